Source: an optimization exercise on an open RTL-to-GDS flow (aim: small area and a short achievable clock period). Production flows keep margins and buffers that such runs may drop. At most, simulation tests tie the RTL to the original design; equivalence was not proved. Runs are listed by start time; runs that overlapped did not see each other's results, and the first one shown may already differ from the original design. Some runs may be left out. An edit can pass the tests and still lose a function that they never use. No functional check of the RTL was part of runs 11, 14, 16 and 19. Power is estimated from default activity; no workload was simulated.

===== design/flow/run.sh =====
#!/bin/bash
# synth_recipe.tcl (not shown) runs the flow's synth.tcl, then flattens the netlist and writes it again
# the make line also repeats each setting of config.mk as NAME=value (left out here)
make -C /OpenROAD-flow-scripts/flow DESIGN_CONFIG=/design/flow/config.mk WORK_HOME=/design/flow/orfs CLKGATE_MAP_FILE= SYNTH_SCRIPT=/design/flow/synth_recipe.tcl finish

===== design/flow/config.mk =====
export PLATFORM = sky130hd
export DESIGN_NAME = JTAG_Interface
export DESIGN_NICKNAME = JTAG_Interface
export VERILOG_FILES = /design/flow/design.v
export SDC_FILE = /design/flow/constraint.sdc
export NUM_CORES = 4
export LEC_CHECK = 0
export CAP_MARGIN = 20
export CORE_AREA = 10 10 350 350
export DIE_AREA = 0 0 360 360
export SLEW_MARGIN = 20

===== design/flow/constraint.sdc =====
create_clock -name core_clock -period 5.0 [get_ports {iCLK}]
set_input_delay 1.0000 -clock core_clock [delete_from_list [all_inputs] [get_ports {iCLK}]]
set_output_delay 1.0000 -clock core_clock [all_outputs]
set_load 0.01 [all_outputs]

===== design/flow/design.v =====
module Synchronizer(iCLK, iRST, iSIGNAL, oSYNCHRONIZED);
	input  iCLK, iRST, iSIGNAL;
	output oSYNCHRONIZED;
	reg sync1;
	reg sync2;
	assign oSYNCHRONIZED = sync2;
	always @(posedge iCLK) begin
		if(iRST) begin
			sync1 <= 1'b0;
			sync2 <= 1'b0;
		end else begin
			sync1 <= iSIGNAL;
			sync2 <= sync1;
		end
	end
endmodule
module JTAG_Synchronizer(
	iMAIN_CLK,
	iRST,
	iTCK,
	iTDI,
	iSTATE_SDR,
	iTDO,
	iSTATE_CDR,
	iSTATE_UDR,
	oTDO,
	oTCK_RISE,
	oTDI,
	oSTATE_SDR,
	oSTATE_CDR,
	oSTATE_UDR
);
input wire	iMAIN_CLK;
input wire	iRST;
input wire	iTCK;
input wire	iTDI;
input wire	iSTATE_SDR;
input wire	iTDO;
input wire	iSTATE_CDR;
input wire	iSTATE_UDR;
output reg	oTDO;
output wire	oTCK_RISE;
output wire	oTDI;
output wire	oSTATE_SDR;
output wire	oSTATE_CDR;
output wire	oSTATE_UDR;
wire	SYNTHESIZED_WIRE_0;
wire	oTCK;
reg	tck_prev;
Synchronizer	b2v_inst(
	.iCLK(iMAIN_CLK),
	.iRST(iRST),
	.iSIGNAL(iTCK),
	.oSYNCHRONIZED(SYNTHESIZED_WIRE_0));
Synchronizer	b2v_inst2(
	.iCLK(iMAIN_CLK),
	.iRST(iRST),
	.iSIGNAL(iTDI),
	.oSYNCHRONIZED(oTDI));
Synchronizer	b2v_inst3(
	.iCLK(iMAIN_CLK),
	.iRST(iRST),
	.iSIGNAL(iSTATE_SDR),
	.oSYNCHRONIZED(oSTATE_SDR));
always@(posedge iMAIN_CLK)
begin
	if(iRST)
		tck_prev <= 1'b0;
	else
		tck_prev <= oTCK;
end
assign	oTCK_RISE = oTCK & ~tck_prev;
always@(posedge iMAIN_CLK)
begin
	if(iRST)
		oTDO <= 1'b0;
	else if(oTCK_RISE)
		oTDO <= iTDO;
end
Synchronizer	b2v_inst5(
	.iCLK(iMAIN_CLK),
	.iRST(iRST),
	.iSIGNAL(SYNTHESIZED_WIRE_0),
	.oSYNCHRONIZED(oTCK));
Synchronizer	b2v_inst6(
	.iCLK(iMAIN_CLK),
	.iRST(iRST),
	.iSIGNAL(iSTATE_CDR),
	.oSYNCHRONIZED(oSTATE_CDR));
Synchronizer	b2v_inst7(
	.iCLK(iMAIN_CLK),
	.iRST(iRST),
	.iSIGNAL(iSTATE_UDR),
	.oSYNCHRONIZED(oSTATE_UDR));
endmodule
module JTAG_Memory(iCLK, iRST, iTCK_RISE, iADDRESS, iTDI, iSTATE_SDR, iSTATE_CDR, iSTATE_UDR,
					    iREAD_0, iREAD_1, iREAD_2, iREAD_3, iREAD_4, iREAD_5, iREAD_6, iREAD_7, iREAD_8, iREAD_9, iREAD_A, iREAD_B, iREAD_C, iREAD_D, iREAD_E,
					    oWRITE_0, oWRITE_1, oWRITE_2, oWRITE_3, oWRITE_4, oWRITE_5, oWRITE_6, oWRITE_7, oWRITE_8, oWRITE_9, oWRITE_A, oWRITE_B, oWRITE_C, oWRITE_D, oWRITE_E,
						 oTDO);
	input  [8:0] iADDRESS;
	input  iCLK, iRST, iTCK_RISE, iTDI;
	input  iSTATE_SDR, iSTATE_CDR, iSTATE_UDR;
	input [31:0] iREAD_0;
	input [31:0] iREAD_1;
	input [31:0] iREAD_2;
	input [31:0] iREAD_3;
	input [31:0] iREAD_4;
	input [31:0] iREAD_5;
	input [31:0] iREAD_6;
	input [31:0] iREAD_7;
	input [31:0] iREAD_8;
	input [31:0] iREAD_9;
	input [31:0] iREAD_A;
	input [31:0] iREAD_B;
	input [31:0] iREAD_C;
	input [31:0] iREAD_D;
	input [31:0] iREAD_E;
	output [31:0] oWRITE_0;
	output [31:0] oWRITE_1;
	output [31:0] oWRITE_2;
	output [31:0] oWRITE_3;
	output [31:0] oWRITE_4;
	output [31:0] oWRITE_5;
	output [31:0] oWRITE_6;
	output [31:0] oWRITE_7;
	output [31:0] oWRITE_8;
	output [31:0] oWRITE_9;
	output [31:0] oWRITE_A;
	output [31:0] oWRITE_B;
	output [31:0] oWRITE_C;
	output [31:0] oWRITE_D;
	output [31:0] oWRITE_E;
	output oTDO;
	reg [31:0] workReg;
	reg [31:0] oWRITE_0;
	reg [31:0] oWRITE_1;
	reg [31:0] oWRITE_2;
	reg [31:0] oWRITE_3;
	reg [31:0] oWRITE_4;
	reg [31:0] oWRITE_5;
	reg [31:0] oWRITE_6;
	reg [31:0] oWRITE_7;
	reg [31:0] oWRITE_8;
	reg [31:0] oWRITE_9;
	reg [31:0] oWRITE_A;
	reg [31:0] oWRITE_B;
	reg [31:0] oWRITE_C;
	reg [31:0] oWRITE_D;
	reg [31:0] oWRITE_E;
	assign oTDO = workReg[0];
	always @(posedge iCLK) begin
		if(iRST) begin
			workReg <= 32'b0;
			oWRITE_0 <= 32'b0;
			oWRITE_1 <= 32'b0;
			oWRITE_2 <= 32'b0;
			oWRITE_3 <= 32'b0;
			oWRITE_4 <= 32'b0;
			oWRITE_5 <= 32'b0;
			oWRITE_6 <= 32'b0;
			oWRITE_7 <= 32'b0;
			oWRITE_8 <= 32'b0;
			oWRITE_9 <= 32'b0;
			oWRITE_A <= 32'b0;
			oWRITE_B <= 32'b0;
			oWRITE_C <= 32'b0;
			oWRITE_D <= 32'b0;
			oWRITE_E <= 32'b0;
		end else if(!iTCK_RISE) begin
		end else if(iSTATE_CDR) begin
			case(iADDRESS[3:0])		 
				4'b0000:	workReg <= iREAD_0;
				4'b0001:	workReg <= iREAD_1;
				4'b0010:	workReg <= iREAD_2;
				4'b0011:	workReg <= iREAD_3;
				4'b0100:	workReg <= iREAD_4;
				4'b0101:	workReg <= iREAD_5;
				4'b0110:	workReg <= iREAD_6;
				4'b0111:	workReg <= iREAD_7;
				4'b1000:	workReg <= iREAD_8;
				4'b1001:	workReg <= iREAD_9;
				4'b1010:	workReg <= iREAD_A;
				4'b1011:	workReg <= iREAD_B;
				4'b1100:	workReg <= iREAD_C;
				4'b1101:	workReg <= iREAD_D;
				4'b1110:	workReg <= iREAD_E;
				default:	workReg <= 32'b0;
			endcase
		end else if(iSTATE_SDR) begin
			workReg <= {iTDI, workReg[31:1]};
		end else if(iSTATE_UDR) begin
			case(iADDRESS[7:4])		 
				4'b0000:	oWRITE_0 <= workReg;
				4'b0001:	oWRITE_1 <= workReg;
				4'b0010:	oWRITE_2 <= workReg;
				4'b0011:	oWRITE_3 <= workReg;
				4'b0100:	oWRITE_4 <= workReg;
				4'b0101:	oWRITE_5 <= workReg;
				4'b0110:	oWRITE_6 <= workReg;
				4'b0111:	oWRITE_7 <= workReg;
				4'b1000:	oWRITE_8 <= workReg;
				4'b1001:	oWRITE_9 <= workReg;
				4'b1010:	oWRITE_A <= workReg;
				4'b1011:	oWRITE_B <= workReg;
				4'b1100:	oWRITE_C <= workReg;
				4'b1101:	oWRITE_D <= workReg;
				4'b1110:	oWRITE_E <= workReg;
				default:	;	 
			endcase
		end
	end
endmodule
module JTAG_Interface(
	iCLK,
	iRST,
	iTCK,
	iTDI,
	iIR_IN,
	iSTATE_CDR,
	iSTATE_SDR,
	iSTATE_UDR,
	iREAD_0,
	iREAD_1,
	iREAD_2,
	iREAD_3,
	iREAD_4,
	iREAD_5,
	iREAD_6,
	iREAD_7,
	iREAD_8,
	iREAD_9,
	iREAD_A,
	iREAD_B,
	iREAD_C,
	iREAD_D,
	iREAD_E,
	oTDO,
	oWRITE_0,
	oWRITE_1,
	oWRITE_2,
	oWRITE_3,
	oWRITE_4,
	oWRITE_5,
	oWRITE_6,
	oWRITE_7,
	oWRITE_8,
	oWRITE_9,
	oWRITE_A,
	oWRITE_B,
	oWRITE_C,
	oWRITE_D,
	oWRITE_E
);
input wire	iCLK;
input wire	iRST;
input wire	iTCK;
input wire	iTDI;
input wire	[8:0] iIR_IN;
input wire	iSTATE_CDR;
input wire	iSTATE_SDR;
input wire	iSTATE_UDR;
input wire	[31:0] iREAD_0;
input wire	[31:0] iREAD_1;
input wire	[31:0] iREAD_2;
input wire	[31:0] iREAD_3;
input wire	[31:0] iREAD_4;
input wire	[31:0] iREAD_5;
input wire	[31:0] iREAD_6;
input wire	[31:0] iREAD_7;
input wire	[31:0] iREAD_8;
input wire	[31:0] iREAD_9;
input wire	[31:0] iREAD_A;
input wire	[31:0] iREAD_B;
input wire	[31:0] iREAD_C;
input wire	[31:0] iREAD_D;
input wire	[31:0] iREAD_E;
output wire	oTDO;
output wire	[31:0] oWRITE_0;
output wire	[31:0] oWRITE_1;
output wire	[31:0] oWRITE_2;
output wire	[31:0] oWRITE_3;
output wire	[31:0] oWRITE_4;
output wire	[31:0] oWRITE_5;
output wire	[31:0] oWRITE_6;
output wire	[31:0] oWRITE_7;
output wire	[31:0] oWRITE_8;
output wire	[31:0] oWRITE_9;
output wire	[31:0] oWRITE_A;
output wire	[31:0] oWRITE_B;
output wire	[31:0] oWRITE_C;
output wire	[31:0] oWRITE_D;
output wire	[31:0] oWRITE_E;
wire	SYNTHESIZED_WIRE_6;
wire	SYNTHESIZED_WIRE_7;
wire	SYNTHESIZED_WIRE_8;
wire	SYNTHESIZED_WIRE_9;
wire	SYNTHESIZED_WIRE_10;
wire	SYNTHESIZED_WIRE_11;
JTAG_Synchronizer	b2v_inst24(
	.iMAIN_CLK(iCLK),
	.iRST(iRST),
	.iTCK(iTCK),
	.iTDI(iTDI),
	.iSTATE_SDR(iSTATE_SDR),
	.iSTATE_CDR(iSTATE_CDR),
	.iSTATE_UDR(iSTATE_UDR),
	.iTDO(SYNTHESIZED_WIRE_6),
	.oTCK_RISE(SYNTHESIZED_WIRE_7),
	.oTDI(SYNTHESIZED_WIRE_8),
	.oSTATE_SDR(SYNTHESIZED_WIRE_9),
	.oSTATE_CDR(SYNTHESIZED_WIRE_10),
	.oSTATE_UDR(SYNTHESIZED_WIRE_11),
	.oTDO(oTDO));
JTAG_Memory	b2v_inst26(
	.iCLK(iCLK),
	.iRST(iRST),
	.iTCK_RISE(SYNTHESIZED_WIRE_7),
	.iTDI(SYNTHESIZED_WIRE_8),
	.iSTATE_SDR(SYNTHESIZED_WIRE_9),
	.iSTATE_CDR(SYNTHESIZED_WIRE_10),
	.iSTATE_UDR(SYNTHESIZED_WIRE_11),
	.iADDRESS(iIR_IN),
	.iREAD_0(iREAD_0),
	.iREAD_1(iREAD_1),
	.iREAD_2(iREAD_2),
	.iREAD_3(iREAD_3),
	.iREAD_4(iREAD_4),
	.iREAD_5(iREAD_5),
	.iREAD_6(iREAD_6),
	.iREAD_7(iREAD_7),
	.iREAD_8(iREAD_8),
	.iREAD_9(iREAD_9),
	.iREAD_A(iREAD_A),
	.iREAD_B(iREAD_B),
	.iREAD_C(iREAD_C),
	.iREAD_D(iREAD_D),
	.iREAD_E(iREAD_E),
	.oTDO(SYNTHESIZED_WIRE_6),
	.oWRITE_0(oWRITE_0),
	.oWRITE_1(oWRITE_1),
	.oWRITE_2(oWRITE_2),
	.oWRITE_3(oWRITE_3),
	.oWRITE_4(oWRITE_4),
	.oWRITE_5(oWRITE_5),
	.oWRITE_6(oWRITE_6),
	.oWRITE_7(oWRITE_7),
	.oWRITE_8(oWRITE_8),
	.oWRITE_9(oWRITE_9),
	.oWRITE_A(oWRITE_A),
	.oWRITE_B(oWRITE_B),
	.oWRITE_C(oWRITE_C),
	.oWRITE_D(oWRITE_D),
	.oWRITE_E(oWRITE_E));
endmodule

==> results_tabular.tex, run 1 <==
\begin{tabular}{lr}
\hline
Metric & Value \\
\hline
\multicolumn{2}{l}{\textbf{Status}} \\
Run status & complete, no violations \\
\multicolumn{2}{l}{\textbf{CTS}} \\
TritonCTS buffer count & 59 \\
TritonCTS clock tree & yes \\
Buffer levels on the longest clock path & 3 \\
Post-cts gate resize count & 0 \\
Reg clk slew, reported paths & 0.07 ns \\
Clock net sink count & 526 \\
H-tree levels & 2 \\
Clk\_lat worst skew & 0.65 ns \\
Buffer cell driving the clock tree root & clkbuf\_16 \\
Hold-fix buffers at CTS & 0 \\
Number of buffers inserted by post-CTS setup repair & 0 \\
\multicolumn{2}{l}{\textbf{STA}} \\
Final-report setup violation count & 0 \\
Fin Setup TNS & 0 ns \\
Minimum period implied by the final worst setup slack & 3.55 ns \\
Fin crit share & 71.0\% \\
Peak Freq & 0.282 GHz \\
Worst Tran Pin Value & 1.14 ns \\
Slew margin rel. & 21.9\% \\
Slew Limit Fails & 0 \\
Layout Skew & 0.0470 ns \\
Setup repair after global routing missed its margin & no \\
Count of endpoints failing hold in the final timing report & 0 \\
\multicolumn{2}{l}{\textbf{Logic synthesis}} \\
Library cells used by synthesis & 45 \\
Syn Area/Cell & 7.58 um2 \\
Most common cell in the synthesized netlist & nand2\_1 \\
Biggest area contributors in the synthesized netlist & dfxtp\_1 47\%, nand2\_1 16\%, a21oi\_1 12\% \\
Top cell types by occurrence after synthesis & 975 x nand2\_1, 526 x dfxtp\_1, 514 x a21oi\_1 \\
Sequential share of the synthesized area & 47.4\% \\
Total number of yosys warnings & 3 \\
Predominant post-synthesis flop cell & dfxtp\_1 \\
Post-synth top area cell & dfxtp\_1 \\
Syn Inst Count & 2932 \\
FF+latch count, synth & 526 \\
Number of flops mapped to enable cells by yosys & 0 \\
Synth top area share & 47.4\% \\
Share of synthesized flip-flops with an asynchronous set or reset & 0\% \\
Synthesized area & 0.0222 mm2 \\
\multicolumn{2}{l}{\textbf{Detailed routing}} \\
Number of nets still failing antenna checks after routing & 0 \\
Average wire per cell in the routed design & 27.2 um \\
Average via count per standard cell & 4.67 \\
Residual DRC count & 0 \\
Router iterations before antenna repair & 6 \\
Total wirelength of the detailed-routed design & 144000 um \\
Via count of the routed design & 24798 \\
Drt initial violations & 2233 \\
\multicolumn{2}{l}{\textbf{Critical path}} \\
Crit start category & primary input \\
Required time at the endpoint of the critical path & 5.52 ns \\
Worst Setup End Kind & register \\
Crit path DAT & 4.07 ns \\
First element of the critical path & iIR\_IN[3] \\
Reg2Reg Launch Point & b2v\_inst24.b2v\_inst6.sync2\$\_SDFF\_PP0\_ \\
Reg-to-reg critical path endpoint & b2v\_inst26.oWRITE\_9[6]\$\_SDFFE\_PP0P\_ \\
R2r worst-path depth & 6 \\
Maximum fanout along the worst path & 29 \\
Flop-to-flop setup slack & 2.14 ns \\
Kind of critical path & in2reg \\
\multicolumn{2}{l}{\textbf{GRT}} \\
Overall fraction of global-route tracks in use & 20.9\% \\
Total congestion overflow after global routing & 0 \\
Global-route wire length before repair & 195000 um \\
Pin count of the biggest net entering global routing & 206 \\
Antenna violations before repair & 40 \\
Via count of the first global-routing pass & 23577 \\
\multicolumn{2}{l}{\textbf{Power}} \\
Post-layout total power & 9.84 mW \\
Peak ir drop on the vdd network & 0.300 mV \\
Pwr dens & 278 mW/mm2 \\
Leakage power figure & 11.7 nW \\
\multicolumn{2}{l}{\textbf{Floorplan}} \\
I/O pin count & 977 \\
Area of the core & 0.115 mm2 \\
Starting density of the core & 19.4\% \\
Width of the die & 360 um \\
Vertical die dimension & 360 um \\
Overall die area & 0.130 mm2 \\
Number of standard-cell rows in the floorplan & 124 \\
\multicolumn{2}{l}{\textbf{Place}} \\
Quantity of I/O buffers inserted on ports & 975 \\
DPL Wire Length & 108000 um \\
Final RePlAce weighted congestion & 0.980 \\
\multicolumn{2}{l}{\textbf{Min path}} \\
Hold path cells & 1 \\
Worst hold path type & reg2reg \\
Worst hold path endpoint & b2v\_inst24.b2v\_inst5.sync2\$\_SDFF\_PP0\_ \\
Hold Startpoint & b2v\_inst24.b2v\_inst5.sync1\$\_SDFF\_PP0\_ \\
\multicolumn{2}{l}{\textbf{Finish}} \\
Share of cells above drive strength 1 & 5.93\% \\
Growth of design area from synthesis to finish & 59.6\% \\
Net total in the final layout & 4225 \\
Multi-input combinational cell area & 0.0106 mm2 \\
FF/Latch Area & 0.0105 mm2 \\
Fillcell total & 12137 \\
\multicolumn{2}{l}{\textbf{Flow run}} \\
Number of max-cap violations & 0 \\
\hline
\end{tabular}
[where the power goes]
part	internal (mW)	total (mW)	switching (mW)
combinational	0.475	0.921	0.445
sequential	4.20	4.21	0.0152
clock	2.80	4.71	1.91
[sequential cells by signal (all words and copies together), names as in the netlist, 32 cells and up]
name                 flops
b2v_inst26.oWRITE_8     32
b2v_inst26.oWRITE_2     32
b2v_inst26.oWRITE_E     32
b2v_inst26.oWRITE_0     32
b2v_inst26.workReg      32
b2v_inst26.oWRITE_4     32
b2v_inst26.oWRITE_7     32
b2v_inst26.oWRITE_B     32
b2v_inst26.oWRITE_1     32
b2v_inst26.oWRITE_D     32
b2v_inst26.oWRITE_3     32
b2v_inst26.oWRITE_9     32
b2v_inst26.oWRITE_6     32
b2v_inst26.oWRITE_C     32
b2v_inst26.oWRITE_A     32
b2v_inst26.oWRITE_5     32
[per-stage QoR]
| step | cells | hold slack, ns | worst slack, ns | cell area, um2 | util (%) |
|---|---|---|---|---|---|
| floorplan | 2932 | 0.414 | 2.44 | 22200 | - |
| global placement | 5178 | 0.422 | 0.885 | 33300 | 29.1 |
| detailed placement | 5178 | 0.421 | 0.944 | 33300 | 29.1 |
| CTS | 5289 | 0.436 | 1.63 | 35400 | 30.9 |
| global route | 5300 | 0.455 | 1.44 | 35400 | 30.9 |
| finish | 5309 | 0.433 | 1.45 | 35500 | 31.0 |
[critical path: stages]
cell and delay [ns]:
buf_2 0.60, inv_1 0.19, nand2_1 0.70, buf_4 0.25, nor2_1 0.04, a2111oi_0 0.95, buf_4 0.25, a21oi_1 0.06
[layout make-up]
class,count,area share (%)
sequential,526,29.7
multi-input combinational,2094,29.8
clock inverter,27,1.08
clock buffer,84,4.83
tap,1512,5.34
timing repair buffer,1042,29.0
antenna,18,0.127
inverter,6,0.0635
[worst max-delay path by stage]
stage,endpoint,slack (ns)
2_1_floorplan,b2v_inst26.workReg[18]$_SDFFE_PP0P_,2.44
3_3_place_gp,b2v_inst26.workReg[2]$_SDFFE_PP0P_,0.88
3_5_place_dp,b2v_inst26.workReg[2]$_SDFFE_PP0P_,0.94
4_1_cts,b2v_inst26.workReg[2]$_SDFFE_PP0P_,1.63
5_1_grt,b2v_inst26.workReg[2]$_SDFFE_PP0P_,1.44
6_report,b2v_inst26.workReg[2]$_SDFFE_PP0P_,1.45
[metal layers]
layer	up-vias	routed length (um)	global-route usage, %
li1	11483	-	-
met1	11945	60600	26.8
met2	1157	62700	31.6
met3	197	16700	8.40
met4	16	4090	6.48
met5	-	106	0
[cell usage in the layout (no fill, tap or decap), drive strengths merged, types with 11 or more instances in the layout]
cell / instances
diode: 18
clkbuf: 84
mux2i: 120
o221ai: 31
inv: 11
o22ai: 58
nor2: 118
nor4: 14
nand2: 975
a2111oi: 15
a22oi: 85
o21ai: 39
clkinv: 11
dfxtp: 526
clkdlybuf4s50: 970
buf: 72
a21oi: 514
nor2b: 22
nor3: 24
[cell families (layout without fill, tap and decap cells)]
family                 Yosys count  in the layout  share of synthesized area (%)
buffers and inverters          312           1159                           5.61
DFF                            526            526                           47.4
muxes                          120            120                           5.41
AOI/OAI and AO/OA              782            782                           20.3
other                            0             18                              0
and+or+nand+nor               1192           1192                           21.3
==> run 2, diff against run 1 <==
==> design/flow/design.v (replaced) <==
module JTAG_Interface(
	iCLK,
	iRST,
	iTCK,
	iTDI,
	iIR_IN,
	iSTATE_CDR,
	iSTATE_SDR,
	iSTATE_UDR,
	iREAD_0,
	iREAD_1,
	iREAD_2,
	iREAD_3,
	iREAD_4,
	iREAD_5,
	iREAD_6,
	iREAD_7,
	iREAD_8,
	iREAD_9,
	iREAD_A,
	iREAD_B,
	iREAD_C,
	iREAD_D,
	iREAD_E,
	oTDO,
	oWRITE_0,
	oWRITE_1,
	oWRITE_2,
	oWRITE_3,
	oWRITE_4,
	oWRITE_5,
	oWRITE_6,
	oWRITE_7,
	oWRITE_8,
	oWRITE_9,
	oWRITE_A,
	oWRITE_B,
	oWRITE_C,
	oWRITE_D,
	oWRITE_E
);
input wire	iCLK;
input wire	iRST;
input wire	iTCK;
input wire	iTDI;
input wire	[8:0] iIR_IN;
input wire	iSTATE_CDR;
input wire	iSTATE_SDR;
input wire	iSTATE_UDR;
input wire	[31:0] iREAD_0;
input wire	[31:0] iREAD_1;
input wire	[31:0] iREAD_2;
input wire	[31:0] iREAD_3;
input wire	[31:0] iREAD_4;
input wire	[31:0] iREAD_5;
input wire	[31:0] iREAD_6;
input wire	[31:0] iREAD_7;
input wire	[31:0] iREAD_8;
input wire	[31:0] iREAD_9;
input wire	[31:0] iREAD_A;
input wire	[31:0] iREAD_B;
input wire	[31:0] iREAD_C;
input wire	[31:0] iREAD_D;
input wire	[31:0] iREAD_E;
output wire	oTDO;
output wire	[31:0] oWRITE_0;
output wire	[31:0] oWRITE_1;
output wire	[31:0] oWRITE_2;
output wire	[31:0] oWRITE_3;
output wire	[31:0] oWRITE_4;
output wire	[31:0] oWRITE_5;
output wire	[31:0] oWRITE_6;
output wire	[31:0] oWRITE_7;
output wire	[31:0] oWRITE_8;
output wire	[31:0] oWRITE_9;
output wire	[31:0] oWRITE_A;
output wire	[31:0] oWRITE_B;
output wire	[31:0] oWRITE_C;
output wire	[31:0] oWRITE_D;
output wire	[31:0] oWRITE_E;
reg t1, t2, t3, t4;
reg c1, s1, u1;
reg d1, d2;
reg ev, cap, shf, upd;
reg tdo;
reg [31:0] W;
reg [479:0] wr;
wire rise = t3 & ~t4;
always @(posedge iCLK) begin
	if (iRST) begin
		t1 <= 1'b0; t2 <= 1'b0; t3 <= 1'b0; t4 <= 1'b0;
		c1 <= 1'b0; s1 <= 1'b0; u1 <= 1'b0;
		d1 <= 1'b0; d2 <= 1'b0;
		ev <= 1'b0; cap <= 1'b0; shf <= 1'b0; upd <= 1'b0;
		tdo <= 1'b0;
	end else begin
		t1 <= iTCK; t2 <= t1; t3 <= t2; t4 <= t3;
		c1 <= iSTATE_CDR; s1 <= iSTATE_SDR; u1 <= iSTATE_UDR;
		d1 <= iTDI; d2 <= d1;
		ev  <= rise;
		cap <= rise & c1;
		shf <= rise & ~c1 & s1;
		upd <= rise & ~c1 & ~s1 & u1;
		if (ev) tdo <= W[0];
	end
end
assign oTDO = tdo;
wire [479:0] rd = {iREAD_E, iREAD_D, iREAD_C, iREAD_B, iREAD_A, iREAD_9, iREAD_8, iREAD_7, iREAD_6, iREAD_5, iREAD_4, iREAD_3, iREAD_2, iREAD_1, iREAD_0};
wire nrst = ~iRST;
wire hold = nrst & ~cap & ~shf;
wire shift = nrst & shf;
wire [31:0] Wsh = {d2, W[31:1]};
reg  [31:0] Wd;
integer n;
always @(*) begin
	Wd = ({32{hold}} & W) | ({32{shift}} & Wsh);
	for (n = 0; n < 15; n = n + 1)
		Wd = Wd | ({32{nrst & cap & (iIR_IN[3:0] == n)}} & rd[32*n +: 32]);
end
always @(posedge iCLK) W <= Wd;
genvar m;
generate for (m = 0; m < 15; m = m + 1) begin : g_wr
	wire sel = upd & (iIR_IN[7:4] == m);
	wire we = nrst & sel;
	wire keep = nrst & ~sel;
	always @(posedge iCLK) wr[32*m +: 32] <= ({32{we}} & W) | ({32{keep}} & wr[32*m +: 32]);
end endgenerate
assign oWRITE_0 = wr[31:0];
assign oWRITE_1 = wr[63:32];
assign oWRITE_2 = wr[95:64];
assign oWRITE_3 = wr[127:96];
assign oWRITE_4 = wr[159:128];
assign oWRITE_5 = wr[191:160];
assign oWRITE_6 = wr[223:192];
assign oWRITE_7 = wr[255:224];
assign oWRITE_8 = wr[287:256];
assign oWRITE_9 = wr[319:288];
assign oWRITE_A = wr[351:320];
assign oWRITE_B = wr[383:352];
assign oWRITE_C = wr[415:384];
assign oWRITE_D = wr[447:416];
assign oWRITE_E = wr[479:448];
endmodule
==> run 2 against run 1 <==
Compared with the run above:
- synthesized area down 9.0%
- non-clock buffer count rose by 54
- flip-flop and latch count unchanged
- register-to-register slack worse by 0.07 ns
- global-route usage increased by 0.53 points
- die area did not move
- critical path depth is the same
- still clean
- sequential power about the same
- highest routed layer unchanged
- clock power rose by 5.3%
- fmax increased by 0.76%
==> results_tabular.tex, run 2 <==
\begin{tabular}{lr}
\hline
Metric & Value \\
\hline
\multicolumn{2}{l}{\textbf{Detailed routing}} \\
Total wirelength of the detailed-routed design & 149000 um \\
Router iterations before antenna repair & 5 \\
Drt initial violations & 2226 \\
Via count of the routed design & 21906 \\
Average wire per cell in the routed design & 33.8 um \\
Residual DRC count & 0 \\
Average via count per standard cell & 4.99 \\
Number of nets still failing antenna checks after routing & 0 \\
\multicolumn{2}{l}{\textbf{Min path}} \\
Hold Startpoint & d1\$\_SDFF\_PP0\_ \\
Worst hold path type & reg2reg \\
\multicolumn{2}{l}{\textbf{CTS}} \\
Reg clk slew, reported paths & 0.06 ns \\
TritonCTS clock tree & yes \\
Clock net sink count & 526 \\
Number of buffers inserted by post-CTS setup repair & 0 \\
Clk\_lat worst skew & 0.66 ns \\
Hold-fix buffers at CTS & 0 \\
Post-cts gate resize count & 0 \\
H-tree levels & 2 \\
Buffer cell driving the clock tree root & clkbuf\_16 \\
TritonCTS buffer count & 57 \\
Buffer levels on the longest clock path & 3 \\
\multicolumn{2}{l}{\textbf{Power}} \\
Pwr dens & 286 mW/mm2 \\
Internal Dissipation & 7.58 mW \\
Share of total power in combinational logic & 7.0\% \\
Peak ir drop on the vdd network & 0.274 mV \\
Net switching share of the total power & 23.1\% \\
Leakage power figure & 13.4 nW \\
NetSw & 2.27 mW \\
Clock power frac & 50.4\% \\
Sequential power share & 42.6\% \\
\multicolumn{2}{l}{\textbf{Critical path}} \\
First element of the critical path & iIR\_IN[1] \\
Required time at the endpoint of the critical path & 5.49 ns \\
Crit path DAT & 4.01 ns \\
Crit start category & primary input \\
Maximum fanout along the worst path & 42 \\
Reg2Reg Launch Point & cap\$\_SDFF\_PP0\_ \\
Kind of critical path & in2reg \\
Worst Setup End Kind & register \\
\multicolumn{2}{l}{\textbf{Logic synthesis}} \\
Syn Area/Cell & 10.6 um2 \\
Number of flops mapped to enable cells by yosys & 0 \\
Library cells used by synthesis & 48 \\
Biggest area contributors in the synthesized netlist & dfxtp\_1 52\%, a22o\_1 22\%, and3\_1 8.3\% \\
FF+latch count, synth & 526 \\
Top cell types by occurrence after synthesis & 526 x dfxtp\_1, 509 x a22o\_1, 267 x and3\_1 \\
Total number of yosys warnings & 1 \\
Sequential share of the synthesized area & 52.1\% \\
Post-synth top area cell & dfxtp\_1 \\
Synth top area share & 52.1\% \\
Most common cell in the synthesized netlist & dfxtp\_1 \\
Synthesized area & 0.0202 mm2 \\
Share of synthesized flip-flops with an asynchronous set or reset & 0\% \\
Syn Inst Count & 1905 \\
Predominant post-synthesis flop cell & dfxtp\_1 \\
\multicolumn{2}{l}{\textbf{STA}} \\
Slew Limit Fails & 0 \\
Final hold slack & 0.439 ns \\
Final-report setup violation count & 0 \\
Fin Setup TNS & 0 ns \\
Minimum period implied by the final worst setup slack & 3.52 ns \\
Worst Tran Pin Value & 1.14 ns \\
Layout Skew & 0.0220 ns \\
Setup repair after global routing missed its margin & no \\
Count of endpoints failing hold in the final timing report & 0 \\
Fin crit share & 70.4\% \\
Peak Freq & 0.284 GHz \\
Slew margin rel. & 24.2\% \\
\multicolumn{2}{l}{\textbf{GRT}} \\
Via count of the first global-routing pass & 21655 \\
Antenna violations before repair & 64 \\
Total congestion overflow after global routing & 0 \\
Overall fraction of global-route tracks in use & 21.4\% \\
Pin count of the biggest net entering global routing & 83 \\
Global-route wire length before repair & 195000 um \\
\multicolumn{2}{l}{\textbf{Finish}} \\
Growth of design area from synthesis to finish & 70.4\% \\
Net total in the final layout & 3298 \\
Max reg flops & 480 \\
Final cell count without fillers & 4393 \\
Share of cells above drive strength 1 & 10.3\% \\
Fillcell total & 11877 \\
Final non-filler cell area & 0.0345 mm2 \\
Largest registers & wr x480, W x32 \\
Leading cell type in the layout, fill and taps excluded & clkdlybuf4s50\_1 \\
Util after Layout & 30.1\% \\
Most flop-heavy register & wr \\
Most used cells in the layout excluding fill and tap cells & 972 x clkdlybuf4s50\_1, 519 x dfxtp\_1, 509 x a22o\_1, 267 x and3\_1, 118 x buf\_4 \\
\multicolumn{2}{l}{\textbf{Place}} \\
Number of cells after detailed placement & 4255 \\
Cell area after placement & 0.0322 mm2 \\
DPL Wire Length & 115000 um \\
Quantity of I/O buffers inserted on ports & 975 \\
Final RePlAce weighted congestion & 0.918 \\
\multicolumn{2}{l}{\textbf{Floorplan}} \\
Vertical die dimension & 360 um \\
Starting density of the core & 17.7\% \\
I/O pin count & 977 \\
Area of the core & 0.115 mm2 \\
Number of standard-cell rows in the floorplan & 124 \\
Overall die area & 0.130 mm2 \\
Width of the die & 360 um \\
\multicolumn{2}{l}{\textbf{Flow run}} \\
Number of max-cap violations & 0 \\
\multicolumn{2}{l}{\textbf{Status}} \\
Run status & complete, no violations \\
\hline
\end{tabular}
## run 2: changes by cell type after synthesis, sizes merged, moves of 26 or more
cell	delta
nor2	-96
and3	+263
a21oi	-498
nand2	-972
o21ai	-39
nand3	+26
o221ai	-31
clkbuf	-66
nand4	+31
mux2i	-119
o22ai	-41
a2111oi	+77
a22o	+500
a22oi	-79
## run 2: path summary, 6_finish.rpt
path / to / slack, ns / cells past startpoint
hold / removal: d2$_SDFF_PP0_ / 0.44 / 1
setup reg to reg: W[24]$_DFF_P_ / 2.07 / 7
setup / recovery: W[24]$_DFF_P_ / 1.48 / 8
hold reg to reg: d2$_SDFF_PP0_ / 0.44 / 1
## run 2: layer usage
| layer | GRT usage [%] | vias up | routed length (um) |
|---|---|---|---|
| met3 | 8.23 | 327 | 16100 |
| met5 | 0 | - | 243 |
| li1 | - | 9310 | - |
| met2 | 35.5 | 1424 | 69400 |
| met4 | 10.8 | 38 | 7970 |
| met1 | 23.8 | 10807 | 54900 |
## run 2: power groups by stage
| stage | Combinational [mW] | Clock, mW | Sequential, mW |
|---|---|---|---|
| 3_5_place_dp | 0.677 | 0 | 4.29 |
| 4_1_cts | 0.680 | 5.04 | 4.20 |
| 2_1_floorplan | 0.133 | 0 | 4.29 |
| 6_report | 0.689 | 4.96 | 4.20 |
| 3_3_place_gp | 0.676 | 0 | 4.29 |
| 5_1_grt | 0.708 | 5.20 | 4.20 |
## run 2: cell type report
cell class	count	area, um2	share of cell area [%]
inverters	1	3.75	0.0109
diodes	30	75.1	0.218
clock buffers	69	1540	4.47
repair buffers	1096	10700	31.1
clock inverters	39	681	1.98
flip-flops and latches	526	10500	30.6
well taps	1512	1890	5.49
multi-input cells	1120	9020	26.2
## run 2: per-stage QoR
step           total power, mW  setup slack (ns)
6_report                  9.85              1.48
5_1_grt                   10.1              1.36
4_1_cts                   9.92              1.41
3_5_place_dp              4.97             0.684
3_3_place_gp              4.97             0.723
2_1_floorplan             4.42              2.58
## run 2: cell families (layout without fill, tap and decap cells)
| group | Yosys count | count (layout) | share of synthesized area (%) |
|---|---|---|---|
| simple gates | 443 | 443 | 13.8 |
| buf+inv | 259 | 1205 | 5.23 |
| mux | 2 | 2 | 0.161 |
| other cells | 0 | 30 | 0 |
| compound gates | 675 | 675 | 28.7 |
| flops | 526 | 526 | 52.1 |
## run 2: worst max-delay path, cell delays in order
cell,delay [ns]
clkdlybuf4s50_1,0.78
nor4b_4,0.09
buf_4,0.31
buf_4,0.36
and3_1,0.23
a2111oi_1,0.85
buf_4,0.25
nand4_1,0.09
==> run 3, diff against run 2 <==
--- a/design/flow/design.v
+++ b/design/flow/design.v
@@ -1,2 +1,27 @@
+module JTAG_AOI222(a0, b0, a1, b1, a2, b2, y);
+	input  a0, b0, a1, b1, a2, b2;
+	output y;
+	assign y = ~((a0 & b0) | (a1 & b1) | (a2 & b2));
+endmodule
+module JTAG_WriteMux(we, keep, w, q, d);
+	input  we, keep;
+	input  [31:0] w, q;
+	output [31:0] d;
+	assign d = ({32{we}} & w) | ({32{keep}} & q);
+endmodule
+module JTAG_ReadBit(sel, r, sh, wsh, hold, w, d);
+	input  [14:0] sel;
+	input  [14:0] r;
+	input  sh, wsh, hold, w;
+	output d;
+	wire [5:0] y;
+	JTAG_AOI222 u0(.a0(sel[0]),  .b0(r[0]),  .a1(sel[1]),  .b1(r[1]),  .a2(sel[2]),  .b2(r[2]),  .y(y[0]));
+	JTAG_AOI222 u1(.a0(sel[3]),  .b0(r[3]),  .a1(sel[4]),  .b1(r[4]),  .a2(sel[5]),  .b2(r[5]),  .y(y[1]));
+	JTAG_AOI222 u2(.a0(sel[6]),  .b0(r[6]),  .a1(sel[7]),  .b1(r[7]),  .a2(sel[8]),  .b2(r[8]),  .y(y[2]));
+	JTAG_AOI222 u3(.a0(sel[9]),  .b0(r[9]),  .a1(sel[10]), .b1(r[10]), .a2(sel[11]), .b2(r[11]), .y(y[3]));
+	JTAG_AOI222 u4(.a0(sel[12]), .b0(r[12]), .a1(sel[13]), .b1(r[13]), .a2(sel[14]), .b2(r[14]), .y(y[4]));
+	assign y[5] = ~((sh & wsh) | (hold & w));
+	assign d = ~(&y);
+endmodule
 module JTAG_Interface(
 	iCLK,
@@ -111,11 +136,17 @@
 wire shift = nrst & shf;
 wire [31:0] Wsh = {d2, W[31:1]};
-reg  [31:0] Wd;
-integer n;
-always @(*) begin
-	Wd = ({32{hold}} & W) | ({32{shift}} & Wsh);
-	for (n = 0; n < 15; n = n + 1)
-		Wd = Wd | ({32{nrst & cap & (iIR_IN[3:0] == n)}} & rd[32*n +: 32]);
-end
+wire [14:0] rsel;
+genvar n, b;
+generate for (n = 0; n < 15; n = n + 1) begin : g_rsel
+	assign rsel[n] = nrst & cap & (iIR_IN[3:0] == n);
+end endgenerate
+wire [31:0] Wd;
+generate for (b = 0; b < 32; b = b + 1) begin : g_wd
+	wire [14:0] rb;
+	for (n = 0; n < 15; n = n + 1) begin : g_rb
+		assign rb[n] = rd[32*n + b];
+	end
+	JTAG_ReadBit u_bit(.sel(rsel), .r(rb), .sh(shift), .wsh(Wsh[b]), .hold(hold), .w(W[b]), .d(Wd[b]));
+end endgenerate
 always @(posedge iCLK) W <= Wd;
 genvar m;
@@ -124,5 +155,7 @@
 	wire we = nrst & sel;
 	wire keep = nrst & ~sel;
-	always @(posedge iCLK) wr[32*m +: 32] <= ({32{we}} & W) | ({32{keep}} & wr[32*m +: 32]);
+	wire [31:0] nxt;
+	JTAG_WriteMux u_mux(.we(we), .keep(keep), .w(W), .q(wr[32*m +: 32]), .d(nxt));
+	always @(posedge iCLK) wr[32*m +: 32] <= nxt;
 end endgenerate
 assign oWRITE_0 = wr[31:0];
==> design/flow/flow/run.sh (new file) <==
#!/bin/bash
# The standard ORFS layout, with the port buffers made of the smallest
# buffer (sky130_fd_sc_hd__buf_1); repair_design resizes them where needed.
set -euo pipefail
bash standard.sh "BUFFER_PORTS_ARGS=-buffer_cell sky130_fd_sc_hd__buf_1" finish > standard_make.log 2>&1
==> design/flow/standard.sh (new file) <==
#!/bin/bash
# synth_recipe.tcl (not shown) runs the flow's synth.tcl, then flattens the netlist and writes it again
# the make line also repeats each setting of config.mk as NAME=value (left out here)
make -C /OpenROAD-flow-scripts/flow DESIGN_CONFIG=/design/flow/config.mk WORK_HOME=/design/flow/orfs CLKGATE_MAP_FILE= SYNTH_SCRIPT=/design/flow/synth_recipe.tcl "${@:-finish}"
--- a/design/flow/config.mk
+++ b/design/flow/config.mk
@@ -10,2 +10,4 @@
 export DIE_AREA = 0 0 360 360
 export SLEW_MARGIN = 20
+export SYNTH_HIERARCHICAL = 1
+export SYNTH_MINIMUM_KEEP_SIZE = 0
removed: design/flow/run.sh
==> run 3 against run 2 <==
Compared with the run above:
- via count decreased by 11%
- largest cell class is now sequential cells
- flip-flop and latch count unchanged
- count of clock-buffer cells in the layout increased by 8
- synthesized cell count decreased by 23%
- global-route usage decreased by 3.7 points
- setup slack improved by 0.44 ns
- first-iteration DRC count increased by 13%
- still clean
- cell area decreased by 24%
- critical path depth decreased by 1
- combinational power decreased by 51%
- worst hold slack got worse by 0.0031 ns
==> results_tabular.tex, run 3 <==
\begin{tabular}{lr}
\hline
Metric & Value \\
\hline
\multicolumn{2}{l}{\textbf{Status}} \\
Run status & complete, no violations \\
\multicolumn{2}{l}{\textbf{Detailed routing}} \\
Average via count per standard cell & 4.83 \\
Drt initial violations & 2511 \\
Average wire per cell in the routed design & 30.4 um \\
Residual DRC count & 0 \\
Total wirelength of the detailed-routed design & 123000 um \\
Via count of the routed design & 19470 \\
Number of nets still failing antenna checks after routing & 0 \\
Router iterations before antenna repair & 10 \\
\multicolumn{2}{l}{\textbf{Logic synthesis}} \\
Predominant post-synthesis flop cell & dfxtp\_1 \\
Share of synthesized flip-flops with an asynchronous set or reset & 0\% \\
FF+latch count, synth & 526 \\
Syn Inst Count & 1473 \\
Post-synth top area cell & dfxtp\_1 \\
Total number of yosys warnings & 7 \\
Sequential share of the synthesized area & 56.5\% \\
Biggest area contributors in the synthesized netlist & dfxtp\_1 56\%, a22o\_1 23\%, a222oi\_1 8.6\% \\
Syn Area/Cell & 12.7 um2 \\
Top cell types by occurrence after synthesis & 526 x dfxtp\_1, 482 x a22o\_1, 160 x a222oi\_1 \\
Library cells used by synthesis & 28 \\
Synth top area share & 56.5\% \\
Synthesized area & 0.0186 mm2 \\
Most common cell in the synthesized netlist & dfxtp\_1 \\
Number of flops mapped to enable cells by yosys & 0 \\
\multicolumn{2}{l}{\textbf{CTS}} \\
Clk\_lat worst skew & 0.65 ns \\
Clock net sink count & 526 \\
Reg clk slew, reported paths & 0.06 ns \\
H-tree levels & 2 \\
Hold-fix buffers at CTS & 0 \\
TritonCTS clock tree & yes \\
Number of buffers inserted by post-CTS setup repair & 0 \\
TritonCTS buffer count & 56 \\
Buffer cell driving the clock tree root & clkbuf\_16 \\
Buffer levels on the longest clock path & 3 \\
Post-cts gate resize count & 0 \\
\multicolumn{2}{l}{\textbf{Critical path}} \\
Worst setup endpoint & W[20]\$\_DFF\_P\_ \\
Worst Setup End Kind & register \\
First element of the critical path & iRST \\
Cell depth of the worst setup path & 7 \\
Required time at the endpoint of the critical path & 5.49 ns \\
Reg-to-reg critical path endpoint & W[15]\$\_DFF\_P\_ \\
Kind of critical path & in2reg \\
Flop-to-flop setup slack & 2.26 ns \\
Crit path DAT & 3.57 ns \\
Critical-path cell list & clkbuf\_2 > nand4bb\_1 > nor2\_4 > buf\_4 > a222oi\_1 > nand3\_1 > or3\_1 \\
Reg2Reg Launch Point & cap\$\_SDFF\_PP0\_ \\
Maximum fanout along the worst path & 18 \\
Bufs and invs on worst path & 2 \\
Top delay family on crit path & simple AND/OR/NAND/NOR gates \\
Crit start category & primary input \\
R2r worst-path depth & 6 \\
Slowest cell delay on critical path & 0.79 ns \\
Slowest stage cell, crit path & a222oi\_1 \\
\multicolumn{2}{l}{\textbf{STA}} \\
Fin Setup TNS & 0 ns \\
Count of endpoints failing hold in the final timing report & 0 \\
Worst Tran Pin Value & 1.18 ns \\
Slew margin rel. & 21.4\% \\
Layout Skew & 0.0415 ns \\
Peak Freq & 0.325 GHz \\
Setup repair after global routing missed its margin & no \\
Fin crit share & 61.6\% \\
Slew Limit Fails & 0 \\
Final worst setup slack & 1.92 ns \\
Final-report setup violation count & 0 \\
Minimum period implied by the final worst setup slack & 3.08 ns \\
\multicolumn{2}{l}{\textbf{GRT}} \\
Via count of the first global-routing pass & 19400 \\
Antenna violations before repair & 30 \\
Total congestion overflow after global routing & 0 \\
Overall fraction of global-route tracks in use & 17.7\% \\
Pin count of the biggest net entering global routing & 33 \\
Global-route wire length before repair & 164000 um \\
\multicolumn{2}{l}{\textbf{Place}} \\
Quantity of I/O buffers inserted on ports & 975 \\
Place WS & 1.33 ns \\
Final RePlAce weighted congestion & 0.874 \\
DPL Wire Length & 94800 um \\
\multicolumn{2}{l}{\textbf{Min path}} \\
Worst hold path type & reg2reg \\
\multicolumn{2}{l}{\textbf{Power}} \\
Net switching share of the total power & 23.2\% \\
NetSw & 2.07 mW \\
Leakage power figure & 9.30 nW \\
Sequential power share & 47.2\% \\
Peak ir drop on the vdd network & 0.228 mV \\
Pwr dens & 342 mW/mm2 \\
Internal Dissipation & 6.84 mW \\
Clock power frac & 49.0\% \\
Share of total power in combinational logic & 3.8\% \\
\multicolumn{2}{l}{\textbf{Floorplan}} \\
Area of the core & 0.115 mm2 \\
Starting density of the core & 16.3\% \\
Vertical die dimension & 360 um \\
Width of the die & 360 um \\
I/O pin count & 977 \\
Number of standard-cell rows in the floorplan & 124 \\
Overall die area & 0.130 mm2 \\
\multicolumn{2}{l}{\textbf{Flow run}} \\
Number of max-cap violations & 0 \\
\multicolumn{2}{l}{\textbf{Finish}} \\
Share of cells above drive strength 1 & 9.71\% \\
Util after Layout & 22.7\% \\
Net total in the final layout & 2963 \\
Leading cell type in the layout, fill and taps excluded & buf\_1 \\
Largest registers & wr x480, W x32 \\
Growth of design area from synthesis to finish & 39.6\% \\
Max reg flops & 480 \\
Most used cells in the layout excluding fill and tap cells & 974 x buf\_1, 512 x dfxtp\_1, 482 x a22o\_1, 160 x a222oi\_1, 57 x clkbuf\_16 \\
Most flop-heavy register & wr \\
Fillcell total & 12605 \\
\hline
\end{tabular}
-- run 3: cell types whose count changed after synthesis, sizes merged, moves of 10 or more --
| cell | previous run | this run |
|---|---|---|
| a2111oi | 92 | 0 |
| a221oi | 18 | 0 |
| a222oi | 1 | 160 |
| a32o | 10 | 0 |
| and3 | 267 | 1 |
| clkbuf | 174 | 3 |
| nand2 | 3 | 34 |
| nand3b | 20 | 0 |
| nand4 | 32 | 0 |
| o22ai | 17 | 0 |
| or3 | 0 | 32 |
-- run 3: per-module statistics from Yosys, one instance, submodules excluded --
module / cells inside / area [um2]
JTAG_Interface: 615 / 11000
JTAG_AOI222: 1 / 10.0
JTAG_WriteMux: 38 / 350
JTAG_ReadBit: 4 / 23.8
-- run 3: kinds of logic (layout without fill, tap and decap cells) --
logic type,after synthesis,count (layout),synth area share [%]
AO/OA/AOI/OAI,687,687,33.3
buffers and inverters,96,1137,5.56
flip-flops,526,526,56.5
multiplexers,1,1,0.0537
other,0,8,0
AND/OR/NAND/NOR,163,163,4.66
-- run 3: per-layer routing --
| metal | share of wire, % | wire length [um] | vias to the layer above | track usage (%) |
|---|---|---|---|---|
| met2 | 50 | 61100 | 1327 | 31.5 |
| li1 | - | - | 8221 | - |
| met4 | 3.7 | 4500 | 4 | 6.30 |
| met5 | 0.028 | 35 | - | 0 |
| met3 | 8.7 | 10600 | 232 | 3.98 |
| met1 | 38 | 46500 | 9686 | 20.8 |
-- run 3: final cells by class --
cell class                 instances  area (um2)  area share (%)
antenna                            8        20.0          0.0769
clock buffer                      77        1610            6.19
clock inverter                    28         327            1.25
inverter                           1        3.75          0.0144
multi-input combinational        851        7480            28.7
sequential                       526       10500            40.5
tap                             1512        1890            7.27
timing repair buffer            1031        4150            16.0
-- run 3: how the worst min path moves through the flow --
stage	startpoint	depth (start not counted)	end	slack [ns]
4_1_cts	t1$_SDFF_PP0_	1	t2$_SDFF_PP0_	0.44
3_3_place_gp	t1$_SDFF_PP0_	1	t2$_SDFF_PP0_	0.42
5_1_grt	t1$_SDFF_PP0_	1	t2$_SDFF_PP0_	0.46
3_5_place_dp	t1$_SDFF_PP0_	1	t2$_SDFF_PP0_	0.43
2_1_floorplan	s1$_SDFF_PP0_	1	upd$_SDFF_PP0_	0.39
6_report	t1$_SDFF_PP0_	1	t2$_SDFF_PP0_	0.44
-- run 3: stage by stage --
step	total power [mW]	area (um2)	cells	hold slack, ns
2_1_floorplan	4.40	18600	1473	0.390
3_3_place_gp	4.63	24000	3918	0.422
3_5_place_dp	4.63	24000	3918	0.428
4_1_cts	8.98	25900	4023	0.443
5_1_grt	9.17	26000	4028	0.455
6_report	8.90	26000	4034	0.436
-- run 3: power by group through the flow --
stage | registers (mW) | clock network, mW | logic [mW]
6_report | 4.21 | 4.36 | 0.337
5_1_grt | 4.20 | 4.61 | 0.359
4_1_cts | 4.21 | 4.44 | 0.334
3_5_place_dp | 4.30 | 0 | 0.333
3_3_place_gp | 4.30 | 0 | 0.329
2_1_floorplan | 4.29 | 0 | 0.105
==> run 4, diff against run 3 <==
--- a/design/flow/config.mk
+++ b/design/flow/config.mk
@@ -7,6 +7,7 @@
 export LEC_CHECK = 0
 export CAP_MARGIN = 20
-export CORE_AREA = 10 10 350 350
-export DIE_AREA = 0 0 360 360
+export CORE_AREA = 5 5 245 245
+export DIE_AREA = 0 0 250 250
+export SETUP_SLACK_MARGIN = 2.6
 export SLEW_MARGIN = 20
 export SYNTH_HIERARCHICAL = 1
==> run 4 against run 3 <==
Compared with the run above:
- the run now fails in I/O pin placement
- synthesized area unchanged
- synthesized cell count unchanged
==> results_tabular.tex, run 4 <==
\begin{tabular}{lr}
\hline
Metric & Value \\
\hline
\multicolumn{2}{l}{\textbf{Status}} \\
Run status & did not finish \\
Stage where the run ended & I/O pin placement \\
Error & [ERROR PPL-0024] Number of IO pins (977) exceeds maximum number of available positions (900). Increase the die perimeter from 1000.00um to 1328.72um. \\
\multicolumn{2}{l}{\textbf{Logic synthesis}} \\
Most common cell in the synthesized netlist & dfxtp\_1 \\
Syn Inst Count & 1473 \\
Top cell types by occurrence after synthesis & 526 x dfxtp\_1, 482 x a22o\_1, 160 x a222oi\_1 \\
Total number of yosys warnings & 7 \\
Syn Area/Cell & 12.7 um2 \\
Synth top area share & 56.5\% \\
Biggest area contributors in the synthesized netlist & dfxtp\_1 56\%, a22o\_1 23\%, a222oi\_1 8.6\% \\
Predominant post-synthesis flop cell & dfxtp\_1 \\
Post-synth top area cell & dfxtp\_1 \\
Library cells used by synthesis & 28 \\
FF+latch count, synth & 526 \\
Share of synthesized flip-flops with an asynchronous set or reset & 0\% \\
Number of flops mapped to enable cells by yosys & 0 \\
Sequential share of the synthesized area & 56.5\% \\
Synthesized area & 0.0186 mm2 \\
\multicolumn{2}{l}{\textbf{Floorplan}} \\
Number of standard-cell rows in the floorplan & 88 \\
Vertical die dimension & 250 um \\
Starting density of the core & 32.5\% \\
Width of the die & 250 um \\
\hline
\end{tabular}
[run 4: cells by family after synthesis]
logic type,share of synthesized area (%)
DFF,56.5
buffers and inverters,5.56
and+or+nand+nor,4.66
AOI/OAI and AO/OA,33.3
muxes,0.0537
[run 4: per-module statistics from Yosys (local to each module, per instance)]
module,cell area [um2],flops+latches
JTAG_Interface,11000,526
JTAG_AOI222,10.0,0
JTAG_ReadBit,23.8,0
JTAG_WriteMux,350,0
==> run 5, diff against run 4 <==
--- a/design/flow/config.mk
+++ b/design/flow/config.mk
@@ -7,6 +7,6 @@
 export LEC_CHECK = 0
 export CAP_MARGIN = 20
-export CORE_AREA = 5 5 245 245
-export DIE_AREA = 0 0 250 250
+export CORE_AREA = 10 10 350 350
+export DIE_AREA = 0 0 360 360
 export SETUP_SLACK_MARGIN = 2.6
 export SLEW_MARGIN = 20
==> run 5 against run 4 <==
Compared with the run above:
- now clean on timing, DRC and antenna
- synthesized cell count unchanged
- synthesized area unchanged
==> results_tabular.tex, run 5 <==
\begin{tabular}{lr}
\hline
Metric & Value \\
\hline
\multicolumn{2}{l}{\textbf{Floorplan}} \\
Vertical die dimension & 360 um \\
Area of the core & 0.115 mm2 \\
Width of the die & 360 um \\
Overall die area & 0.130 mm2 \\
Starting density of the core & 16.3\% \\
I/O pin count & 977 \\
Number of standard-cell rows in the floorplan & 124 \\
\multicolumn{2}{l}{\textbf{CTS}} \\
Clock net sink count & 526 \\
Clk\_lat worst skew & 0.66 ns \\
TritonCTS clock tree & yes \\
Reg clk slew, reported paths & 0.06 ns \\
Hold-fix buffers at CTS & 0 \\
H-tree levels & 2 \\
TritonCTS buffer count & 57 \\
Buffer cell driving the clock tree root & clkbuf\_16 \\
Buffer levels on the longest clock path & 3 \\
\multicolumn{2}{l}{\textbf{Critical path}} \\
Flop-to-flop setup slack & 2.48 ns \\
Kind of critical path & in2reg \\
Crit start category & primary input \\
Worst setup endpoint & W[30]\$\_DFF\_P\_ \\
Required time at the endpoint of the critical path & 5.54 ns \\
Worst Setup End Kind & register \\
R2r worst-path depth & 9 \\
Maximum fanout along the worst path & 6 \\
Crit path DAT & 3.10 ns \\
First element of the critical path & iIR\_IN[0] \\
Reg2Reg Launch Point & cap\$\_SDFF\_PP0\_ \\
Reg-to-reg critical path endpoint & W[30]\$\_DFF\_P\_ \\
\multicolumn{2}{l}{\textbf{Power}} \\
Post-layout total power & 9.07 mW \\
Leakage power figure & 10.0 nW \\
Peak ir drop on the vdd network & 0.241 mV \\
Pwr dens & 331 mW/mm2 \\
\multicolumn{2}{l}{\textbf{Finish}} \\
Net total in the final layout & 3066 \\
Most flop-heavy register & wr \\
Largest registers & wr x480, W x32 \\
Leading cell type in the layout, fill and taps excluded & buf\_1 \\
Most used cells in the layout excluding fill and tap cells & 967 x buf\_1, 509 x dfxtp\_1, 482 x a22o\_1, 160 x a222oi\_1, 118 x buf\_4 \\
Growth of design area from synthesis to finish & 46.9\% \\
Share of cells above drive strength 1 & 14.1\% \\
Max reg flops & 480 \\
\multicolumn{2}{l}{\textbf{STA}} \\
Layout Skew & 0.0240 ns \\
Fin crit share & 51.0\% \\
Fin Setup TNS & 0 ns \\
Count of endpoints failing hold in the final timing report & 0 \\
Final-report setup violation count & 0 \\
Minimum period implied by the final worst setup slack & 2.55 ns \\
Slew Limit Fails & 0 \\
Setup repair after global routing missed its margin & yes \\
Worst Tran Pin Value & 1.16 ns \\
Slew margin rel. & 22.4\% \\
Final worst setup slack & 2.45 ns \\
Peak Freq & 0.392 GHz \\
\multicolumn{2}{l}{\textbf{Detailed routing}} \\
Residual DRC count & 0 \\
Drt initial violations & 3175 \\
Router iterations before antenna repair & 9 \\
Average via count per standard cell & 4.87 \\
Via count of the routed design & 20174 \\
Average wire per cell in the routed design & 33.9 um \\
Total wirelength of the detailed-routed design & 140000 um \\
Number of nets still failing antenna checks after routing & 0 \\
\multicolumn{2}{l}{\textbf{Place}} \\
Place WS & 1.06 ns \\
Quantity of I/O buffers inserted on ports & 975 \\
DPL Wire Length & 99800 um \\
Final RePlAce weighted congestion & 0.946 \\
\multicolumn{2}{l}{\textbf{Logic synthesis}} \\
Predominant post-synthesis flop cell & dfxtp\_1 \\
Synth top area share & 56.5\% \\
Library cells used by synthesis & 28 \\
Biggest area contributors in the synthesized netlist & dfxtp\_1 56\%, a22o\_1 23\%, a222oi\_1 8.6\% \\
Synthesized area & 0.0186 mm2 \\
Sequential share of the synthesized area & 56.5\% \\
Top cell types by occurrence after synthesis & 526 x dfxtp\_1, 482 x a22o\_1, 160 x a222oi\_1 \\
Syn Area/Cell & 12.7 um2 \\
Total number of yosys warnings & 7 \\
Syn Inst Count & 1473 \\
Post-synth top area cell & dfxtp\_1 \\
FF+latch count, synth & 526 \\
Number of flops mapped to enable cells by yosys & 0 \\
Share of synthesized flip-flops with an asynchronous set or reset & 0\% \\
Most common cell in the synthesized netlist & dfxtp\_1 \\
\multicolumn{2}{l}{\textbf{Flow run}} \\
Number of max-cap violations & 0 \\
\multicolumn{2}{l}{\textbf{Status}} \\
Run status & complete, no violations \\
\multicolumn{2}{l}{\textbf{GRT}} \\
Overall fraction of global-route tracks in use & 19.9\% \\
Total congestion overflow after global routing & 0 \\
Global-route wire length before repair & 180000 um \\
Via count of the first global-routing pass & 19626 \\
Antenna violations before repair & 17 \\
Pin count of the biggest net entering global routing & 33 \\
\multicolumn{2}{l}{\textbf{Min path}} \\
Worst hold path type & reg2reg \\
\hline
\end{tabular}
==> run 5: cell counts after synthesis <==
Identical to the previous run, type by type.
==> run 5: how the worst min path moves through the flow <==
| stage | slack [ns] | to | from | cells past startpoint |
|---|---|---|---|---|
| 6_report | 0.43 | t3$_SDFF_PP0_ | t2$_SDFF_PP0_ | 1 |
| 3_5_place_dp | 0.42 | t3$_SDFF_PP0_ | t2$_SDFF_PP0_ | 1 |
| 4_1_cts | 0.43 | t3$_SDFF_PP0_ | t2$_SDFF_PP0_ | 1 |
| 3_3_place_gp | 0.42 | t2$_SDFF_PP0_ | t1$_SDFF_PP0_ | 1 |
| 5_1_grt | 0.45 | t3$_SDFF_PP0_ | t2$_SDFF_PP0_ | 1 |
| 2_1_floorplan | 0.39 | upd$_SDFF_PP0_ | s1$_SDFF_PP0_ | 1 |
==> run 5: stage by stage <==
stage	instance area [um2]	utilization, %	cells	hold WS (ns)
after floorplan	18700	-	1473	0.390
after global placement	24100	21.0	3926	0.417
after detailed placement	24100	21.0	3926	0.424
after CTS	26800	23.4	4082	0.429
after global routing	27400	23.9	4133	0.446
final	27400	23.9	4140	0.429
==> run 5: modules after synthesis (local to each module, per instance) <==
module / times used / area [um2] / cells
JTAG_ReadBit: 32 / 23.8 / 4
JTAG_Interface: 1 / 11000 / 615
JTAG_AOI222: 160 / 10.0 / 1
JTAG_WriteMux: 15 / 350 / 38
==> run 5: cell type report <==
cell class	count	area (um2)
multi-input combinational	859	7690
sequential	526	10600
antenna	16	40.0
timing repair buffer	1125	5270
tap	1512	1890
clock buffer	79	1660
inverter	1	3.75
clock inverter	22	294
fill	12481	87100
==> run 5: what timing repair did <==
action	CTS	global route
gates cloned	9	7
endpoints found under the hold margin	0	0
pin swaps	38	26
endpoints found under the setup margin	411	45
resized for setup	51	23
buffers inserted	46	32
==> run 5: report_power, final <==
part / switching, mW / leakage (nW) / internal, mW
sequential: 0.0126 / 4.25 / 4.19
combinational: 0.262 / 4.80 / 0.127
clock: 1.94 / 0.949 / 2.54
total: 2.21 / 10.0 / 6.86
==> run 5: layer usage <==
metal / up-vias / global-route usage [%] / wire length [um]
met3: 207 / 4.51 / 11800
met5: - / 0 / 45
li1: 8444 / - / -
met1: 10222 / 24.4 / 56800
met4: 6 / 6.53 / 4360
met2: 1295 / 34.0 / 67300
==> run 5: critical path, stage by stage <==
cell and delay, ns:
buf_8 0.11, nand4bb_4 0.18, buf_4 0.12, buf_4 0.13, nor3_4 0.06, buf_4 0.19, a222oi_1 0.73, nand2_1 0.21
or3_1 0.36
==> run 5: kinds of logic after synthesis <==
family,share of synthesized area [%]
compound gates,33.3
buf+inv,5.56
mux,0.0537
simple gates,4.66
flops,56.5
==> run 6, diff against run 5 <==
--- a/design/flow/config.mk
+++ b/design/flow/config.mk
@@ -8,4 +8,5 @@
 export CAP_MARGIN = 20
 export CORE_AREA = 10 10 350 350
+export CTS_BUF_LIST = sky130_fd_sc_hd__clkbuf_4 sky130_fd_sc_hd__clkbuf_8
 export DIE_AREA = 0 0 360 360
 export SETUP_SLACK_MARGIN = 2.6
==> run 6 against run 5 <==
Compared with the run above:
- highest routed layer is now met4
- sequential power barely moved
- synthesized area did not move
- largest cell class unchanged
- flip-flop and latch count did not move
- register-to-register slack improved by 0.06 ns
- clock power rose by 6.7%
- critical path depth did not move
- via count fell by 0.22%
- routed wire length fell by 1.3%
- total power rose by 3.2%
==> results_tabular.tex, run 6 <==
\begin{tabular}{lr}
\hline
Metric & Value \\
\hline
\multicolumn{2}{l}{\textbf{Critical path}} \\
Kind of critical path & in2reg \\
Crit path DAT & 3.17 ns \\
Top delay family on crit path & simple AND/OR/NAND/NOR gates \\
Flop-to-flop setup slack & 2.54 ns \\
Cell depth of the worst setup path & 9 \\
Crit start category & primary input \\
Reg2Reg Launch Point & cap\$\_SDFF\_PP0\_ \\
Critical-path cell list & buf\_4 > nand4bb\_4 > buf\_4 > buf\_4 > nor2\_4 > buf\_12 > a222oi\_1 > nand3\_1 > or3\_1 \\
R2r worst-path depth & 6 \\
Most common cell on crit path & buf\_4 \\
Worst Setup End Kind & register \\
Bufs and invs on worst path & 4 \\
Maximum fanout along the worst path & 11 \\
First element of the critical path & iIR\_IN[0] \\
Required time at the endpoint of the critical path & 5.63 ns \\
Slowest stage cell, crit path & a222oi\_1 \\
Slowest cell delay on critical path & 0.75 ns \\
Worst setup endpoint & W[23]\$\_DFF\_P\_ \\
Reg-to-reg critical path endpoint & W[30]\$\_DFF\_P\_ \\
\multicolumn{2}{l}{\textbf{CTS}} \\
Buffer cell driving the clock tree root & clkbuf\_8 \\
TritonCTS clock tree & yes \\
Reg clk slew, reported paths & 0.06 ns \\
Buffer levels on the longest clock path & 3 \\
H-tree levels & 3 \\
Hold-fix buffers at CTS & 0 \\
Clock net sink count & 526 \\
TritonCTS buffer count & 94 \\
Clk\_lat worst skew & 0.75 ns \\
\multicolumn{2}{l}{\textbf{Floorplan}} \\
Number of standard-cell rows in the floorplan & 124 \\
Starting density of the core & 16.3\% \\
Area of the core & 0.115 mm2 \\
Overall die area & 0.130 mm2 \\
I/O pin count & 977 \\
Width of the die & 360 um \\
Vertical die dimension & 360 um \\
\multicolumn{2}{l}{\textbf{STA}} \\
Layout Skew & 0.0657 ns \\
Minimum period implied by the final worst setup slack & 2.54 ns \\
Fin Setup TNS & 0 ns \\
Final hold slack & 0.439 ns \\
Worst Tran Pin Value & 1.16 ns \\
Slew margin rel. & 22.9\% \\
Setup repair after global routing missed its margin & yes \\
Slew Limit Fails & 0 \\
Peak Freq & 0.393 GHz \\
Count of endpoints failing hold in the final timing report & 0 \\
Final-report setup violation count & 0 \\
Fin crit share & 50.9\% \\
\multicolumn{2}{l}{\textbf{Logic synthesis}} \\
Number of flops mapped to enable cells by yosys & 0 \\
Predominant post-synthesis flop cell & dfxtp\_1 \\
Library cells used by synthesis & 28 \\
Post-synth top area cell & dfxtp\_1 \\
FF+latch count, synth & 526 \\
Synthesized area & 0.0186 mm2 \\
Syn Area/Cell & 12.7 um2 \\
Syn Inst Count & 1473 \\
Most common cell in the synthesized netlist & dfxtp\_1 \\
Biggest area contributors in the synthesized netlist & dfxtp\_1 56\%, a22o\_1 23\%, a222oi\_1 8.6\% \\
Sequential share of the synthesized area & 56.5\% \\
Synth top area share & 56.5\% \\
Total number of yosys warnings & 7 \\
Top cell types by occurrence after synthesis & 526 x dfxtp\_1, 482 x a22o\_1, 160 x a222oi\_1 \\
Share of synthesized flip-flops with an asynchronous set or reset & 0\% \\
\multicolumn{2}{l}{\textbf{Finish}} \\
Most used cells in the layout excluding fill and tap cells & 925 x buf\_1, 507 x dfxtp\_1, 482 x a22o\_1, 160 x a222oi\_1, 122 x clkbuf\_8 \\
Util after Layout & 24.0\% \\
Max reg flops & 480 \\
Net total in the final layout & 3077 \\
Largest registers & wr x480, W x32 \\
Most flop-heavy register & wr \\
Final cell count without fillers & 4180 \\
Leading cell type in the layout, fill and taps excluded & buf\_1 \\
Share of cells above drive strength 1 & 17.3\% \\
Final non-filler cell area & 0.0274 mm2 \\
Growth of design area from synthesis to finish & 47.1\% \\
\multicolumn{2}{l}{\textbf{GRT}} \\
Antenna violations before repair & 10 \\
Pin count of the biggest net entering global routing & 33 \\
Via count of the first global-routing pass & 19931 \\
Overall fraction of global-route tracks in use & 19.7\% \\
Total congestion overflow after global routing & 0 \\
Global-route wire length before repair & 179000 um \\
\multicolumn{2}{l}{\textbf{Power}} \\
Pwr dens & 341 mW/mm2 \\
NetSw & 2.33 mW \\
Net switching share of the total power & 24.9\% \\
Sequential power share & 45.0\% \\
Share of total power in combinational logic & 4.1\% \\
Leakage power figure & 10.2 nW \\
Internal Dissipation & 7.03 mW \\
Peak ir drop on the vdd network & 0.253 mV \\
Clock power frac & 51.0\% \\
\multicolumn{2}{l}{\textbf{Min path}} \\
Worst hold path type & reg2reg \\
\multicolumn{2}{l}{\textbf{Detailed routing}} \\
Total wirelength of the detailed-routed design & 138000 um \\
Average wire per cell in the routed design & 33.1 um \\
Via count of the routed design & 20129 \\
Drt initial violations & 2945 \\
Router iterations before antenna repair & 9 \\
Residual DRC count & 0 \\
Average via count per standard cell & 4.82 \\
Number of nets still failing antenna checks after routing & 0 \\
\multicolumn{2}{l}{\textbf{Place}} \\
Cell area after placement & 0.0241 mm2 \\
Final RePlAce weighted congestion & 0.946 \\
Number of cells after detailed placement & 3926 \\
Quantity of I/O buffers inserted on ports & 975 \\
DPL Wire Length & 99800 um \\
\multicolumn{2}{l}{\textbf{Status}} \\
Run status & complete, no violations \\
\multicolumn{2}{l}{\textbf{Flow run}} \\
Number of max-cap violations & 0 \\
\hline
\end{tabular}
-- run 6: changes by cell type in the layout (fill, tap and decap cells not counted), moves of 5 or more --
cell,before,now
clkbuf_8,15,122
clkinv_2,5,10
buf_6,9,4
buf_4,118,103
diode_2,16,11
buf_1,967,925
clkinvlp_4,4,9
buf_2,1,32
clkbuf_2,0,9
nor2_4,27,21
clkbuf_4,0,17
clkbuf_1,7,0
clkbuf_16,65,4
-- run 6: cells by family after synthesis --
group                  share of synthesized area, %
AO/OA/AOI/OAI                                  33.3
multiplexers                                 0.0537
buffers and inverters                          5.56
AND/OR/NAND/NOR                                4.66
flip-flops                                     56.5
-- run 6: per-stage QoR --
stage	power [mW]	setup WS, ns
after floorplan	4.40	2.31
after global placement	4.65	1.07
after detailed placement	4.65	1.06
after CTS	9.43	2.31
after global routing	9.64	2.33
final	9.36	2.46
-- run 6: worst min path at each step --
stage             startpoint  slack [ns]        endpoint  cells past startpoint
2_1_floorplan  s1$_SDFF_PP0_        0.39  upd$_SDFF_PP0_                      1
3_3_place_gp   t1$_SDFF_PP0_        0.42   t2$_SDFF_PP0_                      1
3_5_place_dp   t2$_SDFF_PP0_        0.42   t3$_SDFF_PP0_                      1
4_1_cts           iSTATE_UDR        0.39   u1$_SDFF_PP0_                      2
5_1_grt           iSTATE_UDR        0.42   u1$_SDFF_PP0_                      2
6_report       t2$_SDFF_PP0_        0.44   t3$_SDFF_PP0_                      1
-- run 6: worst register-to-register path, delay by kind of cell (launching register included) --
kind | cells | cell delay (ns)
simple gates | 4 | 1.10
compound gates | 1 | 0.73
flops | 1 | 0.37
buf+inv | 1 | 0.15
-- run 6: cell type report --
| class | count | area [um2] |
|---|---|---|
| clock buffer | 139 | 1810 |
| fill | 12515 | 87100 |
| antenna | 11 | 27.5 |
| tap | 1512 | 1890 |
| clock inverter | 33 | 409 |
| multi-input combinational | 856 | 7620 |
| sequential | 526 | 10600 |
| inverter | 1 | 3.75 |
| timing repair buffer | 1102 | 5110 |
-- run 6: metal layers --
layer  global-route usage, %  vias up  wire (um)
li1                        -     8464          -
met1                    24.0    10154      56000
met2                    33.3     1287      66100
met3                    4.99      224      11500
met4                    7.21        0       4760
met5                       0        -          0
-- run 6: per-module statistics from Yosys (local to each module, per instance) --
module	area (um2)	flops+latches	times used
JTAG_AOI222	10.0	0	160
JTAG_Interface	11000	526	1
JTAG_ReadBit	23.8	0	32
JTAG_WriteMux	350	0	15
-- run 6: what timing repair did --
item	in CTS	in global routing
gates resized for setup	69	32
buffers inserted	27	27
cloned	6	5
pin swaps	21	22
endpoints found under the hold margin	0	0
endpoints found under the setup margin	429	138
-- run 6: power groups by stage --
stage / combinational (mW) / sequential, mW / clock, mW
2_1_floorplan: 0.106 / 4.29 / 0
3_5_place_dp: 0.352 / 4.30 / 0
4_1_cts: 0.362 / 4.21 / 4.86
5_1_grt: 0.402 / 4.21 / 5.03
3_3_place_gp: 0.353 / 4.30 / 0
6_report: 0.381 / 4.21 / 4.77
==> run 7, diff against run 6 <==
--- a/design/flow/config.mk
+++ b/design/flow/config.mk
@@ -8,7 +8,6 @@
 export CAP_MARGIN = 20
 export CORE_AREA = 10 10 350 350
-export CTS_BUF_LIST = sky130_fd_sc_hd__clkbuf_4 sky130_fd_sc_hd__clkbuf_8
 export DIE_AREA = 0 0 360 360
-export SETUP_SLACK_MARGIN = 2.6
+export SETUP_SLACK_MARGIN = 2.9
 export SLEW_MARGIN = 20
 export SYNTH_HIERARCHICAL = 1
==> run 7 against run 6 <==
Compared with the run above:
- still clean on timing, DRC and antenna
- fmax rose by 5.1%
- routed wire length is 9.8% higher
- final cell count up 2.9%
- non-clock buffer count increased by 178
- utilization up 5.2 points
==> results_tabular.tex, run 7 <==
\begin{tabular}{lr}
\hline
Metric & Value \\
\hline
\multicolumn{2}{l}{\textbf{STA}} \\
Minimum period implied by the final worst setup slack & 2.42 ns \\
Fin crit share & 48.4\% \\
Fin Setup TNS & 0 ns \\
Peak Freq & 0.413 GHz \\
Slew Limit Fails & 0 \\
Count of endpoints failing hold in the final timing report & 0 \\
Worst Tran Pin Value & 1.20 ns \\
Slew margin rel. & 20.2\% \\
Layout Skew & 0.0338 ns \\
Final-report setup violation count & 0 \\
Setup repair after global routing missed its margin & yes \\
\multicolumn{2}{l}{\textbf{Critical path}} \\
Bufs and invs on worst path & 3 \\
Top delay family on crit path & compound AO/OA/AOI/OAI gates \\
Slowest stage cell, crit path & a222oi\_1 \\
Maximum fanout along the worst path & 6 \\
Crit path DAT & 2.94 ns \\
Required time at the endpoint of the critical path & 5.52 ns \\
Reg-to-reg critical path endpoint & W[24]\$\_DFF\_P\_ \\
Critical-path cell list & clkbuf\_16 > nand4bb\_4 > buf\_4 > nor3\_4 > buf\_8 > a222oi\_1 > nand2\_1 > or3\_1 \\
First element of the critical path & iRST \\
R2r worst-path depth & 8 \\
Flop-to-flop setup slack & 2.62 ns \\
Crit start category & primary input \\
Reg2Reg Launch Point & cap\$\_SDFF\_PP0\_ \\
Slowest cell delay on critical path & 0.91 ns \\
Worst Setup End Kind & register \\
Kind of critical path & in2reg \\
\multicolumn{2}{l}{\textbf{Floorplan}} \\
Width of the die & 360 um \\
Starting density of the core & 16.3\% \\
Overall die area & 0.130 mm2 \\
I/O pin count & 977 \\
Area of the core & 0.115 mm2 \\
Vertical die dimension & 360 um \\
Number of standard-cell rows in the floorplan & 124 \\
\multicolumn{2}{l}{\textbf{Finish}} \\
Net total in the final layout & 3225 \\
Share of cells above drive strength 1 & 53.9\% \\
Max reg flops & 480 \\
Most flop-heavy register & wr \\
Growth of design area from synthesis to finish & 78.9\% \\
Leading cell type in the layout, fill and taps excluded & buf\_6 \\
Most used cells in the layout excluding fill and tap cells & 521 x buf\_6, 494 x dfxtp\_2, 486 x buf\_1, 482 x a22o\_1, 213 x buf\_4 \\
Final non-filler cell area & 0.0334 mm2 \\
Largest registers & wr x480, W x32 \\
\multicolumn{2}{l}{\textbf{Place}} \\
Cell area after placement & 0.0241 mm2 \\
Quantity of I/O buffers inserted on ports & 975 \\
DPL Wire Length & 105000 um \\
Final RePlAce weighted congestion & 0.968 \\
\multicolumn{2}{l}{\textbf{CTS}} \\
Buffer levels on the longest clock path & 3 \\
TritonCTS buffer count & 58 \\
H-tree levels & 2 \\
Clock net sink count & 526 \\
Buffer cell driving the clock tree root & clkbuf\_16 \\
Reg clk slew, reported paths & 0.06 ns \\
Clk\_lat worst skew & 0.66 ns \\
TritonCTS clock tree & yes \\
Hold-fix buffers at CTS & 0 \\
\multicolumn{2}{l}{\textbf{Detailed routing}} \\
Average via count per standard cell & 4.99 \\
Average wire per cell in the routed design & 35.3 um \\
Number of nets still failing antenna checks after routing & 0 \\
Via count of the routed design & 21474 \\
Drt initial violations & 2981 \\
Residual DRC count & 0 \\
Router iterations before antenna repair & 7 \\
Total wirelength of the detailed-routed design & 152000 um \\
\multicolumn{2}{l}{\textbf{Logic synthesis}} \\
Biggest area contributors in the synthesized netlist & dfxtp\_1 56\%, a22o\_1 23\%, a222oi\_1 8.6\% \\
Predominant post-synthesis flop cell & dfxtp\_1 \\
Share of synthesized flip-flops with an asynchronous set or reset & 0\% \\
Library cells used by synthesis & 28 \\
Syn Inst Count & 1473 \\
Sequential share of the synthesized area & 56.5\% \\
Most common cell in the synthesized netlist & dfxtp\_1 \\
Syn Area/Cell & 12.7 um2 \\
Post-synth top area cell & dfxtp\_1 \\
FF+latch count, synth & 526 \\
Number of flops mapped to enable cells by yosys & 0 \\
Synth top area share & 56.5\% \\
Synthesized area & 0.0186 mm2 \\
Top cell types by occurrence after synthesis & 526 x dfxtp\_1, 482 x a22o\_1, 160 x a222oi\_1 \\
Total number of yosys warnings & 7 \\
\multicolumn{2}{l}{\textbf{GRT}} \\
Pin count of the biggest net entering global routing & 33 \\
Global-route wire length before repair & 196000 um \\
Via count of the first global-routing pass & 21160 \\
Total congestion overflow after global routing & 0 \\
Overall fraction of global-route tracks in use & 21.6\% \\
Antenna violations before repair & 21 \\
\multicolumn{2}{l}{\textbf{Power}} \\
Peak ir drop on the vdd network & 0.284 mV \\
Post-layout total power & 9.11 mW \\
Leakage power figure & 13.7 nW \\
Pwr dens & 273 mW/mm2 \\
\multicolumn{2}{l}{\textbf{Flow run}} \\
Number of max-cap violations & 0 \\
\multicolumn{2}{l}{\textbf{Min path}} \\
Worst hold path endpoint & t2\$\_SDFF\_PP0\_ \\
Hold path cells & 1 \\
Hold Startpoint & t1\$\_SDFF\_PP0\_ \\
Worst hold path type & reg2reg \\
\multicolumn{2}{l}{\textbf{Status}} \\
Run status & complete, no violations \\
\hline
\end{tabular}
[run 7: cell counts after synthesis]
No cell type changed its count.
[run 7: area by class of cell]
class,count,area [um2]
flip-flops and latches,526,11200
diodes,11,27.5
fillers,11687,81100
multi-input cells,862,7810
repair buffers,1280,10500
clock inverters,28,322
inverters,1,3.75
clock buffers,81,1640
well taps,1512,1890
[run 7: layer usage]
layer | track usage [%] | wire length [um] | part of all wire [%] | up-vias
met1 | 26.2 | 60100 | 40 | 10950
met2 | 36.0 | 72100 | 47 | 1450
met5 | 0 | 11 | 0.0072 | -
met4 | 9.44 | 6730 | 4.4 | 2
li1 | - | - | - | 8761
met3 | 5.32 | 13000 | 8.5 | 311
[run 7: kinds of logic after synthesis]
kind of cell | share of synthesized area (%)
DFF | 56.5
buffers and inverters | 5.56
muxes | 0.0537
and+or+nand+nor | 4.66
AOI/OAI and AO/OA | 33.3
[run 7: repair_timing]
item                                   in CTS  in global routing
resized for setup                        1728                 32
setup buffers                             175                 56
endpoints found under the hold margin       0                  0
gates cloned                               18                  5
setup endpoints to repair                 994                818
pin swaps                                 128                 65
[run 7: modules after synthesis, one instance, submodules excluded]
module,flip-flops and latches,copies in the design,area [um2]
JTAG_ReadBit,0,32,23.8
JTAG_WriteMux,0,15,350
JTAG_Interface,526,1,11000
JTAG_AOI222,0,160,10.0
[run 7: metrics by stage]
step                cells  util (%)  hold slack [ns]  setup slack [ns]
finish               4301      29.1            0.438              2.58
global route         4296      29.1            0.461              2.63
detailed placement   3927      21.1            0.426              1.17
CTS                  4229      28.5            0.440              2.72
global placement     3927      21.1            0.416              1.20
floorplan            1473         -            0.390              2.31
[run 7: how the worst max path moves through the flow]
| stage | endpoint | slack, ns | cells after the start |
|---|---|---|---|
| finish | W[24]$_DFF_P_ | 2.58 | 8 |
| global route | W[24]$_DFF_P_ | 2.63 | 8 |
| CTS | W[31]$_DFF_P_ | 2.72 | 9 |
| detailed placement | W[31]$_DFF_P_ | 1.17 | 7 |
| global placement | W[31]$_DFF_P_ | 1.20 | 7 |
| floorplan | W[0]$_DFF_P_ | 2.31 | 5 |
[run 7: where the power goes]
part / switching [mW] / internal [mW] / total [mW]
clock network: 1.93 / 2.56 / 4.49
registers: 0.0132 / 4.19 / 4.20
logic: 0.278 / 0.141 / 0.419
[run 7: worst register-to-register path, cell delays in order, from the launching register on]
cell       delay, ns
dfxtp_4         0.37
buf_12          0.14
nand4bb_4       0.10
buf_4           0.13
nor3_4          0.07
buf_8           0.13
a222oi_1        0.91
nand2_1         0.08
or3_1           0.34
==> run 8, diff against run 7 <==
==> design/flow/flow/run.sh (replaced) <==
#!/bin/bash
# The standard ORFS layout, with the port buffers made of the smallest
# buffer (sky130_fd_sc_hd__buf_1; repair_design resizes them where needed)
# and the pins placed by flow/pins.tcl (each bit slice's pins together).
set -euo pipefail
here=$(cd "$(dirname "$0")" && pwd)
bash standard.sh "BUFFER_PORTS_ARGS=-buffer_cell sky130_fd_sc_hd__buf_1" \
  "PRE_IO_PLACEMENT_TCL=$here/pins.tcl" finish > standard_make.log 2>&1
==> design/flow/flow/pins.tcl (new file) <==
# Pin placement: each bit slice's fifteen write outputs and fifteen read
# inputs sit together on the die edge, slices in bit order around the die
# (bottom, right, top, left), control pins in the middle of the left edge.
# Die 360 x 360 um. Pins are two routing tracks apart.
set die 360.0
set hex {0 1 2 3 4 5 6 7 8 9 A B C D E}
proc put {name edge t} {
  global die
  if {$edge eq "bottom" || $edge eq "top"} {
    set x [expr {0.23 + 0.46 * $t}]
    set y [expr {$edge eq "bottom" ? 0.24 : $die - 0.24}]
    place_pin -pin_name $name -layer met2 -location [list $x $y] -pin_size {0.14 0.48}
  } else {
    set y [expr {0.34 + 0.68 * $t}]
    set x [expr {$edge eq "left" ? 0.4 : $die - 0.4}]
    place_pin -pin_name $name -layer met3 -location [list $x $y] -pin_size {0.8 0.3}
  }
}
proc slice_pins {b} {
  global hex
  set l {}
  foreach h $hex { lappend l "oWRITE_${h}\[$b\]" }
  foreach h $hex { lappend l "iREAD_${h}\[$b\]" }
  return $l
}
proc put_slice {b edge t0 dir} {
  set j 0
  foreach n [slice_pins $b] {
    put $n $edge [expr {$t0 + $dir * 2 * $j}]
    incr j
  }
}
set b 0
# bottom: 10 slices, left to right, 32 um apart
for {set k 0} {$k < 10} {incr k} {
  put_slice $b bottom [expr {int((20 + 32 * $k) / 0.46)}] 1; incr b
}
# right: 6 slices, bottom to top, 52 um apart
for {set k 0} {$k < 6} {incr k} {
  put_slice $b right [expr {int((25 + 52 * $k) / 0.68)}] 1; incr b
}
# top: 10 slices, right to left
for {set k 0} {$k < 10} {incr k} {
  put_slice $b top [expr {int((340 - 32 * $k) / 0.46)}] -1; incr b
}
# left: 6 slices, top to bottom, around the control pins
foreach y1 {335 288 241 147 100 53} {
  put_slice $b left [expr {int($y1 / 0.68)}] -1; incr b
}
set ctrl {iTDI oTDO iTCK iSTATE_CDR iSTATE_SDR iSTATE_UDR iRST iCLK}
for {set i 0} {$i < 9} {incr i} { lappend ctrl "iIR_IN\[$i\]" }
set j 0
foreach n $ctrl {
  put $n left [expr {int(160 / 0.68) + 2 * $j}]
  incr j
}
--- a/design/flow/config.mk
+++ b/design/flow/config.mk
@@ -9,5 +9,5 @@
 export CORE_AREA = 10 10 350 350
 export DIE_AREA = 0 0 360 360
-export SETUP_SLACK_MARGIN = 2.9
+export SETUP_SLACK_MARGIN = 2.6
 export SLEW_MARGIN = 20
 export SYNTH_HIERARCHICAL = 1
==> run 8 against run 7 <==
Compared with the run above:
- the flow now stops in I/O pin placement
- synthesized cell count unchanged
- synthesized area unchanged
==> results_tabular.tex, run 8 <==
\begin{tabular}{lr}
\hline
Metric & Value \\
\hline
\multicolumn{2}{l}{\textbf{Status}} \\
Run status & did not finish \\
Stage where the run ended & I/O pin placement \\
Error & Error: io\_placement.tcl, 21 can't read "hex": no such variable \\
\multicolumn{2}{l}{\textbf{Logic synthesis}} \\
Post-synth top area cell & dfxtp\_1 \\
Top cell types by occurrence after synthesis & 526 x dfxtp\_1, 482 x a22o\_1, 160 x a222oi\_1 \\
Synthesized area & 0.0186 mm2 \\
Library cells used by synthesis & 28 \\
Predominant post-synthesis flop cell & dfxtp\_1 \\
Share of synthesized flip-flops with an asynchronous set or reset & 0\% \\
Syn Inst Count & 1473 \\
Most common cell in the synthesized netlist & dfxtp\_1 \\
Number of flops mapped to enable cells by yosys & 0 \\
Syn Area/Cell & 12.7 um2 \\
Total number of yosys warnings & 7 \\
Biggest area contributors in the synthesized netlist & dfxtp\_1 56\%, a22o\_1 23\%, a222oi\_1 8.6\% \\
FF+latch count, synth & 526 \\
Synth top area share & 56.5\% \\
Sequential share of the synthesized area & 56.5\% \\
\multicolumn{2}{l}{\textbf{Floorplan}} \\
Starting density of the core & 16.3\% \\
Vertical die dimension & 360 um \\
Number of standard-cell rows in the floorplan & 124 \\
Width of the die & 360 um \\
\hline
\end{tabular}
run 8: cell families after synthesis:
| family | Yosys count | share of synthesized area (%) |
|---|---|---|
| compound gates | 687 | 33.3 |
| flops | 526 | 56.5 |
| simple gates | 163 | 4.66 |
| buf+inv | 96 | 5.56 |
| mux | 1 | 0.0537 |
run 8: Yosys stat by module (local to each module, per instance):
module	flops+latches	area (um2)
JTAG_Interface	526	11000
JTAG_ReadBit	0	23.8
JTAG_AOI222	0	10.0
JTAG_WriteMux	0	350
==> run 9, diff against run 8 <==
--- a/design/flow/flow/pins.tcl
+++ b/design/flow/flow/pins.tcl
@@ -3,8 +3,8 @@
 # (bottom, right, top, left), control pins in the middle of the left edge.
 # Die 360 x 360 um. Pins are two routing tracks apart.
-set die 360.0
-set hex {0 1 2 3 4 5 6 7 8 9 A B C D E}
+set ::die 360.0
+set ::hex {0 1 2 3 4 5 6 7 8 9 A B C D E}
 proc put {name edge t} {
-  global die
+  set die $::die
   if {$edge eq "bottom" || $edge eq "top"} {
     set x [expr {0.23 + 0.46 * $t}]
@@ -18,5 +18,5 @@
 }
 proc slice_pins {b} {
-  global hex
+  set hex $::hex
   set l {}
   foreach h $hex { lappend l "oWRITE_${h}\[$b\]" }
==> run 9 against run 8 <==
Compared with the run above:
- the run now finishes clean
- synthesized cell count is the same
- synthesized area stayed put
==> results_tabular.tex, run 9 <==
\begin{tabular}{lr}
\hline
Metric & Value \\
\hline
\multicolumn{2}{l}{\textbf{Status}} \\
Run status & complete, no violations \\
\multicolumn{2}{l}{\textbf{Critical path}} \\
Bufs and invs on worst path & 2 \\
Slowest stage cell, crit path & or4b\_4 \\
Critical-path cell list & clkbuf\_4 > or4b\_4 > nor3\_4 > buf\_8 > a222oi\_1 > nand2\_1 > or3\_1 \\
Maximum fanout along the worst path & 32 \\
Top delay family on crit path & simple AND/OR/NAND/NOR gates \\
Required time at the endpoint of the critical path & 5.55 ns \\
Slowest cell delay on critical path & 0.59 ns \\
Crit path DAT & 2.96 ns \\
Crit start category & primary input \\
Kind of critical path & in2reg \\
Worst Setup End Kind & register \\
\multicolumn{2}{l}{\textbf{Power}} \\
Internal Dissipation & 6.68 mW \\
Leakage power figure & 9.50 nW \\
NetSw & 2.06 mW \\
Share of total power in combinational logic & 4.4\% \\
Sequential power share & 48.1\% \\
Post-layout total power & 8.74 mW \\
Net switching share of the total power & 23.6\% \\
Pwr dens & 330 mW/mm2 \\
Clock power frac & 47.5\% \\
Peak ir drop on the vdd network & 0.235 mV \\
\multicolumn{2}{l}{\textbf{GRT}} \\
Pin count of the biggest net entering global routing & 33 \\
Overall fraction of global-route tracks in use & 16.0\% \\
Total congestion overflow after global routing & 0 \\
Global-route wire length before repair & 149000 um \\
Via count of the first global-routing pass & 19432 \\
Antenna violations before repair & 2 \\
\multicolumn{2}{l}{\textbf{Detailed routing}} \\
Total wirelength of the detailed-routed design & 114000 um \\
Drt initial violations & 3647 \\
Router iterations before antenna repair & 7 \\
Residual DRC count & 0 \\
Average via count per standard cell & 5.00 \\
Average wire per cell in the routed design & 28.2 um \\
Number of nets still failing antenna checks after routing & 0 \\
Via count of the routed design & 20215 \\
\multicolumn{2}{l}{\textbf{Finish}} \\
Max reg flops & 480 \\
Final non-filler cell area & 0.0265 mm2 \\
Share of cells above drive strength 1 & 10.2\% \\
Most used cells in the layout excluding fill and tap cells & 970 x buf\_1, 526 x dfxtp\_1, 482 x a22o\_1, 160 x a222oi\_1, 58 x clkbuf\_16 \\
Antenna fix cells & 0 \\
Most flop-heavy register & wr \\
Final cell count without fillers & 4046 \\
Leading cell type in the layout, fill and taps excluded & buf\_1 \\
Growth of design area from synthesis to finish & 42.0\% \\
Net total in the final layout & 2987 \\
Largest registers & wr x480, W x32 \\
\multicolumn{2}{l}{\textbf{Floorplan}} \\
Area of the core & 0.115 mm2 \\
Vertical die dimension & 360 um \\
Width of the die & 360 um \\
I/O pin count & 0 \\
Number of standard-cell rows in the floorplan & 124 \\
Overall die area & 0.130 mm2 \\
Starting density of the core & 16.3\% \\
\multicolumn{2}{l}{\textbf{STA}} \\
Slew Limit Fails & 0 \\
Peak Freq & 0.415 GHz \\
Final-report setup violation count & 0 \\
Fin Setup TNS & 0 ns \\
Fin crit share & 48.2\% \\
Minimum period implied by the final worst setup slack & 2.41 ns \\
Count of endpoints failing hold in the final timing report & 0 \\
Layout Skew & 0.0256 ns \\
Slew margin rel. & 34.3\% \\
Worst Tran Pin Value & 0.985 ns \\
Setup repair after global routing missed its margin & no \\
\multicolumn{2}{l}{\textbf{CTS}} \\
Clk\_lat worst skew & 0.63 ns \\
Reg clk slew, reported paths & 0.06 ns \\
Clock net sink count & 526 \\
TritonCTS clock tree & yes \\
TritonCTS buffer count & 56 \\
Hold-fix buffers at CTS & 0 \\
Buffer levels on the longest clock path & 3 \\
Buffer cell driving the clock tree root & clkbuf\_16 \\
H-tree levels & 2 \\
\multicolumn{2}{l}{\textbf{Logic synthesis}} \\
Synth top area share & 56.5\% \\
Syn Inst Count & 1473 \\
Synthesized area & 0.0186 mm2 \\
Number of flops mapped to enable cells by yosys & 0 \\
FF+latch count, synth & 526 \\
Syn Area/Cell & 12.7 um2 \\
Total number of yosys warnings & 7 \\
Most common cell in the synthesized netlist & dfxtp\_1 \\
Library cells used by synthesis & 28 \\
Share of synthesized flip-flops with an asynchronous set or reset & 0\% \\
Sequential share of the synthesized area & 56.5\% \\
Post-synth top area cell & dfxtp\_1 \\
Biggest area contributors in the synthesized netlist & dfxtp\_1 56\%, a22o\_1 23\%, a222oi\_1 8.6\% \\
Predominant post-synthesis flop cell & dfxtp\_1 \\
Top cell types by occurrence after synthesis & 526 x dfxtp\_1, 482 x a22o\_1, 160 x a222oi\_1 \\
\multicolumn{2}{l}{\textbf{Place}} \\
Quantity of I/O buffers inserted on ports & 975 \\
Final RePlAce weighted congestion & 0.728 \\
Cell area after placement & 0.0241 mm2 \\
DPL Wire Length & 71700 um \\
Number of cells after detailed placement & 3920 \\
\multicolumn{2}{l}{\textbf{Min path}} \\
Worst hold path type & reg2reg \\
\multicolumn{2}{l}{\textbf{Flow run}} \\
Number of max-cap violations & 0 \\
\hline
\end{tabular}
-- run 9: metrics by stage --
step / hold WS, ns / util, % / setup WS [ns]
final: 0.429 / 23.1 / 2.59
after global routing: 0.426 / 23.1 / 2.60
after CTS: 0.420 / 23.0 / 2.52
after detailed placement: 0.411 / 21.1 / 1.29
after global placement: 0.404 / 21.0 / 1.34
after floorplan: 0.390 / - / 2.31
-- run 9: final cells by class --
type,count,area (um2)
fillers,12423,88000
flip-flops and latches,526,10500
multi-input cells,851,7590
repair buffers,1055,4670
well taps,1512,1890
clock buffers,84,1640
clock inverters,17,156
inverters,1,3.75
-- run 9: routing by layer --
metal,vias to the layer above,global-route usage (%),part of all wire [%]
met1,9889,18.9,36
met5,-,0,0
met3,336,6.66,14
li1,8226,-,-
met4,0,8.92,6.0
met2,1764,24.3,44
-- run 9: kinds of logic after synthesis --
| kind of cell | count (synthesis) | synth area share (%) |
|---|---|---|
| AOI/OAI and AO/OA | 687 | 33.3 |
| buffers and inverters | 96 | 5.56 |
| DFF | 526 | 56.5 |
| muxes | 1 | 0.0537 |
| and+or+nand+nor | 163 | 4.66 |
-- run 9: timing repair --
action	CTS	global route
hold endpoints to repair	0	0
pin swaps	14	5
gates resized for setup	36	26
setup buffers	20	4
gates cloned	0	1
endpoints found under the setup margin	512	317
-- run 9: path summary, 6_finish.rpt --
kind                                startpoint             end  slack (ns)  cells after the start
worst max-delay path                      iRST   W[11]$_DFF_P_        2.59                      7
worst min-delay path             s1$_SDFF_PP0_  upd$_SDFF_PP0_        0.43                      1
worst max register to register  cap$_SDFF_PP0_   W[11]$_DFF_P_        2.62                      6
worst min register to register   s1$_SDFF_PP0_  upd$_SDFF_PP0_        0.43                      1
-- run 9: Yosys stat by module, one instance, submodules excluded --
module / area, um2 / times used / cells inside / flops+latches
JTAG_AOI222: 10.0 / 160 / 1 / 0
JTAG_Interface: 11000 / 1 / 615 / 526
JTAG_ReadBit: 23.8 / 32 / 4 / 0
JTAG_WriteMux: 350 / 15 / 38 / 0
-- run 9: power by group through the flow --
stage / Clock (mW) / Sequential, mW / Combinational (mW)
after floorplan: 0 / 4.29 / 0.106
after global placement: 0 / 4.30 / 0.341
after detailed placement: 0 / 4.30 / 0.355
after CTS: 4.20 / 4.20 / 0.362
after global routing: 4.36 / 4.20 / 0.397
final: 4.15 / 4.20 / 0.387
==> run 10, diff against run 9 <==
--- a/design/flow/config.mk
+++ b/design/flow/config.mk
@@ -9,5 +9,5 @@
 export CORE_AREA = 10 10 350 350
 export DIE_AREA = 0 0 360 360
-export SETUP_SLACK_MARGIN = 2.6
+export SETUP_SLACK_MARGIN = 2.8
 export SLEW_MARGIN = 20
 export SYNTH_HIERARCHICAL = 1
==> run 10 against run 9 <==
Compared with the run above:
- final cell count about the same
- global-route usage increased by 0.33 points
- first-iteration DRC count increased by 0.52%
==> results_tabular.tex, run 10 <==
\begin{tabular}{lr}
\hline
Metric & Value \\
\hline
\multicolumn{2}{l}{\textbf{Status}} \\
Run status & complete, no violations \\
\multicolumn{2}{l}{\textbf{Logic synthesis}} \\
Synthesized area & 0.0186 mm2 \\
Synth top area share & 56.5\% \\
Top cell types by occurrence after synthesis & 526 x dfxtp\_1, 482 x a22o\_1, 160 x a222oi\_1 \\
Biggest area contributors in the synthesized netlist & dfxtp\_1 56\%, a22o\_1 23\%, a222oi\_1 8.6\% \\
Most common cell in the synthesized netlist & dfxtp\_1 \\
Number of flops mapped to enable cells by yosys & 0 \\
Post-synth top area cell & dfxtp\_1 \\
FF+latch count, synth & 526 \\
Share of synthesized flip-flops with an asynchronous set or reset & 0\% \\
Library cells used by synthesis & 28 \\
Total number of yosys warnings & 7 \\
Predominant post-synthesis flop cell & dfxtp\_1 \\
Sequential share of the synthesized area & 56.5\% \\
Syn Area/Cell & 12.7 um2 \\
Syn Inst Count & 1473 \\
\multicolumn{2}{l}{\textbf{Place}} \\
Cell area after placement & 0.0241 mm2 \\
Final RePlAce weighted congestion & 0.737 \\
DPL Wire Length & 70800 um \\
Quantity of I/O buffers inserted on ports & 975 \\
\multicolumn{2}{l}{\textbf{Finish}} \\
Largest registers & wr x480, W x32 \\
Share of cells above drive strength 1 & 27.3\% \\
Most flop-heavy register & wr \\
Most used cells in the layout excluding fill and tap cells & 556 x buf\_1, 511 x dfxtp\_1, 482 x a22o\_1, 331 x buf\_2, 160 x a222oi\_1 \\
Antenna fix cells & 0 \\
Final non-filler cell area & 0.0273 mm2 \\
Max reg flops & 480 \\
Growth of design area from synthesis to finish & 46.4\% \\
Net total in the final layout & 2985 \\
Leading cell type in the layout, fill and taps excluded & buf\_1 \\
\multicolumn{2}{l}{\textbf{Critical path}} \\
Kind of critical path & in2reg \\
Maximum fanout along the worst path & 32 \\
Worst Setup End Kind & register \\
Crit path DAT & 2.86 ns \\
Required time at the endpoint of the critical path & 5.58 ns \\
Crit start category & primary input \\
\multicolumn{2}{l}{\textbf{STA}} \\
Final-report setup violation count & 0 \\
Count of endpoints failing hold in the final timing report & 0 \\
Slew Limit Fails & 0 \\
Final hold slack & 0.428 ns \\
Fin crit share & 45.7\% \\
Slew margin rel. & 39.8\% \\
Worst Tran Pin Value & 0.903 ns \\
Minimum period implied by the final worst setup slack & 2.28 ns \\
Fin Setup TNS & 0 ns \\
Peak Freq & 0.438 GHz \\
Layout Skew & 0.0189 ns \\
Setup repair after global routing missed its margin & yes \\
\multicolumn{2}{l}{\textbf{Detailed routing}} \\
Router iterations before antenna repair & 9 \\
Average wire per cell in the routed design & 28.4 um \\
Total wirelength of the detailed-routed design & 115000 um \\
Number of nets still failing antenna checks after routing & 0 \\
Average via count per standard cell & 4.98 \\
Via count of the routed design & 20149 \\
Drt initial violations & 3666 \\
Residual DRC count & 0 \\
\multicolumn{2}{l}{\textbf{GRT}} \\
Antenna violations before repair & 0 \\
Via count of the first global-routing pass & 19508 \\
Total congestion overflow after global routing & 0 \\
Pin count of the biggest net entering global routing & 33 \\
Global-route wire length before repair & 152000 um \\
Overall fraction of global-route tracks in use & 16.3\% \\
\multicolumn{2}{l}{\textbf{Power}} \\
Peak ir drop on the vdd network & 0.205 mV \\
Leakage power figure & 11.3 nW \\
Pwr dens & 325 mW/mm2 \\
\multicolumn{2}{l}{\textbf{CTS}} \\
TritonCTS buffer count & 56 \\
Clk\_lat worst skew & 0.64 ns \\
Buffer cell driving the clock tree root & clkbuf\_16 \\
H-tree levels & 2 \\
TritonCTS clock tree & yes \\
Clock net sink count & 526 \\
Reg clk slew, reported paths & 0.06 ns \\
Buffer levels on the longest clock path & 3 \\
Hold-fix buffers at CTS & 0 \\
\multicolumn{2}{l}{\textbf{Floorplan}} \\
Number of standard-cell rows in the floorplan & 124 \\
Overall die area & 0.130 mm2 \\
I/O pin count & 0 \\
Vertical die dimension & 360 um \\
Width of the die & 360 um \\
Starting density of the core & 16.3\% \\
Area of the core & 0.115 mm2 \\
\multicolumn{2}{l}{\textbf{Flow run}} \\
Number of max-cap violations & 0 \\
\multicolumn{2}{l}{\textbf{Min path}} \\
Worst hold path type & reg2reg \\
\hline
\end{tabular}
run 10: cell count changes in the layout (fill, tap and decap cells not counted), sizes merged, moves of 2 or more:
cell	delta
buf	-74
clkbuf	+70
clkdlybuf4s15	-2
inv	-2
clkinvlp	+3
run 10: critical path: stages:
cell and delay, ns:
clkbuf_2 0.13, or4b_4 0.63, nor3_4 0.24, buf_12 0.34
a222oi_1 0.20, nand2_1 0.11, or3_1 0.11
run 10: cells by family after synthesis:
logic type | Yosys count | synth area share, %
flip-flops | 526 | 56.5
AO/OA/AOI/OAI | 687 | 33.3
AND/OR/NAND/NOR | 163 | 4.66
buffers and inverters | 96 | 5.56
multiplexers | 1 | 0.0537
run 10: per-module statistics from Yosys (local to each module, per instance):
module	flip-flops and latches	copies in the design	area, um2	cells inside
JTAG_Interface	526	1	11000	615
JTAG_WriteMux	0	15	350	38
JTAG_ReadBit	0	32	23.8	4
JTAG_AOI222	0	160	10.0	1
run 10: metal layers:
layer  up-vias  track usage (%)  routed length, um  share of wire [%]
met5         -                0                 51              0.044
met4         2             8.39               6940                6.0
met3       342             7.17              16400                 14
met2      1764             25.2              50700                 44
met1      9807             19.0              40900                 36
li1       8234                -                  -                  -
run 10: final timing paths:
kind	cells after the start	startpoint	to	slack, ns
worst max-delay path	7	iIR_IN[0]	W[10]$_DFF_P_	2.72
worst min-delay path	1	s1$_SDFF_PP0_	upd$_SDFF_PP0_	0.43
worst max register to register	6	cap$_SDFF_PP0_	W[10]$_DFF_P_	2.84
worst min register to register	1	s1$_SDFF_PP0_	upd$_SDFF_PP0_	0.43
run 10: power breakdown:
group          leakage (nW)  internal (mW)  total, mW  switching [mW]
sequential             4.24           4.19       4.20         0.00857
clock                 0.915           2.44       4.28            1.83
combinational          6.18          0.126      0.383           0.257
run 10: layout make-up:
type	count	area [um2]
clock buffers	82	1650
clock inverters	20	223
fillers	12269	87200
inverters	1	3.75
multi-input cells	851	7600
flip-flops and latches	526	10500
well taps	1512	1890
repair buffers	1053	5390
run 10: timing repair:
| item | CTS | global route |
|---|---|---|
| pin swaps | 17 | 11 |
| gates cloned | 5 | 0 |
| resized for setup | 406 | 127 |
| endpoints found under the setup margin | 855 | 411 |
| setup buffers | 21 | 1 |
run 10: metrics by stage:
stage,utilization (%),power (mW),setup slack [ns],cells
floorplan,-,4.40,2.31,1473
global placement,21.0,4.64,1.32,3916
detailed placement,21.0,4.64,1.27,3916
CTS,23.6,8.89,2.78,4044
global route,23.9,9.10,2.79,4045
finish,23.9,8.86,2.72,4045
==> run 11, diff against run 10 <==
--- a/design/flow/design.v
+++ b/design/flow/design.v
@@ -9,4 +9,25 @@
 	output [31:0] d;
 	assign d = ({32{we}} & w) | ({32{keep}} & q);
+endmodule
+module JTAG_Decode(a, en, y);
+	input  [3:0] a;
+	input  en;
+	output [14:0] y;
+	wire [3:0] lo, hi;
+	JTAG_Pre2 u_lo(.a(a[1:0]), .en(1'b1), .y(lo));
+	JTAG_Pre2 u_hi(.a(a[3:2]), .en(en), .y(hi));
+	genvar n;
+	generate for (n = 0; n < 15; n = n + 1) begin : g_y
+		assign y[n] = lo[n % 4] & hi[n / 4];
+	end endgenerate
+endmodule
+module JTAG_Pre2(a, en, y);
+	input  [1:0] a;
+	input  en;
+	output [3:0] y;
+	assign y[0] = en & ~a[1] & ~a[0];
+	assign y[1] = en & ~a[1] &  a[0];
+	assign y[2] = en &  a[1] & ~a[0];
+	assign y[3] = en &  a[1] &  a[0];
 endmodule
 module JTAG_ReadBit(sel, r, sh, wsh, hold, w, d);
@@ -138,7 +159,5 @@
 wire [14:0] rsel;
 genvar n, b;
-generate for (n = 0; n < 15; n = n + 1) begin : g_rsel
-	assign rsel[n] = nrst & cap & (iIR_IN[3:0] == n);
-end endgenerate
+JTAG_Decode u_rdec(.a(iIR_IN[3:0]), .en(nrst & cap), .y(rsel));
 wire [31:0] Wd;
 generate for (b = 0; b < 32; b = b + 1) begin : g_wd
@@ -150,9 +169,10 @@
 end endgenerate
 always @(posedge iCLK) W <= Wd;
+wire [14:0] wsel;
+JTAG_Decode u_wdec(.a(iIR_IN[7:4]), .en(nrst & upd), .y(wsel));
 genvar m;
 generate for (m = 0; m < 15; m = m + 1) begin : g_wr
-	wire sel = upd & (iIR_IN[7:4] == m);
-	wire we = nrst & sel;
-	wire keep = nrst & ~sel;
+	wire we = wsel[m];
+	wire keep = ~(iRST | we);
 	wire [31:0] nxt;
 	JTAG_WriteMux u_mux(.we(we), .keep(keep), .w(W), .q(wr[32*m +: 32]), .d(nxt));
==> run 11 against run 10 <==
Compared with the run above:
- still clean on timing, DRC and antenna
- flip-flop and latch count is the same
- global-route usage is 3.7 points higher
- fmax shrank 5.1%
- critical path depth grew 4
- critical endpoint is now W[11]$_DFF_P_
- largest cell class unchanged
- highest routed layer unchanged
==> results_tabular.tex, run 11 <==
\begin{tabular}{lr}
\hline
Metric & Value \\
\hline
\multicolumn{2}{l}{\textbf{Place}} \\
Number of cells after detailed placement & 3897 \\
Final RePlAce weighted congestion & 0.724 \\
DPL Wire Length & 68500 um \\
Quantity of I/O buffers inserted on ports & 975 \\
Cell area after placement & 0.0237 mm2 \\
Place WS & 1.14 ns \\
\multicolumn{2}{l}{\textbf{Power}} \\
Net switching share of the total power & 23.7\% \\
NetSw & 2.15 mW \\
Sequential power share & 46.4\% \\
Peak ir drop on the vdd network & 0.271 mV \\
Post-layout total power & 9.05 mW \\
Share of total power in combinational logic & 4.4\% \\
Pwr dens & 322 mW/mm2 \\
Clock power frac & 49.2\% \\
Leakage power figure & 12.0 nW \\
Internal Dissipation & 6.90 mW \\
\multicolumn{2}{l}{\textbf{GRT}} \\
Pin count of the biggest net entering global routing & 33 \\
Via count of the first global-routing pass & 19906 \\
Total congestion overflow after global routing & 0 \\
Overall fraction of global-route tracks in use & 20.0\% \\
Antenna violations before repair & 13 \\
Global-route wire length before repair & 178000 um \\
\multicolumn{2}{l}{\textbf{Logic synthesis}} \\
Area fraction in compound gates after synthesis & 32.7\% \\
Most common cell in the synthesized netlist & dfxtp\_1 \\
Library cells used by synthesis & 23 \\
Total number of yosys warnings & 7 \\
Predominant post-synthesis flop cell & dfxtp\_1 \\
FF+latch count, synth & 526 \\
Synth Area in XOR/XNOR & 0\% \\
Largest family of logic cells by synthesized area & compound AO/OA/AOI/OAI gates \\
Post-synthesis share of cell area spent on full adders, half adders and majority gates & 0\% \\
Share of synthesized flip-flops with an asynchronous set or reset & 0\% \\
Synth top area share & 56.3\% \\
Sequential share of the synthesized area & 56.3\% \\
Biggest area contributors in the synthesized netlist & dfxtp\_1 56\%, a22o\_1 23\%, a222oi\_1 8.6\% \\
Synthesized area & 0.0187 mm2 \\
Post-synth top area cell & dfxtp\_1 \\
Syn Inst Count & 1470 \\
Syn Area/Cell & 12.7 um2 \\
Top cell types by occurrence after synthesis & 526 x dfxtp\_1, 482 x a22o\_1, 160 x a222oi\_1 \\
Post-synthesis share of cell area spent on and, or, nand and nor gates & 5.34\% \\
Number of flops mapped to enable cells by yosys & 0 \\
Fraction of synthesized area in multiplexers & 0.0535\% \\
\multicolumn{2}{l}{\textbf{Critical path}} \\
Required time at the endpoint of the critical path & 5.52 ns \\
Crit path DAT & 2.92 ns \\
Slowest stage cell, crit path & or3\_1 \\
Slowest cell delay on critical path & 0.37 ns \\
Worst Setup End Kind & register \\
Kind of critical path & in2reg \\
Most common cell on crit path & buf\_6 \\
Maximum fanout along the worst path & 12 \\
Critical-path cell list & clkbuf\_16 > buf\_16 > nor2b\_4 > buf\_6 > buf\_6 > and3b\_4 > and2\_4 > buf\_12 > a222oi\_1 > nand2\_1 > or3\_1 \\
Crit start category & primary input \\
\multicolumn{2}{l}{\textbf{Floorplan}} \\
I/O pin count & 0 \\
Area of the core & 0.115 mm2 \\
Overall die area & 0.130 mm2 \\
Number of standard-cell rows in the floorplan & 124 \\
Width of the die & 360 um \\
Starting density of the core & 16.3\% \\
Vertical die dimension & 360 um \\
\multicolumn{2}{l}{\textbf{Flow run}} \\
Number of max-cap violations & 0 \\
\multicolumn{2}{l}{\textbf{STA}} \\
Worst Tran Pin Value & 0.929 ns \\
Setup repair after global routing missed its margin & yes \\
Layout Skew & 0.0168 ns \\
Slew margin rel. & 38.1\% \\
Final-report setup violation count & 0 \\
Count of endpoints failing hold in the final timing report & 0 \\
Final worst setup slack & 2.59 ns \\
Fin Setup TNS & 0 ns \\
Slew Limit Fails & 0 \\
Final hold slack & 0.437 ns \\
Fin crit share & 48.1\% \\
Minimum period implied by the final worst setup slack & 2.41 ns \\
Peak Freq & 0.415 GHz \\
\multicolumn{2}{l}{\textbf{CTS}} \\
Hold-fix buffers at CTS & 0 \\
Buffer levels on the longest clock path & 3 \\
TritonCTS buffer count & 55 \\
TritonCTS clock tree & yes \\
Reg clk slew, reported paths & 0.06 ns \\
H-tree levels & 2 \\
Clk\_lat worst skew & 0.66 ns \\
Clock net sink count & 526 \\
Buffer cell driving the clock tree root & clkbuf\_16 \\
\multicolumn{2}{l}{\textbf{Finish}} \\
Final cell count without fillers & 4134 \\
Most used cells in the layout excluding fill and tap cells & 536 x buf\_1, 503 x dfxtp\_1, 482 x a22o\_1, 339 x buf\_2, 160 x a222oi\_1 \\
Share of cells above drive strength 1 & 30.6\% \\
Final non-filler cell area & 0.0281 mm2 \\
Growth of design area from synthesis to finish & 50.3\% \\
Largest registers & wr x480, W x32 \\
Most flop-heavy register & wr \\
Fillcell total & 12187 \\
Net total in the final layout & 3065 \\
Leading cell type in the layout, fill and taps excluded & buf\_1 \\
Util after Layout & 24.5\% \\
Max reg flops & 480 \\
\multicolumn{2}{l}{\textbf{Detailed routing}} \\
Number of nets still failing antenna checks after routing & 0 \\
Total wirelength of the detailed-routed design & 142000 um \\
Average via count per standard cell & 5.13 \\
Router iterations before antenna repair & 10 \\
Drt initial violations & 4059 \\
Residual DRC count & 0 \\
Average wire per cell in the routed design & 34.4 um \\
Via count of the routed design & 21198 \\
\multicolumn{2}{l}{\textbf{Min path}} \\
Worst hold path type & reg2reg \\
\multicolumn{2}{l}{\textbf{Status}} \\
Run status & complete, no violations \\
\hline
\end{tabular}
## run 11: cell families (layout without fill, tap and decap cells)
| group | count (synthesis) | after routing |
|---|---|---|
| AO/OA/AOI/OAI | 672 | 672 |
| buffers and inverters | 94 | 1189 |
| flip-flops | 526 | 526 |
| multiplexers | 1 | 1 |
| other | 2 | 16 |
| AND/OR/NAND/NOR | 175 | 218 |
## run 11: layout make-up
class / instances / area, um2 / share of cell area [%]
Inverter: 1 / 3.75 / 0.0134
Multi-Input combinational cell: 899 / 7800 / 27.8
Antenna cell: 8 / 20.0 / 0.0713
Clock buffer: 70 / 1480 / 5.28
Sequential cell: 526 / 10600 / 37.6
Clock inverter: 32 / 444 / 1.58
Tap cell: 1512 / 1890 / 6.73
Timing Repair Buffer: 1086 / 5900 / 21.0
## run 11: metal layers
layer / part of all wire (%) / global-route usage, % / vias to the layer above
met2: 43 / 30.2 / 2018
met4: 6.1 / 10.8 / 2
met5: 0.090 / 0.185 / -
li1: - / - / 8412
met3: 13 / 7.72 / 395
met1: 38 / 24.3 / 10371
## run 11: worst max-delay path, delay by kind of cell
kind,cells,cell delay (ns)
AO/OA/AOI/OAI,1,0.28
buffers and inverters,5,0.61
AND/OR/NAND/NOR,5,0.95
## run 11: modules after synthesis, one instance, submodules excluded
| module | cell area (um2) | flip-flops and latches | cells inside | times used |
|---|---|---|---|---|
| JTAG_ReadBit | 23.8 | 0 | 4 | 32 |
| JTAG_Interface | 10700 | 526 | 564 | 1 |
| JTAG_Decode | 97.6 | 0 | 16 | 2 |
| JTAG_Pre2 | 37.5 | 0 | 4 | 4 |
| JTAG_AOI222 | 10.0 | 0 | 1 | 160 |
| JTAG_WriteMux | 350 | 0 | 38 | 15 |
## run 11: worst paths after layout
kind / start / to / slack [ns] / cells past startpoint
max: iRST / W[11]$_DFF_P_ / 2.59 / 11
min: s1$_SDFF_PP0_ / upd$_SDFF_PP0_ / 0.44 / 1
max reg2reg: cap$_SDFF_PP0_ / W[11]$_DFF_P_ / 2.74 / 9
min reg2reg: s1$_SDFF_PP0_ / upd$_SDFF_PP0_ / 0.44 / 1
## run 11: power groups by stage
stage | registers [mW] | logic (mW) | clock network, mW
final | 4.20 | 0.394 | 4.46
after global routing | 4.20 | 0.402 | 4.67
after CTS | 4.20 | 0.366 | 4.50
after detailed placement | 4.29 | 0.334 | 0
after global placement | 4.29 | 0.326 | 0
after floorplan | 4.29 | 0.103 | 0
## run 11: timing repair
item | in CTS | in global routing
resized for setup | 450 | 123
setup endpoints to repair | 878 | 372
setup buffers | 71 | 10
pin swaps | 111 | 57
gates cloned | 42 | 4
hold endpoints to repair | 0 | 0
==> run 12, diff against run 11 <==
--- a/design/flow/design.v
+++ b/design/flow/design.v
@@ -9,25 +9,4 @@
 	output [31:0] d;
 	assign d = ({32{we}} & w) | ({32{keep}} & q);
-endmodule
-module JTAG_Decode(a, en, y);
-	input  [3:0] a;
-	input  en;
-	output [14:0] y;
-	wire [3:0] lo, hi;
-	JTAG_Pre2 u_lo(.a(a[1:0]), .en(1'b1), .y(lo));
-	JTAG_Pre2 u_hi(.a(a[3:2]), .en(en), .y(hi));
-	genvar n;
-	generate for (n = 0; n < 15; n = n + 1) begin : g_y
-		assign y[n] = lo[n % 4] & hi[n / 4];
-	end endgenerate
-endmodule
-module JTAG_Pre2(a, en, y);
-	input  [1:0] a;
-	input  en;
-	output [3:0] y;
-	assign y[0] = en & ~a[1] & ~a[0];
-	assign y[1] = en & ~a[1] &  a[0];
-	assign y[2] = en &  a[1] & ~a[0];
-	assign y[3] = en &  a[1] &  a[0];
 endmodule
 module JTAG_ReadBit(sel, r, sh, wsh, hold, w, d);
@@ -159,5 +138,7 @@
 wire [14:0] rsel;
 genvar n, b;
-JTAG_Decode u_rdec(.a(iIR_IN[3:0]), .en(nrst & cap), .y(rsel));
+generate for (n = 0; n < 15; n = n + 1) begin : g_rsel
+	assign rsel[n] = nrst & cap & (iIR_IN[3:0] == n);
+end endgenerate
 wire [31:0] Wd;
 generate for (b = 0; b < 32; b = b + 1) begin : g_wd
@@ -169,10 +150,9 @@
 end endgenerate
 always @(posedge iCLK) W <= Wd;
-wire [14:0] wsel;
-JTAG_Decode u_wdec(.a(iIR_IN[7:4]), .en(nrst & upd), .y(wsel));
 genvar m;
 generate for (m = 0; m < 15; m = m + 1) begin : g_wr
-	wire we = wsel[m];
-	wire keep = ~(iRST | we);
+	wire sel = upd & (iIR_IN[7:4] == m);
+	wire we = nrst & sel;
+	wire keep = nrst & ~sel;
 	wire [31:0] nxt;
 	JTAG_WriteMux u_mux(.we(we), .keep(keep), .w(W), .q(wr[32*m +: 32]), .d(nxt));
--- a/design/flow/config.mk
+++ b/design/flow/config.mk
@@ -8,4 +8,6 @@
 export CAP_MARGIN = 20
 export CORE_AREA = 10 10 350 350
+export CTS_CLUSTER_DIAMETER = 80
+export CTS_CLUSTER_SIZE = 30
 export DIE_AREA = 0 0 360 360
 export SETUP_SLACK_MARGIN = 2.8
==> run 12 against run 11 <==
Compared with the run above:
- fmax is 7.1% higher
- first-iteration DRC count down 8.2%
- clock skew rose by 0.0081 ns
- final cell count decreased by 3.5%
- highest routed layer is now met4
==> results_tabular.tex, run 12 <==
\begin{tabular}{lr}
\hline
Metric & Value \\
\hline
\multicolumn{2}{l}{\textbf{Status}} \\
Run status & complete, no violations \\
\multicolumn{2}{l}{\textbf{Detailed routing}} \\
Average via count per standard cell & 5.04 \\
Drt initial violations & 3726 \\
Router iterations before antenna repair & 9 \\
Residual DRC count & 0 \\
Total wirelength of the detailed-routed design & 114000 um \\
Via count of the routed design & 20113 \\
Average wire per cell in the routed design & 28.6 um \\
Number of nets still failing antenna checks after routing & 0 \\
\multicolumn{2}{l}{\textbf{CTS}} \\
Clock net sink count & 526 \\
Hold-fix buffers at CTS & 0 \\
Buffer levels on the longest clock path & 3 \\
Buffer cell driving the clock tree root & clkbuf\_16 \\
TritonCTS buffer count & 26 \\
TritonCTS clock tree & yes \\
Clk\_lat worst skew & 0.65 ns \\
Reg clk slew, reported paths & 0.11 ns \\
H-tree levels & 1 \\
\multicolumn{2}{l}{\textbf{Critical path}} \\
Kind of critical path & in2reg \\
Slowest cell delay on critical path & 0.64 ns \\
Flop-to-flop setup slack & 2.83 ns \\
Required time at the endpoint of the critical path & 5.60 ns \\
Worst Setup End Kind & register \\
Maximum fanout along the worst path & 16 \\
Crit start category & primary input \\
Slowest stage cell, crit path & or4b\_4 \\
R2r worst-path depth & 7 \\
Critical-path cell list & clkbuf\_2 > or4b\_4 > nor3\_4 > buf\_12 > buf\_6 > a222oi\_1 > nand2\_1 > or3\_1 \\
Crit path DAT & 2.85 ns \\
\multicolumn{2}{l}{\textbf{STA}} \\
Slew Limit Fails & 0 \\
Layout Skew & 0.0249 ns \\
Peak Freq & 0.445 GHz \\
Fin crit share & 45.0\% \\
Fin Setup TNS & 0 ns \\
Setup repair after global routing missed its margin & no \\
Slew margin rel. & 40.0\% \\
Minimum period implied by the final worst setup slack & 2.25 ns \\
Count of endpoints failing hold in the final timing report & 0 \\
Worst Tran Pin Value & 0.900 ns \\
Final-report setup violation count & 0 \\
\multicolumn{2}{l}{\textbf{GRT}} \\
Global-route wire length before repair & 148000 um \\
Via count of the first global-routing pass & 18998 \\
Total congestion overflow after global routing & 0 \\
Antenna violations before repair & 0 \\
Global-route met3 utilization & 6.56\% \\
Overall fraction of global-route tracks in use & 15.8\% \\
Pin count of the biggest net entering global routing & 33 \\
Met2 track utilization from global routing & 24.7\% \\
Global route hottest layer & met2 \\
Met1 usage in global routing & 18.8\% \\
\multicolumn{2}{l}{\textbf{Logic synthesis}} \\
Synthesized area & 0.0186 mm2 \\
Biggest area contributors in the synthesized netlist & dfxtp\_1 56\%, a22o\_1 23\%, a222oi\_1 8.6\% \\
Post-synth top area cell & dfxtp\_1 \\
Top cell types by occurrence after synthesis & 526 x dfxtp\_1, 482 x a22o\_1, 160 x a222oi\_1 \\
Synth top area share & 56.5\% \\
Predominant post-synthesis flop cell & dfxtp\_1 \\
Sequential share of the synthesized area & 56.5\% \\
Library cells used by synthesis & 28 \\
FF+latch count, synth & 526 \\
Number of flops mapped to enable cells by yosys & 0 \\
Syn Inst Count & 1473 \\
Share of synthesized flip-flops with an asynchronous set or reset & 0\% \\
Total number of yosys warnings & 7 \\
Syn Area/Cell & 12.7 um2 \\
Most common cell in the synthesized netlist & dfxtp\_1 \\
\multicolumn{2}{l}{\textbf{Place}} \\
Cell area after placement & 0.0241 mm2 \\
DPL Wire Length & 70800 um \\
Quantity of I/O buffers inserted on ports & 975 \\
Final RePlAce weighted congestion & 0.737 \\
\multicolumn{2}{l}{\textbf{Finish}} \\
Largest registers & wr x480, W x32 \\
Max reg flops & 480 \\
Leading cell type in the layout, fill and taps excluded & buf\_1 \\
Util after Layout & 23.2\% \\
Fillcell total & 12340 \\
Growth of design area from synthesis to finish & 42.5\% \\
Most flop-heavy register & wr \\
Share of cells above drive strength 1 & 32.4\% \\
Most used cells in the layout excluding fill and tap cells & 505 x buf\_1, 482 x a22o\_1, 406 x dfxtp\_1, 396 x buf\_2, 160 x a222oi\_1 \\
Net total in the final layout & 2954 \\
Antenna fix cells & 0 \\
Final non-filler cell area & 0.0266 mm2 \\
\multicolumn{2}{l}{\textbf{Floorplan}} \\
I/O pin count & 0 \\
Width of the die & 360 um \\
Area of the core & 0.115 mm2 \\
Number of standard-cell rows in the floorplan & 124 \\
Overall die area & 0.130 mm2 \\
Starting density of the core & 16.3\% \\
Vertical die dimension & 360 um \\
\multicolumn{2}{l}{\textbf{Power}} \\
Net switching share of the total power & 25.2\% \\
Leakage power figure & 11.2 nW \\
NetSw & 1.86 mW \\
Peak ir drop on the vdd network & 0.264 mV \\
Internal Dissipation & 5.54 mW \\
Clock power frac & 38.1\% \\
Sequential power share & 56.7\% \\
Pwr dens & 279 mW/mm2 \\
Share of total power in combinational logic & 5.2\% \\
\multicolumn{2}{l}{\textbf{Min path}} \\
Hold path cells & 1 \\
Worst hold path type & reg2reg \\
\multicolumn{2}{l}{\textbf{Flow run}} \\
Number of max-cap violations & 0 \\
\hline
\end{tabular}
==> run 12: changes by cell type after synthesis, moves of 3 or more <==
cell	before	now
nor2_1	16	24
nand2b_1	0	4
nand4bb_1	0	4
and2_1	31	1
and3b_1	8	2
a31oi_1	0	3
nor3_1	1	9
and3_2	4	0
nor3b_2	4	0
a21oi_1	0	12
==> run 12: final cells by class <==
cell class | instances | area [um2] | area share, %
inverters | 1 | 3.75 | 0.0141
multi-input cells | 851 | 7610 | 28.6
clock inverters | 17 | 263 | 0.989
well taps | 1512 | 1890 | 7.12
flip-flops and latches | 526 | 10700 | 40.2
repair buffers | 1052 | 5430 | 20.4
clock buffers | 29 | 693 | 2.61
==> run 12: cells by family after synthesis <==
logic type	Yosys count	synth area share, %
compound gates	687	33.3
flops	526	56.5
simple gates	163	4.66
buf+inv	96	5.56
mux	1	0.0537
==> run 12: metrics by stage <==
stage               cells  hold slack (ns)  setup WS (ns)  power (mW)
floorplan            1473            0.390           2.31        4.40
global placement     3916            0.405           1.32        4.64
detailed placement   3916            0.409           1.27        4.64
CTS                  3982            0.428           2.73        7.40
global route         3988            0.447           2.79        7.59
finish               3988            0.430           2.75        7.40
==> run 12: power by group through the flow <==
stage | Sequential (mW) | Clock, mW | Combinational [mW]
after floorplan | 4.29 | 0 | 0.108
after global placement | 4.30 | 0 | 0.339
after detailed placement | 4.30 | 0 | 0.347
after CTS | 4.20 | 2.85 | 0.358
after global routing | 4.20 | 2.99 | 0.394
final | 4.20 | 2.82 | 0.385
==> run 12: final timing paths <==
kind,start,endpoint
worst max-delay path,iIR_IN[0],W[28]$_DFF_P_
worst min-delay path,s1$_SDFF_PP0_,upd$_SDFF_PP0_
worst max register to register,cap$_SDFF_PP0_,W[28]$_DFF_P_
worst min register to register,s1$_SDFF_PP0_,upd$_SDFF_PP0_
==> run 12: worst max-delay path, delay by kind of cell <==
kind | cells | cell delay [ns]
AO/OA/AOI/OAI | 1 | 0.18
buffers and inverters | 3 | 0.60
AND/OR/NAND/NOR | 4 | 1.02
==> run 12: Yosys stat by module, one instance, submodules excluded <==
module          copies in the design  flops+latches
JTAG_AOI222                      160              0
JTAG_Interface                     1            526
JTAG_ReadBit                      32              0
JTAG_WriteMux                     15              0
==> run 12: layer usage <==
metal  share of wire (%)  up-vias
met5                   0        -
met4                 5.8        0
met3                  14      328
met2                  44     1810
met1                  36     9829
li1                    -     8146
==> run 12: what timing repair did <==
item,CTS,global route
cloned,2,4
gates resized for setup,496,192
pin swaps,15,9
buffers inserted,18,2
endpoints found under the setup margin,920,463
==> run 13, diff against run 12 <==
--- a/design/flow/config.mk
+++ b/design/flow/config.mk
@@ -8,8 +8,6 @@
 export CAP_MARGIN = 20
 export CORE_AREA = 10 10 350 350
-export CTS_CLUSTER_DIAMETER = 80
-export CTS_CLUSTER_SIZE = 30
 export DIE_AREA = 0 0 360 360
-export SETUP_SLACK_MARGIN = 2.8
+export SETUP_SLACK_MARGIN = 3.0
 export SLEW_MARGIN = 20
 export SYNTH_HIERARCHICAL = 1
==> run 13 against run 12 <==
Compared with the run above:
- still clean on timing, DRC and antenna
- routed wire length rose by 16%
- cell area rose by 25%
- first-iteration DRC count rose by 13%
- non-clock buffer count rose by 196
- die area did not move
- critical path type unchanged
- largest power group is now clock
==> results_tabular.tex, run 13 <==
\begin{tabular}{lr}
\hline
Metric & Value \\
\hline
\multicolumn{2}{l}{\textbf{Place}} \\
Place WS & 1.27 ns \\
DPL Wire Length & 69500 um \\
Final RePlAce weighted congestion & 0.722 \\
Number of cells after detailed placement & 3915 \\
Quantity of I/O buffers inserted on ports & 975 \\
\multicolumn{2}{l}{\textbf{CTS}} \\
Buffer cell driving the clock tree root & clkbuf\_16 \\
Buffer levels on the longest clock path & 3 \\
Clk\_lat worst skew & 0.64 ns \\
TritonCTS clock tree & yes \\
TritonCTS buffer count & 55 \\
Hold-fix buffers at CTS & 0 \\
Reg clk slew, reported paths & 0.06 ns \\
H-tree levels & 2 \\
Clock net sink count & 526 \\
\multicolumn{2}{l}{\textbf{Logic synthesis}} \\
Post-synth top area cell & dfxtp\_1 \\
Synth top area share & 56.5\% \\
Total number of yosys warnings & 7 \\
Top cell types by occurrence after synthesis & 526 x dfxtp\_1, 482 x a22o\_1, 160 x a222oi\_1 \\
Library cells used by synthesis & 28 \\
FF+latch count, synth & 526 \\
Sequential share of the synthesized area & 56.5\% \\
Most common cell in the synthesized netlist & dfxtp\_1 \\
Number of flops mapped to enable cells by yosys & 0 \\
Synthesized area & 0.0186 mm2 \\
Syn Area/Cell & 12.7 um2 \\
Syn Inst Count & 1473 \\
Share of synthesized flip-flops with an asynchronous set or reset & 0\% \\
Predominant post-synthesis flop cell & dfxtp\_1 \\
Biggest area contributors in the synthesized netlist & dfxtp\_1 56\%, a22o\_1 23\%, a222oi\_1 8.6\% \\
\multicolumn{2}{l}{\textbf{Detailed routing}} \\
Residual DRC count & 0 \\
Router iterations before antenna repair & 8 \\
Total wirelength of the detailed-routed design & 133000 um \\
Drt initial violations & 4214 \\
Number of nets still failing antenna checks after routing & 0 \\
Average wire per cell in the routed design & 31.3 um \\
Average via count per standard cell & 5.11 \\
Via count of the routed design & 21674 \\
\multicolumn{2}{l}{\textbf{Status}} \\
Run status & complete, no violations \\
\multicolumn{2}{l}{\textbf{Critical path}} \\
Kind of critical path & in2reg \\
Crit path DAT & 2.80 ns \\
Flop-to-flop setup slack & 2.87 ns \\
Worst Setup End Kind & register \\
Required time at the endpoint of the critical path & 5.56 ns \\
Maximum fanout along the worst path & 8 \\
Crit start category & primary input \\
\multicolumn{2}{l}{\textbf{Power}} \\
Leakage power figure & 13.6 nW \\
Pwr dens & 273 mW/mm2 \\
Post-layout total power & 9.10 mW \\
Peak ir drop on the vdd network & 0.206 mV \\
\multicolumn{2}{l}{\textbf{Finish}} \\
Most flop-heavy register & wr \\
Growth of design area from synthesis to finish & 78.7\% \\
Net total in the final layout & 3179 \\
Share of cells above drive strength 1 & 52.5\% \\
Final cell count without fillers & 4242 \\
Max reg flops & 480 \\
Multi-input combinational cell area & 0.00772 mm2 \\
Most used cells in the layout excluding fill and tap cells & 502 x buf\_6, 486 x buf\_1, 482 x a22o\_1, 481 x dfxtp\_2, 175 x buf\_4 \\
FF/Latch Area & 0.0111 mm2 \\
Fillcell total & 11524 \\
Largest registers & wr x480, W x32 \\
Leading cell type in the layout, fill and taps excluded & buf\_6 \\
\multicolumn{2}{l}{\textbf{STA}} \\
Final worst setup slack & 2.75 ns \\
Layout Skew & 0.0189 ns \\
Slew margin rel. & 38.4\% \\
Final-report setup violation count & 0 \\
Count of endpoints failing hold in the final timing report & 0 \\
Setup repair after global routing missed its margin & yes \\
Fin crit share & 44.9\% \\
Peak Freq & 0.445 GHz \\
Worst Tran Pin Value & 0.924 ns \\
Minimum period implied by the final worst setup slack & 2.25 ns \\
Fin Setup TNS & 0 ns \\
Slew Limit Fails & 0 \\
\multicolumn{2}{l}{\textbf{Floorplan}} \\
Number of standard-cell rows in the floorplan & 124 \\
Area of the core & 0.115 mm2 \\
Starting density of the core & 16.3\% \\
Overall die area & 0.130 mm2 \\
Width of the die & 360 um \\
I/O pin count & 0 \\
Vertical die dimension & 360 um \\
\multicolumn{2}{l}{\textbf{GRT}} \\
Pin count of the biggest net entering global routing & 33 \\
Overall fraction of global-route tracks in use & 17.8\% \\
Total congestion overflow after global routing & 0 \\
Global-route wire length before repair & 166000 um \\
Antenna violations before repair & 9 \\
Via count of the first global-routing pass & 21542 \\
\multicolumn{2}{l}{\textbf{Min path}} \\
Worst hold path type & reg2reg \\
\multicolumn{2}{l}{\textbf{Flow run}} \\
Number of max-cap violations & 0 \\
\hline
\end{tabular}
run 13: modules after synthesis (local to each module, per instance):
module / cells inside / copies in the design / cell area, um2
JTAG_Interface: 615 / 1 / 11000
JTAG_ReadBit: 4 / 32 / 23.8
JTAG_AOI222: 1 / 160 / 10.0
JTAG_WriteMux: 38 / 15 / 350
run 13: timing repair:
action | in CTS | in global routing
pin swaps | 83 | 61
setup endpoints to repair | 993 | 913
gates cloned | 12 | 12
buffers inserted | 151 | 48
gates resized for setup | 1640 | 47
run 13: kinds of logic (layout without fill, tap and decap cells):
family | count (synthesis) | in the layout | share of synthesized area [%]
mux | 1 | 1 | 0.0537
flops | 526 | 526 | 56.5
buf+inv | 96 | 1352 | 5.56
simple gates | 163 | 163 | 4.66
compound gates | 687 | 687 | 33.3
other cells | 0 | 1 | 0
run 13: path summary, 6_finish.rpt:
kind	depth (start not counted)	startpoint	end
worst max-delay path	9	iRST	wr[277]$_DFF_P_
worst min-delay path	1	t2$_SDFF_PP0_	t3$_SDFF_PP0_
worst max register to register	8	cap$_SDFF_PP0_	W[28]$_DFF_P_
worst min register to register	1	t2$_SDFF_PP0_	t3$_SDFF_PP0_
run 13: per-stage QoR:
| step | utilization [%] | hold slack (ns) | area [um2] |
|---|---|---|---|
| 2_1_floorplan | - | 0.390 | 18900 |
| 3_3_place_gp | 21.1 | 0.408 | 24100 |
| 3_5_place_dp | 21.1 | 0.417 | 24100 |
| 4_1_cts | 28.4 | 0.427 | 32500 |
| 5_1_grt | 29.1 | 0.461 | 33300 |
| 6_report | 29.1 | 0.440 | 33300 |
run 13: routing by layer:
metal  vias up  track usage, %  wire length (um)
li1       8638               -                 -
met1     10576            20.3             46900
met2      2039            27.7             59000
met3       415            7.98             18500
met4         6            9.69              8090
met5         -               0               222
run 13: final cells by class:
cell class              instances  share of cell area (%)
repair buffers               1248                    31.8
flip-flops and latches        526                    33.4
multi-input cells             851                    23.2
well taps                    1512                    5.68
inverters                       1                  0.0113
clock inverters                24                   0.969
diodes                          1                 0.00751
clock buffers                  79                    4.94
run 13: where the power goes:
part | switching, mW | total (mW) | internal [mW]
combinational | 0.272 | 0.414 | 0.142
clock | 1.84 | 4.49 | 2.65
sequential | 0.00877 | 4.20 | 4.19
run 13: worst max-delay path, cell delays in order:
cell and delay [ns]:
clkbuf_16 0.13, buf_12 0.12, buf_16 0.12, or4b_4 0.55, buf_6 0.16, nor2_4 0.10, buf_12 0.18, clkbuf_16 0.23
a22o_1 0.16
==> run 14, diff against run 13 <==
--- a/design/flow/design.v
+++ b/design/flow/design.v
@@ -10,8 +10,8 @@
 	assign d = ({32{we}} & w) | ({32{keep}} & q);
 endmodule
-module JTAG_ReadBit(sel, r, sh, wsh, hold, w, d);
+module JTAG_ReadBit(sel, r, sh, wsh, hold, w, nrst, d);
 	input  [14:0] sel;
 	input  [14:0] r;
-	input  sh, wsh, hold, w;
+	input  sh, wsh, hold, w, nrst;
 	output d;
 	wire [5:0] y;
@@ -22,5 +22,5 @@
 	JTAG_AOI222 u4(.a0(sel[12]), .b0(r[12]), .a1(sel[13]), .b1(r[13]), .a2(sel[14]), .b2(r[14]), .y(y[4]));
 	assign y[5] = ~((sh & wsh) | (hold & w));
-	assign d = ~(&y);
+	assign d = nrst & ~(&y);
 endmodule
 module JTAG_Interface(
@@ -133,11 +133,11 @@
 wire [479:0] rd = {iREAD_E, iREAD_D, iREAD_C, iREAD_B, iREAD_A, iREAD_9, iREAD_8, iREAD_7, iREAD_6, iREAD_5, iREAD_4, iREAD_3, iREAD_2, iREAD_1, iREAD_0};
 wire nrst = ~iRST;
-wire hold = nrst & ~cap & ~shf;
-wire shift = nrst & shf;
+wire hold = ~cap & ~shf;
+wire shift = shf;
 wire [31:0] Wsh = {d2, W[31:1]};
 wire [14:0] rsel;
 genvar n, b;
 generate for (n = 0; n < 15; n = n + 1) begin : g_rsel
-	assign rsel[n] = nrst & cap & (iIR_IN[3:0] == n);
+	assign rsel[n] = cap & (iIR_IN[3:0] == n);
 end endgenerate
 wire [31:0] Wd;
@@ -147,5 +147,5 @@
 		assign rb[n] = rd[32*n + b];
 	end
-	JTAG_ReadBit u_bit(.sel(rsel), .r(rb), .sh(shift), .wsh(Wsh[b]), .hold(hold), .w(W[b]), .d(Wd[b]));
+	JTAG_ReadBit u_bit(.sel(rsel), .r(rb), .sh(shift), .wsh(Wsh[b]), .hold(hold), .w(W[b]), .nrst(nrst), .d(Wd[b]));
 end endgenerate
 always @(posedge iCLK) W <= Wd;
--- a/design/flow/config.mk
+++ b/design/flow/config.mk
@@ -8,6 +8,8 @@
 export CAP_MARGIN = 20
 export CORE_AREA = 10 10 350 350
+export CTS_CLUSTER_DIAMETER = 80
+export CTS_CLUSTER_SIZE = 30
 export DIE_AREA = 0 0 360 360
-export SETUP_SLACK_MARGIN = 3.0
+export SETUP_SLACK_MARGIN = 2.8
 export SLEW_MARGIN = 20
 export SYNTH_HIERARCHICAL = 1
==> run 14 against run 13 <==
Compared with the run above:
- still clean on timing, DRC and antenna
- total power decreased by 21%
- utilization decreased by 6.2 points
- cell area decreased by 21%
- routed wire length decreased by 15%
- clock skew increased by 0.0083 ns
- setup slack got worse by 0.035 ns
- flip-flop and latch count unchanged
- combinational power decreased by 6.5%
- critical path depth decreased by 4
- sequential share of layout area increased by 7.0 points
- first-iteration DRC count decreased by 7.4%
- largest cell class unchanged
- largest power group is now sequential cells
- highest routed layer unchanged
==> results_tabular.tex, run 14 <==
\begin{tabular}{lr}
\hline
Metric & Value \\
\hline
\multicolumn{2}{l}{\textbf{Finish}} \\
Leading cell type in the layout, fill and taps excluded & buf\_1 \\
Most used cells in the layout excluding fill and tap cells & 543 x buf\_1, 482 x dfxtp\_1, 482 x a22o\_1, 296 x buf\_2, 160 x a222oi\_1 \\
Final non-filler cell area & 0.0262 mm2 \\
Final cell count without fillers & 3979 \\
Max reg flops & 480 \\
Largest registers & wr x480, W x32 \\
Share of cells above drive strength 1 & 27.4\% \\
Most flop-heavy register & wr \\
Util after Layout & 22.9\% \\
Growth of design area from synthesis to finish & 39.8\% \\
Net total in the final layout & 2948 \\
Antenna fix cells & 0 \\
\multicolumn{2}{l}{\textbf{Place}} \\
Final RePlAce weighted congestion & 0.723 \\
Place WS & 1.19 ns \\
Number of cells after detailed placement & 3919 \\
DPL Wire Length & 70200 um \\
Quantity of I/O buffers inserted on ports & 975 \\
Cell area after placement & 0.0242 mm2 \\
\multicolumn{2}{l}{\textbf{Logic synthesis}} \\
Synth top area share & 56.2\% \\
Synth Area in XOR/XNOR & 0\% \\
Top cell types by occurrence after synthesis & 526 x dfxtp\_1, 482 x a22o\_1, 160 x a222oi\_1 \\
Library cells used by synthesis & 30 \\
Sequential share of the synthesized area & 56.2\% \\
Syn Area/Cell & 12.7 um2 \\
Post-synthesis share of cell area spent on and, or, nand and nor gates & 3.57\% \\
Fraction of synthesized area in multiplexers & 0.0534\% \\
Share of synthesized flip-flops with an asynchronous set or reset & 0\% \\
Most common cell in the synthesized netlist & dfxtp\_1 \\
Post-synth top area cell & dfxtp\_1 \\
Synthesized area & 0.0187 mm2 \\
Largest family of logic cells by synthesized area & compound AO/OA/AOI/OAI gates \\
FF+latch count, synth & 526 \\
Total number of yosys warnings & 7 \\
Area fraction in compound gates after synthesis & 34.6\% \\
Post-synthesis share of cell area spent on full adders, half adders and majority gates & 0\% \\
Number of flops mapped to enable cells by yosys & 0 \\
Predominant post-synthesis flop cell & dfxtp\_1 \\
Biggest area contributors in the synthesized netlist & dfxtp\_1 56\%, a22o\_1 23\%, a222oi\_1 8.5\% \\
Syn Inst Count & 1476 \\
\multicolumn{2}{l}{\textbf{Detailed routing}} \\
Wire length on met1 & 40500 um \\
Total wirelength of the detailed-routed design & 113000 um \\
Number of nets still failing antenna checks after routing & 0 \\
Via count of the routed design & 20119 \\
Average via count per standard cell & 5.06 \\
Router iterations before antenna repair & 8 \\
Residual DRC count & 0 \\
Drt initial violations & 3903 \\
Routed length on met2 & 48800 um \\
Average wire per cell in the routed design & 28.3 um \\
DR WL met3 & 15900 um \\
Highest routing layer actually used & met5 \\
\multicolumn{2}{l}{\textbf{STA}} \\
Slew margin rel. & 34.7\% \\
Worst Tran Pin Value & 0.979 ns \\
Count of endpoints failing hold in the final timing report & 0 \\
Minimum period implied by the final worst setup slack & 2.28 ns \\
Layout Skew & 0.0272 ns \\
Setup repair after global routing missed its margin & yes \\
Peak Freq & 0.438 GHz \\
Fin crit share & 45.6\% \\
Fin Setup TNS & 0 ns \\
Final hold slack & 0.439 ns \\
Final worst setup slack & 2.72 ns \\
Final-report setup violation count & 0 \\
Slew Limit Fails & 0 \\
\multicolumn{2}{l}{\textbf{GRT}} \\
Global-route wire length before repair & 147000 um \\
Total congestion overflow after global routing & 0 \\
Antenna violations before repair & 1 \\
Overall fraction of global-route tracks in use & 15.7\% \\
Pin count of the biggest net entering global routing & 34 \\
Via count of the first global-routing pass & 18935 \\
\multicolumn{2}{l}{\textbf{Critical path}} \\
Slowest stage cell, crit path & buf\_4 \\
Bufs and invs on worst path & 2 \\
First element of the critical path & iIR\_IN[5] \\
Worst setup endpoint & wr[429]\$\_DFF\_P\_ \\
Top delay family on crit path & buffers and inverters \\
Slowest cell delay on critical path & 0.65 ns \\
R2r worst-path depth & 6 \\
Worst Setup End Kind & register \\
Cell depth of the worst setup path & 5 \\
Maximum fanout along the worst path & 32 \\
Flop-to-flop setup slack & 2.77 ns \\
Crit path DAT & 2.84 ns \\
Crit start category & primary input \\
Critical-path cell list & buf\_1 > and3b\_1 > a31oi\_4 > buf\_4 > a22o\_1 \\
Reg2Reg Launch Point & cap\$\_SDFF\_PP0\_ \\
Required time at the endpoint of the critical path & 5.56 ns \\
Kind of critical path & in2reg \\
Reg-to-reg critical path endpoint & W[5]\$\_DFF\_P\_ \\
\multicolumn{2}{l}{\textbf{Power}} \\
Leakage power figure & 10.7 nW \\
Pwr dens & 274 mW/mm2 \\
Post-layout total power & 7.18 mW \\
Peak ir drop on the vdd network & 0.273 mV \\
\multicolumn{2}{l}{\textbf{Flow run}} \\
Number of max-cap violations & 0 \\
\multicolumn{2}{l}{\textbf{CTS}} \\
TritonCTS clock tree & yes \\
TritonCTS buffer count & 25 \\
Clock net sink count & 526 \\
Reg clk slew, reported paths & 0.11 ns \\
H-tree levels & 1 \\
Buffer cell driving the clock tree root & clkbuf\_16 \\
Clk\_lat worst skew & 0.64 ns \\
Buffer levels on the longest clock path & 3 \\
\multicolumn{2}{l}{\textbf{Min path}} \\
Hold Startpoint & c1\$\_SDFF\_PP0\_ \\
Worst hold path type & reg2reg \\
\multicolumn{2}{l}{\textbf{Status}} \\
Run status & complete, no violations \\
\multicolumn{2}{l}{\textbf{Floorplan}} \\
Starting density of the core & 16.4\% \\
Width of the die & 360 um \\
Overall die area & 0.130 mm2 \\
I/O pin count & 0 \\
Vertical die dimension & 360 um \\
Area of the core & 0.115 mm2 \\
Number of standard-cell rows in the floorplan & 124 \\
\hline
\end{tabular}
## run 14: final cells by class
class,count,area [um2]
clock inverter,14,181
fill,12393,88300
sequential,526,10600
clock buffer,28,657
timing repair buffer,1047,5150
tap,1512,1890
inverter,2,7.51
multi-input combinational,850,7730
## run 14: kinds of logic (layout without fill, tap and decap cells)
| group | after synthesis | count (layout) |
|---|---|---|
| AO/OA/AOI/OAI | 719 | 719 |
| multiplexers | 1 | 1 |
| buffers and inverters | 100 | 1091 |
| AND/OR/NAND/NOR | 130 | 130 |
| flip-flops | 526 | 526 |
## run 14: metal layers
layer  vias to the layer above  track usage, %
met5                         -           0.185
met2                      1857            24.1
met3                       346            6.05
met1                      9766            18.9
met4                         2            7.80
li1                       8148               -
## run 14: report_power, final
group	switching (mW)	internal, mW
clock	1.54	1.06
combinational	0.262	0.125
sequential	0.00851	4.19
total	1.81	5.37
## run 14: timing repair
item	CTS	global route
cloned	0	0
setup buffers	17	1
gates resized for setup	350	210
hold buffers	0	0
endpoints found under the setup margin	807	495
pin swaps	14	6
## run 14: worst min-delay path by stage
stage / end / slack (ns) / cells past startpoint
2_1_floorplan: upd$_SDFF_PP0_ / 0.39 / 1
3_3_place_gp: upd$_SDFF_PP0_ / 0.41 / 1
3_5_place_dp: upd$_SDFF_PP0_ / 0.41 / 1
4_1_cts: upd$_SDFF_PP0_ / 0.43 / 1
5_1_grt: upd$_SDFF_PP0_ / 0.45 / 1
6_report: shf$_SDFF_PP0_ / 0.44 / 1
## run 14: per-module statistics from Yosys (local to each module, per instance)
| module | cells | flops+latches |
|---|---|---|
| JTAG_ReadBit | 4 | 0 |
| JTAG_WriteMux | 38 | 0 |
| JTAG_AOI222 | 1 | 0 |
| JTAG_Interface | 618 | 526 |
==> run 15, diff against run 14 <==
--- a/design/flow/design.v
+++ b/design/flow/design.v
@@ -10,8 +10,8 @@
 	assign d = ({32{we}} & w) | ({32{keep}} & q);
 endmodule
-module JTAG_ReadBit(sel, r, sh, wsh, hold, w, nrst, d);
+module JTAG_ReadBit(sel, r, sh, wsh, hold, w, d);
 	input  [14:0] sel;
 	input  [14:0] r;
-	input  sh, wsh, hold, w, nrst;
+	input  sh, wsh, hold, w;
 	output d;
 	wire [5:0] y;
@@ -22,5 +22,5 @@
 	JTAG_AOI222 u4(.a0(sel[12]), .b0(r[12]), .a1(sel[13]), .b1(r[13]), .a2(sel[14]), .b2(r[14]), .y(y[4]));
 	assign y[5] = ~((sh & wsh) | (hold & w));
-	assign d = nrst & ~(&y);
+	assign d = ~(&y);
 endmodule
 module JTAG_Interface(
@@ -133,11 +133,11 @@
 wire [479:0] rd = {iREAD_E, iREAD_D, iREAD_C, iREAD_B, iREAD_A, iREAD_9, iREAD_8, iREAD_7, iREAD_6, iREAD_5, iREAD_4, iREAD_3, iREAD_2, iREAD_1, iREAD_0};
 wire nrst = ~iRST;
-wire hold = ~cap & ~shf;
-wire shift = shf;
+wire hold = nrst & ~cap & ~shf;
+wire shift = nrst & shf;
 wire [31:0] Wsh = {d2, W[31:1]};
 wire [14:0] rsel;
 genvar n, b;
 generate for (n = 0; n < 15; n = n + 1) begin : g_rsel
-	assign rsel[n] = cap & (iIR_IN[3:0] == n);
+	assign rsel[n] = nrst & cap & (iIR_IN[3:0] == n);
 end endgenerate
 wire [31:0] Wd;
@@ -147,5 +147,5 @@
 		assign rb[n] = rd[32*n + b];
 	end
-	JTAG_ReadBit u_bit(.sel(rsel), .r(rb), .sh(shift), .wsh(Wsh[b]), .hold(hold), .w(W[b]), .nrst(nrst), .d(Wd[b]));
+	JTAG_ReadBit u_bit(.sel(rsel), .r(rb), .sh(shift), .wsh(Wsh[b]), .hold(hold), .w(W[b]), .d(Wd[b]));
 end endgenerate
 always @(posedge iCLK) W <= Wd;
--- a/design/flow/config.mk
+++ b/design/flow/config.mk
@@ -8,6 +8,6 @@
 export CAP_MARGIN = 20
 export CORE_AREA = 10 10 350 350
-export CTS_CLUSTER_DIAMETER = 80
-export CTS_CLUSTER_SIZE = 30
+export CTS_CLUSTER_DIAMETER = 70
+export CTS_CLUSTER_SIZE = 22
 export DIE_AREA = 0 0 360 360
 export SETUP_SLACK_MARGIN = 2.8
==> run 15 against run 14 <==
Compared with the run above:
- clock power grew about 30%
- non-clock buffer count is 2 higher
- cell area decreased by 0.19%
- routed wire length is 0.48% higher
- flip-flop and latch count stayed put
- synthesized area decreased by 0.51%
- setup slack lost 0.024 ns
- combinational power hardly changed
- sequential share of layout area is 0.13 points lower
- count of clock-buffer cells in the layout rose by 11
==> results_tabular.tex, run 15 <==
\begin{tabular}{lr}
\hline
Metric & Value \\
\hline
\multicolumn{2}{l}{\textbf{Place}} \\
Final RePlAce weighted congestion & 0.737 \\
DPL Wire Length & 70800 um \\
Quantity of I/O buffers inserted on ports & 975 \\
\multicolumn{2}{l}{\textbf{Logic synthesis}} \\
Most common cell in the synthesized netlist & dfxtp\_1 \\
Synthesized area & 0.0186 mm2 \\
Number of flops mapped to enable cells by yosys & 0 \\
FF+latch count, synth & 526 \\
Predominant post-synthesis flop cell & dfxtp\_1 \\
Share of synthesized flip-flops with an asynchronous set or reset & 0\% \\
Top cell types by occurrence after synthesis & 526 x dfxtp\_1, 482 x a22o\_1, 160 x a222oi\_1 \\
Post-synth top area cell & dfxtp\_1 \\
Library cells used by synthesis & 28 \\
Syn Area/Cell & 12.7 um2 \\
Total number of yosys warnings & 7 \\
Sequential share of the synthesized area & 56.5\% \\
Biggest area contributors in the synthesized netlist & dfxtp\_1 56\%, a22o\_1 23\%, a222oi\_1 8.6\% \\
Syn Inst Count & 1473 \\
Synth top area share & 56.5\% \\
\multicolumn{2}{l}{\textbf{Finish}} \\
Share of cells above drive strength 1 & 12.0\% \\
Leading cell type in the layout, fill and taps excluded & buf\_1 \\
Util after Layout & 22.8\% \\
Largest registers & wr x480, W x32 \\
Most used cells in the layout excluding fill and tap cells & 897 x buf\_1, 525 x dfxtp\_1, 482 x a22o\_1, 160 x a222oi\_1, 44 x clkbuf\_2 \\
Max reg flops & 480 \\
Net total in the final layout & 2959 \\
Most flop-heavy register & wr \\
Antenna fix cells & 0 \\
Growth of design area from synthesis to finish & 40.2\% \\
\multicolumn{2}{l}{\textbf{CTS}} \\
Buffer cell driving the clock tree root & clkbuf\_16 \\
TritonCTS clock tree & yes \\
Clock net sink count & 526 \\
Hold-fix buffers at CTS & 0 \\
Buffer levels on the longest clock path & 3 \\
H-tree levels & 2 \\
TritonCTS buffer count & 34 \\
Reg clk slew, reported paths & 0.08 ns \\
Clk\_lat worst skew & 0.60 ns \\
\multicolumn{2}{l}{\textbf{Critical path}} \\
Maximum fanout along the worst path & 32 \\
Required time at the endpoint of the critical path & 5.54 ns \\
Critical-path cell list & clkbuf\_2 > or4b\_4 > nor3\_4 > clkbuf\_16 > a222oi\_1 > nand2\_1 > or3\_1 \\
Bufs and invs on worst path & 2 \\
Crit path DAT & 2.84 ns \\
Top delay family on crit path & simple AND/OR/NAND/NOR gates \\
Worst Setup End Kind & register \\
Kind of critical path & in2reg \\
Slowest cell delay on critical path & 0.64 ns \\
Slowest stage cell, crit path & or4b\_4 \\
Crit start category & primary input \\
\multicolumn{2}{l}{\textbf{Power}} \\
Net switching share of the total power & 23.6\% \\
Peak ir drop on the vdd network & 0.212 mV \\
Clock power frac & 42.4\% \\
NetSw & 1.88 mW \\
Leakage power figure & 9.52 nW \\
Internal Dissipation & 6.07 mW \\
Sequential power share & 52.8\% \\
Pwr dens & 304 mW/mm2 \\
Share of total power in combinational logic & 4.8\% \\
\multicolumn{2}{l}{\textbf{Status}} \\
Run status & complete, no violations \\
\multicolumn{2}{l}{\textbf{Detailed routing}} \\
Average wire per cell in the routed design & 28.3 um \\
Average via count per standard cell & 5.03 \\
Drt initial violations & 3677 \\
Via count of the routed design & 20101 \\
Router iterations before antenna repair & 7 \\
Number of nets still failing antenna checks after routing & 0 \\
Residual DRC count & 0 \\
Total wirelength of the detailed-routed design & 113000 um \\
\multicolumn{2}{l}{\textbf{STA}} \\
Setup repair after global routing missed its margin & yes \\
Slew Limit Fails & 0 \\
Count of endpoints failing hold in the final timing report & 0 \\
Worst Tran Pin Value & 0.916 ns \\
Final-report setup violation count & 0 \\
Peak Freq & 0.434 GHz \\
Layout Skew & 0.0203 ns \\
Fin crit share & 46.1\% \\
Minimum period implied by the final worst setup slack & 2.30 ns \\
Slew margin rel. & 38.9\% \\
Fin Setup TNS & 0 ns \\
\multicolumn{2}{l}{\textbf{GRT}} \\
Global-route wire length before repair & 149000 um \\
Pin count of the biggest net entering global routing & 33 \\
Via count of the first global-routing pass & 19123 \\
Overall fraction of global-route tracks in use & 16.0\% \\
Total congestion overflow after global routing & 0 \\
Antenna violations before repair & 0 \\
\multicolumn{2}{l}{\textbf{Floorplan}} \\
Starting density of the core & 16.3\% \\
Area of the core & 0.115 mm2 \\
Overall die area & 0.130 mm2 \\
Vertical die dimension & 360 um \\
Width of the die & 360 um \\
I/O pin count & 0 \\
Number of standard-cell rows in the floorplan & 124 \\
\multicolumn{2}{l}{\textbf{Flow run}} \\
Number of max-cap violations & 0 \\
\multicolumn{2}{l}{\textbf{Min path}} \\
Worst hold path type & reg2reg \\
\hline
\end{tabular}
run 15: cell type report:
class | instances | area, um2
sequential | 526 | 10500
timing repair buffer | 1049 | 4860
inverter | 1 | 3.75
multi-input combinational | 851 | 7610
clock buffer | 39 | 943
tap | 1512 | 1890
fill | 12364 | 88300
clock inverter | 18 | 315
run 15: cells by family (layout without fill, tap and decap cells):
kind of cell	Yosys count	count (layout)	share of synthesized area (%)
and+or+nand+nor	163	163	4.66
muxes	1	1	0.0537
AOI/OAI and AO/OA	687	687	33.3
buffers and inverters	96	1107	5.56
DFF	526	526	56.5
run 15: per-module statistics from Yosys, one instance, submodules excluded:
| module | cells inside | cell area (um2) | flip-flops and latches |
|---|---|---|---|
| JTAG_AOI222 | 1 | 10.0 | 0 |
| JTAG_ReadBit | 4 | 23.8 | 0 |
| JTAG_Interface | 615 | 11000 | 526 |
| JTAG_WriteMux | 38 | 350 | 0 |
run 15: what timing repair did:
| item | 4_1_cts | 5_1_grt |
|---|---|---|
| endpoints found under the setup margin | 541 | 394 |
| setup buffers | 19 | 0 |
| gates resized for setup | 95 | 75 |
| pin swaps | 17 | 8 |
| cloned | 4 | 0 |
| hold endpoints to repair | 0 | 0 |
run 15: final timing paths:
check,startpoint,cells past startpoint,to,slack [ns]
max,iIR_IN[0],7,W[10]$_DFF_P_,2.70
min,s1$_SDFF_PP0_,1,upd$_SDFF_PP0_,0.43
max reg2reg,cap$_SDFF_PP0_,6,W[10]$_DFF_P_,2.86
min reg2reg,s1$_SDFF_PP0_,1,upd$_SDFF_PP0_,0.43
run 15: power groups by stage:
stage / clock network (mW) / logic, mW / registers, mW
final: 3.37 / 0.384 / 4.20
after global routing: 3.56 / 0.395 / 4.20
after global placement: 0 / 0.339 / 4.30
after CTS: 3.43 / 0.362 / 4.20
after detailed placement: 0 / 0.347 / 4.30
after floorplan: 0 / 0.108 / 4.29
run 15: metal layers:
metal	global-route usage [%]	vias to the layer above	wire, um
met1	18.8	9816	40400
met4	7.98	2	6650
met2	24.7	1801	49700
li1	-	8156	-
met3	7.12	326	16300
met5	0	-	39
run 15: stage by stage:
stage	setup slack, ns	cells	hold WS [ns]	power [mW]	instance area, um2
6_report	2.70	3996	0.428	7.95	26200
5_1_grt	2.78	3996	0.442	8.16	26200
4_1_cts	2.74	3996	0.424	7.99	26000
3_5_place_dp	1.27	3916	0.409	4.64	24100
3_3_place_gp	1.32	3916	0.405	4.64	24100
2_1_floorplan	2.31	1473	0.390	4.40	18800
==> run 16, diff against run 15 <==
--- a/design/flow/design.v
+++ b/design/flow/design.v
@@ -10,8 +10,37 @@
 	assign d = ({32{we}} & w) | ({32{keep}} & q);
 endmodule
-module JTAG_ReadBit(sel, r, sh, wsh, hold, w, d);
+module JTAG_Decode(a, en, rst, y);
+	input  [3:0] a;
+	input  en, rst;
+	output [14:0] y;
+	wire [3:0] lo, hi;
+	JTAG_Pre2  u_lo(.a(a[1:0]), .y(lo));
+	JTAG_Pre2E u_hi(.a(a[3:2]), .en(en), .rst(rst), .y(hi));
+	genvar n;
+	generate for (n = 0; n < 15; n = n + 1) begin : g_y
+		assign y[n] = lo[n % 4] & hi[n / 4];
+	end endgenerate
+endmodule
+module JTAG_Pre2(a, y);
+	input  [1:0] a;
+	output [3:0] y;
+	assign y[0] = ~a[1] & ~a[0];
+	assign y[1] = ~a[1] &  a[0];
+	assign y[2] =  a[1] & ~a[0];
+	assign y[3] =  a[1] &  a[0];
+endmodule
+module JTAG_Pre2E(a, en, rst, y);
+	input  [1:0] a;
+	input  en, rst;
+	output [3:0] y;
+	assign y[0] = en & ~rst & ~a[1] & ~a[0];
+	assign y[1] = en & ~rst & ~a[1] &  a[0];
+	assign y[2] = en & ~rst &  a[1] & ~a[0];
+	assign y[3] = en & ~rst &  a[1] &  a[0];
+endmodule
+module JTAG_ReadBit(sel, r, sh, wsh, hold, w, nrst, d);
 	input  [14:0] sel;
 	input  [14:0] r;
-	input  sh, wsh, hold, w;
+	input  sh, wsh, hold, w, nrst;
 	output d;
 	wire [5:0] y;
@@ -22,5 +51,5 @@
 	JTAG_AOI222 u4(.a0(sel[12]), .b0(r[12]), .a1(sel[13]), .b1(r[13]), .a2(sel[14]), .b2(r[14]), .y(y[4]));
 	assign y[5] = ~((sh & wsh) | (hold & w));
-	assign d = ~(&y);
+	assign d = nrst & ~(&y);
 endmodule
 module JTAG_Interface(
@@ -133,12 +162,10 @@
 wire [479:0] rd = {iREAD_E, iREAD_D, iREAD_C, iREAD_B, iREAD_A, iREAD_9, iREAD_8, iREAD_7, iREAD_6, iREAD_5, iREAD_4, iREAD_3, iREAD_2, iREAD_1, iREAD_0};
 wire nrst = ~iRST;
-wire hold = nrst & ~cap & ~shf;
-wire shift = nrst & shf;
+wire hold = ~cap & ~shf;
+wire shift = shf;
 wire [31:0] Wsh = {d2, W[31:1]};
 wire [14:0] rsel;
 genvar n, b;
-generate for (n = 0; n < 15; n = n + 1) begin : g_rsel
-	assign rsel[n] = nrst & cap & (iIR_IN[3:0] == n);
-end endgenerate
+JTAG_Decode u_rdec(.a(iIR_IN[3:0]), .en(cap), .rst(1'b0), .y(rsel));
 wire [31:0] Wd;
 generate for (b = 0; b < 32; b = b + 1) begin : g_wd
@@ -147,12 +174,13 @@
 		assign rb[n] = rd[32*n + b];
 	end
-	JTAG_ReadBit u_bit(.sel(rsel), .r(rb), .sh(shift), .wsh(Wsh[b]), .hold(hold), .w(W[b]), .d(Wd[b]));
+	JTAG_ReadBit u_bit(.sel(rsel), .r(rb), .sh(shift), .wsh(Wsh[b]), .hold(hold), .w(W[b]), .nrst(nrst), .d(Wd[b]));
 end endgenerate
 always @(posedge iCLK) W <= Wd;
+wire [14:0] wsel;
+JTAG_Decode u_wdec(.a(iIR_IN[7:4]), .en(upd), .rst(iRST), .y(wsel));
 genvar m;
 generate for (m = 0; m < 15; m = m + 1) begin : g_wr
-	wire sel = upd & (iIR_IN[7:4] == m);
-	wire we = nrst & sel;
-	wire keep = nrst & ~sel;
+	wire we = wsel[m];
+	wire keep = ~(iRST | we);
 	wire [31:0] nxt;
 	JTAG_WriteMux u_mux(.we(we), .keep(keep), .w(W), .q(wr[32*m +: 32]), .d(nxt));
==> design/flow/flow/pins.tcl (replaced) <==
# Pin placement: each bit slice's fifteen write outputs and fifteen read
# inputs sit together on the die edge, slices in bit order around the die
# (10 on the bottom, 6 on the right, 10 on the top, 6 on the left), control
# pins in the middle of the left edge. Pins are two routing tracks apart.
set ::die 320.0
set ::hex {0 1 2 3 4 5 6 7 8 9 A B C D E}
proc put {name edge t} {
  set die $::die
  if {$edge eq "bottom" || $edge eq "top"} {
    set x [expr {0.23 + 0.46 * $t}]
    set y [expr {$edge eq "bottom" ? 0.24 : $die - 0.24}]
    place_pin -pin_name $name -layer met2 -location [list $x $y] -pin_size {0.14 0.48}
  } else {
    set y [expr {0.34 + 0.68 * $t}]
    set x [expr {$edge eq "left" ? 0.4 : $die - 0.4}]
    place_pin -pin_name $name -layer met3 -location [list $x $y] -pin_size {0.8 0.3}
  }
}
proc slice_pins {b} {
  set l {}
  foreach h $::hex { lappend l "oWRITE_${h}\[$b\]" }
  foreach h $::hex { lappend l "iREAD_${h}\[$b\]" }
  return $l
}
# a slice of 30 pins from track t0, 2 tracks apart, in direction dir
proc put_slice {b edge t0 dir} {
  set j 0
  foreach n [slice_pins $b] {
    put $n $edge [expr {$t0 + $dir * 2 * $j}]
    incr j
  }
}
set lo 12.0
set hi [expr {$::die - 12.0}]
# slice pitch along bottom/top (10 slices of 27.6 um) and left/right
set px [expr {($hi - $lo - 27.6) / 9.0}]
set b 0
for {set k 0} {$k < 10} {incr k} {
  put_slice $b bottom [expr {int(($lo + $px * $k) / 0.46)}] 1; incr b
}
# right: 6 slices of 40.8 um, bottom to top, evenly spread
set py [expr {($hi - $lo - 40.8) / 5.0}]
for {set k 0} {$k < 6} {incr k} {
  put_slice $b right [expr {int(($lo + $py * $k) / 0.68)}] 1; incr b
}
for {set k 0} {$k < 10} {incr k} {
  put_slice $b top [expr {int(($hi - $px * $k) / 0.46)}] -1; incr b
}
# left: 3 slices down from the top, 3 slices up from the bottom
set gap 2.0
for {set k 0} {$k < 3} {incr k} {
  put_slice $b left [expr {int(($hi - (40.8 + $gap) * $k) / 0.68)}] -1; incr b
}
for {set k 2} {$k >= 0} {incr k -1} {
  put_slice $b left [expr {int(($lo + 40.8 + (40.8 + $gap) * $k) / 0.68)}] -1; incr b
}
set ctrl {iTDI oTDO iTCK iSTATE_CDR iSTATE_SDR iSTATE_UDR iRST iCLK}
for {set i 0} {$i < 9} {incr i} { lappend ctrl "iIR_IN\[$i\]" }
set j 0
foreach n $ctrl {
  put $n left [expr {int(($::die / 2 - 11.0) / 0.68) + 2 * $j}]
  incr j
}
--- a/design/flow/config.mk
+++ b/design/flow/config.mk
@@ -7,8 +7,8 @@
 export LEC_CHECK = 0
 export CAP_MARGIN = 20
-export CORE_AREA = 10 10 350 350
+export CORE_AREA = 10 10 310 310
 export CTS_CLUSTER_DIAMETER = 70
 export CTS_CLUSTER_SIZE = 22
-export DIE_AREA = 0 0 360 360
+export DIE_AREA = 0 0 320 320
 export SETUP_SLACK_MARGIN = 2.8
 export SLEW_MARGIN = 20
==> run 16 against run 15 <==
Compared with the run above:
- register-to-register slack worse by 0.16 ns
- flip-flop and latch count did not move
- global-route usage up 3.1 points
- clock skew is essentially flat
- total power fell by 7.9%
- via count rose by 1.8%
- synthesized area grew 0.66%
- clock power decreased by 18%
- synthesized cell count down 0.41%
- critical path depth fell by 1
- largest power group unchanged
==> results_tabular.tex, run 16 <==
\begin{tabular}{lr}
\hline
Metric & Value \\
\hline
\multicolumn{2}{l}{\textbf{Floorplan}} \\
Area of the core & 0.0888 mm2 \\
Number of standard-cell rows in the floorplan & 109 \\
I/O pin count & 0 \\
Overall die area & 0.102 mm2 \\
Vertical die dimension & 320 um \\
Width of the die & 320 um \\
Starting density of the core & 21.1\% \\
\multicolumn{2}{l}{\textbf{GRT}} \\
Overall fraction of global-route tracks in use & 19.2\% \\
Total congestion overflow after global routing & 0 \\
Via count of the first global-routing pass & 18742 \\
Pin count of the biggest net entering global routing & 34 \\
Antenna violations before repair & 10 \\
Global-route wire length before repair & 143000 um \\
\multicolumn{2}{l}{\textbf{Flow run}} \\
Number of max-cap violations & 0 \\
\multicolumn{2}{l}{\textbf{Power}} \\
Peak ir drop on the vdd network & 0.270 mV \\
Post-layout total power & 7.32 mW \\
Leakage power figure & 10.8 nW \\
Pwr dens & 279 mW/mm2 \\
\multicolumn{2}{l}{\textbf{Logic synthesis}} \\
Top cell types by occurrence after synthesis & 526 x dfxtp\_1, 482 x a22o\_1, 160 x a222oi\_1 \\
Number of flops mapped to enable cells by yosys & 0 \\
FF+latch count, synth & 526 \\
Synthesized area & 0.0188 mm2 \\
Fraction of synthesized area in multiplexers & 0.0533\% \\
Most common cell in the synthesized netlist & dfxtp\_1 \\
Post-synth top area cell & dfxtp\_1 \\
Synth Area in XOR/XNOR & 0\% \\
Sequential share of the synthesized area & 56.1\% \\
Synth top area share & 56.1\% \\
Post-synthesis share of cell area spent on full adders, half adders and majority gates & 0\% \\
Share of synthesized flip-flops with an asynchronous set or reset & 0\% \\
Library cells used by synthesis & 25 \\
Largest family of logic cells by synthesized area & compound AO/OA/AOI/OAI gates \\
Syn Area/Cell & 12.8 um2 \\
Biggest area contributors in the synthesized netlist & dfxtp\_1 56\%, a22o\_1 22\%, a222oi\_1 8.5\% \\
Total number of yosys warnings & 7 \\
Post-synthesis share of cell area spent on and, or, nand and nor gates & 4.17\% \\
Syn Inst Count & 1467 \\
Predominant post-synthesis flop cell & dfxtp\_1 \\
Area fraction in compound gates after synthesis & 34.1\% \\
\multicolumn{2}{l}{\textbf{Place}} \\
DPL Wire Length & 68600 um \\
Quantity of I/O buffers inserted on ports & 975 \\
Number of cells after detailed placement & 3557 \\
Final RePlAce weighted congestion & 0.770 \\
\multicolumn{2}{l}{\textbf{CTS}} \\
H-tree levels & 1 \\
Buffer levels on the longest clock path & 3 \\
Reg clk slew, reported paths & 0.09 ns \\
Buffer cell driving the clock tree root & clkbuf\_16 \\
TritonCTS clock tree & yes \\
Clock net sink count & 526 \\
Clk\_lat worst skew & 0.63 ns \\
TritonCTS buffer count & 31 \\
\multicolumn{2}{l}{\textbf{Min path}} \\
Hold path cells & 1 \\
Worst hold path type & reg2reg \\
Worst hold path endpoint & upd\$\_SDFF\_PP0\_ \\
Hold Startpoint & s1\$\_SDFF\_PP0\_ \\
\multicolumn{2}{l}{\textbf{Detailed routing}} \\
Average via count per standard cell & 5.56 \\
Router iterations before antenna repair & 11 \\
Total wirelength of the detailed-routed design & 127000 um \\
Residual DRC count & 0 \\
Number of nets still failing antenna checks after routing & 0 \\
Average wire per cell in the routed design & 34.4 um \\
Drt initial violations & 3904 \\
Via count of the routed design & 20471 \\
\multicolumn{2}{l}{\textbf{Critical path}} \\
Reg-to-reg critical path endpoint & W[1]\$\_DFF\_P\_ \\
Maximum fanout along the worst path & 16 \\
Reg2Reg Launch Point & cap\$\_SDFF\_PP0\_ \\
Required time at the endpoint of the critical path & 5.58 ns \\
Kind of critical path & in2reg \\
R2r worst-path depth & 5 \\
Crit start category & primary input \\
Flop-to-flop setup slack & 2.70 ns \\
Crit path DAT & 2.98 ns \\
Worst Setup End Kind & register \\
\multicolumn{2}{l}{\textbf{STA}} \\
Worst Tran Pin Value & 1.26 ns \\
Minimum period implied by the final worst setup slack & 2.40 ns \\
Setup repair after global routing missed its margin & no \\
Layout Skew & 0.0204 ns \\
Slew margin rel. & 15.9\% \\
Final-report setup violation count & 0 \\
Count of endpoints failing hold in the final timing report & 0 \\
Fin Setup TNS & 0 ns \\
Peak Freq & 0.417 GHz \\
Slew Limit Fails & 0 \\
Fin crit share & 47.9\% \\
\multicolumn{2}{l}{\textbf{Finish}} \\
Final cell count without fillers & 3685 \\
Most flop-heavy register & wr \\
Max reg flops & 480 \\
Leading cell type in the layout, fill and taps excluded & buf\_1 \\
Most used cells in the layout excluding fill and tap cells & 602 x buf\_1, 482 x a22o\_1, 468 x dfxtp\_1, 284 x buf\_2, 160 x a222oi\_1 \\
Share of cells above drive strength 1 & 27.1\% \\
Growth of design area from synthesis to finish & 39.6\% \\
Net total in the final layout & 2995 \\
Largest registers & wr x480, W x32 \\
Fillcell total & 9275 \\
\multicolumn{2}{l}{\textbf{Status}} \\
Run status & complete, no violations \\
\hline
\end{tabular}
[run 16: per-module statistics from Yosys, one instance, submodules excluded, excerpt]
module / area (um2) / times used
JTAG_Pre2E: 50.0 / 2
JTAG_Decode: 93.8 / 2
JTAG_Interface: 10700 / 1
JTAG_WriteMux: 350 / 15
JTAG_Pre2: 26.3 / 2
JTAG_AOI222: 10.0 / 160
[run 16: layout make-up]
cell class / instances / area [um2] / area share [%]
diodes: 8 / 20.0 / 0.0764
clock buffers: 33 / 783 / 2.99
clock inverters: 13 / 148 / 0.563
inverters: 2 / 7.51 / 0.0286
multi-input cells: 869 / 7590 / 29.0
flip-flops and latches: 526 / 10600 / 40.5
well taps: 1165 / 1460 / 5.56
repair buffers: 1069 / 5600 / 21.4
[run 16: report_power, final]
part           internal, mW  switching (mW)  leakage [nW]  total [mW]
clock network          1.21            1.54         0.452        2.75
logic                 0.133           0.241          6.13       0.375
registers              4.19         0.00552          4.27        4.19
[run 16: worst max path at each step]
stage / end / slack, ns / start / cells past startpoint
3_5_place_dp: wr[414]$_DFF_P_ / 1.43 / iRST / 8
5_1_grt: W[31]$_DFF_P_ / 2.70 / iIR_IN[3] / 6
2_1_floorplan: W[0]$_DFF_P_ / 2.78 / iIR_IN[2] / 5
3_3_place_gp: wr[414]$_DFF_P_ / 1.45 / iRST / 8
6_report: W[1]$_DFF_P_ / 2.60 / iIR_IN[2] / 6
4_1_cts: W[10]$_DFF_P_ / 2.77 / iIR_IN[2] / 6
[run 16: cell families (layout without fill, tap and decap cells)]
group | Yosys count | in the layout
AOI/OAI and AO/OA | 704 | 704
buffers and inverters | 95 | 1117
DFF | 526 | 526
muxes | 1 | 1
other | 1 | 12
and+or+nand+nor | 140 | 160
[run 16: layer usage]
| layer | wire (um) | track usage [%] | vias to the layer above |
|---|---|---|---|
| li1 | - | - | 8249 |
| met1 | 46500 | 23.0 | 9972 |
| met2 | 55200 | 30.5 | 1901 |
| met3 | 17600 | 7.00 | 344 |
| met4 | 7120 | 8.36 | 5 |
| met5 | 251 | 0 | - |
[run 16: what timing repair did]
action | in CTS | in global routing
setup endpoints to repair | 639 | 335
cloned | 1 | 21
resized for setup | 367 | 154
hold buffers | 0 | 0
pin swaps | 7 | 23
setup buffers | 12 | 40
[run 16: through the flow]
stage | area, um2 | util [%] | setup slack, ns | hold slack [ns]
after floorplan | 18800 | - | 2.78 | 0.406
after global routing | 26200 | 29.5 | 2.70 | 0.460
after CTS | 25000 | 28.1 | 2.77 | 0.440
final | 26200 | 29.5 | 2.60 | 0.446
after detailed placement | 23400 | 26.3 | 1.43 | 0.427
after global placement | 23300 | 26.3 | 1.45 | 0.422
[run 16: critical path, stage by stage]
cell	delay (ns)
buf_1	0.15
nor4b_4	0.69
and2_4	0.61
a222oi_1	0.24
nand2_1	0.12
o31a_1	0.13
==> run 17, diff against run 16 <==
==> design/flow/design.v: back to that of run 3 <==
--- a/design/flow/flow/pins.tcl
+++ b/design/flow/flow/pins.tcl
@@ -3,5 +3,5 @@
 # (10 on the bottom, 6 on the right, 10 on the top, 6 on the left), control
 # pins in the middle of the left edge. Pins are two routing tracks apart.
-set ::die 320.0
+set ::die 310.0
 set ::hex {0 1 2 3 4 5 6 7 8 9 A B C D E}
 proc put {name edge t} {
--- a/design/flow/config.mk
+++ b/design/flow/config.mk
@@ -7,8 +7,8 @@
 export LEC_CHECK = 0
 export CAP_MARGIN = 20
-export CORE_AREA = 10 10 310 310
+export CORE_AREA = 10 10 300 300
 export CTS_CLUSTER_DIAMETER = 70
 export CTS_CLUSTER_SIZE = 22
-export DIE_AREA = 0 0 320 320
+export DIE_AREA = 0 0 310 310
 export SETUP_SLACK_MARGIN = 2.8
 export SLEW_MARGIN = 20
==> run 17 against run 16 <==
Compared with the run above:
- total power down 0.34%
- clock power about the same
- die area down 6.2%
- via count shrank 5.1%
- combinational power is 7.2% lower
- register-to-register slack improved by 0.22 ns
- final cell count is 3.7% lower
- utilization is 0.76 points higher
- worst hold slack gained 0.0051 ns
- clock skew is 0.0010 ns lower
- critical path type unchanged
- critical endpoint is now W[6]$_DFF_P_
- highest routed layer unchanged
==> results_tabular.tex, run 17 <==
\begin{tabular}{lr}
\hline
Metric & Value \\
\hline
\multicolumn{2}{l}{\textbf{Place}} \\
Quantity of I/O buffers inserted on ports & 975 \\
DPL Wire Length & 66500 um \\
Final RePlAce weighted congestion & 0.776 \\
Number of cells after detailed placement & 3482 \\
\multicolumn{2}{l}{\textbf{Logic synthesis}} \\
Sequential share of the synthesized area & 56.5\% \\
Biggest area contributors in the synthesized netlist & dfxtp\_1 56\%, a22o\_1 23\%, a222oi\_1 8.6\% \\
FF+latch count, synth & 526 \\
Synth Area in XOR/XNOR & 0\% \\
Largest family of logic cells by synthesized area & compound AO/OA/AOI/OAI gates \\
Area fraction in compound gates after synthesis & 33.3\% \\
Post-synth top area cell & dfxtp\_1 \\
Synthesized area & 0.0186 mm2 \\
Top cell types by occurrence after synthesis & 526 x dfxtp\_1, 482 x a22o\_1, 160 x a222oi\_1 \\
Post-synthesis share of cell area spent on full adders, half adders and majority gates & 0\% \\
Library cells used by synthesis & 28 \\
Number of flops mapped to enable cells by yosys & 0 \\
Syn Inst Count & 1473 \\
Predominant post-synthesis flop cell & dfxtp\_1 \\
Total number of yosys warnings & 7 \\
Syn Area/Cell & 12.7 um2 \\
Most common cell in the synthesized netlist & dfxtp\_1 \\
Share of synthesized flip-flops with an asynchronous set or reset & 0\% \\
Synth top area share & 56.5\% \\
Fraction of synthesized area in multiplexers & 0.0537\% \\
Post-synthesis share of cell area spent on and, or, nand and nor gates & 4.66\% \\
\multicolumn{2}{l}{\textbf{CTS}} \\
Buffer cell driving the clock tree root & clkbuf\_16 \\
Buffer levels on the longest clock path & 3 \\
TritonCTS buffer count & 30 \\
TritonCTS clock tree & yes \\
Hold-fix buffers at CTS & 0 \\
Clk\_lat worst skew & 0.63 ns \\
Reg clk slew, reported paths & 0.09 ns \\
H-tree levels & 1 \\
Clock net sink count & 526 \\
\multicolumn{2}{l}{\textbf{Detailed routing}} \\
Average via count per standard cell & 5.47 \\
Router iterations before antenna repair & 6 \\
Drt initial violations & 3290 \\
Residual DRC count & 0 \\
Total wirelength of the detailed-routed design & 102000 um \\
Via count of the routed design & 19425 \\
Number of nets still failing antenna checks after routing & 0 \\
Average wire per cell in the routed design & 28.9 um \\
\multicolumn{2}{l}{\textbf{GRT}} \\
Pin count of the biggest net entering global routing & 33 \\
Total congestion overflow after global routing & 0 \\
Overall fraction of global-route tracks in use & 19.2\% \\
Antenna violations before repair & 1 \\
Via count of the first global-routing pass & 18090 \\
Global-route wire length before repair & 135000 um \\
\multicolumn{2}{l}{\textbf{Finish}} \\
Net total in the final layout & 2950 \\
Most used cells in the layout excluding fill and tap cells & 654 x buf\_1, 516 x dfxtp\_1, 482 x a22o\_1, 207 x buf\_2, 160 x a222oi\_1 \\
Share of cells above drive strength 1 & 21.5\% \\
Antenna fix cells & 0 \\
Final cell count without fillers & 3548 \\
Largest registers & wr x480, W x32 \\
Leading cell type in the layout, fill and taps excluded & buf\_1 \\
Most flop-heavy register & wr \\
Max reg flops & 480 \\
Growth of design area from synthesis to finish & 35.7\% \\
\multicolumn{2}{l}{\textbf{Critical path}} \\
Slowest cell delay on critical path & 0.42 ns \\
Maximum fanout along the worst path & 32 \\
Flop-to-flop setup slack & 2.92 ns \\
Reg2Reg Launch Point & cap\$\_SDFF\_PP0\_ \\
Reg-to-reg critical path endpoint & W[10]\$\_DFF\_P\_ \\
First element of the critical path & iRST \\
Slowest stage cell, crit path & a222oi\_1 \\
Crit path DAT & 2.73 ns \\
Worst Setup End Kind & register \\
Critical-path cell list & clkbuf\_8 > nand4bb\_4 > nor2\_4 > buf\_8 > a222oi\_1 > nand3\_1 > or3\_1 \\
Worst setup endpoint & W[6]\$\_DFF\_P\_ \\
Crit start category & primary input \\
Kind of critical path & in2reg \\
R2r worst-path depth & 6 \\
Required time at the endpoint of the critical path & 5.51 ns \\
\multicolumn{2}{l}{\textbf{STA}} \\
Final-report setup violation count & 0 \\
Slew margin rel. & 42.0\% \\
Worst Tran Pin Value & 0.870 ns \\
Setup repair after global routing missed its margin & yes \\
Fin Setup TNS & 0 ns \\
Minimum period implied by the final worst setup slack & 2.22 ns \\
Layout Skew & 0.0194 ns \\
Slew Limit Fails & 0 \\
Peak Freq & 0.451 GHz \\
Fin crit share & 44.4\% \\
Count of endpoints failing hold in the final timing report & 0 \\
\multicolumn{2}{l}{\textbf{Power}} \\
Sequential power share & 57.5\% \\
NetSw & 1.73 mW \\
Peak ir drop on the vdd network & 0.262 mV \\
Net switching share of the total power & 23.7\% \\
Share of total power in combinational logic & 4.8\% \\
Internal Dissipation & 5.56 mW \\
Pwr dens & 288 mW/mm2 \\
Leakage power figure & 10.3 nW \\
Clock power frac & 37.7\% \\
\multicolumn{2}{l}{\textbf{Floorplan}} \\
Number of standard-cell rows in the floorplan & 106 \\
Area of the core & 0.0836 mm2 \\
Vertical die dimension & 310 um \\
Width of the die & 310 um \\
Starting density of the core & 22.3\% \\
Overall die area & 0.0961 mm2 \\
I/O pin count & 0 \\
\multicolumn{2}{l}{\textbf{Flow run}} \\
Number of max-cap violations & 0 \\
\multicolumn{2}{l}{\textbf{Min path}} \\
Worst hold path type & reg2reg \\
\multicolumn{2}{l}{\textbf{Status}} \\
Run status & complete, no violations \\
\hline
\end{tabular}
[run 17: per-stage QoR]
stage	worst slack (ns)	util, %	hold WS (ns)	power, mW	instance area (um2)
4_1_cts	2.80	30.0	0.432	7.32	25100
3_5_place_dp	1.31	28.1	0.417	4.62	23500
5_1_grt	2.73	30.3	0.463	7.49	25300
6_report	2.78	30.3	0.451	7.30	25300
3_3_place_gp	1.33	28.1	0.410	4.61	23500
2_1_floorplan	2.31	-	0.390	4.40	18800
[run 17: power groups by stage]
stage	logic (mW)	registers (mW)	clock network, mW
final	0.348	4.20	2.75
after global routing	0.366	4.20	2.92
after CTS	0.335	4.20	2.79
after detailed placement	0.324	4.30	0
after global placement	0.318	4.30	0
after floorplan	0.108	4.29	0
[run 17: Yosys stat by module (local to each module, per instance)]
| module | cells | flops+latches |
|---|---|---|
| JTAG_ReadBit | 4 | 0 |
| JTAG_Interface | 615 | 526 |
| JTAG_AOI222 | 1 | 0 |
| JTAG_WriteMux | 38 | 0 |
[run 17: timing repair]
item | 4_1_cts | 5_1_grt
setup endpoints to repair | 721 | 304
gates resized for setup | 259 | 146
pin swaps | 17 | 17
cloned | 0 | 0
buffers inserted | 18 | 2
[run 17: kinds of logic (layout without fill, tap and decap cells)]
| family | after synthesis | in the layout |
|---|---|---|
| AND/OR/NAND/NOR | 163 | 163 |
| AO/OA/AOI/OAI | 687 | 687 |
| buffers and inverters | 96 | 1091 |
| multiplexers | 1 | 1 |
| flip-flops | 526 | 526 |
[run 17: how the worst min path moves through the flow]
stage / startpoint / endpoint / slack (ns) / cells after the start
4_1_cts: s1$_SDFF_PP0_ / upd$_SDFF_PP0_ / 0.43 / 1
5_1_grt: s1$_SDFF_PP0_ / upd$_SDFF_PP0_ / 0.46 / 1
3_3_place_gp: s1$_SDFF_PP0_ / upd$_SDFF_PP0_ / 0.41 / 1
2_1_floorplan: s1$_SDFF_PP0_ / upd$_SDFF_PP0_ / 0.39 / 1
6_report: s1$_SDFF_PP0_ / upd$_SDFF_PP0_ / 0.45 / 1
3_5_place_dp: s1$_SDFF_PP0_ / upd$_SDFF_PP0_ / 0.42 / 1
[run 17: critical path, delay by kind of cell]
kind / cells / cell delay (ns)
AND/OR/NAND/NOR: 4 / 0.82
buffers and inverters: 2 / 0.42
AO/OA/AOI/OAI: 1 / 0.42
[run 17: layout make-up]
cell class / count / area, um2
clock buffer: 38 / 842
clock inverter: 8 / 103
fill: 8685 / 58300
inverter: 1 / 3.75
multi-input combinational: 851 / 7620
sequential: 526 / 10500
tap: 1080 / 1350
timing repair buffer: 1044 / 4840
[run 17: layer usage]
metal | share of wire, % | track usage, % | vias up | wire length (um)
met5 | 0.013 | 0 | - | 13
met4 | 4.8 | 7.73 | 2 | 4930
met3 | 13 | 5.52 | 267 | 12900
met2 | 45 | 30.2 | 1517 | 46100
met1 | 38 | 24.5 | 9501 | 38500
li1 | - | - | 8138 | -
==> run 18, diff against run 17 <==
--- a/design/flow/flow/pins.tcl
+++ b/design/flow/flow/pins.tcl
@@ -3,5 +3,5 @@
 # (10 on the bottom, 6 on the right, 10 on the top, 6 on the left), control
 # pins in the middle of the left edge. Pins are two routing tracks apart.
-set ::die 310.0
+set ::die 320.0
 set ::hex {0 1 2 3 4 5 6 7 8 9 A B C D E}
 proc put {name edge t} {
--- a/design/flow/config.mk
+++ b/design/flow/config.mk
@@ -7,8 +7,8 @@
 export LEC_CHECK = 0
 export CAP_MARGIN = 20
-export CORE_AREA = 10 10 300 300
+export CORE_AREA = 10 10 310 310
 export CTS_CLUSTER_DIAMETER = 70
 export CTS_CLUSTER_SIZE = 22
-export DIE_AREA = 0 0 310 310
+export DIE_AREA = 0 0 320 320
 export SETUP_SLACK_MARGIN = 2.8
 export SLEW_MARGIN = 20
==> run 18 against run 17 <==
Compared with the run above:
- still clean on timing, DRC and antenna
- fmax grew 0.54%
- utilization decreased by 1.7 points
- final cell count up 2.3%
- die area up 6.6%
- worst hold slack got worse by 0.013 ns
- routed wire length is 3.5% higher
==> results_tabular.tex, run 18 <==
\begin{tabular}{lr}
\hline
Metric & Value \\
\hline
\multicolumn{2}{l}{\textbf{CTS}} \\
Clock net sink count & 526 \\
Buffer cell driving the clock tree root & clkbuf\_16 \\
Reg clk slew, reported paths & 0.09 ns \\
Clk\_lat worst skew & 0.63 ns \\
Buffer levels on the longest clock path & 3 \\
TritonCTS buffer count & 31 \\
TritonCTS clock tree & yes \\
H-tree levels & 1 \\
\multicolumn{2}{l}{\textbf{Finish}} \\
Most flop-heavy register & wr \\
Leading cell type in the layout, fill and taps excluded & buf\_1 \\
Antenna fix cells & 0 \\
Largest registers & wr x480, W x32 \\
Growth of design area from synthesis to finish & 36.1\% \\
Most used cells in the layout excluding fill and tap cells & 697 x buf\_1, 522 x dfxtp\_1, 482 x a22o\_1, 160 x a222oi\_1, 159 x clkbuf\_2 \\
Net total in the final layout & 2948 \\
Share of cells above drive strength 1 & 19.5\% \\
Final cell count without fillers & 3629 \\
Max reg flops & 480 \\
Fillcell total & 9360 \\
\multicolumn{2}{l}{\textbf{Power}} \\
Share of total power in combinational logic & 4.8\% \\
Pwr dens & 288 mW/mm2 \\
Net switching share of the total power & 24.0\% \\
NetSw & 1.76 mW \\
Leakage power figure & 10.0 nW \\
Internal Dissipation & 5.56 mW \\
Sequential power share & 57.4\% \\
Peak ir drop on the vdd network & 0.267 mV \\
Clock power frac & 37.8\% \\
\multicolumn{2}{l}{\textbf{GRT}} \\
Global-route wire length before repair & 140000 um \\
Via count of the first global-routing pass & 18033 \\
Pin count of the biggest net entering global routing & 33 \\
Antenna violations before repair & 0 \\
Overall fraction of global-route tracks in use & 18.6\% \\
Total congestion overflow after global routing & 0 \\
\multicolumn{2}{l}{\textbf{Floorplan}} \\
Number of standard-cell rows in the floorplan & 109 \\
Overall die area & 0.102 mm2 \\
Area of the core & 0.0888 mm2 \\
Width of the die & 320 um \\
Starting density of the core & 21.0\% \\
I/O pin count & 0 \\
Vertical die dimension & 320 um \\
\multicolumn{2}{l}{\textbf{STA}} \\
Peak Freq & 0.453 GHz \\
Worst Tran Pin Value & 0.894 ns \\
Setup repair after global routing missed its margin & yes \\
Layout Skew & 0.0293 ns \\
Minimum period implied by the final worst setup slack & 2.21 ns \\
Slew margin rel. & 40.4\% \\
Count of endpoints failing hold in the final timing report & 0 \\
Fin Setup TNS & 0 ns \\
Slew Limit Fails & 0 \\
Final-report setup violation count & 0 \\
Fin crit share & 44.1\% \\
\multicolumn{2}{l}{\textbf{Place}} \\
DPL Wire Length & 67300 um \\
Quantity of I/O buffers inserted on ports & 975 \\
Final RePlAce weighted congestion & 0.775 \\
Number of cells after detailed placement & 3568 \\
\multicolumn{2}{l}{\textbf{Detailed routing}} \\
Average wire per cell in the routed design & 29.2 um \\
Number of nets still failing antenna checks after routing & 0 \\
Residual DRC count & 0 \\
Via count of the routed design & 19738 \\
Router iterations before antenna repair & 8 \\
Average via count per standard cell & 5.44 \\
Total wirelength of the detailed-routed design & 106000 um \\
Drt initial violations & 3589 \\
\multicolumn{2}{l}{\textbf{Logic synthesis}} \\
Most common cell in the synthesized netlist & dfxtp\_1 \\
Post-synth top area cell & dfxtp\_1 \\
Share of synthesized flip-flops with an asynchronous set or reset & 0\% \\
Area fraction in compound gates after synthesis & 33.3\% \\
Syn Inst Count & 1473 \\
Largest family of logic cells by synthesized area & compound AO/OA/AOI/OAI gates \\
Post-synthesis share of cell area spent on full adders, half adders and majority gates & 0\% \\
Top cell types by occurrence after synthesis & 526 x dfxtp\_1, 482 x a22o\_1, 160 x a222oi\_1 \\
Post-synthesis share of cell area spent on and, or, nand and nor gates & 4.66\% \\
Fraction of synthesized area in multiplexers & 0.0537\% \\
Synth Area in XOR/XNOR & 0\% \\
Total number of yosys warnings & 7 \\
Number of flops mapped to enable cells by yosys & 0 \\
Sequential share of the synthesized area & 56.5\% \\
Syn Area/Cell & 12.7 um2 \\
FF+latch count, synth & 526 \\
Biggest area contributors in the synthesized netlist & dfxtp\_1 56\%, a22o\_1 23\%, a222oi\_1 8.6\% \\
Synth top area share & 56.5\% \\
Library cells used by synthesis & 28 \\
Synthesized area & 0.0186 mm2 \\
Predominant post-synthesis flop cell & dfxtp\_1 \\
\multicolumn{2}{l}{\textbf{Critical path}} \\
R2r worst-path depth & 7 \\
Kind of critical path & in2reg \\
Crit start category & primary input \\
Crit path DAT & 2.72 ns \\
Maximum fanout along the worst path & 20 \\
Required time at the endpoint of the critical path & 5.51 ns \\
Worst Setup End Kind & register \\
\multicolumn{2}{l}{\textbf{Min path}} \\
Worst hold path type & reg2reg \\
Hold path cells & 1 \\
\multicolumn{2}{l}{\textbf{Flow run}} \\
Number of max-cap violations & 0 \\
\multicolumn{2}{l}{\textbf{Status}} \\
Run status & complete, no violations \\
\hline
\end{tabular}
## run 18: worst max-delay path, cell delays in order
cell and delay, ns:
buf_8 0.15, nand4b_1 0.20, buf_4 0.17, nor2_4 0.04, buf_4 0.24, a222oi_1 0.35, nand3_1 0.12, or3_1 0.37
## run 18: worst paths after layout
check / from / endpoint / slack [ns]
worst max-delay path: iRST / W[11]$_DFF_P_ / 2.79
worst max register to register: cap$_SDFF_PP0_ / W[10]$_DFF_P_ / 2.92
worst min-delay path: c1$_SDFF_PP0_ / shf$_SDFF_PP0_ / 0.44
worst min register to register: c1$_SDFF_PP0_ / shf$_SDFF_PP0_ / 0.44
## run 18: area by class of cell
| class | count | area [um2] | share of cell area (%) |
|---|---|---|---|
| sequential | 526 | 10500 | 41.5 |
| timing repair buffer | 1041 | 4830 | 19.0 |
| inverter | 1 | 3.75 | 0.0148 |
| clock buffer | 35 | 821 | 3.23 |
| clock inverter | 10 | 133 | 0.523 |
| multi-input combinational | 851 | 7610 | 30.0 |
| tap | 1165 | 1460 | 5.74 |
## run 18: timing repair
| action | 4_1_cts | 5_1_grt |
|---|---|---|
| gates cloned | 0 | 1 |
| hold buffers | 0 | 0 |
| buffers inserted | 13 | 2 |
| endpoints found under the setup margin | 626 | 367 |
| resized for setup | 164 | 192 |
| pin swaps | 17 | 13 |
## run 18: metrics by stage
stage / total power, mW / cell area [um2] / util, % / hold slack [ns] / setup slack [ns]
after floorplan: 4.40 / 18800 / - / 0.390 / 2.31
final: 7.32 / 25400 / 28.6 / 0.439 / 2.79
after CTS: 7.32 / 25100 / 28.2 / 0.438 / 2.80
after global routing: 7.50 / 25400 / 28.6 / 0.457 / 2.78
after detailed placement: 4.63 / 23600 / 26.6 / 0.425 / 1.40
after global placement: 4.62 / 23600 / 26.6 / 0.413 / 1.42
## run 18: cells by family (layout without fill, tap and decap cells)
kind of cell,Yosys count,count (layout)
flops,526,526
compound gates,687,687
simple gates,163,163
buf+inv,96,1087
mux,1,1
## run 18: modules after synthesis (local to each module, per instance)
module / area, um2 / cells / copies in the design
JTAG_WriteMux: 350 / 38 / 15
JTAG_AOI222: 10.0 / 1 / 160
JTAG_ReadBit: 23.8 / 4 / 32
JTAG_Interface: 11000 / 615 / 1
## run 18: routing by layer
metal,vias to the layer above,track usage (%),wire length (um)
met2,1649,29.3,47500
met5,-,0,0
li1,8133,-,-
met1,9669,23.2,39300
met3,287,6.00,13900
met4,0,7.59,5400
## run 18: power groups by stage
stage | clock network [mW] | logic, mW | registers, mW
3_3_place_gp | 0 | 0.324 | 4.30
4_1_cts | 2.78 | 0.340 | 4.20
5_1_grt | 2.93 | 0.367 | 4.20
2_1_floorplan | 0 | 0.108 | 4.29
3_5_place_dp | 0 | 0.330 | 4.30
6_report | 2.76 | 0.354 | 4.20
==> run 19, diff against run 18 <==
--- a/design/flow/design.v
+++ b/design/flow/design.v
@@ -10,8 +10,8 @@
 	assign d = ({32{we}} & w) | ({32{keep}} & q);
 endmodule
-module JTAG_ReadBit(sel, r, sh, wsh, hold, w, d);
+module JTAG_ReadBit(sel, r, sh, wsh, hold, w, nrst, d);
 	input  [14:0] sel;
 	input  [14:0] r;
-	input  sh, wsh, hold, w;
+	input  sh, wsh, hold, w, nrst;
 	output d;
 	wire [5:0] y;
@@ -22,5 +22,5 @@
 	JTAG_AOI222 u4(.a0(sel[12]), .b0(r[12]), .a1(sel[13]), .b1(r[13]), .a2(sel[14]), .b2(r[14]), .y(y[4]));
 	assign y[5] = ~((sh & wsh) | (hold & w));
-	assign d = ~(&y);
+	assign d = nrst & ~(&y);
 endmodule
 module JTAG_Interface(
@@ -133,11 +133,11 @@
 wire [479:0] rd = {iREAD_E, iREAD_D, iREAD_C, iREAD_B, iREAD_A, iREAD_9, iREAD_8, iREAD_7, iREAD_6, iREAD_5, iREAD_4, iREAD_3, iREAD_2, iREAD_1, iREAD_0};
 wire nrst = ~iRST;
-wire hold = nrst & ~cap & ~shf;
-wire shift = nrst & shf;
+wire hold = ~cap & ~shf;
+wire shift = shf;
 wire [31:0] Wsh = {d2, W[31:1]};
 wire [14:0] rsel;
 genvar n, b;
 generate for (n = 0; n < 15; n = n + 1) begin : g_rsel
-	assign rsel[n] = nrst & cap & (iIR_IN[3:0] == n);
+	assign rsel[n] = cap & (iIR_IN[3:0] == n);
 end endgenerate
 wire [31:0] Wd;
@@ -147,5 +147,5 @@
 		assign rb[n] = rd[32*n + b];
 	end
-	JTAG_ReadBit u_bit(.sel(rsel), .r(rb), .sh(shift), .wsh(Wsh[b]), .hold(hold), .w(W[b]), .d(Wd[b]));
+	JTAG_ReadBit u_bit(.sel(rsel), .r(rb), .sh(shift), .wsh(Wsh[b]), .hold(hold), .w(W[b]), .nrst(nrst), .d(Wd[b]));
 end endgenerate
 always @(posedge iCLK) W <= Wd;
==> run 19 against run 18 <==
Compared with the run above:
- largest power group unchanged
- sequential power about the same
- still clean
- sequential share of layout area decreased by 0.15 points
- final cell count decreased by 0.11%
- routed wire length increased by 0.26%
- utilization increased by 0.15 points
- fmax about the same
- worst hold slack improved by 0.0049 ns
- count of clock-buffer cells in the layout decreased by 2
- synthesized cell count increased by 0.20%
- first-iteration DRC count decreased by 2.8%
- die area unchanged
- via count decreased by 0.20%
==> results_tabular.tex, run 19 <==
\begin{tabular}{lr}
\hline
Metric & Value \\
\hline
\multicolumn{2}{l}{\textbf{Place}} \\
Quantity of I/O buffers inserted on ports & 975 \\
Final RePlAce weighted congestion & 0.762 \\
DPL Wire Length & 67100 um \\
\multicolumn{2}{l}{\textbf{Logic synthesis}} \\
Top cell types by occurrence after synthesis & 526 x dfxtp\_1, 482 x a22o\_1, 160 x a222oi\_1 \\
Share of synthesized flip-flops with an asynchronous set or reset & 0\% \\
Post-synth top area cell & dfxtp\_1 \\
Synthesized area & 0.0187 mm2 \\
Predominant post-synthesis flop cell & dfxtp\_1 \\
Number of flops mapped to enable cells by yosys & 0 \\
Most common cell in the synthesized netlist & dfxtp\_1 \\
Syn Area/Cell & 12.7 um2 \\
Total number of yosys warnings & 7 \\
Sequential share of the synthesized area & 56.2\% \\
FF+latch count, synth & 526 \\
Biggest area contributors in the synthesized netlist & dfxtp\_1 56\%, a22o\_1 23\%, a222oi\_1 8.5\% \\
Syn Inst Count & 1476 \\
Library cells used by synthesis & 30 \\
Synth top area share & 56.2\% \\
\multicolumn{2}{l}{\textbf{Detailed routing}} \\
DR WL met3 & 14000 um \\
Via count of the routed design & 19698 \\
Router iterations before antenna repair & 10 \\
Number of nets still failing antenna checks after routing & 0 \\
Average wire per cell in the routed design & 29.3 um \\
Highest routing layer actually used & met5 \\
Average via count per standard cell & 5.43 \\
Wire length on met1 & 39400 um \\
Drt initial violations & 3489 \\
Total wirelength of the detailed-routed design & 106000 um \\
Residual DRC count & 0 \\
Routed length on met2 & 47500 um \\
\multicolumn{2}{l}{\textbf{CTS}} \\
H-tree levels & 1 \\
Clock net sink count & 526 \\
Buffer cell driving the clock tree root & clkbuf\_16 \\
Buffer levels on the longest clock path & 3 \\
TritonCTS clock tree & yes \\
TritonCTS buffer count & 31 \\
Clk\_lat worst skew & 0.63 ns \\
Reg clk slew, reported paths & 0.09 ns \\
\multicolumn{2}{l}{\textbf{STA}} \\
Final hold slack & 0.443 ns \\
Slew margin rel. & 39.1\% \\
Peak Freq & 0.453 GHz \\
Worst Tran Pin Value & 0.914 ns \\
Setup repair after global routing missed its margin & yes \\
Count of endpoints failing hold in the final timing report & 0 \\
Layout Skew & 0.0173 ns \\
Fin Setup TNS & 0 ns \\
Slew Limit Fails & 0 \\
Minimum period implied by the final worst setup slack & 2.21 ns \\
Fin crit share & 44.2\% \\
Final-report setup violation count & 0 \\
\multicolumn{2}{l}{\textbf{Floorplan}} \\
Width of the die & 320 um \\
Starting density of the core & 21.1\% \\
Overall die area & 0.102 mm2 \\
Area of the core & 0.0888 mm2 \\
Vertical die dimension & 320 um \\
I/O pin count & 0 \\
Number of standard-cell rows in the floorplan & 109 \\
\multicolumn{2}{l}{\textbf{Critical path}} \\
Top delay family on crit path & buffers and inverters \\
Kind of critical path & in2reg \\
Required time at the endpoint of the critical path & 5.56 ns \\
Slowest cell delay on critical path & 0.71 ns \\
Worst Setup End Kind & register \\
Crit start category & primary input \\
Critical-path cell list & buf\_1 > nand2\_2 > nor4\_4 > buf\_4 > a222oi\_1 > nand2\_1 > o31a\_1 \\
Bufs and invs on worst path & 2 \\
Slowest stage cell, crit path & buf\_4 \\
Crit path DAT & 2.77 ns \\
Maximum fanout along the worst path & 32 \\
\multicolumn{2}{l}{\textbf{Finish}} \\
Multi-input combinational cell area & 0.00769 mm2 \\
Most flop-heavy register & wr \\
Antenna fix cells & 0 \\
Most used cells in the layout excluding fill and tap cells & 590 x buf\_1, 508 x dfxtp\_1, 482 x a22o\_1, 200 x clkbuf\_2, 172 x buf\_2 \\
Largest registers & wr x480, W x32 \\
Leading cell type in the layout, fill and taps excluded & buf\_1 \\
Max reg flops & 480 \\
Fillcell total & 9316 \\
Growth of design area from synthesis to finish & 36.2\% \\
FF/Latch Area & 0.0106 mm2 \\
Net total in the final layout & 2945 \\
Share of cells above drive strength 1 & 24.2\% \\
\multicolumn{2}{l}{\textbf{Power}} \\
Leakage power figure & 10.3 nW \\
Post-layout total power & 7.22 mW \\
Pwr dens & 283 mW/mm2 \\
Peak ir drop on the vdd network & 0.273 mV \\
\multicolumn{2}{l}{\textbf{GRT}} \\
Via count of the first global-routing pass & 18585 \\
Total congestion overflow after global routing & 0 \\
Global-route wire length before repair & 141000 um \\
Antenna violations before repair & 2 \\
Overall fraction of global-route tracks in use & 18.8\% \\
Pin count of the biggest net entering global routing & 34 \\
\multicolumn{2}{l}{\textbf{Min path}} \\
Worst hold path type & reg2reg \\
\multicolumn{2}{l}{\textbf{Status}} \\
Run status & complete, no violations \\
\multicolumn{2}{l}{\textbf{Flow run}} \\
Number of max-cap violations & 0 \\
\hline
\end{tabular}
run 19: path summary, 6_finish.rpt:
path / start / slack [ns] / cells after the start / endpoint
setup / recovery: iIR_IN[1] / 2.79 / 7 / W[12]$_DFF_P_
hold / removal: s1$_SDFF_PP0_ / 0.44 / 1 / upd$_SDFF_PP0_
setup reg to reg: cap$_SDFF_PP0_ / 2.81 / 6 / W[12]$_DFF_P_
hold reg to reg: s1$_SDFF_PP0_ / 0.44 / 1 / upd$_SDFF_PP0_
run 19: timing repair:
action	4_1_cts	5_1_grt
pin swaps	5	11
buffers inserted	9	0
hold buffers	0	0
hold endpoints to repair	0	0
gates resized for setup	212	260
setup endpoints to repair	694	520
run 19: per-module statistics from Yosys (local to each module, per instance):
module          area, um2  flip-flops and latches  cells inside  times used
JTAG_ReadBit         26.3                       0             4          32
JTAG_WriteMux         350                       0            38          15
JTAG_AOI222          10.0                       0             1         160
JTAG_Interface      11000                     526           618           1
run 19: cell families (layout without fill, tap and decap cells):
kind of cell | Yosys count | count (layout) | share of synthesized area, %
AOI/OAI and AO/OA | 719 | 719 | 34.6
buffers and inverters | 100 | 1084 | 5.61
DFF | 526 | 526 | 56.2
muxes | 1 | 1 | 0.0534
and+or+nand+nor | 130 | 130 | 3.57
run 19: power breakdown:
| group | total (mW) | switching, mW | internal, mW |
|---|---|---|---|
| Sequential | 4.20 | 0.00822 | 4.19 |
| Combinational | 0.361 | 0.240 | 0.121 |
| Clock | 2.66 | 1.51 | 1.15 |
run 19: area by class of cell:
type	instances	area share, %
clock buffers	33	3.07
flip-flops and latches	526	41.4
well taps	1165	5.71
repair buffers	1038	19.2
inverters	2	0.0392
clock inverters	11	0.466
multi-input cells	850	30.2
run 19: through the flow:
step,worst slack (ns),instance area [um2],util (%),instances
6_report,2.79,25500,28.7,3625
5_1_grt,2.78,25500,28.7,3625
4_1_cts,2.80,25100,28.3,3625
3_5_place_dp,1.40,23800,26.8,3572
3_3_place_gp,1.39,23800,26.8,3572
2_1_floorplan,2.38,19000,-,1476
run 19: routing by layer:
metal	vias up	global-route usage, %
li1	8168	-
met1	9564	22.9
met2	1688	29.9
met3	274	6.72
met4	4	7.82
met5	-	0
run 19: worst reg2reg max path, stage by stage (launching register included):
cell	delay, ns
dfxtp_1	0.53
nand2_2	0.23
nor4_4	0.17
buf_4	0.71
a222oi_1	0.27
nand2_1	0.11
o31a_1	0.11
==> run 20, diff against run 19 <==
--- a/design/flow/design.v
+++ b/design/flow/design.v
@@ -10,8 +10,8 @@
 	assign d = ({32{we}} & w) | ({32{keep}} & q);
 endmodule
-module JTAG_ReadBit(sel, r, sh, wsh, hold, w, nrst, d);
+module JTAG_ReadBit(sel, r, sh, wsh, hold, w, d);
 	input  [14:0] sel;
 	input  [14:0] r;
-	input  sh, wsh, hold, w, nrst;
+	input  sh, wsh, hold, w;
 	output d;
 	wire [5:0] y;
@@ -22,5 +22,5 @@
 	JTAG_AOI222 u4(.a0(sel[12]), .b0(r[12]), .a1(sel[13]), .b1(r[13]), .a2(sel[14]), .b2(r[14]), .y(y[4]));
 	assign y[5] = ~((sh & wsh) | (hold & w));
-	assign d = nrst & ~(&y);
+	assign d = ~(&y);
 endmodule
 module JTAG_Interface(
@@ -133,11 +133,11 @@
 wire [479:0] rd = {iREAD_E, iREAD_D, iREAD_C, iREAD_B, iREAD_A, iREAD_9, iREAD_8, iREAD_7, iREAD_6, iREAD_5, iREAD_4, iREAD_3, iREAD_2, iREAD_1, iREAD_0};
 wire nrst = ~iRST;
-wire hold = ~cap & ~shf;
-wire shift = shf;
+wire hold = nrst & ~cap & ~shf;
+wire shift = nrst & shf;
 wire [31:0] Wsh = {d2, W[31:1]};
 wire [14:0] rsel;
 genvar n, b;
 generate for (n = 0; n < 15; n = n + 1) begin : g_rsel
-	assign rsel[n] = cap & (iIR_IN[3:0] == n);
+	assign rsel[n] = nrst & cap & (iIR_IN[3:0] == n);
 end endgenerate
 wire [31:0] Wd;
@@ -147,5 +147,5 @@
 		assign rb[n] = rd[32*n + b];
 	end
-	JTAG_ReadBit u_bit(.sel(rsel), .r(rb), .sh(shift), .wsh(Wsh[b]), .hold(hold), .w(W[b]), .nrst(nrst), .d(Wd[b]));
+	JTAG_ReadBit u_bit(.sel(rsel), .r(rb), .sh(shift), .wsh(Wsh[b]), .hold(hold), .w(W[b]), .d(Wd[b]));
 end endgenerate
 always @(posedge iCLK) W <= Wd;
--- a/design/flow/config.mk
+++ b/design/flow/config.mk
@@ -11,5 +11,5 @@
 export CTS_CLUSTER_SIZE = 22
 export DIE_AREA = 0 0 320 320
-export SETUP_SLACK_MARGIN = 2.8
+export SETUP_SLACK_MARGIN = 2.7
 export SLEW_MARGIN = 20
 export SYNTH_HIERARCHICAL = 1
==> run 20 against run 19 <==
Compared with the run above:
- combinational power down 3%
- cell area down 2.1%
- largest power group unchanged
- setup slack worse by 0.096 ns
- die area unchanged
- sequential share of layout area up 0.81 points
- utilization down 0.61 points
- first-iteration DRC count up 3.8%
- sequential power about the same
- synthesized area down 0.51%
==> results_tabular.tex, run 20 <==
\begin{tabular}{lr}
\hline
Metric & Value \\
\hline
\multicolumn{2}{l}{\textbf{Logic synthesis}} \\
Library cells used by synthesis & 28 \\
Largest family of logic cells by synthesized area & compound AO/OA/AOI/OAI gates \\
Synthesized area & 0.0186 mm2 \\
Syn Inst Count & 1473 \\
Post-synthesis share of cell area spent on and, or, nand and nor gates & 4.66\% \\
Most common cell in the synthesized netlist & dfxtp\_1 \\
Post-synth top area cell & dfxtp\_1 \\
Fraction of synthesized area in multiplexers & 0.0537\% \\
Predominant post-synthesis flop cell & dfxtp\_1 \\
Number of flops mapped to enable cells by yosys & 0 \\
Post-synthesis share of cell area spent on full adders, half adders and majority gates & 0\% \\
Synth Area in XOR/XNOR & 0\% \\
FF+latch count, synth & 526 \\
Synth top area share & 56.5\% \\
Syn Area/Cell & 12.7 um2 \\
Total number of yosys warnings & 7 \\
Area fraction in compound gates after synthesis & 33.3\% \\
Share of synthesized flip-flops with an asynchronous set or reset & 0\% \\
Sequential share of the synthesized area & 56.5\% \\
Top cell types by occurrence after synthesis & 526 x dfxtp\_1, 482 x a22o\_1, 160 x a222oi\_1 \\
Biggest area contributors in the synthesized netlist & dfxtp\_1 56\%, a22o\_1 23\%, a222oi\_1 8.6\% \\
\multicolumn{2}{l}{\textbf{Detailed routing}} \\
Number of nets still failing antenna checks after routing & 0 \\
Average via count per standard cell & 5.38 \\
Total wirelength of the detailed-routed design & 105000 um \\
Average wire per cell in the routed design & 28.8 um \\
Router iterations before antenna repair & 10 \\
Residual DRC count & 0 \\
Via count of the routed design & 19514 \\
Drt initial violations & 3620 \\
\multicolumn{2}{l}{\textbf{STA}} \\
Final-report setup violation count & 0 \\
Fin crit share & 46.1\% \\
Slew Limit Fails & 0 \\
Layout Skew & 0.0330 ns \\
Minimum period implied by the final worst setup slack & 2.30 ns \\
Peak Freq & 0.434 GHz \\
Setup repair after global routing missed its margin & yes \\
Worst Tran Pin Value & 0.856 ns \\
Final worst setup slack & 2.70 ns \\
Count of endpoints failing hold in the final timing report & 0 \\
Fin Setup TNS & 0 ns \\
Slew margin rel. & 43.0\% \\
\multicolumn{2}{l}{\textbf{Critical path}} \\
Reg2Reg Launch Point & cap\$\_SDFF\_PP0\_ \\
R2r worst-path depth & 6 \\
Crit path DAT & 2.85 ns \\
Worst Setup End Kind & register \\
Slowest cell delay on critical path & 0.74 ns \\
Slowest stage cell, crit path & or4b\_1 \\
Required time at the endpoint of the critical path & 5.55 ns \\
Critical-path cell list & buf\_1 > or4b\_1 > nor3\_4 > buf\_6 > a22o\_1 \\
Maximum fanout along the worst path & 32 \\
First element of the critical path & iIR\_IN[5] \\
Kind of critical path & in2reg \\
Crit start category & primary input \\
Worst setup endpoint & wr[12]\$\_DFF\_P\_ \\
Flop-to-flop setup slack & 2.75 ns \\
Reg-to-reg critical path endpoint & W[14]\$\_DFF\_P\_ \\
\multicolumn{2}{l}{\textbf{Floorplan}} \\
I/O pin count & 0 \\
Starting density of the core & 21.0\% \\
Area of the core & 0.0888 mm2 \\
Width of the die & 320 um \\
Overall die area & 0.102 mm2 \\
Number of standard-cell rows in the floorplan & 109 \\
Vertical die dimension & 320 um \\
\multicolumn{2}{l}{\textbf{Finish}} \\
Net total in the final layout & 2949 \\
Share of cells above drive strength 1 & 8.25\% \\
Leading cell type in the layout, fill and taps excluded & buf\_1 \\
Most flop-heavy register & wr \\
Most used cells in the layout excluding fill and tap cells & 968 x buf\_1, 526 x dfxtp\_1, 482 x a22o\_1, 160 x a222oi\_1, 36 x buf\_4 \\
Max reg flops & 480 \\
Final non-filler cell area & 0.0250 mm2 \\
Util after Layout & 28.1\% \\
Antenna fix cells & 0 \\
Final cell count without fillers & 3627 \\
Growth of design area from synthesis to finish & 33.9\% \\
Largest registers & wr x480, W x32 \\
\multicolumn{2}{l}{\textbf{Min path}} \\
Worst hold path type & reg2reg \\
\multicolumn{2}{l}{\textbf{GRT}} \\
Total congestion overflow after global routing & 0 \\
Pin count of the biggest net entering global routing & 33 \\
Global-route wire length before repair & 139000 um \\
Antenna violations before repair & 0 \\
Via count of the first global-routing pass & 18128 \\
Overall fraction of global-route tracks in use & 18.5\% \\
\multicolumn{2}{l}{\textbf{CTS}} \\
Clock net sink count & 526 \\
TritonCTS clock tree & yes \\
H-tree levels & 1 \\
Reg clk slew, reported paths & 0.09 ns \\
Buffer cell driving the clock tree root & clkbuf\_16 \\
TritonCTS buffer count & 30 \\
Buffer levels on the longest clock path & 3 \\
Clk\_lat worst skew & 0.63 ns \\
\multicolumn{2}{l}{\textbf{Power}} \\
Peak ir drop on the vdd network & 0.243 mV \\
Pwr dens & 290 mW/mm2 \\
Leakage power figure & 8.96 nW \\
\multicolumn{2}{l}{\textbf{Place}} \\
Cell area after placement & 0.0236 mm2 \\
Quantity of I/O buffers inserted on ports & 975 \\
DPL Wire Length & 68300 um \\
Final RePlAce weighted congestion & 0.775 \\
Number of cells after detailed placement & 3567 \\
Place WS & 1.38 ns \\
\multicolumn{2}{l}{\textbf{Flow run}} \\
Number of max-cap violations & 0 \\
\multicolumn{2}{l}{\textbf{Status}} \\
Run status & complete, no violations \\
\hline
\end{tabular}
run 20: cell types whose count changed after synthesis, moves of 2 or more:
cell / change
o31a_1: -32
or3_1: +32
nor2_1: +5
clkbuf_1: -4
nand4bb_1: +2
nor4_1: -2
nor4b_1: -2
nor4bb_1: -2
run 20: power breakdown:
| part | switching, mW | total, mW | internal [mW] |
|---|---|---|---|
| sequential | 0.00871 | 4.20 | 4.19 |
| combinational | 0.231 | 0.350 | 0.119 |
| clock | 1.50 | 2.70 | 1.20 |
| total | 1.74 | 7.25 | 5.51 |
run 20: worst min path at each step:
stage | slack, ns | to | start | depth (start not counted)
finish | 0.45 | upd$_SDFF_PP0_ | s1$_SDFF_PP0_ | 1
global route | 0.45 | upd$_SDFF_PP0_ | s1$_SDFF_PP0_ | 1
CTS | 0.43 | upd$_SDFF_PP0_ | s1$_SDFF_PP0_ | 1
detailed placement | 0.41 | upd$_SDFF_PP0_ | s1$_SDFF_PP0_ | 1
global placement | 0.41 | upd$_SDFF_PP0_ | s1$_SDFF_PP0_ | 1
floorplan | 0.39 | upd$_SDFF_PP0_ | s1$_SDFF_PP0_ | 1
run 20: repair_timing:
action,in CTS,in global routing
hold buffers,0,0
setup buffers,17,2
gates cloned,0,0
pin swaps,16,9
setup endpoints to repair,512,160
resized for setup,32,27
run 20: per-stage QoR:
stage | power [mW] | hold slack (ns)
3_3_place_gp | 4.62 | 0.408
2_1_floorplan | 4.40 | 0.390
4_1_cts | 7.25 | 0.426
6_report | 7.25 | 0.448
5_1_grt | 7.41 | 0.449
3_5_place_dp | 4.62 | 0.411
run 20: area by class of cell:
type	count	area (um2)
fillers	9373	63800
flip-flops and latches	526	10500
multi-input cells	851	7580
repair buffers	1043	4500
well taps	1165	1460
clock buffers	32	790
clock inverters	9	110
inverters	1	3.75
run 20: kinds of logic (layout without fill, tap and decap cells):
| kind of cell | Yosys count | in the layout |
|---|---|---|
| DFF | 526 | 526 |
| and+or+nand+nor | 163 | 163 |
| muxes | 1 | 1 |
| AOI/OAI and AO/OA | 687 | 687 |
| buffers and inverters | 96 | 1085 |
run 20: critical path: cells and delay by family:
kind                   cells  cell delay [ns]
AO/OA/AOI/OAI              1             0.23
buffers and inverters      2             0.62
AND/OR/NAND/NOR            2             0.93
run 20: layer usage:
layer	vias to the layer above	GRT usage (%)	wire length (um)
li1	8131	-	-
met1	9553	23.1	39200
met2	1575	29.6	47000
met3	255	5.75	13400
met4	0	6.91	5000
met5	-	0	0
run 20: per-module statistics from Yosys, one instance, submodules excluded:
module | copies in the design | area [um2] | flops+latches | cells inside
JTAG_AOI222 | 160 | 10.0 | 0 | 1
JTAG_Interface | 1 | 11000 | 526 | 615
JTAG_WriteMux | 15 | 350 | 0 | 38
JTAG_ReadBit | 32 | 23.8 | 0 | 4
==> run 21, diff against run 20 <==
--- a/design/flow/config.mk
+++ b/design/flow/config.mk
@@ -11,5 +11,5 @@
 export CTS_CLUSTER_SIZE = 22
 export DIE_AREA = 0 0 320 320
-export SETUP_SLACK_MARGIN = 2.7
+export SETUP_SLACK_MARGIN = 2.88
 export SLEW_MARGIN = 20
 export SYNTH_HIERARCHICAL = 1
==> run 21 against run 20 <==
Compared with the run above:
- still clean on timing, DRC and antenna
- critical endpoint is now W[14]$_DFF_P_
- highest routed layer is now met5
- sequential power barely moved
- critical path depth grew 2
- fmax up 6.8%
- routed wire length rose by 9.1%
==> results_tabular.tex, run 21 <==
\begin{tabular}{lr}
\hline
Metric & Value \\
\hline
\multicolumn{2}{l}{\textbf{Status}} \\
Run status & complete, no violations \\
\multicolumn{2}{l}{\textbf{GRT}} \\
Via count of the first global-routing pass & 19380 \\
Antenna violations before repair & 4 \\
Overall fraction of global-route tracks in use & 19.5\% \\
Global-route wire length before repair & 146000 um \\
Total congestion overflow after global routing & 0 \\
Pin count of the biggest net entering global routing & 33 \\
\multicolumn{2}{l}{\textbf{Finish}} \\
Max reg flops & 480 \\
Share of cells above drive strength 1 & 48.8\% \\
Net total in the final layout & 3013 \\
Util after Layout & 33.5\% \\
Most used cells in the layout excluding fill and tap cells & 487 x buf\_1, 482 x a22o\_1, 480 x dfxtp\_2, 460 x buf\_6, 160 x a222oi\_1 \\
Most flop-heavy register & wr \\
Largest registers & wr x480, W x32 \\
Growth of design area from synthesis to finish & 59.5\% \\
Leading cell type in the layout, fill and taps excluded & buf\_1 \\
\multicolumn{2}{l}{\textbf{STA}} \\
Final-report setup violation count & 0 \\
Count of endpoints failing hold in the final timing report & 0 \\
Fin Setup TNS & 0 ns \\
Layout Skew & 0.0272 ns \\
Peak Freq & 0.464 GHz \\
Slew margin rel. & 43.7\% \\
Setup repair after global routing missed its margin & yes \\
Slew Limit Fails & 0 \\
Worst Tran Pin Value & 0.844 ns \\
Fin crit share & 43.1\% \\
Minimum period implied by the final worst setup slack & 2.16 ns \\
\multicolumn{2}{l}{\textbf{Flow run}} \\
Number of max-cap violations & 0 \\
\multicolumn{2}{l}{\textbf{Detailed routing}} \\
Router iterations before antenna repair & 10 \\
Routed length on met2 & 52700 um \\
Number of nets still failing antenna checks after routing & 0 \\
Average wire per cell in the routed design & 30.9 um \\
Drt initial violations & 3838 \\
Total wirelength of the detailed-routed design & 114000 um \\
Highest routing layer actually used & met5 \\
DR WL met3 & 14000 um \\
Average via count per standard cell & 5.48 \\
Residual DRC count & 0 \\
Via count of the routed design & 20240 \\
Wire length on met1 & 41900 um \\
\multicolumn{2}{l}{\textbf{Floorplan}} \\
Area of the core & 0.0888 mm2 \\
Overall die area & 0.102 mm2 \\
Width of the die & 320 um \\
Starting density of the core & 21.0\% \\
I/O pin count & 0 \\
Number of standard-cell rows in the floorplan & 109 \\
Vertical die dimension & 320 um \\
\multicolumn{2}{l}{\textbf{Critical path}} \\
Worst Setup End Kind & register \\
Bufs and invs on worst path & 2 \\
Crit start category & primary input \\
Top delay family on crit path & simple AND/OR/NAND/NOR gates \\
Required time at the endpoint of the critical path & 5.51 ns \\
Maximum fanout along the worst path & 16 \\
Kind of critical path & in2reg \\
Critical-path cell list & buf\_6 > nand2b\_4 > nor2\_4 > buf\_12 > a222oi\_1 > nand3\_1 > or3\_1 \\
Slowest stage cell, crit path & a222oi\_1 \\
Crit path DAT & 2.67 ns \\
Slowest cell delay on critical path & 0.44 ns \\
\multicolumn{2}{l}{\textbf{Logic synthesis}} \\
Sequential share of the synthesized area & 56.5\% \\
Number of flops mapped to enable cells by yosys & 0 \\
FF+latch count, synth & 526 \\
Syn Area/Cell & 12.7 um2 \\
Post-synth top area cell & dfxtp\_1 \\
Biggest area contributors in the synthesized netlist & dfxtp\_1 56\%, a22o\_1 23\%, a222oi\_1 8.6\% \\
Share of synthesized flip-flops with an asynchronous set or reset & 0\% \\
Library cells used by synthesis & 28 \\
Total number of yosys warnings & 7 \\
Predominant post-synthesis flop cell & dfxtp\_1 \\
Most common cell in the synthesized netlist & dfxtp\_1 \\
Top cell types by occurrence after synthesis & 526 x dfxtp\_1, 482 x a22o\_1, 160 x a222oi\_1 \\
Syn Inst Count & 1473 \\
Synthesized area & 0.0186 mm2 \\
Synth top area share & 56.5\% \\
\multicolumn{2}{l}{\textbf{Min path}} \\
Worst hold path type & reg2reg \\
\multicolumn{2}{l}{\textbf{Power}} \\
Pwr dens & 247 mW/mm2 \\
Post-layout total power & 7.35 mW \\
Peak ir drop on the vdd network & 0.267 mV \\
Leakage power figure & 12.0 nW \\
\multicolumn{2}{l}{\textbf{Place}} \\
DPL Wire Length & 66900 um \\
Final RePlAce weighted congestion & 0.768 \\
Quantity of I/O buffers inserted on ports & 975 \\
\multicolumn{2}{l}{\textbf{CTS}} \\
TritonCTS buffer count & 30 \\
H-tree levels & 1 \\
Buffer cell driving the clock tree root & clkbuf\_16 \\
TritonCTS clock tree & yes \\
Reg clk slew, reported paths & 0.09 ns \\
Clock net sink count & 526 \\
Clk\_lat worst skew & 0.63 ns \\
Buffer levels on the longest clock path & 3 \\
\hline
\end{tabular}
==> run 21: per-stage QoR <==
stage	instances	hold slack, ns	area (um2)	setup WS (ns)
2_1_floorplan	1473	0.390	18800	2.31
6_report	3696	0.427	29700	2.84
4_1_cts	3657	0.423	28700	2.84
3_3_place_gp	3566	0.415	23600	1.42
5_1_grt	3693	0.437	29700	2.81
3_5_place_dp	3566	0.408	23600	1.37
==> run 21: metal layers <==
layer	vias up	GRT usage (%)
met2	1688	31.5
li1	8261	-
met3	280	6.14
met5	-	0
met4	2	7.50
met1	10009	23.8
==> run 21: worst paths after layout <==
check	startpoint	endpoint	slack, ns	depth (start not counted)
hold reg to reg	s1$_SDFF_PP0_	upd$_SDFF_PP0_	0.43	1
hold / removal	s1$_SDFF_PP0_	upd$_SDFF_PP0_	0.43	1
setup / recovery	iIR_IN[2]	W[14]$_DFF_P_	2.84	7
setup reg to reg	cap$_SDFF_PP0_	W[5]$_DFF_P_	2.98	6
==> run 21: timing repair <==
action | 4_1_cts | 5_1_grt
buffers inserted | 45 | 31
endpoints found under the setup margin | 993 | 745
pin swaps | 17 | 16
hold buffers | 0 | 0
resized for setup | 1500 | 154
cloned | 3 | 5
==> run 21: final cells by class <==
class / count / area (um2)
Multi-Input combinational cell: 851 / 7630
Inverter: 1 / 3.75
Clock buffer: 35 / 821
Fill cell: 8735 / 59000
Sequential cell: 526 / 11100
Clock inverter: 8 / 125
Tap cell: 1165 / 1460
Timing Repair Buffer: 1107 / 8560
Antenna cell: 3 / 7.51
==> run 21: logic make-up after synthesis <==
logic type | synth area share (%)
AO/OA/AOI/OAI | 33.3
AND/OR/NAND/NOR | 4.66
multiplexers | 0.0537
flip-flops | 56.5
buffers and inverters | 5.56
==> run 21: power breakdown <==
part / internal, mW / leakage, nW / switching [mW]
clock network: 1.28 / 0.459 / 1.51
logic: 0.125 / 7.09 / 0.238
registers: 4.18 / 4.49 / 0.00866
total: 5.59 / 12.0 / 1.76
==> run 21: modules after synthesis (local to each module, per instance) <==
| module | flops+latches | area [um2] |
|---|---|---|
| JTAG_AOI222 | 0 | 10.0 |
| JTAG_ReadBit | 0 | 23.8 |
| JTAG_WriteMux | 0 | 350 |
| JTAG_Interface | 526 | 11000 |
==> run 21: worst register-to-register path: stages (launching register included) <==
cell,delay [ns]
dfxtp_2,0.39
nand4bb_4,0.19
nor2_4,0.11
clkbuf_16,0.24
a222oi_1,0.46
nand3_1,0.12
or3_1,0.38
==> run 22, diff against run 21 <==
--- a/design/flow/config.mk
+++ b/design/flow/config.mk
@@ -11,5 +11,6 @@
 export CTS_CLUSTER_SIZE = 22
 export DIE_AREA = 0 0 320 320
-export SETUP_SLACK_MARGIN = 2.88
+export PLACE_DENSITY = 0.75
+export SETUP_SLACK_MARGIN = 2.8
 export SLEW_MARGIN = 20
 export SYNTH_HIERARCHICAL = 1
==> run 22 against run 21 <==
Compared with the run above:
- synthesized cell count stayed put
- sequential share of layout area is 4.1 points higher
- total power is 1.5% lower
- cell area fell by 15%
- utilization down 4.9 points
- sequential power barely moved
- via count fell by 0.13%
- register-to-register slack lost 0.11 ns
- clock power down 4%
- setup slack lost 0.17 ns
- highest routed layer unchanged
==> results_tabular.tex, run 22 <==
\begin{tabular}{lr}
\hline
Metric & Value \\
\hline
\multicolumn{2}{l}{\textbf{Critical path}} \\
Slowest cell delay on critical path & 0.42 ns \\
Crit path DAT & 2.83 ns \\
Maximum fanout along the worst path & 32 \\
Slowest stage cell, crit path & a222oi\_1 \\
Kind of critical path & in2reg \\
Critical-path cell list & clkbuf\_8 > nand4bb\_4 > nor3\_4 > buf\_4 > a222oi\_1 > nand2\_1 > or3\_1 \\
R2r worst-path depth & 6 \\
Worst Setup End Kind & register \\
Required time at the endpoint of the critical path & 5.51 ns \\
Flop-to-flop setup slack & 2.87 ns \\
Reg-to-reg critical path endpoint & W[0]\$\_DFF\_P\_ \\
Crit start category & primary input \\
Reg2Reg Launch Point & cap\$\_SDFF\_PP0\_ \\
\multicolumn{2}{l}{\textbf{Power}} \\
Clock power frac & 36.9\% \\
Sequential power share & 58.0\% \\
Peak ir drop on the vdd network & 0.249 mV \\
Pwr dens & 285 mW/mm2 \\
NetSw & 1.68 mW \\
Share of total power in combinational logic & 5.1\% \\
Leakage power figure & 9.74 nW \\
Internal Dissipation & 5.55 mW \\
Net switching share of the total power & 23.3\% \\
Post-layout total power & 7.24 mW \\
\multicolumn{2}{l}{\textbf{Logic synthesis}} \\
FF+latch count, synth & 526 \\
Share of synthesized flip-flops with an asynchronous set or reset & 0\% \\
Biggest area contributors in the synthesized netlist & dfxtp\_1 56\%, a22o\_1 23\%, a222oi\_1 8.6\% \\
Top cell types by occurrence after synthesis & 526 x dfxtp\_1, 482 x a22o\_1, 160 x a222oi\_1 \\
Predominant post-synthesis flop cell & dfxtp\_1 \\
Syn Inst Count & 1473 \\
Total number of yosys warnings & 7 \\
Synthesized area & 0.0186 mm2 \\
Number of flops mapped to enable cells by yosys & 0 \\
Synth top area share & 56.5\% \\
Library cells used by synthesis & 28 \\
Post-synth top area cell & dfxtp\_1 \\
Syn Area/Cell & 12.7 um2 \\
Sequential share of the synthesized area & 56.5\% \\
Most common cell in the synthesized netlist & dfxtp\_1 \\
\multicolumn{2}{l}{\textbf{Min path}} \\
Hold path cells & 1 \\
Worst hold path endpoint & upd\$\_SDFF\_PP0\_ \\
Hold Startpoint & s1\$\_SDFF\_PP0\_ \\
Worst hold path type & reg2reg \\
\multicolumn{2}{l}{\textbf{CTS}} \\
TritonCTS buffer count & 29 \\
Clk\_lat worst skew & 0.61 ns \\
H-tree levels & 1 \\
Buffer levels on the longest clock path & 3 \\
Hold-fix buffers at CTS & 0 \\
TritonCTS clock tree & yes \\
Buffer cell driving the clock tree root & clkbuf\_16 \\
Reg clk slew, reported paths & 0.09 ns \\
Clock net sink count & 526 \\
\multicolumn{2}{l}{\textbf{Finish}} \\
Share of cells above drive strength 1 & 16.2\% \\
Antenna fix cells & 0 \\
Fillcell total & 9191 \\
Largest registers & wr x480, W x32 \\
Growth of design area from synthesis to finish & 36.1\% \\
Most used cells in the layout excluding fill and tap cells & 774 x buf\_1, 523 x dfxtp\_1, 482 x a22o\_1, 160 x a222oi\_1, 142 x clkbuf\_2 \\
Leading cell type in the layout, fill and taps excluded & buf\_1 \\
Max reg flops & 480 \\
Most flop-heavy register & wr \\
Final non-filler cell area & 0.0254 mm2 \\
Final cell count without fillers & 3627 \\
Net total in the final layout & 2947 \\
\multicolumn{2}{l}{\textbf{STA}} \\
Slew margin rel. & 37.9\% \\
Worst Tran Pin Value & 0.932 ns \\
Peak Freq & 0.430 GHz \\
Layout Skew & 0.0120 ns \\
Minimum period implied by the final worst setup slack & 2.32 ns \\
Fin crit share & 46.5\% \\
Slew Limit Fails & 0 \\
Setup repair after global routing missed its margin & yes \\
Fin Setup TNS & 0 ns \\
Final-report setup violation count & 0 \\
Count of endpoints failing hold in the final timing report & 0 \\
\multicolumn{2}{l}{\textbf{Status}} \\
Run status & complete, no violations \\
\multicolumn{2}{l}{\textbf{GRT}} \\
Via count of the first global-routing pass & 19222 \\
Pin count of the biggest net entering global routing & 33 \\
Antenna violations before repair & 0 \\
Global-route wire length before repair & 140000 um \\
Total congestion overflow after global routing & 0 \\
Overall fraction of global-route tracks in use & 18.5\% \\
\multicolumn{2}{l}{\textbf{Floorplan}} \\
I/O pin count & 0 \\
Overall die area & 0.102 mm2 \\
Vertical die dimension & 320 um \\
Area of the core & 0.0888 mm2 \\
Number of standard-cell rows in the floorplan & 109 \\
Starting density of the core & 21.0\% \\
Width of the die & 320 um \\
\multicolumn{2}{l}{\textbf{Detailed routing}} \\
Router iterations before antenna repair & 9 \\
Via count of the routed design & 20213 \\
Number of nets still failing antenna checks after routing & 0 \\
Average wire per cell in the routed design & 29.1 um \\
Average via count per standard cell & 5.57 \\
Total wirelength of the detailed-routed design & 106000 um \\
Drt initial violations & 3834 \\
Residual DRC count & 0 \\
\multicolumn{2}{l}{\textbf{Place}} \\
Cell area after placement & 0.0237 mm2 \\
Quantity of I/O buffers inserted on ports & 975 \\
DPL Wire Length & 65700 um \\
Number of cells after detailed placement & 3567 \\
Final RePlAce weighted congestion & 0.769 \\
\multicolumn{2}{l}{\textbf{Flow run}} \\
Number of max-cap violations & 0 \\
\hline
\end{tabular}
[run 22: timing repair]
item	4_1_cts	5_1_grt
buffers inserted	15	2
cloned	0	1
gates resized for setup	109	184
pin swaps	19	20
setup endpoints to repair	566	389
[run 22: per-module statistics from Yosys, one instance, submodules excluded]
module | area (um2) | flip-flops and latches | times used | cells
JTAG_AOI222 | 10.0 | 0 | 160 | 1
JTAG_WriteMux | 350 | 0 | 15 | 38
JTAG_Interface | 11000 | 526 | 1 | 615
JTAG_ReadBit | 23.8 | 0 | 32 | 4
[run 22: cells by family after synthesis]
logic type | synth area share [%]
buffers and inverters | 5.56
AND/OR/NAND/NOR | 4.66
multiplexers | 0.0537
flip-flops | 56.5
AO/OA/AOI/OAI | 33.3
[run 22: power groups by stage]
stage	registers (mW)	logic (mW)	clock network, mW
after floorplan	4.29	0.108	0
after global placement	4.30	0.325	0
after detailed placement	4.30	0.333	0
after global routing	4.20	0.378	2.82
final	4.20	0.371	2.67
after CTS	4.20	0.344	2.69
[run 22: metal layers]
metal	global-route usage [%]	wire, um
met4	9.69	6850
met3	8.70	17000
met5	0	57
met2	28.7	46300
met1	21.1	35300
[run 22: worst max-delay path: cells and delay by family]
kind	cells	cell delay [ns]
compound gates	1	0.42
simple gates	4	0.73
buf+inv	2	0.52
[run 22: cell type report]
class | count | area (um2) | area share, %
Timing Repair Buffer | 1042 | 4850 | 19.1
Tap cell | 1165 | 1460 | 5.74
Inverter | 1 | 3.75 | 0.0148
Sequential cell | 526 | 10500 | 41.5
Multi-Input combinational cell | 851 | 7640 | 30.1
Clock buffer | 33 | 761 | 3.00
Clock inverter | 9 | 133 | 0.523
[run 22: how the worst max path moves through the flow]
stage                                from               to  slack (ns)
after global placement          iIR_IN[7]  wr[271]$_DFF_P_        1.50
after floorplan                 iIR_IN[0]     W[0]$_DFF_P_        2.31
after detailed placement        iIR_IN[3]    W[10]$_DFF_P_        1.35
after CTS                 wr[319]$_DFF_P_     oWRITE_9[31]        2.80
final                                iRST     W[0]$_DFF_P_        2.68
after global routing                 iRST     W[4]$_DFF_P_        2.74
[run 22: metrics by stage]
stage          hold slack, ns  util, %  worst slack [ns]
2_1_floorplan           0.390        -              2.31
3_3_place_gp            0.409     26.6              1.50
3_5_place_dp            0.412     26.6              1.35
4_1_cts                 0.424     28.2              2.80
5_1_grt                 0.451     28.6              2.74
6_report                0.438     28.6              2.68
==> run 23, diff against run 22 <==
--- a/design/flow/config.mk
+++ b/design/flow/config.mk
@@ -11,5 +11,5 @@
 export CTS_CLUSTER_SIZE = 22
 export DIE_AREA = 0 0 320 320
-export PLACE_DENSITY = 0.75
+export PLACE_DENSITY = 0.9
 export SETUP_SLACK_MARGIN = 2.8
 export SLEW_MARGIN = 20
==> run 23 against run 22 <==
Compared with the run above:
- flip-flop and latch count unchanged
- utilization up 0.24 points
- sequential power about the same
- non-clock buffer count up 12
- synthesized cell count unchanged
- clock skew up 0.017 ns
- cell area up 0.82%
- count of clock-buffer cells in the layout up 1
- routed wire length up 3.5%
- combinational power up 4%
- largest power group unchanged
==> results_tabular.tex, run 23 <==
\begin{tabular}{lr}
\hline
Metric & Value \\
\hline
\multicolumn{2}{l}{\textbf{STA}} \\
Final hold slack & 0.438 ns \\
Worst Tran Pin Value & 0.906 ns \\
Count of endpoints failing hold in the final timing report & 0 \\
Final worst setup slack & 2.72 ns \\
Minimum period implied by the final worst setup slack & 2.28 ns \\
Setup repair after global routing missed its margin & yes \\
Peak Freq & 0.439 GHz \\
Slew margin rel. & 39.6\% \\
Fin Setup TNS & 0 ns \\
Layout Skew & 0.0289 ns \\
Slew Limit Fails & 0 \\
Final-report setup violation count & 0 \\
Fin crit share & 45.5\% \\
\multicolumn{2}{l}{\textbf{CTS}} \\
Buffer levels on the longest clock path & 3 \\
TritonCTS buffer count & 29 \\
Hold-fix buffers at CTS & 0 \\
Reg clk slew, reported paths & 0.09 ns \\
Buffer cell driving the clock tree root & clkbuf\_16 \\
Clk\_lat worst skew & 0.63 ns \\
TritonCTS clock tree & yes \\
H-tree levels & 1 \\
Clock net sink count & 526 \\
\multicolumn{2}{l}{\textbf{Logic synthesis}} \\
Share of synthesized flip-flops with an asynchronous set or reset & 0\% \\
Total number of yosys warnings & 7 \\
Number of flops mapped to enable cells by yosys & 0 \\
Synthesized area & 0.0186 mm2 \\
Post-synth top area cell & dfxtp\_1 \\
Syn Area/Cell & 12.7 um2 \\
FF+latch count, synth & 526 \\
Predominant post-synthesis flop cell & dfxtp\_1 \\
Top cell types by occurrence after synthesis & 526 x dfxtp\_1, 482 x a22o\_1, 160 x a222oi\_1 \\
Biggest area contributors in the synthesized netlist & dfxtp\_1 56\%, a22o\_1 23\%, a222oi\_1 8.6\% \\
Sequential share of the synthesized area & 56.5\% \\
Most common cell in the synthesized netlist & dfxtp\_1 \\
Synth top area share & 56.5\% \\
Syn Inst Count & 1473 \\
Library cells used by synthesis & 28 \\
\multicolumn{2}{l}{\textbf{Finish}} \\
Largest registers & wr x480, W x32 \\
Growth of design area from synthesis to finish & 37.2\% \\
Leading cell type in the layout, fill and taps excluded & buf\_1 \\
Most used cells in the layout excluding fill and tap cells & 674 x buf\_1, 516 x dfxtp\_1, 482 x a22o\_1, 258 x clkbuf\_2, 160 x a222oi\_1 \\
Net total in the final layout & 2959 \\
Final cell count without fillers & 3637 \\
Util after Layout & 28.8\% \\
Fillcell total & 9011 \\
Max reg flops & 480 \\
Antenna fix cells & 0 \\
Share of cells above drive strength 1 & 21.0\% \\
Final non-filler cell area & 0.0256 mm2 \\
Most flop-heavy register & wr \\
\multicolumn{2}{l}{\textbf{Critical path}} \\
Reg2Reg Launch Point & cap\$\_SDFF\_PP0\_ \\
Critical-path cell list & clkbuf\_2 > nand4bb\_4 > nor3\_4 > buf\_4 > buf\_4 > a222oi\_1 > nand2\_1 > or3\_1 \\
Maximum fanout along the worst path & 13 \\
Slowest stage cell, crit path & a222oi\_1 \\
Crit path DAT & 2.77 ns \\
Most common cell on crit path & buf\_4 \\
Worst Setup End Kind & register \\
Kind of critical path & in2reg \\
Required time at the endpoint of the critical path & 5.49 ns \\
R2r worst-path depth & 6 \\
Flop-to-flop setup slack & 2.82 ns \\
Reg-to-reg critical path endpoint & W[12]\$\_DFF\_P\_ \\
Slowest cell delay on critical path & 0.40 ns \\
Crit start category & primary input \\
\multicolumn{2}{l}{\textbf{Detailed routing}} \\
Router iterations before antenna repair & 13 \\
Average via count per standard cell & 5.76 \\
Average wire per cell in the routed design & 30.0 um \\
Residual DRC count & 0 \\
Via count of the routed design & 20936 \\
Total wirelength of the detailed-routed design & 109000 um \\
Drt initial violations & 4350 \\
Number of nets still failing antenna checks after routing & 0 \\
\multicolumn{2}{l}{\textbf{GRT}} \\
Overall fraction of global-route tracks in use & 19.1\% \\
Global-route wire length before repair & 145000 um \\
Total congestion overflow after global routing & 0 \\
Pin count of the biggest net entering global routing & 33 \\
Antenna violations before repair & 0 \\
Via count of the first global-routing pass & 20481 \\
\multicolumn{2}{l}{\textbf{Place}} \\
Number of cells after detailed placement & 3568 \\
DPL Wire Length & 66800 um \\
Place WS & 1.45 ns \\
Cell area after placement & 0.0237 mm2 \\
Quantity of I/O buffers inserted on ports & 975 \\
Final RePlAce weighted congestion & 0.779 \\
\multicolumn{2}{l}{\textbf{Min path}} \\
Worst hold path type & reg2reg \\
Hold path cells & 1 \\
Hold Startpoint & s1\$\_SDFF\_PP0\_ \\
Worst hold path endpoint & upd\$\_SDFF\_PP0\_ \\
\multicolumn{2}{l}{\textbf{Power}} \\
Leakage power figure & 10.1 nW \\
Pwr dens & 279 mW/mm2 \\
Post-layout total power & 7.14 mW \\
Peak ir drop on the vdd network & 0.249 mV \\
\multicolumn{2}{l}{\textbf{Floorplan}} \\
Overall die area & 0.102 mm2 \\
Vertical die dimension & 320 um \\
I/O pin count & 0 \\
Number of standard-cell rows in the floorplan & 109 \\
Area of the core & 0.0888 mm2 \\
Width of the die & 320 um \\
Starting density of the core & 21.0\% \\
\multicolumn{2}{l}{\textbf{Flow run}} \\
Number of max-cap violations & 0 \\
\multicolumn{2}{l}{\textbf{Status}} \\
Run status & complete, no violations \\
\hline
\end{tabular}
run 23: per-module statistics from Yosys, one instance, submodules excluded:
module          cell area (um2)  copies in the design  flip-flops and latches  cells
JTAG_AOI222                10.0                   160                       0      1
JTAG_Interface            11000                     1                     526    615
JTAG_WriteMux               350                    15                       0     38
JTAG_ReadBit               23.8                    32                       0      4
run 23: cells by family (layout without fill, tap and decap cells):
kind of cell | count (synthesis) | count (layout) | synth area share, %
simple gates | 163 | 163 | 4.66
flops | 526 | 526 | 56.5
compound gates | 687 | 687 | 33.3
mux | 1 | 1 | 0.0537
buf+inv | 96 | 1095 | 5.56
run 23: where the power goes:
group / total [mW] / internal, mW / switching, mW
combinational: 0.384 / 0.125 / 0.259
clock: 2.56 / 1.12 / 1.44
sequential: 4.20 / 4.19 / 0.00918
run 23: area by class of cell:
class,instances,area [um2],share of cell area (%)
Sequential cell,526,10500,41.2
Multi-Input combinational cell,851,7610,29.7
Timing Repair Buffer,1054,5130,20.0
Tap cell,1165,1460,5.70
Clock buffer,34,785,3.07
Clock inverter,6,60.1,0.235
Inverter,1,3.75,0.0147
run 23: how the worst max path moves through the flow:
stage | endpoint | cells past startpoint | startpoint
floorplan | W[0]$_DFF_P_ | 5 | iIR_IN[0]
finish | W[12]$_DFF_P_ | 8 | iRST
global placement | W[9]$_DFF_P_ | 7 | iIR_IN[3]
global route | W[21]$_DFF_P_ | 8 | iRST
detailed placement | W[6]$_DFF_P_ | 7 | iIR_IN[3]
CTS | wr[75]$_DFF_P_ | 6 | iRST
run 23: per-layer routing:
metal  track usage (%)  part of all wire, %  wire [um]
met3              9.90                   17      18600
met2              29.7                   44      47700
met1              20.6                   32      34800
met4              11.0                  7.4       8110
met5             0.284                0.054         59
run 23: critical path: cells and delay by family:
family / cells / cell delay (ns)
and+or+nand+nor: 4 / 0.73
AOI/OAI and AO/OA: 1 / 0.40
buffers and inverters: 3 / 0.61
run 23: what timing repair did:
item | CTS | global route
resized for setup | 85 | 316
hold endpoints to repair | 0 | 0
buffers inserted | 18 | 8
pin swaps | 19 | 10
setup endpoints to repair | 551 | 577
cloned | 0 | 3

[what the ideal ports hide]
In the flow no input, the clock included, has a driving cell. The finished layouts below were timed again as built, in two steps. Step 1 (the two cells are an assumption about what drives the block):
set clk [get_ports {iCLK}]
set_driving_cell -lib_cell sky130_fd_sc_hd__clkbuf_16 $clk
set_driving_cell -lib_cell sky130_fd_sc_hd__buf_2 [delete_from_list [all_inputs] $clk]
Step 2 moves the port delays by t, midway between the first and last clock arrival at a register: inputs arrive t later, outputs are due t later. That takes back most of the time a late clock gives input paths. a / b / c = ideal / step 1 / step 2; a / b = the first two.
| run | t, ns | setup WS [ns] | slew at the worst register clock pin (ns) | worst slew at a driven data input, ns | cell pins on the clock port's net |
|---|---|---|---|---|---|
| run 1 | 0.697 | 1.452 / 1.482 / 0.785 | 0.07 / 0.07 | 0.29 | 1 |
| run 2 | 0.719 | 1.479 / 1.513 / 0.794 | 0.07 / 0.07 | 0.26 | 1 |
| run 3 | 0.703 | 1.922 / 1.967 / 1.264 | 0.07 / 0.07 | 0.31 | 1 |
| run 5 | 0.706 | 2.448 / 2.424 / 1.718 | 0.07 / 0.07 | 0.15 | 1 |
| run 6 | 0.772 | 2.457 / 2.427 / 1.656 | 0.07 / 0.07 | 0.16 | 1 |
| run 7 | 0.701 | 2.580 / 2.471 / 1.770 | 0.07 / 0.07 | 0.25 | 1 |
| run 9 | 0.678 | 2.592 / 2.610 / 1.932 | 0.07 / 0.07 | 0.05 | 1 |
| run 10 | 0.687 | 2.716 / 2.740 / 2.053 | 0.07 / 0.07 | 0.06 | 1 |
| run 11 | 0.706 | 2.593 / 2.597 / 1.892 | 0.07 / 0.07 | 0.05 | 1 |
| run 12 | 0.691 | 2.752 / 2.779 / 2.088 | 0.12 / 0.12 | 0.06 | 1 |
| run 13 | 0.682 | 2.755 / 2.760 / 2.078 | 0.07 / 0.07 | 0.07 | 1 |
| run 14 | 0.675 | 2.719 / 2.703 / 2.027 | 0.12 / 0.12 | 0.06 | 1 |
| run 15 | 0.635 | 2.696 / 2.723 / 2.088 | 0.09 / 0.09 | 0.06 | 1 |
| run 16 | 0.677 | 2.604 / 2.624 / 1.947 | 0.09 / 0.09 | 0.06 | 1 |
| run 17 | 0.664 | 2.781 / 2.785 / 2.126 | 0.09 / 0.09 | 0.05 | 1 |
| run 18 | 0.665 | 2.793 / 2.774 / 2.113 | 0.09 / 0.09 | 0.06 | 1 |
| run 19 | 0.670 | 2.792 / 2.778 / 2.139 | 0.09 / 0.09 | 0.06 | 1 |
| run 20 | 0.666 | 2.695 / 2.691 / 2.028 | 0.09 / 0.09 | 0.06 | 1 |
| run 21 | 0.672 | 2.843 / 2.821 / 2.168 | 0.10 / 0.10 | 0.06 | 1 |
| run 22 | 0.660 | 2.675 / 2.674 / 2.014 | 0.09 / 0.09 | 0.06 | 1 |
| run 23 | 0.667 | 2.723 / 2.733 / 2.066 | 0.09 / 0.09 | 0.05 | 1 |
After both steps setup and hold are still met in every run listed. The setup slack of run 7, which loses most, moves by -0.109 ns with the drivers and by -0.810 ns with both steps.
